Context: an optimization exercise on an open-source flow, tuned for small area. The choices shown serve that exercise and are no tape-out recipe. The RTL was checked by simulation tests, not by an equivalence proof against the original design. Order is by start time. A run may have started before the one above it ended, and the first run may already hold edits. Some runs may be left out. An edit can pass the tests and still lose a function that they never use. The clock cells of runs 7 to 17 come from the design's own scripts or RTL, not from TritonCTS. No driver is modelled on the clock port, so clock power and skew are understated where the tree is cut down; a real chip needs a root buffer or a tree.

[config.mk]
export PLATFORM = sky130hd
export DESIGN_NAME = reuleaux
export DESIGN_NICKNAME = reuleaux
export VERILOG_FILES = /design/flow/design.v
export SDC_FILE = /design/flow/constraint.sdc
export NUM_CORES = 4
export LEC_CHECK = 0
export CAP_MARGIN = 20
export CORE_MARGIN = 2
export CORE_UTILIZATION = 40
export SLEW_MARGIN = 20
[design.v]
module reuleaux(input logic clk, input logic rst_n, input logic [2:0] colour,
                input logic [7:0] centre_x, input logic [6:0] centre_y, input logic [7:0] diameter,
                input logic start, output logic done,
                output logic [7:0] vga_x, output logic [6:0] vga_y,
                output logic [2:0] vga_colour, output logic vga_plot);
     localparam logic [15:0] sqrt3_fixed = 16'd444;  
     logic [7:0] c_x1, c_x2, c_x3;
     logic [6:0] c_y1, c_y2, c_y3;
     logic [15:0] diameter_val_fixed;  
     logic [23:0] temp_x1, temp_x2, temp_x3;   
     logic [23:0] temp_y1, temp_y2, temp_y3;
     logic [7:0] offset_y;
     logic [7:0] offset_x ;
     logic signed [15:0] crit;
     logic [7:0] x_count;
     logic [6:0] y_count;
     logic [7:0] centre_x_rst;
     logic [6:0] centre_y_rst;
     logic [7:0] diameter_val;
     enum{s0,s1,s2,s3,s4,s5,s6,s7,s8,s9,s10,s11,s12,s13,s14,s15,s16,s17,s18,s19,s20,s21,s22,s23,s24,s25,s26,s27,s28,s29,s30, start_state} ps;
     always_comb begin 
          diameter_val_fixed = diameter_val << 8;
          temp_x1 = (centre_x_rst << 8) + (diameter_val_fixed >> 1);   
          temp_y1 = (centre_y_rst << 8) + ((diameter_val_fixed * sqrt3_fixed) / 6);   
          temp_x2 = (centre_x_rst << 8) - (diameter_val_fixed >> 1);   
          temp_y2 = (centre_y_rst << 8) + ((diameter_val_fixed * sqrt3_fixed) / 6);   
          temp_x3 = (centre_x_rst << 8);   
          temp_y3 = 120 - ((centre_y_rst << 8) - ((diameter_val * sqrt3_fixed) / 3));   
          c_x1 = (temp_x1 + (1 << 7)) >> 8;   
          c_y1 = (temp_y1 + (1 << 7)) >> 8;   
          c_x2 = (temp_x2 + (1 << 7)) >> 8;   
          c_y2 = (temp_y2 + (1 << 7)) >> 8;   
          c_x3 = (temp_x3 + (1 << 7)) >> 8;   
			 c_y3 = 6'd23;
     end
     always_ff @(posedge clk) begin 
          if(!rst_n) begin 
          	done <= 1'b0;
               vga_plot <= 1'b0;
               x_count <= 8'b0;
               y_count <= 7'b0;
               centre_x_rst <= 8'd80;
               centre_y_rst <= 7'd60;
               diameter_val <= 8'd80;
               ps <= s0;
          end
          else begin 
               case(ps) 
                    s0 : begin 
                         if(x_count < 8'd160) begin  
                    		if(y_count < 7'd120) begin  
                              	vga_colour <= 3'b000;
                              	vga_x <= x_count;
                              	vga_y <= y_count;
                              	y_count <= y_count + 1'b1;
                              	vga_plot <= 1'b1;
                              	ps <= s0;
                            	end
                            	else begin 
                              	x_count <= x_count + 1'b1;
                              	y_count <= 7'b0;
                              	ps <= s0;
                            	end
                        end
                         else begin 
                              vga_plot <= 1'b0;
                         	x_count <= 8'b0;
                         	y_count <= 7'b0;
                              offset_y <= 8'b0;
                              offset_x <= diameter_val;
                              crit <= 1 - diameter_val;
                              ps <= s1;
                         end
                    end
				s1 : begin 
					if(offset_y <= offset_x) begin
                              vga_colour <= colour;
                              done <= 1'b0;
                              if((c_x1 + offset_x) < 8'd160 && (c_y1 + offset_y) < 7'd120 && ((c_x1 + offset_x) <= c_x3 && (c_x1 + offset_x) >= c_x2 && (c_y1 + offset_y) <= c_y2 && (c_y1 + offset_y) >= c_y3)) begin 
                                   vga_plot <= 1'b1;
                                   vga_x <= c_x1 + offset_x;  
                                   vga_y <= c_y1 + offset_y;
                              end
                              else begin 
                                   vga_plot <= 1'b0;
                                   vga_x <= c_x1 + offset_x;  
                                   vga_y <= c_y1 + offset_y;
                              end
                              ps <= s2;
                         end
                         else begin 
                              vga_plot <= 1'b0;
                              offset_y <= 8'b0;
                              offset_x <= diameter_val;
                              crit <= 1 - diameter_val;
                              ps <= s9;
                         end
				end
				s2 : begin 
                         vga_colour <= colour;
                         done <= 1'b0;
                         if((c_x1 + offset_y) < 8'd160 && (c_y1 + offset_x) < 7'd120 && ((c_x1 + offset_y) <= c_x3 && (c_x1 + offset_y) >= c_x2 && (c_y1 + offset_x) <= c_y2 && (c_y1 + offset_x) >= c_y3)) begin 
                              vga_plot <= 1'b1;
                              vga_x <= c_x1 + offset_y;  
                              vga_y <= c_y1 + offset_x;
                         end
                         else begin 
                              vga_plot <= 1'b0;
                              vga_x <= c_x1 + offset_y;  
                              vga_y <= c_y1 + offset_x;
                         end
                         ps <= s3;
				end
				s3 : begin 
                         vga_colour <= colour;
                         done <= 1'b0;
                         if((c_x1 - offset_y) < 8'd160 && (c_y1 + offset_x) < 7'd120 && ((c_x1 - offset_y) <= c_x3 && (c_x1 - offset_y) >= c_x2 && (c_y1 + offset_x) <= c_y2 && (c_y1 + offset_x) >= c_y3)) begin 
                              vga_plot <= 1'b1;
                              vga_x <= c_x1 - offset_y;  
                              vga_y <= c_y1 + offset_x;
                         end
                         else begin 
                              vga_plot <= 1'b0;
                              vga_x <= c_x1 - offset_y;  
                              vga_y <= c_y1 + offset_x;
                         end
                         ps <= s4;
				end
				s4 : begin 
                         vga_colour <= colour;
                         done <= 1'b0;
                         if((c_x1 - offset_x) < 8'd160 && (c_y1 + offset_y) < 7'd120 && ((c_x1 - offset_x) <= c_x3 && (c_x1 - offset_x) >= c_x2 && (c_y1 + offset_y) <= c_y2 && (c_y1 + offset_y) >= c_y3)) begin 
                              vga_plot <= 1'b1;
                              vga_x <= c_x1 - offset_x;  
                              vga_y <= c_y1 + offset_y;
                         end
                         else begin 
                              vga_plot <= 1'b0;
                              vga_x <= c_x1 - offset_x;  
                              vga_y <= c_y1 + offset_y;
                         end
                         ps <= s5;
				end
				s5 : begin 
                         vga_colour <= colour;
                         done <= 1'b0;
                         if((c_x1 - offset_x) < 8'd160 && (c_y1 - offset_y) < 7'd120 && ((c_x1 - offset_x) <= c_x3 && (c_x1 - offset_x) >= c_x2 && (c_y1 - offset_y) <= c_y2 && (c_y1 - offset_y) >= c_y3)) begin 
                              vga_plot <= 1'b1;
                              vga_x <= c_x1 - offset_x;  
                              vga_y <= c_y1 - offset_y;
                         end
                         else begin 
                              vga_plot <= 1'b0;
                              vga_x <= c_x1 - offset_x;  
                              vga_y <= c_y1 - offset_y;
                         end
                         ps <= s6;
				end
				s6 : begin 
                         vga_colour <= colour;
                         done <= 1'b0;
                         vga_x <= c_x1 - offset_y;  
                         vga_y <= c_y1 - offset_x;
                         if((c_x1 - offset_y) < 8'd160 && (c_y1 - offset_x) < 7'd120 && ((c_x1 - offset_y) <= c_x3 && (c_x1 - offset_y) >= c_x2 && (c_y1 - offset_x) <= c_y2 && (c_y1 - offset_x) >= c_y3)) begin 
                              vga_plot <= 1'b1;
                              vga_x <= c_x1 - offset_y;  
                              vga_y <= c_y1 - offset_x;
                         end
                         else begin 
                              vga_plot <= 1'b0;
                              vga_x <= c_x1 - offset_y;  
                              vga_y <= c_y1 - offset_x;
                         end
                         ps <= s7;
				end
				s7 : begin 
                         vga_colour <= colour;
                         done <= 1'b0;
                         if((c_x1 + offset_y) < 8'd160 && (c_y1 - offset_x) < 7'd120 && ((c_x1 + offset_y) <= c_x3 && (c_x1 + offset_y) >= c_x2 && (c_y1 - offset_x) <= c_y2 && (c_y1 - offset_x) >= c_y3)) begin 
                              vga_plot <= 1'b1;
                              vga_x <= c_x1 + offset_y;  
                              vga_y <= c_y1 - offset_x;
                         end
                         else begin 
                              vga_plot <= 1'b0;
                              vga_x <= c_x1 + offset_y;  
                              vga_y <= c_y1 - offset_x;
                         end
                         ps <= s8;
				end
				s8 : begin 
                         vga_colour <= colour;
                         done <= 1'b0;
                         if((c_x1 + offset_x) < 8'd160 && (c_y1 - offset_y) < 7'd120 && ((c_x1 + offset_x) <= c_x3 && (c_x1 + offset_x) >= c_x2 && (c_y1 - offset_y) <= c_y2 && (c_y1 - offset_y) >= c_y3)) begin 
                              vga_plot <= 1'b1;
                              vga_x <= c_x1 + offset_x;  
                              vga_y <= c_y1 - offset_y;
                         end
                         else begin 
                              vga_plot <= 1'b0;
                              vga_x <= c_x1 + offset_x;  
                              vga_y <= c_y1 - offset_y;
                         end
                         offset_y <= (offset_y) + 1;
                         ps <= s25;
				end
                    s25 : begin 
                         if(crit <= 0) begin 
                              crit <= (crit) + 2 * offset_y + 1;
                              ps <= s1;
                         end
                         else begin 
                              offset_x <= offset_x - 1;
                              ps <= s26;
                         end
                    end
                    s26 : begin 
                         crit <= (crit) + 2 * ((offset_y) - (offset_x)) + 1;
                         ps <= s1;
                    end
				s9 : begin 
					if(offset_y <= offset_x) begin
                              vga_colour <= colour;
                              done <= 1'b0;
                              if((c_x2 + offset_x) < 8'd160 && (c_y2 + offset_y) < 7'd120 && ((c_x2 + offset_x) <= c_x1 && (c_x2 + offset_x) >= c_x3 && (c_y2 + offset_y) <= c_y1 && (c_y2 + offset_y) >= c_y3)) begin 
                                   vga_plot <= 1'b1;
                                   vga_x <= c_x2 + offset_x;  
                                   vga_y <= c_y2 + offset_y;
                              end
                              else begin 
                                   vga_plot <= 1'b0;
                                   vga_x <= c_x2 + offset_x;  
                                   vga_y <= c_y2 + offset_y;
                              end
                              ps <= s10;
                         end
                         else begin 
                              vga_plot <= 1'b0;
                              offset_y <= 8'b0;
                              offset_x <= diameter_val;
                              crit <= 1 - diameter_val;
                              ps <= s17;
                         end
				end
				s10 : begin 
                         vga_colour <= colour;
                         done <= 1'b0;
                         if((c_x2 + offset_y) < 8'd160 && (c_y2 + offset_x) < 7'd120 && ((c_x2 + offset_y) <= c_x1 && (c_x2 + offset_y) >= c_x3 && (c_y2 + offset_x) <= c_y1 && (c_y2 + offset_x) >= c_y3)) begin 
                              vga_plot <= 1'b1;
                              vga_x <= c_x2 + offset_y;  
                              vga_y <= c_y2 + offset_x;
                         end
                         else begin 
                              vga_plot <= 1'b0;
                              vga_x <= c_x2 + offset_y;  
                              vga_y <= c_y2 + offset_x;
                         end
                         ps <= s11;
				end
				s11 : begin 
                         vga_colour <= colour;
                         done <= 1'b0;
                         if((c_x2 - offset_y) < 8'd160 && (c_y2 + offset_x) < 7'd120 && ((c_x2 - offset_y) <= c_x1 && (c_x2 - offset_y) >= c_x3 && (c_y2 + offset_x) <= c_y1 && (c_y2 + offset_x) >= c_y3)) begin 
                              vga_plot <= 1'b1;
                              vga_x <= c_x2 - offset_y;  
                              vga_y <= c_y2 + offset_x;
                         end
                         else begin 
                              vga_plot <= 1'b0;
                              vga_x <= c_x2 - offset_y;  
                              vga_y <= c_y2 + offset_x;
                         end
                         ps <= s12;
				end
				s12 : begin 
                         vga_colour <= colour;
                         done <= 1'b0;
                         if((c_x2 - offset_x) < 8'd160 && (c_y2 + offset_y) < 7'd120 && ((c_x2 - offset_x) <= c_x1 && (c_x2 - offset_x) >= c_x3 && (c_y2 + offset_y) <= c_y1 && (c_y2 + offset_y) >= c_y3)) begin 
                              vga_plot <= 1'b1;
                              vga_x <= c_x2 - offset_x;  
                              vga_y <= c_y2 + offset_y;
                         end
                         else begin 
                              vga_plot <= 1'b0;
                              vga_x <= c_x2 - offset_x;  
                              vga_y <= c_y2 + offset_y;
                         end
                         ps <= s13;
				end
				s13 : begin 
                         vga_colour <= colour;
                         done <= 1'b0;
                         if((c_x2 - offset_x) < 8'd160 && (c_y2 - offset_y) < 7'd120 && ((c_x2 - offset_x) <= c_x1 && (c_x2 - offset_x) >= c_x3 && (c_y2 - offset_y) <= c_y1 && (c_y2 - offset_y) >= c_y3)) begin 
                              vga_plot <= 1'b1;
                              vga_x <= c_x2 - offset_x;  
                              vga_y <= c_y2 - offset_y;
                         end
                         else begin 
                              vga_plot <= 1'b0;
                              vga_x <= c_x2 - offset_x;  
                              vga_y <= c_y2 - offset_y;
                         end
                         ps <= s14;
				end
				s14 : begin 
                         vga_colour <= colour;
                         done <= 1'b0;
                         if((c_x2 - offset_y) < 8'd160 && (c_y2 - offset_x) < 7'd120 && ((c_x2 - offset_y) <= c_x1 && (c_x2 - offset_y) >= c_x3 && (c_y2 - offset_x) <= c_y1 && (c_y2 - offset_x) >= c_y3)) begin 
                              vga_plot <= 1'b1;
                              vga_x <= c_x2 - offset_y;  
                              vga_y <= c_y2 - offset_x;
                         end
                         else begin 
                              vga_plot <= 1'b0;
                              vga_x <= c_x2 - offset_y;  
                              vga_y <= c_y2 - offset_x;
                         end
                         ps <= s15;
				end
				s15 : begin 
                         vga_colour <= colour;
                         done <= 1'b0;
                         if((c_x2 + offset_y) < 8'd160 && (c_y2 - offset_x) < 7'd120 && ((c_x2 + offset_y) <= c_x1 && (c_x2 + offset_y) >= c_x3 && (c_y2 - offset_x) <= c_y1 && (c_y2 - offset_x) >= c_y3)) begin 
                              vga_plot <= 1'b1;
                              vga_x <= c_x2 + offset_y;  
                              vga_y <= c_y2 - offset_x;
                         end
                         else begin 
                              vga_plot <= 1'b0;
                              vga_x <= c_x2 + offset_y;  
                              vga_y <= c_y2 - offset_x;
                         end
                         ps <= s16;
				end
				s16 : begin 
                         vga_colour <= colour;
                         done <= 1'b0;
                         if((c_x2 + offset_x) < 8'd160 && (c_y2 - offset_y) < 7'd120 && ((c_x2 + offset_x) <= c_x1 && (c_x2 + offset_x) >= c_x3 && (c_y2 - offset_y) <= c_y1 && (c_y2 - offset_y) >= c_y3)) begin 
                              vga_plot <= 1'b1;
                              vga_x <= c_x2 + offset_x;  
                              vga_y <= c_y2 - offset_y;
                         end
                         else begin 
                              vga_plot <= 1'b0;
                              vga_x <= c_x2 + offset_x;  
                              vga_y <= c_y2 - offset_y;
                         end
                         offset_y <= (offset_y) + 1;
                         ps <= s27;
				end
                    s27 : begin 
                         if(crit <= 0) begin 
                              crit <= (crit) + 2 * offset_y + 1;
                              ps <= s9;
                         end
                         else begin 
                              offset_x <= offset_x - 1;
                              ps <= s28;
                         end
                    end
                    s28 : begin 
                         crit <= (crit) + 2 * ((offset_y) - (offset_x)) + 1;
                         ps <= s9;
                    end
				s17 : begin 
					if(offset_y <= offset_x) begin
                              vga_colour <= colour;
                              done <= 1'b0;
                              if((c_x3 + offset_x) < 8'd160 && (c_y3 + offset_y) < 7'd120 && ((c_x3 + offset_x) <= c_x1 && (c_x3 + offset_x) >= c_x2 && (c_y3 + offset_y) >= c_y1)) begin 
                                   vga_plot <= 1'b1;
                                   vga_x <= c_x3 + offset_x;  
                                   vga_y <= c_y3 + offset_y;
                              end
                              else begin 
                                   vga_plot <= 1'b0;
                                   vga_x <= c_x3 + offset_x;  
                                   vga_y <= c_y3 + offset_y;
                              end
                              ps <= s18;
                         end
                         else begin 
                              done <= 1'b1;
                              vga_plot <= 1'b0;
                              offset_y <= 8'b0;
                              ps <= start_state;
                         end
				end
				s18 : begin 
                         vga_colour <= colour;
                         done <= 1'b0;
                         if((c_x3 + offset_y) < 8'd160 && (c_y3 + offset_x) < 7'd120 && ((c_x3 + offset_y) <= c_x1 && (c_x3 + offset_y) >= c_x2 && (c_y3 + offset_x) >= c_y1)) begin 
                              vga_plot <= 1'b1;
                              vga_x <= c_x3 + offset_y;  
                              vga_y <= c_y3 + offset_x;
                         end
                         else begin 
                              vga_plot <= 1'b0;
                              vga_x <= c_x3 + offset_y;  
                              vga_y <= c_y3 + offset_x;
                         end
                         ps <= s19;
				end
				s19 : begin 
                         vga_colour <= colour;
                         done <= 1'b0;
                         if((c_x3 - offset_y) < 8'd160 && (c_y3 + offset_x) < 7'd120 && ((c_x3 - offset_y) <= c_x1 && (c_x3 - offset_y) >= c_x2 && (c_y3 + offset_x) >= c_y1)) begin 
                              vga_plot <= 1'b1;
                              vga_x <= c_x3 - offset_y;  
                              vga_y <= c_y3 + offset_x;
                         end
                         else begin 
                              vga_plot <= 1'b0;
                              vga_x <= c_x3 - offset_y;  
                              vga_y <= c_y3 + offset_x;
                         end
                         ps <= s20;
				end
				s20 : begin 
                         vga_colour <= colour;
                         done <= 1'b0;
                         if((c_x3 - offset_x) < 8'd160 && (c_y3 + offset_y) < 7'd120 && ((c_x3 - offset_x) <= c_x1 && (c_x3 - offset_x) >= c_x2 && (c_y3 + offset_y) >= c_y1)) begin 
                              vga_plot <= 1'b1;
                              vga_x <= c_x3 - offset_x;  
                              vga_y <= c_y3 + offset_y;
                         end
                         else begin 
                              vga_plot <= 1'b0;
                              vga_x <= c_x3 - offset_x;  
                              vga_y <= c_y3 + offset_y;
                         end
                         ps <= s21;
				end
				s21 : begin 
                         vga_colour <= colour;
                         done <= 1'b0;
                         if((c_x3 - offset_x) < 8'd160 && (c_y3 - offset_y) < 7'd120 && ((c_x3 - offset_x) <= c_x1 && (c_x3 - offset_x) >= c_x2 && (c_y3 - offset_y) >= c_y1)) begin 
                              vga_plot <= 1'b1;
                              vga_x <= c_x3 - offset_x;  
                              vga_y <= c_y3 - offset_y;
                         end
                         else begin 
                              vga_plot <= 1'b0;
                              vga_x <= c_x3 - offset_x;  
                              vga_y <= c_y3 - offset_y;
                         end
                         ps <= s22;
				end
				s22 : begin 
                         vga_colour <= colour;
                         done <= 1'b0;
                         if((c_x3 - offset_y) < 8'd160 && (c_y3 - offset_x) < 7'd120 && ((c_x3 - offset_y) <= c_x1 && (c_x3 - offset_y) >= c_x2 && (c_y3 - offset_x) >= c_y1)) begin 
                              vga_plot <= 1'b1;
                              vga_x <= c_x3 - offset_y;  
                              vga_y <= c_y3 - offset_x;
                         end
                         else begin 
                              vga_plot <= 1'b0;
                              vga_x <= c_x3 - offset_y;  
                              vga_y <= c_y3 - offset_x;
                         end
                         ps <= s23;
				end
				s23 : begin 
                         vga_colour <= colour;
                         done <= 1'b0;
                         if((c_x3 + offset_y) < 8'd160 && (c_y3 - offset_x) < 7'd120 && ((c_x3 + offset_y) <= c_x1 && (c_x3 + offset_y) >= c_x2 && (c_y3 - offset_x) >= c_y1)) begin 
                              vga_plot <= 1'b1;
                              vga_x <= c_x3 + offset_y;  
                              vga_y <= c_y3 - offset_x;
                         end
                         else begin 
                              vga_plot <= 1'b0;
                              vga_x <= c_x3 + offset_y;  
                              vga_y <= c_y3 - offset_x;
                         end
                         ps <= s24;
				end
				s24 : begin 
                         vga_colour <= colour;
                         done <= 1'b0;
                         if((c_x3 + offset_x) < 8'd160 && (c_y3 - offset_y) < 7'd120 && ((c_x3 + offset_x) <= c_x1 && (c_x3 + offset_x) >= c_x2 && (c_y3 - offset_y) >= c_y1)) begin 
                              vga_plot <= 1'b1;
                              vga_x <= c_x3 + offset_x;  
                              vga_y <= c_y3 - offset_y;
                         end
                         else begin 
                              vga_plot <= 1'b0;
                              vga_x <= c_x3 + offset_x;  
                              vga_y <= c_y3 - offset_y;
                         end
                         offset_y <= (offset_y) + 1;
                         ps <= s29;
				end
                    s29 : begin 
                         if(crit <= 0) begin 
                              crit <= (crit) + 2 * offset_y + 1;
                              ps <= s17;
                         end
                         else begin 
                              offset_x <= offset_x - 1;
                              ps <= s30;
                         end
                    end
                    s30 : begin 
                         crit <= (crit) + 2 * ((offset_y) - (offset_x)) + 1;
                         ps <= s17;
                    end
                    start_state : begin 
                         if(start) begin 
                              done <= 1'b0;
                              centre_x_rst <= centre_x;
                              centre_y_rst <= centre_y;
                              diameter_val <= diameter;
                              offset_x <= diameter;
                              crit <= 1 - diameter;
                              ps <= s1;
                         end
                         else begin 
                              ps <= start_state;
                         end
                    end
               endcase
          end
     end
endmodule
[constraint.sdc]
create_clock -name core_clock -period 18.0 [get_ports {clk}]
set_input_delay 3.6000 -clock core_clock [delete_from_list [all_inputs] [get_ports {clk}]]
set_output_delay 3.6000 -clock core_clock [all_outputs]
set_load 0.01 [all_outputs]
[run.sh]
#!/bin/bash
# synth_recipe.tcl (not shown) runs the flow's synth.tcl, then flattens the netlist and writes it again
# the make line also repeats each setting of config.mk as NAME=value (left out here)
make -C /OpenROAD-flow-scripts/flow DESIGN_CONFIG=/design/flow/config.mk WORK_HOME=/design/flow/orfs CLKGATE_MAP_FILE= SYNTH_SCRIPT=/design/flow/synth_recipe.tcl finish
==> results of run 1 <==
## stage by stage
step           hold slack, ps  TNS, ps  cells  cell area (µm²)  utilization, %
2_1_floorplan             447        0   3031            23500               -
3_3_place_gp              475        0   3814            25000            43.2
3_5_place_dp              480     -190   3814            25000            43.2
4_1_cts                   495        0   3834            25400            43.9
5_1_grt                   518     -209   3875            26200            45.2
6_report                  492        0   3877            26200            45.2
## cell type report
| type | count | area, µm² | area share (%) |
|---|---|---|---|
| multi-input combinational | 2652 | 20400 | 78.1 |
| sequential | 95 | 2410 | 9.21 |
| timing repair buffer | 159 | 1320 | 5.04 |
| tap | 765 | 957 | 3.66 |
| inverter | 188 | 717 | 2.74 |
| clock buffer | 9 | 225 | 0.861 |
| clock inverter | 7 | 88.8 | 0.340 |
| antenna | 2 | 5.00 | 0.0191 |
## per-layer routing
metal / vias to the layer above / GRT usage (%) / wire length [µm]
met3: 216 / 3.83 / 6580
met5: - / 0 / 26
met1: 11300 / 39.3 / 40000
li1: 11200 / - / -
met4: 4 / 13.9 / 4690
met2: 999 / 49.5 / 42400
## timing repair
action / CTS / global route
buffers inserted: 4 / 40
hold buffers: 0 / 0
pin swaps: 2 / 24
gates resized for setup: 8 / 82
cloned: 0 / 1
setup endpoints to repair: 1 / 4
## cells in the final DEF, fill, tap and decap left out, types with 16 or more instances in the layout
master | netlist | routed
nand2b_1 | 79 | 79
o22ai_1 | 20 | 20
a221oi_1 | 27 | 25
nor2_1 | 300 | 298
inv_1 | 188 | 184
nor2b_1 | 66 | 66
nand4_1 | 48 | 48
dfxtp_1 | 45 | 41
a21boi_0 | 20 | 19
ha_1 | 461 | 458
and3_1 | 27 | 26
nand3_1 | 82 | 82
a31oi_1 | 22 | 18
a21o_1 | 75 | 75
o21bai_1 | 40 | 40
o211ai_1 | 36 | 36
a21oi_1 | 255 | 251
edfxtp_1 | 50 | 50
nor4_1 | 18 | 18
o21ai_0 | 165 | 162
clkdlybuf4s50_1 | 0 | 48
fa_1 | 42 | 41
and2_1 | 21 | 20
or2_2 | 17 | 17
buf_4 | 1 | 110
nand2_1 | 206 | 206
a211oi_1 | 21 | 16
xnor2_1 | 138 | 131
xor2_1 | 102 | 99
o21a_1 | 21 | 21
mux2i_1 | 21 | 19
nor3_1 | 58 | 52
## cells by family after synthesis
family	after synthesis
AND/OR/NAND/NOR	991
flip-flops	95
buffers and inverters	285
multiplexers	29
XOR/XNOR	241
AO/OA/AOI/OAI	884
adder cells (fa/ha/maj)	506
## registers in the layout, indices dropped and copies added (netlist names)
signal and flops:
vga_y 7, crit 16, offset_y 8, diameter_val 8, done 1, y_count 7, vga_x 8, centre_y_rst 7
centre_x_rst 8, ps 5, x_count 8, vga_colour 3, offset_x 8, vga_plot 1
## final timing paths
| path | endpoint | start | slack, ps | cells after the start |
|---|---|---|---|---|
| worst max-delay path | vga_plot | diameter_val[3] | 610 | 77 |
| worst min-delay path | centre_y_rst[5] | centre_y_rst[5] | 490 | 2 |
| worst max register to register | vga_plot | diameter_val[3] | 610 | 77 |
| worst min register to register | centre_y_rst[5] | centre_y_rst[5] | 490 | 2 |
## worst max-delay path, delay by kind of cell (launching register included)
kind                       cells  cell delay, ps
xor gates and xnor gates       3             660
AOI/OAI and AO/OA             28            6120
and+or+nand+nor               21            3960
buffers and inverters         11            1330
muxes                          4            1210
DFF                            1             380
adders and majority gates     10            3570
==> results.yml, run 1 <==
run_status:
  status: "complete, no violations"
synthesis:
  synth.most_common_cell: "ha_1"
  synthAdderAreaFrac_pct: 28.3
  synth_compound_area_share_pct: 25.3
  yosys.area_share.simple_pct: 21.0
  yosys_most_used_dff: "edfxtp_1"
  synth_largest_area_cell: "ha_1"
  synth-seq-area-share_pct: 10.2
  synth_cell_types: 119
  synth_commonest_cells: "ha_1 (461), nor2_1 (300), a21oi_1 (255), nand2_1 (206), inv_1 (188)"
  syn_area_per_cell_um2: 7.75
  synth-async-reset-ratio_pct: 0
  syn_nets: 3563
  synth_top_area_share_pct: 24.6
  synth_edf_count: 50
  yosys-top-cells-area: "ha_1 (25%), edfxtp_1 (6.4%), a21oi_1 (5.4%), xnor2_1 (5.1%), nor2_1 (4.8%)"
  synth_top_family_by_area: "adder cells"
  ys_warn_count: 1
  synthMuxAreaShare_pct: 1.35
  synthCells: 3031
  ys_ff_latch: 95
  netlist_area_um2: 23500
  synthXorXnorAreaFrac_pct: 9.06
timing:
  min_period_over_period_pct: 96.6
  worst_pin_slew_ps: 1120
  period_minus_slack_ps: 17390
  max_freq_ghz: 0.0575
  hold_viol: 0
  fin_worst_skew_ps: 18.5
  fin_ws_ps: 607
  slew_viol_final: 0
  slew-limit-headroom_pct: 25.5
  setup-violations-final: 0
die:
  start_util_pct: 40.6
  io_pins: 49
  die_area_um2: 60700
  core-area_um2: 57900
  die_y_um: 246
  die_w_um: 246
  rows: 88
final_layout:
  layout-area-overhead-vs-synth_pct: 11.3
  fill_cells: 5834
  finalNetCount: 3637
  drive_gt1_share_pct: 9.20
setup_path:
  path_max_fanout: 11
  cp.arrival_ps: 17690
  start_kind: "register"
  crit_required_ps: 18300
  cp_slowest_cell: "fa_1"
  max_stage_delay_ps: 560
  end_kind: "register"
  cp_common_cell: "nor2_1"
  critPathKind: "register to register"
clocking:
  clkLatencyLatePin_ps: 400
  ctsLongestPathBuffers: 2
  clk_pin_slew_ps: 90
  root_buffer: "clkbuf_16"
  numCtsBuffers: 9
  cts_tree: "built"
  clock-sinks: 95
  htreeDepth: 3
route:
  first_pass_iters: 6
  num_vias: 23700
  drc_errors: 0
  wl_per_cell_um: 24.2
  viasPerCell: 6.11
  drt_iter0_markers: 2283
  drtAntennaViolNets: 0
  wl_um: 93600
placement:
  portBuffers: 48
  dpl_worst_slack_ps: -190
  dp_hpwl_um: 75700
  gp_congestion: 1.06
grt:
  overflow: 0
  grt_max_degree: 43
  antenna_found_initial: 5
  grt_usage_pct: 30.2
  grt_pass1_vias: 22800
  grt_pass1_wl_um: 140000
min_path:
  min_path_type: "register to register"
flow_run:
  drv_cap: 0
Power of run 1 is not shown: the default activity estimate is doubtful for this run.
==> run 2, diff against run 1 <==
==> design.v (replaced) <==
module reuleaux(input logic clk, input logic rst_n, input logic [2:0] colour,
                input logic [7:0] centre_x, input logic [6:0] centre_y, input logic [7:0] diameter,
                input logic start, output logic done,
                output logic [7:0] vga_x, output logic [6:0] vga_y,
                output logic [2:0] vga_colour, output logic vga_plot);
     function automatic logic [8:0] add8(input logic [7:0] x, input logic [7:0] y, input logic ci);
          logic c;
          c = ci;
          for (int i = 0; i < 8; i++) begin
               add8[i] = x[i] ^ y[i] ^ c;
               c = (x[i] & y[i]) | (c & (x[i] ^ y[i]));
          end
          add8[8] = c;
     endfunction
     function automatic logic [9:0] add10(input logic [9:0] x, input logic [9:0] y);
          logic c;
          c = 1'b0;
          for (int i = 0; i < 10; i++) begin
               add10[i] = x[i] ^ y[i] ^ c;
               c = (x[i] & y[i]) | (c & (x[i] ^ y[i]));
          end
     endfunction
     function automatic logic ge8(input logic [7:0] x, input logic [7:0] y);
          logic c;
          c = 1'b1;
          for (int i = 0; i < 8; i++)
               c = (x[i] & ~y[i]) | (c & (x[i] | ~y[i]));
          ge8 = c;
     endfunction
     logic       busy;       
     logic       dflt;       
     logic [1:0] circ;       
     logic [2:0] oct;        
     logic [7:0] ox, oy;
     logic [9:0] k;          
     logic [7:0] d, cx;
     logic [6:0] cy;
     assign d  = dflt ? 8'd80 : diameter;
     assign cx = dflt ? 8'd80 : centre_x;
     assign cy = dflt ? 7'd60 : centre_y;
     logic [7:0] cx1, cx2;
     logic [6:0] cy1;
     assign cx1 = add8(cx, {1'b0, d[7:1]}, d[0]);
     assign cx2 = add8(cx, {1'b1, ~d[7:1]}, 1'b1);
     logic [8:0] cy_t, cy_u;    
     assign cy_t = add8({2'b0, cy[6:1]}, {2'b0, d[5:0]}, 1'b0);
     assign cy_u = add8({2'b0, cy_t[5:0]}, {2'b0, d[3] ^ d[0], d[2:0], 2'b0}, 1'b0);
     assign cy1  = {cy_u[5:0], cy[0]};
     logic clr;
     assign clr = (circ == 2'd3);
     logic [7:0] ccx;
     logic [6:0] ccy;
     always_comb begin
          case (circ)
               2'd0: begin ccx = cx1; ccy = cy1; end
               2'd1: begin ccx = cx2; ccy = cy1; end
               2'd2: begin ccx = cx;  ccy = 7'd23; end
               default: begin ccx = 8'd0; ccy = 7'd0; end
          endcase
     end
     logic [7:0] a, b, px, py;
     assign a  = oct[0] ? oy : ox;
     assign b  = oct[0] ? ox : oy;
     assign px = add8(ccx, a ^ {8{oct[1]}}, oct[1]);
     assign py = add8({1'b0, ccy}, b ^ {8{oct[2]}}, oct[2]);
     logic [7:0] lo, hi;
     assign lo = (circ == 2'd1) ? cx : cx2;
     assign hi = (circ == 2'd0) ? cx : cx1;
     logic inx, iny, onscr, loop_ok;
     assign inx   = ge8(px, lo) && ge8(hi, px);
     assign iny   = circ[1] ? ge8(py, {1'b0, cy1}) : (ge8({1'b0, cy1}, py) && (py >= 8'd23));
     assign onscr = (px < 8'd160) && (py < 8'd120);
     assign loop_ok = ge8(ox, oy);
     assign vga_x      = px;
     assign vga_y      = py[6:0];
     assign vga_colour = clr ? 3'b000 : colour;
     assign vga_plot   = busy && onscr && (clr || (inx && iny && loop_ok));
     assign done       = !busy;
     logic [7:0] oy_inc, ox_dec;
     assign oy_inc = add8(oy, 8'd0, 1'b1);
     assign ox_dec = add8(ox, 8'hff, 1'b0);
     logic [9:0] k_sum;
     assign k_sum = add10(k, (oct == 3'd0) ? {2'b11, ~oy, 1'b1} : {2'b00, ox_dec, 1'b0});
     always_ff @(posedge clk) begin
          if (!rst_n) begin
               busy <= 1'b1;
               dflt <= 1'b1;
               circ <= 2'd3;
               oct  <= 3'd0;
               ox[7] <= 1'b1;
               ox[5] <= 1'b1;
          end else if (!busy) begin
               if (start) begin
                    busy <= 1'b1;
                    circ <= 2'd0;
                    oct  <= 3'd0;
                    ox   <= d;
                    oy   <= 8'd0;
                    k    <= {2'b00, d};
               end
          end else if (clr) begin
               oy <= oy_inc;
               if (oy == 8'hff) begin
                    ox <= ox_dec;
                    if (ox == 8'd0) begin
                         circ <= 2'd0;
                         oct  <= 3'd0;
                         ox   <= d;
                         oy   <= 8'd0;
                         k    <= {2'b00, d};
                    end
               end
          end else if (!loop_ok) begin
               if (circ == 2'd2) begin
                    busy <= 1'b0;
                    dflt <= 1'b0;
               end
               circ <= circ + 2'd1;
               oct  <= 3'd0;
               ox   <= d;
               oy   <= 8'd0;
               k    <= {2'b00, d};
          end else begin
               oct <= oct + 3'd1;
               if (oct == 3'd0) k <= k_sum;
               if (oct == 3'd7) begin
                    oy <= oy_inc;
                    if (k[9]) begin
                         ox <= ox_dec;
                         k  <= k_sum;
                    end
               end
          end
     end
endmodule
==> run 2 against run 1 <==
  * Worst hold slack better by 110 ps
  * Fmax up 24%
  * Still clean
  * Sequential share of layout area up 7.6 points
==> results.yml, run 2 <==
grt:
  grt_max_degree: 25
  overflow: 0
  grt_pass1_wl_um: 19600
  antenna_found_initial: 0
  grt_usage_pct: 19.5
  grt_pass1_vias: 3906
setup_path:
  path_buf_inv: 6
  cp.arrival_ps: 10410
  cp_slowest_cell: "clkdlybuf4s50_1"
  path_delay_family: "adder cells"
  critPathKind: "input port to output port"
  end_kind: "output port"
  cp_common_cell: "fa_1"
  crit_required_ps: 14400
  start_kind: "input port"
  path_max_fanout: 5
  max_stage_delay_ps: 580
timing:
  setup_tns_ps: 0
  period_minus_slack_ps: 14010
  min_period_over_period_pct: 77.9
  slew_viol_final: 0
  fin_worst_skew_ps: 3.17
  max_freq_ghz: 0.0714
  slew-limit-headroom_pct: 37.2
  hold_viol: 0
  rsz0062_at_grt: "no"
  setup-violations-final: 0
  worst_pin_slew_ps: 941
synthesis:
  yosys_most_used_dff: "edfxtp_1"
  synth-seq-area-share_pct: 19.6
  syn_nets: 620
  yosys-top-cells-area: "fa_1 (17%), edfxtp_1 (16%), ha_1 (6.5%), inv_1 (5.7%), mux2i_1 (5.4%)"
  netlist_area_um2: 4600
  synth_edf_count: 24
  synth-async-reset-ratio_pct: 0
  ys_ff_latch: 33
  syn_area_per_cell_um2: 8.70
  synth_top_area_share_pct: 16.5
  synthCells: 529
  synth_largest_area_cell: "fa_1"
  synth_cell_types: 65
  ys_warn_count: 1
  synth.most_common_cell: "inv_1"
  synth_commonest_cells: "inv_1 (70), nand2_1 (51), fa_1 (38), nor2_1 (35), o21ai_0 (34)"
final_layout:
  reg_top3: "k: 10 flops, ox: 8 flops, oy: 8 flops"
  finalNetCount: 661
  layout_commonest_cell: "inv_1"
  layout-area-overhead-vs-synth_pct: 16.7
  mostFrequentLayoutCells: "inv_1 (70), nand2_1 (51), clkdlybuf4s50_1 (48)"
  fill_cells: 1141
  regMostFlops: "k"
  largest_reg_flops: 10
  diodes: 0
  drive_gt1_share_pct: 6.83
  multi_input_area_um2: 3350
  regArea_um2: 901
clocking:
  post_cts_buffers: 0
  ctsLongestPathBuffers: 2
  cts_tree: "built"
  root_buffer: "clkbuf_16"
  hold_buffers: 0
  clock-sinks: 33
  htreeDepth: 2
  clkLatencyLatePin_ps: 280
  cts_resized: 0
  numCtsBuffers: 5
  clk_pin_slew_ps: 50
route:
  viasPerCell: 5.49
  drtAntennaViolNets: 0
  num_vias: 3923
  wl_per_cell_um: 16.9
  drt_iter0_markers: 265
  drc_errors: 0
  first_pass_iters: 5
  wl_um: 12000
placement:
  dp_hpwl_um: 9510
  portBuffers: 48
  gp_congestion: 0.875
die:
  die_y_um: 111
  die_area_um2: 12400
  start_util_pct: 40.6
  io_pins: 49
  core-area_um2: 11300
  die_w_um: 111
  rows: 39
run_status:
  status: "complete, no violations"
min_path:
  min_path_type: "register to register"
flow_run:
  drv_cap: 0
==> run 2: worst paths after layout <==
kind | start | endpoint | slack [ps] | cells past startpoint
hold reg to reg | busy | circ[1] | 600 | 2
setup / recovery | diameter[1] | vga_plot | 3990 | 26
hold / removal | busy | circ[1] | 600 | 2
setup reg to reg | oct[0] | k[9] | 12580 | 15
==> run 2: cells by family after synthesis <==
group	Yosys count	synth area share (%)
simple gates	148	15.4
compound gates	122	18.3
buf+inv	91	7.78
fa+ha+maj	68	24.4
mux	35	8.13
flops	33	19.6
xor+xnor	32	6.42
==> run 2: cell type report <==
| class | instances | area share [%] |
|---|---|---|
| Inverter | 70 | 4.89 |
| Timing Repair Buffer | 55 | 9.93 |
| Multi-Input combinational cell | 405 | 62.3 |
| Clock buffer | 8 | 2.73 |
| Sequential cell | 33 | 16.8 |
| Tap cell | 143 | 3.33 |
==> run 2: per-layer routing <==
| layer | vias to the layer above | GRT usage, % | part of all wire [%] | wire length [µm] |
|---|---|---|---|---|
| li1 | 1911 | - | - | - |
| met1 | 1899 | 26.5 | 46 | 5590 |
| met2 | 98 | 33.1 | 48 | 5730 |
| met3 | 15 | 2.13 | 3.9 | 471 |
| met4 | 0 | 5.60 | 2.0 | 244 |
| met5 | - | 0 | 0 | 0 |
==> run 2: worst register-to-register path, delay by kind of cell, from the launching register on <==
| kind | cells | cell delay (ps) |
|---|---|---|
| buffers and inverters | 3 | 370 |
| AO/OA/AOI/OAI | 2 | 570 |
| flip-flops | 1 | 940 |
| adder cells (fa/ha/maj) | 9 | 3170 |
| AND/OR/NAND/NOR | 1 | 120 |
==> run 2: through the flow <==
stage | hold WS (ps) | setup slack [ps] | area, µm² | util, % | std cells
after floorplan | 543 | 5220 | 4600 | - | 529
after global placement | 576 | 4120 | 5220 | 46.1 | 706
after detailed placement | 596 | 4000 | 5220 | 46.1 | 706
after CTS | 601 | 3990 | 5370 | 47.4 | 714
after global routing | 637 | 3520 | 5370 | 47.4 | 714
final | 604 | 3990 | 5370 | 47.4 | 714
Power of run 2 is not shown: the default activity estimate is doubtful for this run.
==> run 3, diff against run 2 <==
==> design.v (replaced) <==
module reuleaux(input logic clk, input logic rst_n, input logic [2:0] colour,
                input logic [7:0] centre_x, input logic [6:0] centre_y, input logic [7:0] diameter,
                input logic start, output logic done,
                output logic [7:0] vga_x, output logic [6:0] vga_y,
                output logic [2:0] vga_colour, output logic vga_plot);
     logic       busy;       
     logic       dflt;       
     logic [1:0] circ;       
     logic       ini;        
     logic [2:0] oct;        
     logic [2:0] bc;         
     logic [7:0] ox, oy, m;  
     logic       ms;         
     logic [6:0] srx, sry;   
     logic       e;          
     logic [3:0] dl;         
     logic       c1, c2, ca, cb, cx_c, cy_c, cm, ci, bi;   
     logic       gl, gh, gy, lp;                           
     logic clr, b0, b7;
     assign clr = (circ == 2'd3);
     assign b0  = (bc == 3'd0);
     assign b7  = (bc == 3'd7);
     logic [7:0] dv, xv;
     logic [6:0] yv;
     assign dv = dflt ? 8'd80 : diameter;
     assign xv = dflt ? 8'd80 : centre_x;
     assign yv = dflt ? 7'd60 : centre_y;
     logic dn, xb, yb, d0, hb;
     assign dn = dv[bc + 3'd1];           
     assign xb = xv[bc];
     assign yb = b7 ? 1'b0 : yv[bc];
     assign d0 = dv[0];
     assign hb = b7 ? 1'b0 : dn;          
     logic x1b, x2b, k1, k2, ta, tb, ty, yc, y1b;
     assign k1  = b0 ? d0 : c1;
     assign x1b = xb ^ hb ^ k1;
     assign k2  = b0 ? 1'b1 : c2;
     assign x2b = xb ^ ~hb ^ k2;
     assign ta  = b0 ? 1'b0 : dl[1];                      
     assign ty  = yb ^ ta ^ (ca & !b0);
     assign tb  = (bc >= 3'd3) ? dl[3] : 1'b0;            
     assign yc  = cb & !b0;
     assign y1b = b7 ? 1'b0 : (ty ^ tb ^ yc ^ ((bc == 3'd6) & d0));    
     logic cxb, cyb, lob, hib;
     always_comb begin
          case (circ)
               2'd0: begin cxb = x1b; cyb = y1b; end
               2'd1: begin cxb = x2b; cyb = y1b; end
               default: begin cxb = xb; cyb = (bc == 3'd0) | (bc == 3'd1) | (bc == 3'd2) | (bc == 3'd4); end   
          endcase
     end
     assign lob = (circ == 2'd1) ? xb : x2b;
     assign hib = (circ == 2'd0) ? xb : x1b;
     logic ab, bb, sx, sy, kx, ky, pxb, pyb, ax, by;
     assign sx  = oct[1];
     assign sy  = oct[2];
     assign ab  = oct[0] ? oy[0] : ox[0];
     assign bb  = oct[0] ? ox[0] : oy[0];
     assign ax  = ab ^ sx;
     assign by  = bb ^ sy;
     assign kx  = b0 ? sx : cx_c;
     assign ky  = b0 ? sy : cy_c;
     assign pxb = cxb ^ ax ^ kx;
     assign pyb = cyb ^ by ^ ky;
     logic gl_n, gh_n, gy_n, lp_n, yp, yq;
     assign gl_n = (pxb ^ lob) ? pxb : (b0 | gl);           
     assign gh_n = (pxb ^ hib) ? hib : (b0 | gh);           
     assign yp   = circ[1] ? pyb : y1b;
     assign yq   = circ[1] ? y1b : pyb;
     assign gy_n = (yp ^ yq) ? yp : (b0 | gy);              
     assign lp_n = (ox[0] ^ oy[0]) ? ox[0] : (b0 | lp);     
     logic x_on, y_on, y_23, draw_ok;
     assign x_on = !pxb | (!srx[6] & !srx[5]);                     
     assign y_on = !pyb & !(sry[6] & sry[5] & sry[4] & sry[3]);    
     assign y_23 = pyb | sry[6] | sry[5] | (sry[4] & (sry[3] | (sry[2] & sry[1] & sry[0])));
     assign draw_ok = b7 && !ini && x_on && y_on && gl_n && gh_n && gy_n && lp_n && (circ[1] || y_23);
     logic c_on, lz;
     assign c_on = (!e | (!srx[6] & !srx[5])) & !(sry[6] & sry[5] & sry[4] & sry[3]);
     assign lz   = !e && (srx == 7'd0) && (sry == 7'd0);
     assign vga_x      = {clr ? e : pxb, srx};
     assign vga_y      = sry;
     assign vga_colour = clr ? 3'b000 : colour;
     assign vga_plot   = busy && (clr ? c_on : draw_ok);
     assign done       = !busy;
     logic o7, o0, kc, kb, oy_n, ox_n, mop, mk, m_n, mc;
     assign o7   = !ini && (oct == 3'd7);
     assign o0   = !ini && (oct == 3'd0);
     assign kc   = b0 ? o7 : ci;
     assign kb   = b0 ? (o7 & ms) : bi;
     assign oy_n = oy[0] ^ kc;
     assign ox_n = ox[0] ^ kb;
     assign mop  = o0 ? !oy[0] : (o7 & ms & ox_n);
     assign mk   = b0 ? (o0 & (d0 ^ oy[0])) : cm;
     assign m_n  = m[0] ^ mop ^ mk;
     assign mc   = (m[0] & mop) | (mk & (m[0] ^ mop));
     always_ff @(posedge clk) begin
          bc   <= bc + 3'd1;
          dl   <= {dl[2:0], dn};
          c1   <= (xb & hb) | (k1 & (xb ^ hb));
          c2   <= (xb & ~hb) | (k2 & (xb ^ ~hb));
          ca   <= (yb & ta) | ((ca & !b0) & (yb ^ ta));
          cb   <= (ty & tb) | (yc & (ty ^ tb));
          cx_c <= (cxb & ax) | (kx & (cxb ^ ax));
          cy_c <= (cyb & by) | (ky & (cyb ^ by));
          gl   <= gl_n;
          gh   <= gh_n;
          gy   <= gy_n;
          lp   <= lp_n;
          ci   <= oy[0] & kc;
          bi   <= !ox[0] & kb;
          cm   <= mc;
          oy   <= {ini ? 1'b0 : oy_n, oy[7:1]};
          ox   <= {ini ? (b0 ? d0 : dl[0]) : ox_n, ox[7:1]};
          m    <= {ini ? hb : m_n, m[7:1]};
          if (ini) ms <= 1'b0;
          else if (b7) ms <= ms ^ o0 ^ mc;
          srx  <= {clr ? sry[0] : pxb, srx[6:1]};
          sry  <= {clr ? !(e ^ srx[0]) : pyb, sry[6:1]};
          e    <= srx[0];
          if (!rst_n) begin
               busy   <= 1'b1;
               dflt   <= 1'b1;
               circ   <= 2'd3;
               oct[0] <= 1'b0;
               e      <= 1'b0;
          end else if (!busy) begin
               if (start) begin
                    busy <= 1'b1;
                    dflt <= 1'b0;
                    circ <= 2'd0;
                    ini  <= 1'b1;
                    oct  <= 3'd0;
                    bc   <= 3'd0;
               end
          end else if (clr) begin
               if (lz) begin
                    oct[0] <= 1'b1;
                    if (oct[0]) begin
                         circ <= 2'd0;
                         ini  <= 1'b1;
                         oct  <= 3'd0;
                         bc   <= 3'd0;
                    end
               end
          end else if (b7) begin
               if (ini) begin
                    ini <= 1'b0;
               end else if (oct == 3'd0 && !lp_n) begin
                    if (circ == 2'd2) busy <= 1'b0;
                    circ <= circ + 2'd1;
                    ini  <= 1'b1;
               end else begin
                    oct <= oct + 3'd1;
               end
          end
     end
endmodule
==> run 3 against run 2 <==
  * Area after synthesis is 36% lower
  * Critical path depth is 7 lower
  * Design area is 31% lower
  * Fmax is 19% higher
  * Clock-buffer cell count is 1 higher
  * Worst setup slack better by 2300 ps
  * Core utilization is 4.0 points higher
  * First-iteration DRC count is 82% lower
  * Wire length is 52% lower
  * Synthesized cell count is 47% lower
  * Via count is 46% lower
  * Flip-flop and latch count is 35 higher
  * Largest cell class unchanged
  * Highest routed layer unchanged
==> results.yml, run 3 <==
setup_path:
  startpoint: "centre_y[0]"
  cp_common_cell: "fa_1"
  critPathKind: "input port to output port"
  start_kind: "input port"
  timing.rr.end: "gy"
  reg2reg_depth: 15
  path_buf_inv: 3
  cp.arrival_ps: 8160
  cp_slowest_cell: "fa_1"
  max_stage_delay_ps: 590
  path_max_fanout: 3
  end_kind: "output port"
  reg2reg_slack_ps: 13490
  cp_cell_sequence: "clkdlybuf4s50_1, mux2_2, a21oi_1, a31oi_1, o21ai_0, nor2_1, fa_1, inv_1, fa_1, nor2b_1, mux2i_1, o21ai_0, fa_1, or4_1, a21oi_1, nor4_1, nand2_1, o41ai_2, clkdlybuf4s50_1"
  path_delay_family: "adder cells"
  r2r_start: "bc[0]"
  crit_required_ps: 14400
synthesis:
  synth-seq-area-share_pct: 47.4
  syn_nets: 332
  syn_area_per_cell_um2: 10.4
  synthCells: 281
  synth_largest_area_cell: "dfxtp_1"
  yosys_most_used_dff: "dfxtp_1"
  synth_commonest_cells: "dfxtp_1 (65), inv_1 (24), nand2_1 (24), nor2_1 (16), ha_1 (15)"
  ys_warn_count: 1
  synth_top_area_share_pct: 44.3
  yosys-top-cells-area: "dfxtp_1 (44%), ha_1 (6.4%), fa_1 (4.8%), edfxtp_1 (3.1%), inv_1 (3.1%)"
  synth_cell_types: 53
  synth-async-reset-ratio_pct: 0
  synth_edf_count: 3
  netlist_area_um2: 2930
  synth.most_common_cell: "dfxtp_1"
  ys_ff_latch: 68
route:
  drtAntennaViolNets: 0
  wl_um: 5790
  drt_iter0_markers: 47
  num_vias: 2132
  first_pass_iters: 4
  drc_errors: 0
  viasPerCell: 4.88
  wl_per_cell_um: 13.2
grt:
  antenna_found_initial: 0
  grt_usage_pct: 16.0
  grtUsageMet1_pct: 20.1
  use_met2_pct: 25.7
  grt_pass1_wl_um: 9520
  overflow: 0
  grt_busiest_layer: "met2"
  grtUsageMet3_pct: 5.30
  grt_max_degree: 16
  grt_pass1_vias: 2025
flow_run:
  drv_cap: 0
timing:
  slew_viol_final: 0
  max_freq_ghz: 0.0850
  min_period_over_period_pct: 65.3
  slew-limit-headroom_pct: 61.9
  period_minus_slack_ps: 11760
  hold_viol: 0
  worst_pin_slew_ps: 570
  setup_tns_ps: 0
  setup-violations-final: 0
  fin_worst_skew_ps: 8.32
  rsz0062_at_grt: "no"
final_layout:
  reg_top3: "m: 8 flops, ox: 8 flops, oy: 8 flops"
  diodes: 0
  mostFrequentLayoutCells: "dfxtp_1 (65), clkdlybuf4s50_1 (48), inv_1 (24), nand2_1 (24), nor2_1 (16)"
  layout-area-overhead-vs-synth_pct: 25.8
  layout_commonest_cell: "dfxtp_1"
  drive_gt1_share_pct: 9.47
  finalNetCount: 384
clocking:
  numCtsBuffers: 9
  clk_pin_slew_ps: 80
  cts_tree: "built"
  post_cts_buffers: 0
  root_buffer: "clkbuf_8"
  hold_buffers: 0
  clkLatencyLatePin_ps: 340
  ctsLongestPathBuffers: 2
  htreeDepth: 3
  clock-sinks: 68
  cts_resized: 0
min_path:
  min_delay_worst_endpoint: "ox[0]"
  hold_path.startpoint: "ox[1]"
  holdPathStages: 0
  min_path_type: "register to register"
placement:
  gp_congestion: 0.822
  portBuffers: 48
  dp_hpwl_um: 4330
die:
  io_pins: 49
  rows: 31
  die_w_um: 89.6
  core-area_um2: 7180
  die_y_um: 89.6
  die_area_um2: 8040
  start_util_pct: 40.9
run_status:
  status: "complete, no violations"
## run 3: cell types whose count changed after synthesis, sizes merged, moves of 12 or more
cell    change
nand2      -27
clkbuf     -12
dfxtp      +56
xnor2      -17
nor2       -19
inv        -46
o21ai      -23
mux2i      -19
edfxtp     -21
fa         -31
## run 3: layout make-up
class                           instances  area, µm²
Clock buffer                            9        124
Tap cell                               99        124
Multi-Input combinational cell        182       1400
Inverter                               24       90.1
Sequential cell                        68       1390
Clock inverter                          7       80.1
Timing Repair Buffer                   48        480
Fill cell                             654       3480
## run 3: cell families after synthesis
kind of cell	synth area share [%]
and+or+nand+nor	15.8
adders and majority gates	12.2
DFF	47.4
muxes	4.95
xor gates and xnor gates	1.79
AOI/OAI and AO/OA	13.0
buffers and inverters	4.78
## run 3: worst max-delay path by stage
| stage | slack, ps | cells past startpoint | to |
|---|---|---|---|
| after floorplan | 7360 | 17 | vga_plot |
| after global placement | 6210 | 19 | vga_plot |
| after detailed placement | 6190 | 19 | vga_plot |
| after CTS | 6190 | 19 | vga_plot |
| after global routing | 5820 | 19 | vga_plot |
| final | 6240 | 19 | vga_plot |
## run 3: per-layer routing
layer / share of wire (%) / routed length, µm / vias to the layer above
li1: - / - / 1086
met3: 5.2 / 301 / 6
met2: 46 / 2640 / 42
met4: 1.1 / 65 / 0
met1: 48 / 2780 / 998
met5: 0 / 0 / -
## run 3: worst reg2reg max path, delay by kind of cell, from the launching register on
family | cells | cell delay, ps
flops | 1 | 620
mux | 2 | 410
fa+ha+maj | 5 | 2020
buf+inv | 4 | 390
simple gates | 3 | 810
compound gates | 1 | 150
## run 3: metrics by stage
| stage | setup WS (ps) | instance area [µm²] | cells | utilization, % | hold slack, ps |
|---|---|---|---|---|---|
| floorplan | 7360 | 2930 | 281 | - | 310 |
| global placement | 6210 | 3490 | 421 | 48.6 | 311 |
| detailed placement | 6190 | 3490 | 421 | 48.6 | 314 |
| CTS | 6190 | 3690 | 437 | 51.5 | 325 |
| global route | 5820 | 3690 | 437 | 51.5 | 329 |
| finish | 6240 | 3690 | 437 | 51.5 | 321 |
Power of run 3 is not shown: the default activity estimate is doubtful for this run.
==> run 4, diff against run 3 <==
--- a/config.mk
+++ b/config.mk
@@ -6,6 +6,7 @@
 export NUM_CORES = 4
 export LEC_CHECK = 0
-export CAP_MARGIN = 20
+export CAP_MARGIN = 0
 export CORE_MARGIN = 2
 export CORE_UTILIZATION = 40
-export SLEW_MARGIN = 20
+export CTS_BUF_LIST = sky130_fd_sc_hd__clkbuf_4
+export SLEW_MARGIN = 0
==> run 4 against run 3 <==
  * Flip-flop and latch count is the same
  * Critical path depth unchanged
  * Critical path type unchanged
  * Still clean on timing, DRC and antenna
  * Register-to-register slack got worse by 30 ps
  * Critical endpoint unchanged
  * Global-route usage fell by 0.099 points
==> results.yml, run 4 <==
route:
  drt_iter0_markers: 45
  first_pass_iters: 4
  drc_errors: 0
  viasPerCell: 4.89
  wl_um: 5750
  drtAntennaViolNets: 0
  wl_per_cell_um: 13.2
  num_vias: 2139
timing:
  slew_viol_final: 0
  setup_tns_ps: 0
  hold_viol: 0
  rsz0062_at_grt: "no"
  setup-violations-final: 0
  fin_worst_skew_ps: 15.5
  min_period_over_period_pct: 65.3
  worst_pin_slew_ps: 577
  slew-limit-headroom_pct: 61.5
  period_minus_slack_ps: 11760
  max_freq_ghz: 0.0850
grt:
  use_met2_pct: 25.5
  overflow: 0
  grt_pass1_wl_um: 9470
  grt_usage_pct: 15.9
  grt_max_degree: 16
  grtUsageMet3_pct: 5.30
  grt_busiest_layer: "met2"
  antenna_found_initial: 0
  grtUsageMet1_pct: 19.7
  grt_pass1_vias: 2029
synthesis:
  synth_largest_area_cell: "dfxtp_1"
  synth_commonest_cells: "dfxtp_1 (65), inv_1 (24), nand2_1 (24), nor2_1 (16), ha_1 (15)"
  yosys-top-cells-area: "dfxtp_1 (44%), ha_1 (6.4%), fa_1 (4.8%), edfxtp_1 (3.1%), inv_1 (3.1%)"
  synth.most_common_cell: "dfxtp_1"
  synth_edf_count: 3
  synthXorXnorAreaFrac_pct: 1.79
  ys_warn_count: 1
  yosys.area_share.simple_pct: 15.8
  synth_top_family_by_area: "simple AND/OR/NAND/NOR gates"
  syn_area_per_cell_um2: 10.4
  ys_ff_latch: 68
  synthCells: 281
  synth-seq-area-share_pct: 47.4
  synth_cell_types: 53
  synth_top_area_share_pct: 44.3
  synth_compound_area_share_pct: 13.0
  synth-async-reset-ratio_pct: 0
  synthMuxAreaShare_pct: 4.95
  syn_nets: 332
  netlist_area_um2: 2930
  yosys_most_used_dff: "dfxtp_1"
  synthAdderAreaFrac_pct: 12.2
clocking:
  clock-sinks: 68
  cts_resized: 0
  cts_tree: "built"
  clk_pin_slew_ps: 120
  htreeDepth: 3
  root_buffer: "clkbuf_4"
  hold_buffers: 0
  numCtsBuffers: 9
  ctsLongestPathBuffers: 2
  clkLatencyLatePin_ps: 430
  post_cts_buffers: 0
final_layout:
  diodes: 0
  reg_top3: "m: 8 flops, ox: 8 flops, oy: 8 flops"
  layout-area-overhead-vs-synth_pct: 23.9
  finalNetCount: 384
  drive_gt1_share_pct: 9.47
  mostFrequentLayoutCells: "dfxtp_1 (65), clkdlybuf4s50_1 (48), inv_1 (24), nand2_1 (24), nor2_1 (16)"
  layout_commonest_cell: "dfxtp_1"
  fin_area_um2: 3640
setup_path:
  end_kind: "output port"
  max_stage_delay_ps: 590
  cp.arrival_ps: 8160
  start_kind: "input port"
  path_max_fanout: 3
  critPathKind: "input port to output port"
  cp_slowest_cell: "fa_1"
  cp_cell_sequence: "clkdlybuf4s50_1, mux2_2, a21oi_1, a31oi_1, o21ai_0, nor2_1, fa_1, inv_1, fa_1, nor2b_1, mux2i_1, o21ai_0, fa_1, or4_1, a21oi_1, nor4_1, nand2_1, o41ai_2, clkdlybuf4s50_1"
  cp_common_cell: "fa_1"
  crit_required_ps: 14400
die:
  die_w_um: 89.6
  core-area_um2: 7180
  start_util_pct: 40.9
  die_y_um: 89.6
  rows: 31
  io_pins: 49
  die_area_um2: 8040
placement:
  detailed_place.area_um2: 3490
  portBuffers: 48
  gp_congestion: 0.822
  dp_hpwl_um: 4330
flow_run:
  drv_cap: 0
run_status:
  status: "complete, no violations"
min_path:
  min_path_type: "register to register"
==> run 4: routing by layer <==
metal  wire (µm)  part of all wire [%]
met5           0                     0
met4          68                   1.2
met3         325                   5.7
met2        2580                    45
met1        2770                    48
==> run 4: final cells by class <==
class	instances	area (µm²)
Clock buffer	9	67.6
Clock inverter	7	80.1
Fill cell	665	3540
Inverter	24	90.1
Multi-Input combinational cell	182	1400
Sequential cell	68	1390
Tap cell	99	124
Timing Repair Buffer	48	480
==> run 4: cell families (layout without fill, tap and decap cells) <==
logic type | Yosys count | count (layout)
AOI/OAI and AO/OA | 51 | 51
xor gates and xnor gates | 6 | 6
adders and majority gates | 25 | 25
buffers and inverters | 31 | 88
DFF | 68 | 68
muxes | 12 | 12
and+or+nand+nor | 88 | 88
==> run 4: stage by stage <==
stage / std cells / hold WS, ps / worst slack (ps) / utilization (%)
floorplan: 281 / 310 / 7360 / -
global placement: 421 / 311 / 6210 / 48.6
detailed placement: 421 / 314 / 6190 / 48.6
CTS: 437 / 325 / 6190 / 50.7
global route: 437 / 326 / 5820 / 50.7
finish: 437 / 324 / 6240 / 50.7
==> run 4: worst paths after layout <==
kind / startpoint / end / slack [ps] / depth (start not counted)
max: centre_y[0] / vga_plot / 6240 / 19
min: ox[1] / ox[0] / 320 / 0
max reg2reg: bc[0] / gy / 13460 / 15
min reg2reg: ox[1] / ox[0] / 320 / 0
==> run 4: critical path: cells and delay by family <==
family,cells,cell delay [ps]
buffers and inverters,3,1040
adders and majority gates,3,1610
and+or+nand+nor,5,700
AOI/OAI and AO/OA,6,760
muxes,2,450
Power of run 4 is not shown: the default activity estimate is doubtful for this run.
==> run 5, diff against run 4 <==
--- a/config.mk
+++ b/config.mk
@@ -6,7 +6,8 @@
 export NUM_CORES = 4
 export LEC_CHECK = 0
-export CAP_MARGIN = 0
+export CAP_MARGIN = 20
 export CORE_MARGIN = 2
 export CORE_UTILIZATION = 40
-export CTS_BUF_LIST = sky130_fd_sc_hd__clkbuf_4
-export SLEW_MARGIN = 0
+export CTS_CLUSTER_DIAMETER = 200
+export CTS_CLUSTER_SIZE = 30
+export SLEW_MARGIN = 20
==> run 5 against run 4 <==
  * Still clean on timing, DRC and antenna
  * Worst setup slack is essentially flat
  * Critical path depth is the same
  * Sequential share of layout area shrank 0.58 points
  * Area after synthesis is the same
  * Clock-buffer cell count is the same
  * First-iteration DRC count grew 4.4%
  * Critical path type unchanged
==> results.yml, run 5 <==
timing:
  worst_pin_slew_ps: 570
  hold_viol: 0
  rsz0062_at_grt: "no"
  setup-violations-final: 0
  min_period_over_period_pct: 65.3
  slew-limit-headroom_pct: 61.9
  fin_worst_skew_ps: 8.32
  setup_tns_ps: 0
  slew_viol_final: 0
  period_minus_slack_ps: 11760
  max_freq_ghz: 0.0850
route:
  maxUsedRoutingLayer: "met4"
  wl_met3_um: 301
  drtAntennaViolNets: 0
  first_pass_iters: 4
  wl_um: 5790
  num_vias: 2132
  viasPerCell: 4.88
  m1WireLength_um: 2780
  wl_met2_um: 2640
  wl_per_cell_um: 13.2
  drc_errors: 0
  drt_iter0_markers: 47
clocking:
  numCtsBuffers: 9
  cts_tree: "built"
  hold_buffers: 0
  htreeDepth: 3
  clkLatencyLatePin_ps: 340
  root_buffer: "clkbuf_8"
  clock-sinks: 68
  ctsLongestPathBuffers: 2
  clk_pin_slew_ps: 80
  post_cts_buffers: 0
  cts_resized: 0
synthesis:
  synth_cell_types: 53
  ys_warn_count: 1
  netlist_area_um2: 2930
  ys_ff_latch: 68
  synth_top_area_share_pct: 44.3
  yosys_most_used_dff: "dfxtp_1"
  synth_edf_count: 3
  synth-async-reset-ratio_pct: 0
  synthCells: 281
  syn_area_per_cell_um2: 10.4
  synth_commonest_cells: "dfxtp_1 (65), inv_1 (24), nand2_1 (24), nor2_1 (16), ha_1 (15)"
  syn_nets: 332
  synth.most_common_cell: "dfxtp_1"
  yosys-top-cells-area: "dfxtp_1 (44%), ha_1 (6.4%), fa_1 (4.8%), edfxtp_1 (3.1%), inv_1 (3.1%)"
  synth_largest_area_cell: "dfxtp_1"
  synth-seq-area-share_pct: 47.4
final_layout:
  layout-area-overhead-vs-synth_pct: 25.8
  reg_top3: "m: 8 flops, ox: 8 flops, oy: 8 flops"
  drive_gt1_share_pct: 9.47
  finalNetCount: 384
  mostFrequentLayoutCells: "dfxtp_1 (65), clkdlybuf4s50_1 (48), inv_1 (24), nand2_1 (24), nor2_1 (16)"
  diodes: 0
  fill_cells: 654
  layout_commonest_cell: "dfxtp_1"
setup_path:
  cp_common_cell: "fa_1"
  cp_slowest_cell: "fa_1"
  cp.arrival_ps: 8160
  end_kind: "output port"
  path_buf_inv: 3
  start_kind: "input port"
  path_delay_family: "adder cells"
  crit_required_ps: 14400
  cp_cell_sequence: "clkdlybuf4s50_1, mux2_2, a21oi_1, a31oi_1, o21ai_0, nor2_1, fa_1, inv_1, fa_1, nor2b_1, mux2i_1, o21ai_0, fa_1, or4_1, a21oi_1, nor4_1, nand2_1, o41ai_2, clkdlybuf4s50_1"
  max_stage_delay_ps: 590
  path_max_fanout: 3
  critPathKind: "input port to output port"
die:
  core-area_um2: 7180
  io_pins: 49
  start_util_pct: 40.9
  rows: 31
  die_area_um2: 8040
  die_w_um: 89.6
  die_y_um: 89.6
grt:
  grt_pass1_vias: 2025
  grt_usage_pct: 16.0
  grt_max_degree: 16
  overflow: 0
  grt_pass1_wl_um: 9520
  antenna_found_initial: 0
placement:
  portBuffers: 48
  dp_hpwl_um: 4330
  gp_congestion: 0.822
flow_run:
  drv_cap: 0
run_status:
  status: "complete, no violations"
min_path:
  min_path_type: "register to register"
run 5: cell counts after synthesis:
No cell type changed its count.
run 5: area by class of cell:
class | instances | area, µm² | share of cell area [%]
multi-input cells | 182 | 1400 | 38.0
flip-flops and latches | 68 | 1390 | 37.7
repair buffers | 48 | 480 | 13.0
clock buffers | 9 | 124 | 3.35
well taps | 99 | 124 | 3.35
inverters | 24 | 90.1 | 2.44
clock inverters | 7 | 80.1 | 2.17
run 5: path summary, 6_finish.rpt:
| path | startpoint | to | slack [ps] | cells past startpoint |
|---|---|---|---|---|
| setup reg to reg | bc[0] | gy | 13490 | 15 |
| hold / removal | ox[1] | ox[0] | 320 | 0 |
| hold reg to reg | ox[1] | ox[0] | 320 | 0 |
| setup / recovery | centre_y[0] | vga_plot | 6240 | 19 |
run 5: worst register-to-register path, cell delays in order, from the launching register on:
cell      delay [ps]
dfxtp_1          620
inv_1            170
ha_1             260
nand2b_1         420
and2_1           240
fa_1             430
inv_1             90
fa_1             400
nor2b_1          150
mux2i_1          200
o21ai_0          150
fa_1             590
inv_1             70
maj3_1           340
mux2i_1          210
inv_1             60
run 5: stage by stage:
step | utilization (%) | setup WS [ps] | cell area, µm² | hold slack (ps) | std cells
2_1_floorplan | - | 7360 | 2930 | 310 | 281
3_3_place_gp | 48.6 | 6210 | 3490 | 311 | 421
3_5_place_dp | 48.6 | 6190 | 3490 | 314 | 421
4_1_cts | 51.5 | 6190 | 3690 | 325 | 437
5_1_grt | 51.5 | 5820 | 3690 | 329 | 437
6_report | 51.5 | 6240 | 3690 | 321 | 437
run 5: routing by layer:
| layer | up-vias | track usage, % |
|---|---|---|
| li1 | 1086 | - |
| met1 | 998 | 20.1 |
| met2 | 42 | 25.7 |
| met3 | 6 | 5.30 |
| met4 | 0 | 5.83 |
| met5 | - | 0 |
run 5: kinds of logic after synthesis:
| family | count (synthesis) | share of synthesized area, % |
|---|---|---|
| AOI/OAI and AO/OA | 51 | 13.0 |
| DFF | 68 | 47.4 |
| and+or+nand+nor | 88 | 15.8 |
| buffers and inverters | 31 | 4.78 |
| adders and majority gates | 25 | 12.2 |
| muxes | 12 | 4.95 |
| xor gates and xnor gates | 6 | 1.79 |
Power of run 5 is not shown: the default activity estimate is doubtful for this run.
==> run 6, diff against run 5 <==
==> flow/run.sh (new file) <==
#!/bin/bash
# Standard layout, with the port buffers made of the smallest buffer cell.
set -euo pipefail
bash standard.sh 'BUFFER_PORTS_ARGS=-buffer_cell sky130_fd_sc_hd__buf_1' finish > standard_flow.log 2>&1
==> standard.sh (new file) <==
#!/bin/bash
# synth_recipe.tcl (not shown) runs the flow's synth.tcl, then flattens the netlist and writes it again
# the make line also repeats each setting of config.mk as NAME=value (left out here)
make -C /OpenROAD-flow-scripts/flow DESIGN_CONFIG=/design/flow/config.mk WORK_HOME=/design/flow/orfs CLKGATE_MAP_FILE= SYNTH_SCRIPT=/design/flow/synth_recipe.tcl "${@:-finish}"
--- a/config.mk
+++ b/config.mk
@@ -9,5 +9,3 @@
 export CORE_MARGIN = 2
 export CORE_UTILIZATION = 40
-export CTS_CLUSTER_DIAMETER = 200
-export CTS_CLUSTER_SIZE = 30
 export SLEW_MARGIN = 20
removed: run.sh
==> run 6 against run 5 <==
  * Sequential share of layout area rose by 3.5 points
  * Worst hold slack improved by 4.7 ps
  * Via count rose by 0.42%
  * Design area fell by 8.5%
  * Area after synthesis did not move
  * Wire length fell by 2.5%
  * Critical path depth did not move
  * Core utilization fell by 4.4 points
  * Cell count fell by 0.23%
  * Die area did not move
  * First-iteration DRC count rose by 8.5%
  * Critical endpoint unchanged
==> results.yml, run 6 <==
clocking:
  cts_tree: "built"
  clkLatencyLatePin_ps: 330
  clock-sinks: 68
  clk_pin_slew_ps: 70
  cts_resized: 0
  htreeDepth: 3
  root_buffer: "clkbuf_8"
  post_cts_buffers: 0
  numCtsBuffers: 9
  hold_buffers: 0
  ctsLongestPathBuffers: 2
synthesis:
  synth_largest_area_cell: "dfxtp_1"
  syn_nets: 332
  synth_cell_types: 53
  synth-seq-area-share_pct: 47.4
  syn_area_per_cell_um2: 10.4
  synth_commonest_cells: "dfxtp_1 (65), inv_1 (24), nand2_1 (24), nor2_1 (16), ha_1 (15)"
  yosys_most_used_dff: "dfxtp_1"
  netlist_area_um2: 2930
  synth.most_common_cell: "dfxtp_1"
  synth-async-reset-ratio_pct: 0
  synth_top_area_share_pct: 44.3
  ys_ff_latch: 68
  synthCells: 281
  ys_warn_count: 1
  synth_edf_count: 3
  yosys-top-cells-area: "dfxtp_1 (44%), ha_1 (6.4%), fa_1 (4.8%), edfxtp_1 (3.1%), inv_1 (3.1%)"
timing:
  slew_viol_final: 0
  setup_tns_ps: 0
  hold_viol: 0
  slew-limit-headroom_pct: 64.8
  max_freq_ghz: 0.0902
  setup-violations-final: 0
  worst_pin_slew_ps: 528
  rsz0062_at_grt: "no"
  fin_worst_skew_ps: 6.48
  period_minus_slack_ps: 11080
  min_period_over_period_pct: 61.6
min_path:
  hold_path.startpoint: "dl[2]"
  min_path_type: "register to register"
route:
  num_vias: 2141
  drc_errors: 0
  first_pass_iters: 4
  wl_um: 5640
  drt_iter0_markers: 51
  drtAntennaViolNets: 0
  viasPerCell: 4.91
  wl_per_cell_um: 12.9
die:
  start_util_pct: 40.9
  die_area_um2: 8040
  core-area_um2: 7180
  die_y_um: 89.6
  io_pins: 49
  rows: 31
  die_w_um: 89.6
grt:
  antenna_found_initial: 0
  grt_pass1_vias: 2020
  grt_max_degree: 16
  grt_usage_pct: 15.3
  overflow: 0
  grt_pass1_wl_um: 9130
final_layout:
  drive_gt1_share_pct: 8.90
  diodes: 0
  reg_top3: "m: 8 flops, ox: 8 flops, oy: 8 flops"
  finalNetCount: 384
  layout_commonest_cell: "dfxtp_1"
  mostFrequentLayoutCells: "dfxtp_1 (65), buf_1 (48), inv_1 (24), nand2_1 (24), nor2_1 (16)"
  layout-area-overhead-vs-synth_pct: 15.1
  fill_cells: 684
setup_path:
  end_kind: "output port"
  startpoint: "centre_y[1]"
  critPathKind: "input port to output port"
  crit_required_ps: 14400
  path_max_fanout: 3
  r2r_start: "bc[0]"
  start_kind: "input port"
  cp.arrival_ps: 7480
run_status:
  status: "complete, no violations"
flow_run:
  drv_cap: 0
placement:
  dp_hpwl_um: 4370
  portBuffers: 48
  gp_congestion: 0.775
## run 6: changes by cell type in the layout (fill, tap and decap cells not counted), sizes merged
cell           before  now
buf                 0   48
clkdlybuf4s50      48    0
inv                28   25
clkbuf              9   11
clkinv              0    1
clkinvlp            2    1
## run 6: kinds of logic (layout without fill, tap and decap cells)
kind of cell    Yosys count  after routing  share of synthesized area [%]
fa+ha+maj                25             25                           12.2
compound gates           51             51                           13.0
flops                    68             68                           47.4
mux                      12             12                           4.95
xor+xnor                  6              6                           1.79
simple gates             88             88                           15.8
buf+inv                  31             87                           4.78
## run 6: critical path, stage by stage
cell and delay (ps):
buf_1 70, mux2_2 250, a21oi_1 140, a31oi_1 50, o21ai_0 170, nor2_1 80, fa_1 540, inv_1 60
fa_1 490, nor2b_1 160, mux2i_1 230, o21ai_0 180, fa_1 600, or4_1 110, a21oi_1 30, nor4_1 260
nand2_1 90, o41ai_2 200, buf_1 180
## run 6: routing by layer
layer,up-vias,part of all wire (%),track usage [%]
met5,-,0,0
met4,0,1.7,6.51
met3,9,5.4,5.03
met2,53,48,25.4
met1,999,45,18.2
li1,1080,-,-
## run 6: area by class of cell
cell class	count	area [µm²]	share of cell area, %
Sequential cell	68	1390	41.2
Clock inverter	4	48.8	1.44
Inverter	24	90.1	2.67
Clock buffer	11	141	4.19
Multi-Input combinational cell	182	1400	41.5
Timing Repair Buffer	48	180	5.33
Tap cell	99	124	3.67
## run 6: path summary, 6_finish.rpt
check / end / slack, ps / cells past startpoint
max reg2reg: gy / 13440 / 15
min: dl[3] / 330 / 0
min reg2reg: dl[3] / 330 / 0
max: vga_plot / 6920 / 19
## run 6: through the flow
stage | hold slack (ps) | instances | cell area [µm²] | setup slack (ps) | utilization (%)
after global placement | 311 | 421 | 3190 | 6970 | 44.4
after CTS | 327 | 436 | 3380 | 6910 | 47.1
after floorplan | 310 | 281 | 2930 | 7360 | -
final | 325 | 436 | 3380 | 6920 | 47.1
after global routing | 332 | 436 | 3380 | 6480 | 47.1
after detailed placement | 315 | 421 | 3190 | 6920 | 44.4
Power of run 6 is not shown: the default activity estimate is doubtful for this run.
==> run 7, diff against run 6 <==
--- a/design.v
+++ b/design.v
@@ -4,5 +4,4 @@
                 output logic [7:0] vga_x, output logic [6:0] vga_y,
                 output logic [2:0] vga_colour, output logic vga_plot);
-     logic       busy;       
      logic       dflt;       
      logic [1:0] circ;       
@@ -13,10 +12,10 @@
      logic       ms;         
      logic [6:0] srx, sry;   
-     logic       e;          
      logic [3:0] dl;         
      logic       c1, c2, ca, cb, cx_c, cy_c, cm, ci, bi;   
      logic       gl, gh, gy, lp;                           
-     logic clr, b0, b7;
-     assign clr = (circ == 2'd3);
+     logic clr, idle, b0, b7;
+     assign clr  = (circ == 2'd3) & !oct[2];
+     assign idle = (circ == 2'd3) & oct[2];
      assign b0  = (bc == 3'd0);
      assign b7  = (bc == 3'd7);
@@ -74,13 +73,13 @@
      assign y_on = !pyb & !(sry[6] & sry[5] & sry[4] & sry[3]);    
      assign y_23 = pyb | sry[6] | sry[5] | (sry[4] & (sry[3] | (sry[2] & sry[1] & sry[0])));
-     assign draw_ok = b7 && !ini && x_on && y_on && gl_n && gh_n && gy_n && lp_n && (circ[1] || y_23);
+     assign draw_ok = (circ != 2'd3) && b7 && !ini && x_on && y_on && gl_n && gh_n && gy_n && lp_n && (circ[1] || y_23);
      logic c_on, lz;
-     assign c_on = (!e | (!srx[6] & !srx[5])) & !(sry[6] & sry[5] & sry[4] & sry[3]);
-     assign lz   = !e && (srx == 7'd0) && (sry == 7'd0);
-     assign vga_x      = {clr ? e : pxb, srx};
+     assign c_on = (!bc[0] | (!srx[6] & !srx[5])) & !(sry[6] & sry[5] & sry[4] & sry[3]);
+     assign lz   = !bc[0] && (srx == 7'd0) && (sry == 7'd0);
+     assign vga_x      = {clr ? bc[0] : pxb, srx};
      assign vga_y      = sry;
      assign vga_colour = clr ? 3'b000 : colour;
-     assign vga_plot   = busy && (clr ? c_on : draw_ok);
-     assign done       = !busy;
+     assign vga_plot   = clr ? c_on : draw_ok;
+     assign done       = idle;
      logic o7, o0, kc, kb, oy_n, ox_n, mop, mk, m_n, mc;
      assign o7   = !ini && (oct == 3'd7);
@@ -116,15 +115,13 @@
           else if (b7) ms <= ms ^ o0 ^ mc;
           srx  <= {clr ? sry[0] : pxb, srx[6:1]};
-          sry  <= {clr ? !(e ^ srx[0]) : pyb, sry[6:1]};
-          e    <= srx[0];
+          sry  <= {clr ? !(srx[0] ^ srx[1] ^ srx[2] ^ sry[5]) : pyb, sry[6:1]};
           if (!rst_n) begin
-               busy   <= 1'b1;
                dflt   <= 1'b1;
                circ   <= 2'd3;
+               oct[2] <= 1'b0;
                oct[0] <= 1'b0;
-               e      <= 1'b0;
-          end else if (!busy) begin
+               srx[0] <= 1'b0;
+          end else if (idle) begin
                if (start) begin
-                    busy <= 1'b1;
                     dflt <= 1'b0;
                     circ <= 2'd0;
@@ -147,7 +144,7 @@
                     ini <= 1'b0;
                end else if (oct == 3'd0 && !lp_n) begin
-                    if (circ == 2'd2) busy <= 1'b0;
                     circ <= circ + 2'd1;
-                    ini  <= 1'b1;
+                    if (circ == 2'd2) oct <= 3'b100;
+                    else ini <= 1'b1;
                end else begin
                     oct <= oct + 3'd1;
==> flow/run.sh (replaced) <==
#!/bin/bash
# Standard layout, except: the port buffers are the smallest buffer cell, and
# the clock tree is built by flow/cts.tcl in place of TritonCTS.
set -euo pipefail
B='BUFFER_PORTS_ARGS=-buffer_cell sky130_fd_sc_hd__buf_1'
bash standard.sh "$B" place > standard_place.log 2>&1
RDIR="$PWD/orfs/results/$FLOW_PLATFORM/reuleaux/base" LEAVES=4 LEAFBUF=sky130_fd_sc_hd__clkbuf_8 ROOTBUF=none \
  openroad -exit flow/cts.tcl > cts.log 2>&1
bash standard.sh "$B" finish > standard_finish.log 2>&1
==> flow/cts.tcl (new file) <==
# Clock tree: the registers are split by place into groups (halves, then
# quarters); each group gets a leaf buffer at its centre, and the leaves hang
# off one root buffer at their centre (or, with no root, off the clock port).
set pdir $::env(FLOW_HOME)/platforms/sky130hd
set rdir $::env(RDIR)
read_liberty $pdir/lib/sky130_fd_sc_hd__tt_025C_1v80.lib
read_db $rdir/3_place.odb
read_sdc $rdir/3_place.sdc
source $pdir/setRC.tcl
set block [ord::get_db_block]
set db [ord::get_db]
set clk [$block findNet clk]

proc centre {its} {
  set sx 0; set sy 0
  foreach it $its {
    set bb [[$it getInst] getBBox]
    set sx [expr {$sx + ([$bb xMin] + [$bb xMax]) / 2}]
    set sy [expr {$sy + ([$bb yMin] + [$bb yMax]) / 2}]
  }
  set n [llength $its]
  return [list [expr {$sx / $n}] [expr {$sy / $n}]]
}
# split a list of iterms in two by the median of x (axis 0) or y (axis 1)
proc split2 {its axis} {
  set keyed {}
  foreach it $its {
    set bb [[$it getInst] getBBox]
    if {$axis == 0} { set k [expr {[$bb xMin] + [$bb xMax]}] } else { set k [expr {[$bb yMin] + [$bb yMax]}] }
    lappend keyed [list $k $it]
  }
  set keyed [lsort -integer -index 0 $keyed]
  set h [expr {[llength $keyed] / 2}]
  set a {}; set b {}
  foreach p [lrange $keyed 0 [expr {$h - 1}]] { lappend a [lindex $p 1] }
  foreach p [lrange $keyed $h end] { lappend b [lindex $p 1] }
  return [list $a $b]
}
proc add_buf {name master its loc} {
  set block [ord::get_db_block]
  set buf [odb::dbInst_create $block [[ord::get_db] findMaster $master] $name]
  set net [odb::dbNet_create $block net_$name]
  $net setSigType CLOCK
  foreach it $its { $it disconnect; $it connect $net }
  [$buf findITerm X] connect $net
  $buf setLocation [lindex $loc 0] [lindex $loc 1]
  $buf setPlacementStatus PLACED
  return $buf
}

set sinks [$clk getITerms]
set groups [list $sinks]
set nl $::env(LEAVES)
if {$nl >= 2} { set groups [split2 $sinks 0] }
if {$nl >= 4} {
  set g {}
  foreach grp $groups { foreach s [split2 $grp 1] { lappend g $s } }
  set groups $g
}
set leaves {}
set i 0
foreach grp $groups {
  set b [add_buf clkbuf_leaf_$i $::env(LEAFBUF) $grp [centre $grp]]
  lappend leaves [$b findITerm A]
  puts "leaf $i: [llength $grp] registers"
  incr i
}
if {$::env(ROOTBUF) ne "none"} {
  set r [add_buf clkbuf_root $::env(ROOTBUF) $leaves [centre $leaves]]
  [$r findITerm A] connect $clk
} else {
  foreach a $leaves { $a connect $clk }
}
detailed_placement
check_placement -verbose
set_propagated_clock [all_clocks]
estimate_parasitics -placement
report_clock_skew
write_db $rdir/4_1_cts.odb
write_sdc $rdir/4_cts.sdc
==> run 7 against run 6 <==
  * Still clean
  * Global-route usage is 0.18 points higher
  * Worst hold slack got worse by 7.1 ps
  * Largest cell class unchanged
  * Critical endpoint unchanged
  * Fmax fell by 0.83%
  * Sequential share of layout area up 0.53 points
  * Wire length up 5.4%
  * Flip-flop and latch count down 2
  * Critical path type unchanged
  * Clock skew rose by 6.7 ps
  * Cell count down 1.4%
  * Highest routed layer unchanged
  * Via count about the same
  * Critical path depth unchanged
  * Synthesized cell count up 2.8%
  * Design area decreased by 4.8%
==> results.yml, run 7 <==
final_layout:
  mostFrequentLayoutCells: "dfxtp_1 (64), buf_1 (48), inv_1 (21), nor2_1 (21), nand2_1 (19)"
  layout-area-overhead-vs-synth_pct: 10.6
  finalNetCount: 385
  diodes: 0
  layout_commonest_cell: "dfxtp_1"
  reg_top3: "m: 8 flops, ox: 8 flops, oy: 8 flops"
  fill_cells: 743
  drive_gt1_share_pct: 5.44
synthesis:
  yosys-top-cells-area: "dfxtp_1 (44%), ha_1 (6.9%), fa_1 (4.8%), inv_1 (2.7%), nor2_1 (2.7%)"
  syn_nets: 341
  ys_warn_count: 1
  synth_largest_area_cell: "dfxtp_1"
  synth-seq-area-share_pct: 46.1
  synth_commonest_cells: "dfxtp_1 (64), inv_1 (21), nor2_1 (21), nand2_1 (19), ha_1 (16)"
  netlist_area_um2: 2910
  ys_ff_latch: 66
  synth.most_common_cell: "dfxtp_1"
  synth_cell_types: 55
  synthCells: 289
  yosys_most_used_dff: "dfxtp_1"
  synth-async-reset-ratio_pct: 0
  syn_area_per_cell_um2: 10.1
  synth_top_area_share_pct: 44.1
  synth_edf_count: 2
die:
  io_pins: 49
  start_util_pct: 40.7
  die_area_um2: 7970
  core-area_um2: 7140
  die_w_um: 89.3
  rows: 31
  die_y_um: 89.3
timing:
  hold_viol: 0
  slew_viol_final: 0
  slew-limit-headroom_pct: 59.5
  fin_worst_skew_ps: 13.2
  rsz0062_at_grt: "no"
  period_minus_slack_ps: 11180
  setup-violations-final: 0
  max_freq_ghz: 0.0895
  min_period_over_period_pct: 62.1
  worst_pin_slew_ps: 607
  setup_tns_ps: 0
clocking:
  clk_pin_slew_ps: 110
  clkLatencyLatePin_ps: 160
route:
  drtAntennaViolNets: 0
  first_pass_iters: 4
  viasPerCell: 4.98
  num_vias: 2142
  wl_per_cell_um: 13.8
  drt_iter0_markers: 65
  wl_um: 5940
  drc_errors: 0
setup_path:
  reg2reg_depth: 14
  cp_common_cell: "fa_1"
  critPathKind: "input port to output port"
  reg2reg_slack_ps: 13320
  cp.arrival_ps: 7580
  cp_slowest_cell: "fa_1"
  path_max_fanout: 7
  crit_required_ps: 14400
  max_stage_delay_ps: 670
  r2r_start: "bc[0]"
  start_kind: "input port"
  cp_cell_sequence: "buf_1, mux2_2, a21oi_1, a31oi_1, o21ai_0, nor2_1, fa_1, inv_1, fa_1, nor2b_1, mux2i_1, o21ai_0, fa_1, nor4_1, nand3_1, o311a_1, o211ai_1, o31ai_1, buf_1"
  timing.rr.end: "gy"
  end_kind: "output port"
  startpoint: "centre_y[0]"
run_status:
  status: "complete, no violations"
placement:
  gp_congestion: 0.802
  dp_hpwl_um: 4490
  portBuffers: 48
grt:
  grt_pass1_vias: 2064
  antenna_found_initial: 0
  grt_max_degree: 18
  grt_pass1_wl_um: 9840
  grt_usage_pct: 15.5
  overflow: 0
min_path:
  hold_path.startpoint: "ox[4]"
  min_delay_worst_endpoint: "ox[3]"
  holdPathStages: 0
  min_path_type: "register to register"
flow_run:
  drv_cap: 0
## run 7: layer usage
metal | wire length, µm | GRT usage (%) | up-vias
met5 | 0 | 0 | -
met4 | 85 | 2.04 | 0
met3 | 242 | 0.923 | 6
met2 | 2720 | 27.3 | 48
met1 | 2890 | 21.6 | 1009
li1 | - | - | 1079
## run 7: cells by family after synthesis
group,share of synthesized area (%)
simple gates,16.8
flops,46.1
compound gates,14.3
buf+inv,4.48
fa+ha+maj,11.7
mux,4.52
xor+xnor,2.11
## run 7: worst max path at each step
stage                     to  slack, ps
finish              vga_plot       6820
global route        vga_plot       6570
detailed placement  vga_plot       6810
global placement    vga_plot       6960
floorplan           vga_plot       7240
## run 7: final cells by class
class | instances | area, µm² | area share [%]
inverters | 21 | 78.8 | 2.45
well taps | 99 | 124 | 3.85
repair buffers | 48 | 180 | 5.60
flip-flops and latches | 66 | 1340 | 41.7
multi-input cells | 192 | 1440 | 44.7
plain buffers | 4 | 55.1 | 1.71
## run 7: critical path, delay by kind of cell
| kind | cells | cell delay [ps] |
|---|---|---|
| buffers and inverters | 3 | 310 |
| adders and majority gates | 3 | 1720 |
| AOI/OAI and AO/OA | 7 | 1010 |
| and+or+nand+nor | 4 | 390 |
| muxes | 2 | 550 |
## run 7: stage by stage
stage	instances	utilization, %	worst slack (ps)	hold slack [ps]	cell area [µm²]
after floorplan	289	-	7240	310	2910
after global placement	426	44.3	6960	310	3160
after detailed placement	426	44.3	6810	312	3160
after global routing	430	45.1	6570	333	3220
final	430	45.1	6820	318	3220
Power of run 7 is not shown: the default activity estimate is doubtful for this run.
==> run 8, diff against run 7 <==
--- a/flow/run.sh
+++ b/flow/run.sh
@@ -5,5 +5,5 @@
 B='BUFFER_PORTS_ARGS=-buffer_cell sky130_fd_sc_hd__buf_1'
 bash standard.sh "$B" place > standard_place.log 2>&1
-RDIR="$PWD/orfs/results/$FLOW_PLATFORM/reuleaux/base" LEAVES=4 LEAFBUF=sky130_fd_sc_hd__clkbuf_8 ROOTBUF=none \
+RDIR="$PWD/orfs/results/$FLOW_PLATFORM/reuleaux/base" LEAVES=4 LEAFBUF=sky130_fd_sc_hd__clkbuf_8 ROOTBUF=sky130_fd_sc_hd__clkbuf_4 \
   openroad -exit flow/cts.tcl > cts.log 2>&1
 bash standard.sh "$B" finish > standard_finish.log 2>&1
==> run 8 against run 7 <==
  * Area after synthesis is the same
  * Fmax is essentially flat
  * Design area grew 0.23%
  * Critical path depth is the same
  * Flip-flop and latch count is the same
  * Synthesized cell count is the same
  * Via count grew 1.1%
==> results.yml, run 8 <==
run_status:
  status: "complete, no violations"
setup_path:
  critPathKind: "input port to output port"
  cp_common_cell: "fa_1"
  timing.rr.end: "gy"
  end_kind: "output port"
  cp_slowest_cell: "fa_1"
  reg2reg_depth: 14
  cp_cell_sequence: "buf_1, mux2_2, a21oi_1, a31oi_1, o21ai_0, nor2_1, fa_1, inv_1, fa_1, nor2b_1, mux2i_1, o21ai_0, fa_1, nor4_1, nand3_1, o311a_1, o211ai_1, o31ai_1, buf_1"
  cp.arrival_ps: 7580
  r2r_start: "bc[0]"
  max_stage_delay_ps: 670
  path_max_fanout: 7
  reg2reg_slack_ps: 13320
  start_kind: "input port"
  crit_required_ps: 14400
final_layout:
  finalNonFillerCells: 431
  layout_commonest_cell: "dfxtp_1"
  multi_input_area_um2: 1440
  regArea_um2: 1340
  diodes: 0
  post-route-util_pct: 45.2
  finalNetCount: 386
  mostFrequentLayoutCells: "dfxtp_1 (64), buf_1 (48), inv_1 (21), nor2_1 (21), nand2_1 (19)"
  drive_gt1_share_pct: 5.72
  layout-area-overhead-vs-synth_pct: 10.8
  fill_cells: 742
  reg_top3: "m: 8 flops, ox: 8 flops, oy: 8 flops"
route:
  num_vias: 2166
  wl_um: 6000
  drtAntennaViolNets: 0
  viasPerCell: 5.03
  first_pass_iters: 4
  drc_errors: 0
  drt_iter0_markers: 77
  wl_per_cell_um: 13.9
grt:
  grt_pass1_wl_um: 9900
  grt_usage_pct: 15.6
  grt_max_degree: 18
  grt_pass1_vias: 2077
  antenna_found_initial: 0
  overflow: 0
die:
  die_y_um: 89.3
  io_pins: 49
  core-area_um2: 7140
  die_area_um2: 7970
  die_w_um: 89.3
  rows: 31
  start_util_pct: 40.7
clocking:
  clk_pin_slew_ps: 110
  clkLatencyLatePin_ps: 390
min_path:
  holdPathStages: 0
  hold_path.startpoint: "ox[4]"
  min_delay_worst_endpoint: "ox[3]"
  min_path_type: "register to register"
timing:
  rsz0062_at_grt: "no"
  hold_viol: 0
  setup-violations-final: 0
  min_period_over_period_pct: 62.1
  slew-limit-headroom_pct: 59.3
  period_minus_slack_ps: 11180
  setup_tns_ps: 0
  worst_pin_slew_ps: 610
  slew_viol_final: 0
  max_freq_ghz: 0.0895
  fin_worst_skew_ps: 14.9
synthesis:
  syn_area_per_cell_um2: 10.1
  synth_cell_types: 55
  yosys-top-cells-area: "dfxtp_1 (44%), ha_1 (6.9%), fa_1 (4.8%), inv_1 (2.7%), nor2_1 (2.7%)"
  syn_nets: 341
  synth_edf_count: 2
  synthCells: 289
  netlist_area_um2: 2910
  synth_largest_area_cell: "dfxtp_1"
  ys_ff_latch: 66
  yosys_most_used_dff: "dfxtp_1"
  synth_top_area_share_pct: 44.1
  synth-async-reset-ratio_pct: 0
  synth-seq-area-share_pct: 46.1
  synth.most_common_cell: "dfxtp_1"
  ys_warn_count: 1
  synth_commonest_cells: "dfxtp_1 (64), inv_1 (21), nor2_1 (21), nand2_1 (19), ha_1 (16)"
placement:
  gp_congestion: 0.802
  portBuffers: 48
  dp_hpwl_um: 4490
  dpl.cell_count: 426
flow_run:
  drv_cap: 0
==> run 8: cell count changes in the layout (fill, tap and decap cells not counted), sizes merged <==
cell,delta
clkbuf,+1
==> run 8: area by class of cell <==
cell class / count / share of cell area, %
inverter: 21 / 2.45
sequential: 66 / 41.6
timing repair buffer: 48 / 5.59
buffer: 5 / 1.94
tap: 99 / 3.84
multi-input combinational: 192 / 44.6
==> run 8: critical path, delay by kind of cell <==
family                     cells  cell delay (ps)
adders and majority gates      3             1720
AOI/OAI and AO/OA              7             1010
muxes                          2              550
and+or+nand+nor                4              390
buffers and inverters          3              310
==> run 8: kinds of logic after synthesis <==
logic type                 share of synthesized area [%]
adders and majority gates                           11.7
DFF                                                 46.1
AOI/OAI and AO/OA                                   14.3
xor gates and xnor gates                            2.11
buffers and inverters                               4.48
muxes                                               4.52
and+or+nand+nor                                     16.8
==> run 8: worst max-delay path by stage <==
stage | from | endpoint | slack (ps) | depth (start not counted)
3_3_place_gp | centre_y[1] | vga_plot | 6960 | 19
2_1_floorplan | centre_y[1] | vga_plot | 7240 | 17
5_1_grt | centre_y[0] | vga_plot | 6570 | 19
6_report | centre_y[0] | vga_plot | 6820 | 19
3_5_place_dp | centre_y[0] | vga_plot | 6810 | 19
==> run 8: metrics by stage <==
step / hold slack [ps] / setup slack [ps] / area, µm²
floorplan: 310 / 7240 / 2910
global placement: 310 / 6960 / 3160
detailed placement: 312 / 6810 / 3160
global route: 333 / 6570 / 3220
finish: 316 / 6820 / 3220
==> run 8: routing by layer <==
metal | GRT usage [%] | vias up | part of all wire (%)
met4 | 2.44 | 0 | 1.7
met2 | 27.3 | 55 | 45
met1 | 21.6 | 1023 | 48
met5 | 0 | - | 0
li1 | - | 1080 | -
met3 | 1.29 | 8 | 4.9
Power of run 8 is not shown: the default activity estimate is doubtful for this run.
==> run 9, diff against run 8 <==
==> flow/run.sh (replaced) <==
#!/bin/bash
# The standard layout (standard.sh), with three changes:
#  - synthesis maps the logic with an area-oriented ABC script (flow/abc_area.script)
#    and leaves adders to ABC instead of mapping them to full-adder cells first;
#    registers are mapped exactly as in the standard synthesis;
#  - the port buffers are the smallest buffer cell;
#  - the clock tree is built by flow/cts.tcl in place of TritonCTS: one root
#    buffer and four leaf buffers, one per quarter of the registers.
# Each step's output goes to its own log file here.
set -euo pipefail
rm -rf synth_scripts
cp -r "$FLOW_HOME/scripts" synth_scripts
cp flow/abc_area.script synth_scripts/abc_speed.script
bash standard.sh "SCRIPTS_DIR=$PWD/synth_scripts" 'ADDER_MAP_FILE=' synth > standard_synth.log 2>&1
B='BUFFER_PORTS_ARGS=-buffer_cell sky130_fd_sc_hd__buf_1'
bash standard.sh "$B" place > standard_place.log 2>&1
RDIR="$PWD/orfs/results/$FLOW_PLATFORM/reuleaux/base" LEAVES=4 LEAFBUF=sky130_fd_sc_hd__clkbuf_8 \
  ROOTBUF=sky130_fd_sc_hd__clkbuf_4 openroad -exit flow/cts.tcl > cts.log 2>&1
bash standard.sh "$B" finish > standard_finish.log 2>&1
==> flow/abc_area.script (new file) <==
strash
&get -n
&deepsyn -T 20
&put
dch -f
amap
topo
dnsize -c
==> run 9 against run 8 <==
  * Register-to-register slack improved by 520 ps
  * Clock skew decreased by 3.4 ps
  * Critical endpoint unchanged
  * Worst hold slack improved by 18 ps
  * Wire length decreased by 8.3%
  * Cell count decreased by 0.93%
  * Area after synthesis decreased by 13%
  * Global-route usage about the same
  * Fmax increased by 7.4%
  * Sequential share of layout area increased by 5.3 points
==> results.yml, run 9 <==
synthesis:
  synth_top_area_share_pct: 50.7
  synth_largest_area_cell: "dfxtp_1"
  syn_nets: 328
  syn_area_per_cell_um2: 8.44
  synth-async-reset-ratio_pct: 0
  yosys-top-cells-area: "dfxtp_1 (51%), nor2_1 (7.9%), clkinv_1 (5.9%), a21oi_1 (4.4%), o21ai_0 (4.4%)"
  yosys_most_used_dff: "dfxtp_1"
  netlist_area_um2: 2520
  synth.most_common_cell: "dfxtp_1"
  synth-seq-area-share_pct: 53.1
  synthCells: 299
  ys_ff_latch: 66
  synth_commonest_cells: "dfxtp_1 (64), nor2_1 (53), clkinv_1 (40), a21oi_1 (22), o21ai_0 (22)"
  ys_warn_count: 1
  synth_cell_types: 34
  synth_edf_count: 2
min_path:
  min_delay_worst_endpoint: "oy[1]"
  holdPathStages: 0
  hold_path.startpoint: "oy[2]"
  min_path_type: "register to register"
setup_path:
  timing.rr.end: "gh"
  cp.arrival_ps: 6800
  start_kind: "input port"
  crit_required_ps: 14400
  startpoint: "diameter[1]"
  end_kind: "output port"
  reg2reg_slack_ps: 13840
  path_max_fanout: 5
  reg2reg_depth: 24
  critPathKind: "input port to output port"
  r2r_start: "bc[1]"
final_layout:
  layout-area-overhead-vs-synth_pct: 13.3
  regArea_um2: 1340
  layout_commonest_cell: "dfxtp_1"
  reg_top3: "m: 8 flops, ox: 8 flops, oy: 8 flops"
  fill_cells: 634
  mostFrequentLayoutCells: "dfxtp_1 (64), nor2_1 (53), buf_1 (48)"
  finalNetCount: 383
  multi_input_area_um2: 1030
  drive_gt1_share_pct: 1.42
  diodes: 0
grt:
  grt_max_degree: 18
  grt_pass1_wl_um: 9350
  overflow: 0
  antenna_found_initial: 0
  grt_pass1_vias: 2019
  grt_usage_pct: 15.6
timing:
  max_freq_ghz: 0.0961
  hold_viol: 0
  setup_tns_ps: 0
  worst_pin_slew_ps: 432
  setup-violations-final: 0
  slew-limit-headroom_pct: 71.0
  period_minus_slack_ps: 10400
  slew_viol_final: 0
  rsz0062_at_grt: "no"
  fin_worst_skew_ps: 11.5
  min_period_over_period_pct: 57.8
die:
  rows: 28
  die_y_um: 83.5
  core-area_um2: 6030
  die_area_um2: 6960
  start_util_pct: 41.9
  die_w_um: 83.5
  io_pins: 49
flow_run:
  drv_cap: 0
placement:
  portBuffers: 48
  gp_congestion: 0.893
  dp_hpwl_um: 4190
route:
  drc_errors: 0
  wl_um: 5500
  wl_per_cell_um: 12.9
  drt_iter0_markers: 96
  drtAntennaViolNets: 0
  first_pass_iters: 5
  viasPerCell: 5.16
  num_vias: 2203
clocking:
  clkLatencyLatePin_ps: 380
  clk_pin_slew_ps: 90
run_status:
  status: "complete, no violations"
[run 9: cell count changes after synthesis, sizes merged, moves of 9 or more]
cell	change
and2	-9
o22ai	+11
a21oi	+10
ha	-16
nor2	+32
inv	-21
clkinv	+40
[run 9: area by class of cell]
cell class,count,area share (%)
sequential,66,46.9
timing repair buffer,48,6.30
inverter,40,5.25
buffer,5,2.19
multi-input combinational,193,36.1
tap,75,3.28
[run 9: worst max-delay path, stage by stage]
cell	delay (ps)
buf_1	70
a221o_1	330
nand3_1	80
o211ai_1	120
o32ai_1	210
nor2_1	140
clkinv_1	100
nor3_1	60
nor2b_1	190
clkinv_1	110
a21oi_1	140
or2_0	150
nor2_1	50
a211oi_1	260
nor2_1	110
a21oi_1	310
nor2_1	90
nor2_1	100
a21oi_1	60
o22a_1	210
a41oi_1	150
buf_1	170
[run 9: kinds of logic after synthesis]
logic type / synth area share [%]
AND/OR/NAND/NOR: 17.1
buffers and inverters: 5.95
AO/OA/AOI/OAI: 23.4
XOR/XNOR: 0.347
flip-flops: 53.1
[run 9: how the worst max path moves through the flow]
| stage | to | slack, ps | cells after the start |
|---|---|---|---|
| after floorplan | vga_plot | 8230 | 20 |
| after global placement | vga_plot | 7610 | 22 |
| after detailed placement | vga_plot | 7660 | 22 |
| after global routing | vga_plot | 7200 | 22 |
| final | vga_plot | 7600 | 22 |
[run 9: routing by layer]
metal	wire length (µm)	global-route usage, %	vias up	part of all wire, %
li1	-	-	1161	-
met5	0	0	-	0
met2	2450	26.5	53	45
met1	2690	22.0	981	49
met3	275	1.88	8	5.0
met4	80	2.05	0	1.5
[run 9: metrics by stage]
stage / utilization [%] / hold slack [ps] / worst slack, ps / std cells / instance area [µm²]
global route: 47.5 / 345 / 7200 / 427 / 2860
detailed placement: 46.4 / 312 / 7660 / 422 / 2800
finish: 47.5 / 334 / 7600 / 427 / 2860
floorplan: - / 310 / 8230 / 299 / 2520
global placement: 46.4 / 310 / 7610 / 422 / 2800
Power of run 9 is not shown: the default activity estimate is doubtful for this run.
==> run 10, diff against run 9 <==
--- a/design.v
+++ b/design.v
@@ -12,22 +12,25 @@
      logic       ms;         
      logic [6:0] srx, sry;   
-     logic [3:0] dl;         
-     logic       c1, c2, ca, cb, cx_c, cy_c, cm, ci, bi;   
-     logic       gl, gh, gy, lp;                           
-     logic clr, idle, b0, b7;
+     logic [1:0] dl;         
+     logic       c1, c2, ca, cb, cx_c, cy_c, cm;       
+     logic       gl, gh, gy;                           
+     logic       lb;         
+     logic clr, idle, b0, b7, o0, o1, o7;
      assign clr  = (circ == 2'd3) & !oct[2];
      assign idle = (circ == 2'd3) & oct[2];
      assign b0  = (bc == 3'd0);
      assign b7  = (bc == 3'd7);
-     logic [7:0] dv, xv;
-     logic [6:0] yv;
-     assign dv = dflt ? 8'd80 : diameter;
-     assign xv = dflt ? 8'd80 : centre_x;
-     assign yv = dflt ? 7'd60 : centre_y;
-     logic dn, xb, yb, d0, hb;
-     assign dn = dv[bc + 3'd1];           
-     assign xb = xv[bc];
-     assign yb = b7 ? 1'b0 : yv[bc];
-     assign d0 = dv[0];
+     assign o0  = !ini && (oct == 3'd0);    
+     assign o1  = !ini && (oct == 3'd1);
+     assign o7  = !ini && (oct == 3'd7);
+     logic [2:0] bn;
+     logic k80, k80n, dn, xb, yb, d0, hb;
+     assign bn   = bc + 3'd1;
+     assign k80  = (bc == 3'd4) | (bc == 3'd6);             
+     assign k80n = (bn == 3'd4) | (bn == 3'd6);
+     assign dn = dflt ? k80n : diameter[bn];              
+     assign xb = dflt ? k80 : centre_x[bc];
+     assign yb = b7 ? 1'b0 : (dflt ? ((bc >= 3'd2) & (bc <= 3'd5)) : centre_y[bc]);    
+     assign d0 = !dflt & diameter[0];
      assign hb = b7 ? 1'b0 : dn;          
      logic x1b, x2b, k1, k2, ta, tb, ty, yc, y1b;
@@ -38,5 +41,5 @@
      assign ta  = b0 ? 1'b0 : dl[1];                      
      assign ty  = yb ^ ta ^ (ca & !b0);
-     assign tb  = (bc >= 3'd3) ? dl[3] : 1'b0;            
+     assign tb  = (bc >= 3'd3) & !dflt & diameter[{1'b0, bn[1:0]}];    
      assign yc  = cb & !b0;
      assign y1b = b7 ? 1'b0 : (ty ^ tb ^ yc ^ ((bc == 3'd6) & d0));    
@@ -68,10 +71,10 @@
      assign yq   = circ[1] ? y1b : pyb;
      assign gy_n = (yp ^ yq) ? yp : (b0 | gy);              
-     assign lp_n = (ox[0] ^ oy[0]) ? ox[0] : (b0 | lp);     
+     assign lp_n = (ox[0] ^ oy[0]) ? ox[0] : (b0 | lb);     
      logic x_on, y_on, y_23, draw_ok;
      assign x_on = !pxb | (!srx[6] & !srx[5]);                     
      assign y_on = !pyb & !(sry[6] & sry[5] & sry[4] & sry[3]);    
      assign y_23 = pyb | sry[6] | sry[5] | (sry[4] & (sry[3] | (sry[2] & sry[1] & sry[0])));
-     assign draw_ok = (circ != 2'd3) && b7 && !ini && x_on && y_on && gl_n && gh_n && gy_n && lp_n && (circ[1] || y_23);
+     assign draw_ok = (circ != 2'd3) && b7 && !ini && x_on && y_on && gl_n && gh_n && gy_n && (lp_n || !o0) && (circ[1] || y_23);
      logic c_on, lz;
      assign c_on = (!bc[0] | (!srx[6] & !srx[5])) & !(sry[6] & sry[5] & sry[4] & sry[3]);
@@ -82,18 +85,16 @@
      assign vga_plot   = clr ? c_on : draw_ok;
      assign done       = idle;
-     logic o7, o0, kc, kb, oy_n, ox_n, mop, mk, m_n, mc;
-     assign o7   = !ini && (oct == 3'd7);
-     assign o0   = !ini && (oct == 3'd0);
-     assign kc   = b0 ? o7 : ci;
-     assign kb   = b0 ? (o7 & ms) : bi;
+     logic kc, kb, oy_n, ox_n, mop, mk, m_n, mc;
+     assign kc   = o7 & (b0 | cm);
+     assign kb   = o7 & (b0 ? ms : lb);
      assign oy_n = oy[0] ^ kc;
      assign ox_n = ox[0] ^ kb;
-     assign mop  = o0 ? !oy[0] : (o7 & ms & ox_n);
-     assign mk   = b0 ? (o0 & (d0 ^ oy[0])) : cm;
+     assign mop  = o1 ? !oy[0] : (o0 & ms & ox[0]);
+     assign mk   = b0 ? (o1 & (d0 ^ oy[0])) : (cm & !o7);
      assign m_n  = m[0] ^ mop ^ mk;
      assign mc   = (m[0] & mop) | (mk & (m[0] ^ mop));
      always_ff @(posedge clk) begin
           bc   <= bc + 3'd1;
-          dl   <= {dl[2:0], dn};
+          dl   <= {dl[0], dn};
           c1   <= (xb & hb) | (k1 & (xb ^ hb));
           c2   <= (xb & ~hb) | (k2 & (xb ^ ~hb));
@@ -105,13 +106,11 @@
           gh   <= gh_n;
           gy   <= gy_n;
-          lp   <= lp_n;
-          ci   <= oy[0] & kc;
-          bi   <= !ox[0] & kb;
-          cm   <= mc;
+          lb   <= o7 ? (!ox[0] & kb) : lp_n;
+          cm   <= o7 ? (oy[0] & kc) : mc;
           oy   <= {ini ? 1'b0 : oy_n, oy[7:1]};
           ox   <= {ini ? (b0 ? d0 : dl[0]) : ox_n, ox[7:1]};
           m    <= {ini ? hb : m_n, m[7:1]};
           if (ini) ms <= 1'b0;
-          else if (b7) ms <= ms ^ o0 ^ mc;
+          else if (b7) ms <= ms ^ o1 ^ mc;
           srx  <= {clr ? sry[0] : pxb, srx[6:1]};
           sry  <= {clr ? !(srx[0] ^ srx[1] ^ srx[2] ^ sry[5]) : pyb, sry[6:1]};
==> flow/abc_area.script (replaced) <==
strash
dch -f
amap
strash
dch -f
amap
strash
dch -f
amap
topo
dnsize -c
==> run 10 against run 9 <==
  * Clock skew shrank 6.7 ps
  * Wire length increased by 1.1%
  * First-iteration DRC count is 1.0% higher
  * Critical path type unchanged
  * Sequential share of layout area decreased by 1.6 points
  * Via count grew 1.8%
  * Synthesized cell count grew 0.33%
  * Critical path depth down 1
  * Fmax shrank 5.6%
==> results.yml, run 10 <==
run_status:
  status: "complete, no violations"
synthesis:
  synthXorXnorAreaFrac_pct: 0
  syn_nets: 329
  synthCells: 300
  yosys.area_share.simple_pct: 20.0
  synth.most_common_cell: "dfxtp_1"
  synth_commonest_cells: "dfxtp_1 (60), nor2_1 (54), clkinv_1 (36), nand2_1 (27), o21ai_0 (24)"
  synth_compound_area_share_pct: 23.0
  synth_edf_count: 2
  synth_top_area_share_pct: 49.0
  synth_top_family_by_area: "compound AO/OA/AOI/OAI gates"
  ys_warn_count: 1
  yosys-top-cells-area: "dfxtp_1 (49%), nor2_1 (8.3%), clkinv_1 (5.5%), o21ai_0 (4.9%), nand2_1 (4.1%)"
  yosys_most_used_dff: "dfxtp_1"
  ys_ff_latch: 62
  netlist_area_um2: 2450
  synth-seq-area-share_pct: 51.5
  synthAdderAreaFrac_pct: 0
  syn_area_per_cell_um2: 8.17
  synth_cell_types: 35
  synth_largest_area_cell: "dfxtp_1"
  synthMuxAreaShare_pct: 0
  synth-async-reset-ratio_pct: 0
grt:
  overflow: 0
  grt_max_degree: 17
  grt_pass1_vias: 2043
  grt_pass1_wl_um: 9350
  antenna_found_initial: 0
  grt_usage_pct: 17.2
timing:
  max_freq_ghz: 0.0908
  setup-violations-final: 0
  min_period_over_period_pct: 61.2
  fin_ws_ps: 6980
  fin_worst_skew_ps: 4.73
  slew_viol_final: 0
  period_minus_slack_ps: 11020
  setup_tns_ps: 0
  holdWs_ps: 333
  rsz0062_at_grt: "no"
  worst_pin_slew_ps: 926
  hold_viol: 0
  slew-limit-headroom_pct: 38.0
placement:
  portBuffers: 48
  dp_hpwl_um: 4310
  gp_congestion: 0.825
  dpl_worst_slack_ps: 7010
  detailed_place.area_um2: 2720
die:
  core-area_um2: 5920
  die_y_um: 82.3
  io_pins: 49
  die_w_um: 82.3
  rows: 28
  die_area_um2: 6770
  start_util_pct: 41.4
clocking:
  clk_pin_slew_ps: 90
  clkLatencyLatePin_ps: 370
setup_path:
  crit_required_ps: 14400
  max_stage_delay_ps: 500
  path_buf_inv: 3
  path_delay_family: "compound AO/OA/AOI/OAI gates"
  critPathKind: "input port to output port"
  cp_cell_sequence: "buf_1, o22ai_1, or3_1, a31o_1, a21oi_1, nand2_1, o21a_1, o21ai_0, nor2_1, a21oi_1, nor2_1, a211oi_1, o32a_1, o21ai_0, o21ai_0, or2_0, o22ai_1, a31oi_1, clkinv_1, o21ai_0, buf_1"
  cp_common_cell: "o21ai_0"
  start_kind: "input port"
  path_depth: 21
  cp.arrival_ps: 7420
  end_kind: "output port"
  reg2reg_depth: 20
  path_max_fanout: 4
  cp_slowest_cell: "o21ai_0"
final_layout:
  fin_area_um2: 2790
  finalNetCount: 384
  mostFrequentLayoutCells: "dfxtp_1 (60), nor2_1 (54), buf_1 (48)"
  drive_gt1_share_pct: 1.42
  layout_commonest_cell: "dfxtp_1"
  layout-area-overhead-vs-synth_pct: 13.7
  reg_top3: "m: 8 flops, ox: 8 flops, oy: 8 flops"
  diodes: 0
flow_run:
  drv_cap: 0
route:
  wl_per_cell_um: 13.0
  drtAntennaViolNets: 0
  first_pass_iters: 5
  drc_errors: 0
  viasPerCell: 5.24
  wl_um: 5570
  drt_iter0_markers: 97
  num_vias: 2242
min_path:
  min_path_type: "register to register"
  holdPathStages: 0
[run 10: worst paths after layout]
kind / from / to / slack [ps]
max reg2reg: bc[0] / gy / 12740
max: centre_y[0] / vga_plot / 6980
min reg2reg: oy[3] / oy[2] / 330
min: oy[3] / oy[2] / 330
[run 10: per-stage QoR]
stage                     cells  util (%)
final                       428      47.1
after global routing        428      47.1
after detailed placement    423      46.0
after global placement      423      46.0
after floorplan             300         -
[run 10: cell type report]
class,count,area (µm²)
Buffer,5,62.6
Fill cell,617,3130
Inverter,36,135
Multi-Input combinational cell,202,1050
Sequential cell,62,1260
Tap cell,75,93.8
Timing Repair Buffer,48,180
[run 10: cell families (layout without fill, tap and decap cells)]
family | after synthesis | count (layout)
buffers and inverters | 36 | 89
flip-flops | 62 | 62
AO/OA/AOI/OAI | 89 | 89
AND/OR/NAND/NOR | 113 | 113
[run 10: routing by layer]
metal	vias up	part of all wire, %	global-route usage (%)
met5	-	0	0
met4	0	2.0	3.00
met3	10	6.8	1.30
met2	68	43	28.7
met1	993	48	24.6
li1	1171	-	-
[run 10: worst reg2reg max path, cell delays in order, from the launching register on]
cell and delay, ps:
dfxtp_1 420, nor2_1 370, clkinv_1 250, nor2_1 750, clkinv_1 490, nand2_1 240
nor2_1 70, a21oi_1 150, nand2_1 90, o21a_1 110, o21ai_0 260, nor2_1 70
a21oi_1 160, nor2_1 60, a211oi_1 350, o32a_1 210, o21ai_0 130, o21ai_0 500
or2_0 210, o22ai_1 80, a31oi_1 210
Power of run 10 is not shown: the default activity estimate is doubtful for this run.
==> run 11, diff against run 10 <==
--- a/design.v
+++ b/design.v
@@ -79,5 +79,5 @@
      logic c_on, lz;
      assign c_on = (!bc[0] | (!srx[6] & !srx[5])) & !(sry[6] & sry[5] & sry[4] & sry[3]);
-     assign lz   = !bc[0] && (srx == 7'd0) && (sry == 7'd0);
+     assign lz   = bc[0] && (srx == 7'd1) && (sry == 7'd0);
      assign vga_x      = {clr ? bc[0] : pxb, srx};
      assign vga_y      = sry;
@@ -119,6 +119,7 @@
                circ   <= 2'd3;
                oct[2] <= 1'b0;
-               oct[0] <= 1'b0;
-               srx[0] <= 1'b0;
+               bc     <= 3'd0;
+               srx    <= 7'd0;
+               sry    <= 7'd0;
           end else if (idle) begin
                if (start) begin
@@ -131,11 +132,8 @@
           end else if (clr) begin
                if (lz) begin
-                    oct[0] <= 1'b1;
-                    if (oct[0]) begin
-                         circ <= 2'd0;
-                         ini  <= 1'b1;
-                         oct  <= 3'd0;
-                         bc   <= 3'd0;
-                    end
+                    circ <= 2'd0;
+                    ini  <= 1'b1;
+                    oct  <= 3'd0;
+                    bc   <= 3'd0;
                end
           end else if (b7) begin
==> run 11 against run 10 <==
  * Cell count is 2.1% higher
  * Highest routed layer unchanged
  * Fmax is 2.3% lower
  * Worst setup slack worse by 260 ps
  * Synthesized cell count is 2.7% higher
  * Sequential share of layout area is 0.66 points lower
  * First-iteration DRC count is 13% lower
  * Worst hold slack hardly changed
  * Critical endpoint unchanged
==> results.yml, run 11 <==
synthesis:
  netlist_area_um2: 2510
  synth_edf_count: 3
  synth_top_area_share_pct: 47.1
  ys_ff_latch: 62
  ys_warn_count: 1
  synth_commonest_cells: "dfxtp_1 (59), nor2_1 (59), clkinv_1 (40), o21ai_0 (25), nand2_1 (22)"
  yosys-top-cells-area: "dfxtp_1 (47%), nor2_1 (8.8%), clkinv_1 (6.0%), o21ai_0 (5.0%), o22ai_1 (4.2%)"
  synthCells: 308
  syn_area_per_cell_um2: 8.14
  synth-seq-area-share_pct: 50.7
  synth_largest_area_cell: "dfxtp_1"
  syn_nets: 337
  synth-async-reset-ratio_pct: 0
  synth_cell_types: 34
  yosys_most_used_dff: "dfxtp_1"
placement:
  dp_hpwl_um: 4330
  portBuffers: 48
  gp_congestion: 0.813
die:
  die_y_um: 83.2
  io_pins: 49
  die_area_um2: 6910
  die_w_um: 83.2
  start_util_pct: 41.8
  core-area_um2: 5990
  rows: 28
route:
  wl_um: 5740
  drt_iter0_markers: 84
  num_vias: 2270
  wl_per_cell_um: 13.1
  drtAntennaViolNets: 0
  viasPerCell: 5.19
  drc_errors: 0
  first_pass_iters: 4
timing:
  period_minus_slack_ps: 11270
  min_period_over_period_pct: 62.6
  setup-violations-final: 0
  worst_pin_slew_ps: 758
  rsz0062_at_grt: "no"
  fin_worst_skew_ps: 12.7
  hold_viol: 0
  slew_viol_final: 0
  max_freq_ghz: 0.0887
  slew-limit-headroom_pct: 48.9
  setup_tns_ps: 0
grt:
  grt_max_degree: 20
  overflow: 0
  grt_usage_pct: 16.4
  grt_pass1_wl_um: 9920
  grt_pass1_vias: 2147
  antenna_found_initial: 0
run_status:
  status: "complete, no violations"
clocking:
  clk_pin_slew_ps: 80
  clkLatencyLatePin_ps: 380
setup_path:
  critPathCapture: "vga_plot"
  startpoint: "centre_x[1]"
  cp_cell_sequence: "buf_1, and3_1, a2111o_1, o21ai_0, nor2_1, a21oi_1, clkinv_1, o21ai_0, nor2_1, nor3_1, a21oi_1, o21ai_0, clkinv_1, a222oi_1, nor2_1, nor4_1, nand3_1, o31ai_1, buf_1"
  reg2reg_slack_ps: 13050
  r2r_start: "bc[0]"
  cp_slowest_cell: "o21ai_0"
  timing.rr.end: "gl"
  start_kind: "input port"
  critPathKind: "input port to output port"
  cp.arrival_ps: 7670
  reg2reg_depth: 20
  end_kind: "output port"
  crit_required_ps: 14400
  path_max_fanout: 7
  max_stage_delay_ps: 600
final_layout:
  mostFrequentLayoutCells: "nor2_1 (59), dfxtp_1 (59), buf_1 (48)"
  diodes: 0
  finalNetCount: 393
  drive_gt1_share_pct: 1.66
  reg_top3: "m: 8 flops, ox: 8 flops, oy: 8 flops"
  layout-area-overhead-vs-synth_pct: 13.7
min_path:
  min_path_type: "register to register"
  holdPathStages: 0
flow_run:
  drv_cap: 0
[run 11: cell families after synthesis]
| group | Yosys count | synth area share [%] |
|---|---|---|
| simple gates | 115 | 20.1 |
| compound gates | 91 | 23.2 |
| flops | 62 | 50.7 |
| buf+inv | 40 | 5.99 |
[run 11: how the worst min path moves through the flow]
| stage | from | endpoint | slack [ps] |
|---|---|---|---|
| floorplan | m[1] | m[0] | 310 |
| global placement | m[5] | m[4] | 310 |
| detailed placement | oy[3] | oy[2] | 310 |
| global route | m[2] | m[1] | 340 |
| finish | oy[6] | oy[5] | 330 |
[run 11: metrics by stage]
stage	cells	cell area (µm²)	utilization, %	hold WS (ps)	setup WS, ps
2_1_floorplan	308	2510	-	310	7650
3_3_place_gp	432	2790	46.5	311	6740
3_5_place_dp	432	2790	46.5	313	6740
5_1_grt	437	2850	47.6	339	6100
6_report	437	2850	47.6	333	6730
[run 11: layout make-up]
type                            instances  area (µm²)
Buffer                                  5        62.6
Fill cell                             629        3140
Inverter                               40         150
Multi-Input combinational cell        206        1080
Sequential cell                        62        1270
Tap cell                               75        93.8
Timing Repair Buffer                   49         188
[run 11: critical path: cells and delay by family]
| family | cells | cell delay, ps |
|---|---|---|
| buf+inv | 4 | 650 |
| compound gates | 8 | 2360 |
| simple gates | 7 | 1060 |
[run 11: per-layer routing]
| metal | global-route usage, % | vias to the layer above | wire length [µm] |
|---|---|---|---|
| li1 | - | 1202 | - |
| met3 | 2.29 | 7 | 236 |
| met4 | 2.83 | 0 | 93 |
| met1 | 22.1 | 1026 | 2790 |
| met5 | 0 | - | 0 |
| met2 | 28.2 | 35 | 2610 |
Power of run 11 is not shown: the default activity estimate is doubtful for this run.
==> run 12, diff against run 11 <==
--- a/design.v
+++ b/design.v
@@ -83,5 +83,5 @@
      assign vga_y      = sry;
      assign vga_colour = clr ? 3'b000 : colour;
-     assign vga_plot   = clr ? c_on : draw_ok;
+     assign vga_plot   = rst_n && (clr ? c_on : draw_ok);    
      assign done       = idle;
      logic kc, kb, oy_n, ox_n, mop, mk, m_n, mc;
==> run 12 against run 11 <==
  * Still clean on timing, DRC and antenna
  * Worst setup slack lost 310 ps
  * Via count grew 2.2%
  * Sequential share of layout area shrank 0.18 points
  * Area after synthesis grew 0.45%
  * Critical endpoint unchanged
==> results.yml, run 12 <==
synthesis:
  synth.most_common_cell: "nor2_1"
  syn_area_per_cell_um2: 7.99
  netlist_area_um2: 2520
  synth_largest_area_cell: "dfxtp_1"
  synth_cell_types: 32
  synthCells: 315
  synth_commonest_cells: "nor2_1 (62), dfxtp_1 (59), clkinv_1 (43), o21ai_0 (25), nand2_1 (24)"
  synth-seq-area-share_pct: 50.5
  yosys_most_used_dff: "dfxtp_1"
  syn_nets: 344
  synth-async-reset-ratio_pct: 0
  synth_edf_count: 3
  yosys-top-cells-area: "dfxtp_1 (47%), nor2_1 (9.2%), clkinv_1 (6.4%), o21ai_0 (5.0%), a21oi_1 (3.8%)"
  ys_warn_count: 1
  ys_ff_latch: 62
  synth_top_area_share_pct: 46.9
final_layout:
  layout_commonest_cell: "nor2_1"
  drive_gt1_share_pct: 1.63
  finalNetCount: 400
  finalNonFillerCells: 444
  mostFrequentLayoutCells: "nor2_1 (62), dfxtp_1 (59), buf_1 (48)"
  layout-area-overhead-vs-synth_pct: 13.7
  diodes: 0
  reg_top3: "m: 8 flops, ox: 8 flops, oy: 8 flops"
clocking:
  clkLatencyLatePin_ps: 370
  clk_pin_slew_ps: 100
route:
  wl_um: 5660
  viasPerCell: 5.22
  num_vias: 2319
  wl_per_cell_um: 12.8
  first_pass_iters: 5
  drt_iter0_markers: 157
  drtAntennaViolNets: 0
  drc_errors: 0
timing:
  hold_viol: 0
  worst_pin_slew_ps: 608
  min_period_over_period_pct: 64.3
  fin_worst_skew_ps: 9.73
  slew_viol_final: 0
  period_minus_slack_ps: 11580
  setup_tns_ps: 0
  rsz0062_at_grt: "no"
  setup-violations-final: 0
  slew-limit-headroom_pct: 59.3
  max_freq_ghz: 0.0863
  fin_ws_ps: 6420
setup_path:
  critPathKind: "input port to output port"
  r2r_start: "bc[0]"
  cp_common_cell: "o21ai_0"
  cp_cell_sequence: "buf_1, and3_1, a2111oi_0, nor3_1, a21oi_1, nor2_1, a21oi_1, clkinv_1, o21ai_0, o22a_1, o21ai_0, nand2_1, o21ai_0, o21ai_0, clkinv_1, a222oi_1, nor2_1, nor4_1, a21oi_1, a2111oi_0, buf_1"
  end_kind: "output port"
  max_stage_delay_ps: 420
  start_kind: "input port"
  path_max_fanout: 7
  cp.arrival_ps: 7980
  startpoint: "centre_x[5]"
  cp_slowest_cell: "a2111oi_0"
  crit_required_ps: 14400
min_path:
  hold_path.startpoint: "ox[3]"
  min_path_type: "register to register"
die:
  die_y_um: 83.3
  die_w_um: 83.3
  io_pins: 49
  core-area_um2: 5990
  start_util_pct: 42.0
  rows: 28
  die_area_um2: 6940
placement:
  dpl.cell_count: 439
  dp_hpwl_um: 4270
  portBuffers: 48
  dpl_worst_slack_ps: 6470
  gp_congestion: 0.883
grt:
  grt_pass1_vias: 2117
  grt_pass1_wl_um: 9630
  antenna_found_initial: 0
  overflow: 0
  grt_usage_pct: 16.1
  grt_max_degree: 19
flow_run:
  drv_cap: 0
run_status:
  status: "complete, no violations"
-- run 12: cell types whose count changed in the layout (fill, tap and decap cells not counted), moves of 3 or more --
cell,previous run,this run
nor2_1,59,62
and3_1,6,3
nor4_1,3,6
clkinv_1,40,43
-- run 12: metal layers --
metal	vias up	routed length (µm)	global-route usage [%]
met5	-	0	0
met4	0	86	2.09
met3	8	333	1.79
met2	56	2390	25.8
met1	1038	2850	23.9
li1	1217	-	-
-- run 12: area by class of cell --
class	count	area [µm²]
Fill cell	610	3130
Buffer	5	62.6
Tap cell	75	93.8
Inverter	43	161
Timing Repair Buffer	49	188
Sequential cell	62	1270
Multi-Input combinational cell	210	1080
-- run 12: final timing paths --
kind	end	slack, ps	depth (start not counted)
max	vga_plot	6420	21
min	ox[2]	330	0
max reg2reg	gh	13410	23
min reg2reg	ox[2]	330	0
-- run 12: worst max-delay path, delay by kind of cell --
family          cells  cell delay [ps]
compound gates     11             2820
simple gates        6              880
buf+inv             4              660
-- run 12: stage by stage --
step                utilization (%)  instance area [µm²]  hold slack, ps
floorplan                         -                 2520             310
global placement               46.7                 2800             310
detailed placement             46.7                 2800             312
global route                   47.8                 2860             342
finish                         47.8                 2860             328
-- run 12: logic make-up (layout without fill, tap and decap cells) --
family | Yosys count | in the layout | share of synthesized area (%)
AND/OR/NAND/NOR | 121 | 121 | 20.8
AO/OA/AOI/OAI | 89 | 89 | 22.3
flip-flops | 62 | 62 | 50.5
buffers and inverters | 43 | 97 | 6.41
Power of run 12 is not shown: the default activity estimate is doubtful for this run.
==> run 13, diff against run 12 <==
--- a/design.v
+++ b/design.v
@@ -6,5 +6,4 @@
      logic       dflt;       
      logic [1:0] circ;       
-     logic       ini;        
      logic [2:0] oct;        
      logic [2:0] bc;         
@@ -16,12 +15,13 @@
      logic       gl, gh, gy;                           
      logic       lb;         
-     logic clr, idle, b0, b7, o0, o1, o7;
-     assign clr  = (circ == 2'd3) & !oct[2];
+     logic clr, idle, ini, b0, b7, o0, o1, o7;
+     assign clr  = (circ == 2'd3) & !oct[2] & !oct[1];
      assign idle = (circ == 2'd3) & oct[2];
+     assign ini  = (circ == 2'd3) & oct[1];
      assign b0  = (bc == 3'd0);
      assign b7  = (bc == 3'd7);
-     assign o0  = !ini && (oct == 3'd0);    
-     assign o1  = !ini && (oct == 3'd1);
-     assign o7  = !ini && (oct == 3'd7);
+     assign o0  = (circ == 2'd0) && (oct == 3'd0);    
+     assign o1  = (circ == 2'd0) && (oct == 3'd1);
+     assign o7  = (circ == 2'd2) && (oct == 3'd7);
      logic [2:0] bn;
      logic k80, k80n, dn, xb, yb, d0, hb;
@@ -76,12 +76,12 @@
      assign y_on = !pyb & !(sry[6] & sry[5] & sry[4] & sry[3]);    
      assign y_23 = pyb | sry[6] | sry[5] | (sry[4] & (sry[3] | (sry[2] & sry[1] & sry[0])));
-     assign draw_ok = (circ != 2'd3) && b7 && !ini && x_on && y_on && gl_n && gh_n && gy_n && (lp_n || !o0) && (circ[1] || y_23);
+     assign draw_ok = (circ != 2'd3) && b7 && x_on && y_on && gl_n && gh_n && gy_n && (lp_n || !o0) && (circ[1] || y_23);
      logic c_on, lz;
      assign c_on = (!bc[0] | (!srx[6] & !srx[5])) & !(sry[6] & sry[5] & sry[4] & sry[3]);
-     assign lz   = bc[0] && (srx == 7'd1) && (sry == 7'd0);
+     assign lz   = !bc[0] && (srx == 7'd0) && (sry == 7'd0);
      assign vga_x      = {clr ? bc[0] : pxb, srx};
      assign vga_y      = sry;
      assign vga_colour = clr ? 3'b000 : colour;
-     assign vga_plot   = rst_n && (clr ? c_on : draw_ok);    
+     assign vga_plot   = clr ? c_on : draw_ok;
      assign done       = idle;
      logic kc, kb, oy_n, ox_n, mop, mk, m_n, mc;
@@ -118,32 +118,30 @@
                dflt   <= 1'b1;
                circ   <= 2'd3;
-               oct[2] <= 1'b0;
-               bc     <= 3'd0;
-               srx    <= 7'd0;
-               sry    <= 7'd0;
+               oct    <= 3'd0;
+               srx[0] <= 1'b0;
           end else if (idle) begin
                if (start) begin
                     dflt <= 1'b0;
-                    circ <= 2'd0;
-                    ini  <= 1'b1;
-                    oct  <= 3'd0;
+                    oct  <= 3'b010;
                     bc   <= 3'd0;
                end
           end else if (clr) begin
                if (lz) begin
-                    circ <= 2'd0;
-                    ini  <= 1'b1;
-                    oct  <= 3'd0;
-                    bc   <= 3'd0;
+                    oct[0] <= 1'b1;
+                    if (oct[0]) begin
+                         oct  <= 3'b010;
+                         bc   <= 3'd0;
+                    end
                end
           end else if (b7) begin
                if (ini) begin
-                    ini <= 1'b0;
-               end else if (oct == 3'd0 && !lp_n) begin
-                    circ <= circ + 2'd1;
-                    if (circ == 2'd2) oct <= 3'b100;
-                    else ini <= 1'b1;
+                    circ <= 2'd0;
+                    oct  <= 3'd0;
+               end else if (o0 && !lp_n) begin
+                    circ <= 2'd3;
+                    oct  <= 3'b100;
                end else begin
                     oct <= oct + 3'd1;
+                    if (oct == 3'd7) circ <= (circ == 2'd2) ? 2'd0 : circ + 2'd1;
                end
           end
==> run 13 against run 12 <==
  * Worst hold slack better by 3.7 ps
  * Die area fell by 4.2%
  * Clock skew down 3.5 ps
  * Largest cell class unchanged
==> results.yml, run 13 <==
run_status:
  status: "complete, no violations"
synthesis:
  synthCells: 300
  synth_cell_types: 26
  synth-async-reset-ratio_pct: 0
  synth.most_common_cell: "dfxtp_1"
  ys_ff_latch: 61
  syn_area_per_cell_um2: 8.02
  syn_nets: 329
  netlist_area_um2: 2410
  yosys-top-cells-area: "dfxtp_1 (51%), nor2_1 (8.1%), clkinv_1 (6.1%), o21ai_0 (5.4%), nand2_1 (4.5%)"
  synth-seq-area-share_pct: 50.8
  yosys_most_used_dff: "dfxtp_1"
  synth_commonest_cells: "dfxtp_1 (61), nor2_1 (52), clkinv_1 (39), nand2_1 (29), o21ai_0 (26)"
  synth_top_area_share_pct: 50.8
  synth_largest_area_cell: "dfxtp_1"
  synth_edf_count: 0
  ys_warn_count: 1
die:
  die_y_um: 81.6
  io_pins: 49
  rows: 28
  die_area_um2: 6650
  core-area_um2: 5850
  die_w_um: 81.6
  start_util_pct: 41.1
final_layout:
  finalNetCount: 385
  regArea_um2: 1220
  post-route-util_pct: 47.0
  mostFrequentLayoutCells: "dfxtp_1 (61), nor2_1 (52), buf_1 (48)"
  multi_input_area_um2: 1040
  layout-area-overhead-vs-synth_pct: 14.3
  layout_commonest_cell: "dfxtp_1"
  diodes: 0
  fill_cells: 591
  drive_gt1_share_pct: 1.69
  reg_top3: "m: 8 flops, ox: 8 flops, oy: 8 flops"
route:
  num_vias: 2206
  wl_per_cell_um: 12.8
  wl_um: 5490
  drtAntennaViolNets: 0
  drt_iter0_markers: 75
  first_pass_iters: 4
  viasPerCell: 5.14
  drc_errors: 0
placement:
  gp_congestion: 0.904
  dp_hpwl_um: 4300
  portBuffers: 48
  dpl_worst_slack_ps: 6750
setup_path:
  crit_required_ps: 14400
  critPathKind: "input port to output port"
  path_max_fanout: 3
  end_kind: "output port"
  cp.arrival_ps: 7640
  start_kind: "input port"
timing:
  max_freq_ghz: 0.0890
  hold_viol: 0
  slew-limit-headroom_pct: 46.2
  fin_worst_skew_ps: 6.28
  min_period_over_period_pct: 62.4
  fin_ws_ps: 6760
  rsz0062_at_grt: "no"
  slew_viol_final: 0
  setup_tns_ps: 0
  holdWs_ps: 332
  worst_pin_slew_ps: 800
  setup-violations-final: 0
  period_minus_slack_ps: 11240
flow_run:
  drv_cap: 0
clocking:
  clkLatencyLatePin_ps: 360
  clk_pin_slew_ps: 90
grt:
  antenna_found_initial: 0
  grt_pass1_wl_um: 8980
  grt_max_degree: 17
  grt_pass1_vias: 1980
  overflow: 0
  grt_usage_pct: 16.6
min_path:
  min_path_type: "register to register"
[run 13: changes by cell type after synthesis, moves of 4 or more]
cell      before  now
nand2_1       24   29
o22ai_1       15   11
a31oi_1        0    7
nor2_1        62   52
a22oi_1        6    2
clkinv_1      43   39
[run 13: through the flow]
step | instances | area, µm²
finish | 429 | 2750
global route | 429 | 2750
global placement | 424 | 2690
floorplan | 300 | 2410
detailed placement | 424 | 2690
[run 13: cells by family (layout without fill, tap and decap cells)]
logic type	Yosys count	in the layout	synth area share (%)
AOI/OAI and AO/OA	90	90	23.7
DFF	61	61	50.8
buffers and inverters	39	93	6.08
and+or+nand+nor	110	110	19.4
[run 13: worst max-delay path, stage by stage]
cell and delay [ps]:
buf_1 70, a21oi_1 130, nor3_1 70, o22a_1 150, o21ai_0 280, nor2_1 70, a21oi_1 170, nand2_1 90
o21a_1 110, o21ai_0 250, nor2_1 70, a21oi_1 160, nor2_1 60, a211oi_1 440, o32a_1 240, nand2_1 60
o21ai_0 130, nor2_1 90, a21oi_1 230, clkinv_1 190, nor2_1 150, nor3_1 60, a221oi_1 340, o2111ai_1 150
o21ai_0 100, buf_1 180
[run 13: metal layers]
metal / vias up / wire length [µm] / GRT usage, %
li1: 1179 / - / -
met1: 967 / 2640 / 22.5
met2: 50 / 2520 / 29.0
met3: 10 / 252 / 1.87
met4: 0 / 84 / 2.71
met5: - / 0 / 0
[run 13: path summary, 6_finish.rpt]
| kind | start | to | slack, ps | cells after the start |
|---|---|---|---|---|
| min reg2reg | oy[1] | oy[0] | 330 | 0 |
| max reg2reg | bc[0] | gy | 12980 | 25 |
| max | centre_y[5] | vga_plot | 6760 | 26 |
| min | oy[1] | oy[0] | 330 | 0 |
[run 13: cell type report]
| class | instances | area share (%) |
|---|---|---|
| Buffer | 5 | 2.27 |
| Inverter | 39 | 5.32 |
| Sequential cell | 61 | 44.4 |
| Timing Repair Buffer | 49 | 6.82 |
| Multi-Input combinational cell | 200 | 37.8 |
| Tap cell | 75 | 3.41 |
Power of run 13 is not shown: the default activity estimate is doubtful for this run.
==> run 14, diff against run 13 <==
--- a/design.v
+++ b/design.v
@@ -15,8 +15,9 @@
      logic       gl, gh, gy;                           
      logic       lb;         
-     logic clr, idle, ini, b0, b7, o0, o1, o7;
+     logic clr, idle, ini, pre, b0, b7, o0, o1, o7;
      assign clr  = (circ == 2'd3) & !oct[2] & !oct[1];
      assign idle = (circ == 2'd3) & oct[2];
-     assign ini  = (circ == 2'd3) & oct[1];
+     assign ini  = (circ == 2'd3) & oct[1] & !oct[0];
+     assign pre  = (circ == 2'd3) & oct[1] & oct[0];
      assign b0  = (bc == 3'd0);
      assign b7  = (bc == 3'd7);
@@ -25,5 +26,5 @@
      assign o7  = (circ == 2'd2) && (oct == 3'd7);
      logic [2:0] bn;
-     logic k80, k80n, dn, xb, yb, d0, hb;
+     logic k80, k80n, dn, xb, yb, hb;
      assign bn   = bc + 3'd1;
      assign k80  = (bc == 3'd4) | (bc == 3'd6);             
@@ -32,8 +33,7 @@
      assign xb = dflt ? k80 : centre_x[bc];
      assign yb = b7 ? 1'b0 : (dflt ? ((bc >= 3'd2) & (bc <= 3'd5)) : centre_y[bc]);    
-     assign d0 = !dflt & diameter[0];
      assign hb = b7 ? 1'b0 : dn;          
      logic x1b, x2b, k1, k2, ta, tb, ty, yc, y1b;
-     assign k1  = b0 ? d0 : c1;
+     assign k1  = b0 ? dl[0] : c1;                       
      assign x1b = xb ^ hb ^ k1;
      assign k2  = b0 ? 1'b1 : c2;
@@ -41,7 +41,9 @@
      assign ta  = b0 ? 1'b0 : dl[1];                      
      assign ty  = yb ^ ta ^ (ca & !b0);
-     assign tb  = (bc >= 3'd3) & !dflt & diameter[{1'b0, bn[1:0]}];    
+     logic [3:0] d9;
+     assign d9  = {diameter[3] ^ diameter[0], diameter[2:0]};        
+     assign tb  = (bc >= 3'd3) & !dflt & d9[bn[1:0]];    
      assign yc  = cb & !b0;
-     assign y1b = b7 ? 1'b0 : (ty ^ tb ^ yc ^ ((bc == 3'd6) & d0));    
+     assign y1b = b7 ? 1'b0 : (ty ^ tb ^ yc);
      logic cxb, cyb, lob, hib;
      always_comb begin
@@ -91,5 +93,5 @@
      assign ox_n = ox[0] ^ kb;
      assign mop  = o1 ? !oy[0] : (o0 & ms & ox[0]);
-     assign mk   = b0 ? (o1 & (d0 ^ oy[0])) : (cm & !o7);
+     assign mk   = b0 ? (o1 & (dl[0] ^ oy[0])) : (cm & !o7);
      assign m_n  = m[0] ^ mop ^ mk;
      assign mc   = (m[0] & mop) | (mk & (m[0] ^ mop));
@@ -109,5 +111,5 @@
           cm   <= o7 ? (oy[0] & kc) : mc;
           oy   <= {ini ? 1'b0 : oy_n, oy[7:1]};
-          ox   <= {ini ? (b0 ? d0 : dl[0]) : ox_n, ox[7:1]};
+          ox   <= {ini ? dl[0] : ox_n, ox[7:1]};
           m    <= {ini ? hb : m_n, m[7:1]};
           if (ini) ms <= 1'b0;
@@ -123,17 +125,15 @@
                if (start) begin
                     dflt <= 1'b0;
-                    oct  <= 3'b010;
-                    bc   <= 3'd0;
+                    oct  <= 3'b011;
                end
           end else if (clr) begin
                if (lz) begin
                     oct[0] <= 1'b1;
-                    if (oct[0]) begin
-                         oct  <= 3'b010;
-                         bc   <= 3'd0;
-                    end
+                    if (oct[0]) oct <= 3'b011;
                end
           end else if (b7) begin
-               if (ini) begin
+               if (pre) begin
+                    oct  <= 3'b010;
+               end else if (ini) begin
                     circ <= 2'd0;
                     oct  <= 3'd0;
==> run 14 against run 13 <==
  * Core utilization down 0.32 points
  * Worst setup slack better by 350 ps
  * Register-to-register slack better by 400 ps
  * Worst hold slack about the same
  * Flip-flop and latch count unchanged
  * Sequential share of layout area up 0.31 points
  * First-iteration DRC count up 13%
  * Cell count down 2.1%
  * Clock skew up 8.0 ps
  * Die area down 1.0%
  * Critical endpoint unchanged
==> results.yml, run 14 <==
die:
  die_y_um: 81.1
  die_area_um2: 6580
  rows: 28
  io_pins: 49
  core-area_um2: 5850
  die_w_um: 81.1
  start_util_pct: 40.7
synthesis:
  synth_cell_types: 35
  synth_commonest_cells: "dfxtp_1 (61), nor2_1 (53), clkinv_1 (33), nand2_1 (23), o21ai_0 (22)"
  yosys_most_used_dff: "dfxtp_1"
  synth.most_common_cell: "dfxtp_1"
  ys_ff_latch: 61
  syn_nets: 319
  netlist_area_um2: 2380
  ys_warn_count: 1
  yosys-top-cells-area: "dfxtp_1 (51%), nor2_1 (8.4%), clkinv_1 (5.2%), o21ai_0 (4.6%), a21oi_1 (4.0%)"
  synth-seq-area-share_pct: 51.3
  synth_largest_area_cell: "dfxtp_1"
  synthCells: 290
  synth-async-reset-ratio_pct: 0
  syn_area_per_cell_um2: 8.21
  synth_top_area_share_pct: 51.3
  synth_edf_count: 0
placement:
  dp_hpwl_um: 4090
  portBuffers: 48
  gp_congestion: 0.812
timing:
  hold_viol: 0
  rsz0062_at_grt: "no"
  max_freq_ghz: 0.0919
  min_period_over_period_pct: 60.5
  fin_worst_skew_ps: 14.3
  period_minus_slack_ps: 10890
  slew_viol_final: 0
  setup_tns_ps: 0
  setup-violations-final: 0
  slew-limit-headroom_pct: 39.5
  worst_pin_slew_ps: 900
run_status:
  status: "complete, no violations"
final_layout:
  diodes: 0
  layout_commonest_cell: "dfxtp_1"
  reg_top3: "m: 8 flops, ox: 8 flops, oy: 8 flops"
  drive_gt1_share_pct: 2.03
  layout-area-overhead-vs-synth_pct: 14.8
  finalNetCount: 376
  mostFrequentLayoutCells: "dfxtp_1 (61), nor2_1 (53), buf_1 (48)"
setup_path:
  path_delay_family: "compound AO/OA/AOI/OAI gates"
  cp_slowest_cell: "o21ai_0"
  start_kind: "input port"
  path_max_fanout: 5
  cp.arrival_ps: 7290
  critPathKind: "input port to output port"
  cp_cell_sequence: "buf_1, o22ai_1, a2111oi_0, nor3_1, a211oi_1, nand2_1, clkinv_1, nor2_1, a21oi_1, clkinv_1, o21ai_0, nor2_1, nor3_1, a21oi_1, o21ai_0, o21ai_0, a21oi_1, o2111ai_1, o32ai_1, buf_1"
  end_kind: "output port"
  path_buf_inv: 4
  max_stage_delay_ps: 410
  crit_required_ps: 14400
flow_run:
  drv_cap: 0
grt:
  grt_pass1_wl_um: 8660
  grt_usage_pct: 16.1
  grt_pass1_vias: 1952
  grt_max_degree: 17
  overflow: 0
  antenna_found_initial: 0
min_path:
  min_path_type: "register to register"
route:
  drt_iter0_markers: 85
  maxUsedRoutingLayer: "met4"
  wl_um: 5270
  viasPerCell: 5.22
  first_pass_iters: 4
  drc_errors: 0
  drtAntennaViolNets: 0
  num_vias: 2192
  wl_met2_um: 2350
  wl_met3_um: 284
  m1WireLength_um: 2560
  wl_per_cell_um: 12.6
clocking:
  clkLatencyLatePin_ps: 360
  clk_pin_slew_ps: 80
==> run 14: cell count changes after synthesis, moves of 4 or more <==
cell and delta:
a31oi_1 -6, clkinv_1 -6, nand2_1 -6, o21ai_0 -4
==> run 14: worst paths after layout <==
path	startpoint	endpoint	slack (ps)	depth (start not counted)
worst max register to register	bc[0]	gh	13380	21
worst min-delay path	m[5]	m[4]	330	0
worst max-delay path	diameter[0]	vga_plot	7110	20
worst min register to register	m[5]	m[4]	330	0
==> run 14: cell type report <==
cell class / count / area, µm²
sequential: 61 / 1220
tap: 75 / 93.8
fill: 616 / 3120
timing repair buffer: 50 / 195
buffer: 5 / 62.6
multi-input combinational: 196 / 1030
inverter: 33 / 124
==> run 14: layer usage <==
layer	global-route usage (%)	vias to the layer above
met5	0	-
met4	2.20	0
met3	1.22	8
met2	27.5	57
met1	22.8	980
li1	-	1147
==> run 14: per-stage QoR <==
stage	instance area [µm²]	hold slack (ps)	worst slack, ps	cells	utilization, %
after floorplan	2380	310	7740	290	-
after global placement	2670	310	7150	415	45.6
after detailed placement	2670	312	7120	415	45.6
after global routing	2730	339	6540	420	46.7
final	2730	332	7110	420	46.7
==> run 14: logic make-up after synthesis <==
group | count (synthesis) | share of synthesized area [%]
flip-flops | 61 | 51.3
AND/OR/NAND/NOR | 113 | 21.3
AO/OA/AOI/OAI | 83 | 22.1
buffers and inverters | 33 | 5.21
Power of run 14 is not shown: the default activity estimate is doubtful for this run.
==> run 15, diff against run 14 <==
--- a/config.mk
+++ b/config.mk
@@ -6,6 +6,6 @@
 export NUM_CORES = 4
 export LEC_CHECK = 0
-export CAP_MARGIN = 20
+export CAP_MARGIN = 0
 export CORE_MARGIN = 2
 export CORE_UTILIZATION = 40
-export SLEW_MARGIN = 20
+export SLEW_MARGIN = 0
==> run 15 against run 14 <==
  * Fmax unchanged
  * Sequential share of layout area unchanged
  * Core utilization unchanged
  * First-iteration DRC count unchanged
  * Worst setup slack unchanged
  * Synthesized cell count unchanged
  * Die area unchanged
  * Via count unchanged
  * Highest routed layer unchanged
==> results.yml, run 15 <==
run_status:
  status: "complete, no violations"
die:
  io_pins: 49
  die_y_um: 81.1
  rows: 28
  start_util_pct: 40.7
  die_area_um2: 6580
  core-area_um2: 5850
  die_w_um: 81.1
final_layout:
  layout_commonest_cell: "dfxtp_1"
  drive_gt1_share_pct: 2.03
  diodes: 0
  layout-area-overhead-vs-synth_pct: 14.8
  post-route-util_pct: 46.7
  mostFrequentLayoutCells: "dfxtp_1 (61), nor2_1 (53), buf_1 (48)"
  reg_top3: "m: 8 flops, ox: 8 flops, oy: 8 flops"
  finalNetCount: 376
route:
  wl_per_cell_um: 12.6
  wl_um: 5270
  drc_errors: 0
  drt_iter0_markers: 85
  first_pass_iters: 4
  viasPerCell: 5.22
  num_vias: 2192
  drtAntennaViolNets: 0
synthesis:
  synth_edf_count: 0
  ys_ff_latch: 61
  yosys_most_used_dff: "dfxtp_1"
  synth_commonest_cells: "dfxtp_1 (61), nor2_1 (53), clkinv_1 (33), nand2_1 (23), o21ai_0 (22)"
  synthCells: 290
  synth_cell_types: 35
  yosys-top-cells-area: "dfxtp_1 (51%), nor2_1 (8.4%), clkinv_1 (5.2%), o21ai_0 (4.6%), a21oi_1 (4.0%)"
  synth-seq-area-share_pct: 51.3
  synth_top_area_share_pct: 51.3
  synth_largest_area_cell: "dfxtp_1"
  syn_nets: 319
  synth.most_common_cell: "dfxtp_1"
  syn_area_per_cell_um2: 8.21
  ys_warn_count: 1
  synth-async-reset-ratio_pct: 0
  netlist_area_um2: 2380
setup_path:
  path_buf_inv: 4
  end_kind: "output port"
  crit_required_ps: 14400
  startpoint: "diameter[0]"
  max_stage_delay_ps: 410
  path_max_fanout: 5
  cp.arrival_ps: 7290
  cp_cell_sequence: "buf_1, o22ai_1, a2111oi_0, nor3_1, a211oi_1, nand2_1, clkinv_1, nor2_1, a21oi_1, clkinv_1, o21ai_0, nor2_1, nor3_1, a21oi_1, o21ai_0, o21ai_0, a21oi_1, o2111ai_1, o32ai_1, buf_1"
  r2r_start: "bc[0]"
  critPathKind: "input port to output port"
  path_delay_family: "compound AO/OA/AOI/OAI gates"
  cp_slowest_cell: "o21ai_0"
  start_kind: "input port"
timing:
  rsz0062_at_grt: "no"
  hold_viol: 0
  min_period_over_period_pct: 60.5
  slew_viol_final: 0
  period_minus_slack_ps: 10890
  setup_tns_ps: 0
  setup-violations-final: 0
  slew-limit-headroom_pct: 39.5
  worst_pin_slew_ps: 900
  fin_worst_skew_ps: 14.3
  max_freq_ghz: 0.0919
min_path:
  min_path_type: "register to register"
  hold_path.startpoint: "m[5]"
grt:
  grt_pass1_vias: 1952
  overflow: 0
  grt_pass1_wl_um: 8660
  antenna_found_initial: 0
  grt_max_degree: 17
  grt_usage_pct: 16.1
clocking:
  clkLatencyLatePin_ps: 360
  clk_pin_slew_ps: 80
placement:
  gp_congestion: 0.812
  portBuffers: 48
  dp_hpwl_um: 4090
flow_run:
  drv_cap: 0
[run 15: area by class of cell]
type,count,area [µm²]
plain buffers,5,62.6
fillers,616,3120
inverters,33,124
multi-input cells,196,1030
flip-flops and latches,61,1220
well taps,75,93.8
repair buffers,50,195
[run 15: worst paths after layout]
kind / endpoint / slack [ps] / depth (start not counted)
worst max-delay path: vga_plot / 7110 / 20
worst min-delay path: m[4] / 330 / 0
worst max register to register: gh / 13380 / 21
worst min register to register: m[4] / 330 / 0
[run 15: through the flow]
| step | setup slack (ps) | hold WS, ps | area, µm² | instances |
|---|---|---|---|---|
| global route | 6540 | 339 | 2730 | 420 |
| finish | 7110 | 332 | 2730 | 420 |
| global placement | 7150 | 310 | 2670 | 415 |
| floorplan | 7740 | 310 | 2380 | 290 |
| detailed placement | 7120 | 312 | 2670 | 415 |
[run 15: cells by family after synthesis]
kind of cell           count (synthesis)  synth area share (%)
AOI/OAI and AO/OA                     83                  22.1
buffers and inverters                 33                  5.21
and+or+nand+nor                      113                  21.3
DFF                                   61                  51.3
[run 15: metal layers]
| metal | track usage, % | wire length (µm) |
|---|---|---|
| met3 | 1.22 | 284 |
| met4 | 2.20 | 77 |
| met5 | 0 | 0 |
| met2 | 27.5 | 2350 |
| met1 | 22.8 | 2560 |
Power of run 15 is not shown: the default activity estimate is doubtful for this run.
==> run 16, diff against run 15 <==
--- a/config.mk
+++ b/config.mk
@@ -6,6 +6,7 @@
 export NUM_CORES = 4
 export LEC_CHECK = 0
-export CAP_MARGIN = 0
+export CAP_MARGIN = 20
 export CORE_MARGIN = 2
 export CORE_UTILIZATION = 40
-export SLEW_MARGIN = 0
+export GPL_TIMING_DRIVEN = 0
+export SLEW_MARGIN = 20
==> run 16 against run 15 <==
  * Register-to-register slack got worse by 350 ps
  * Critical path depth did not move
  * Wire length fell by 0.21%
  * Worst hold slack barely moved
  * Clock skew fell by 0.82 ps
  * Area after synthesis did not move
  * Cell count fell by 0.48%
  * Fmax fell by 1.8%
  * First-iteration DRC count rose by 52%
  * Critical endpoint unchanged
  * Highest routed layer unchanged
==> results.yml, run 16 <==
route:
  num_vias: 2138
  viasPerCell: 5.11
  drc_errors: 0
  wl_um: 5260
  wl_per_cell_um: 12.6
  drt_iter0_markers: 129
  first_pass_iters: 4
  drtAntennaViolNets: 0
final_layout:
  layout_commonest_cell: "dfxtp_1"
  mostFrequentLayoutCells: "dfxtp_1 (61), nor2_1 (53), buf_1 (48)"
  finalNetCount: 374
  reg_top3: "m: 8 flops, ox: 8 flops, oy: 8 flops"
  regArea_um2: 1220
  drive_gt1_share_pct: 1.75
  finalNonFillerCells: 418
  multi_input_area_um2: 1040
  fill_cells: 603
  diodes: 0
  layout-area-overhead-vs-synth_pct: 14.5
timing:
  period_minus_slack_ps: 11080
  slew-limit-headroom_pct: 37.3
  rsz0062_at_grt: "no"
  setup_tns_ps: 0
  hold_viol: 0
  max_freq_ghz: 0.0902
  min_period_over_period_pct: 61.6
  fin_worst_skew_ps: 13.5
  setup-violations-final: 0
  holdWs_ps: 332
  slew_viol_final: 0
  worst_pin_slew_ps: 936
synthesis:
  ys_ff_latch: 61
  synth_largest_area_cell: "dfxtp_1"
  synth_commonest_cells: "dfxtp_1 (61), nor2_1 (53), clkinv_1 (33), nand2_1 (23), o21ai_0 (22)"
  synthCells: 290
  synth_edf_count: 0
  netlist_area_um2: 2380
  syn_area_per_cell_um2: 8.21
  synth_top_area_share_pct: 51.3
  synth-seq-area-share_pct: 51.3
  synth.most_common_cell: "dfxtp_1"
  synth-async-reset-ratio_pct: 0
  yosys_most_used_dff: "dfxtp_1"
  ys_warn_count: 1
  syn_nets: 319
  yosys-top-cells-area: "dfxtp_1 (51%), nor2_1 (8.4%), clkinv_1 (5.2%), o21ai_0 (4.6%), a21oi_1 (4.0%)"
  synth_cell_types: 35
grt:
  grt_max_degree: 17
  grt_usage_pct: 16.8
  grt_pass1_wl_um: 9050
  antenna_found_initial: 0
  grt_pass1_vias: 1942
  overflow: 0
setup_path:
  start_kind: "input port"
  timing.rr.end: "gy"
  critPathKind: "input port to output port"
  reg2reg_depth: 23
  path_max_fanout: 5
  startpoint: "diameter[0]"
  end_kind: "output port"
  r2r_start: "bc[1]"
  reg2reg_slack_ps: 13030
  crit_required_ps: 14400
  cp.arrival_ps: 7480
die:
  die_w_um: 81.1
  io_pins: 49
  die_area_um2: 6580
  core-area_um2: 5850
  start_util_pct: 40.7
  die_y_um: 81.1
  rows: 28
clocking:
  clk_pin_slew_ps: 90
  clkLatencyLatePin_ps: 380
min_path:
  hold_path.startpoint: "oy[2]"
  holdPathStages: 0
  min_delay_worst_endpoint: "oy[1]"
  min_path_type: "register to register"
placement:
  dpl.cell_count: 413
  gp_congestion: 0.805
  dp_hpwl_um: 3960
  portBuffers: 48
flow_run:
  drv_cap: 0
run_status:
  status: "complete, no violations"
## run 16: cell counts after synthesis
No cell type changed its count.
## run 16: logic make-up after synthesis
family,share of synthesized area [%]
compound gates,22.1
buf+inv,5.21
flops,51.3
simple gates,21.3
## run 16: worst max-delay path, cell delays in order
cell	delay [ps]
buf_1	130
o22ai_1	120
a2111oi_0	380
nor3_1	90
a211oi_1	360
nand2_1	170
clkinv_1	100
nor2_1	40
a21oi_1	270
clkinv_1	150
o21ai_0	260
nor2_1	70
nor3_1	310
a21oi_1	140
o21ai_0	480
o21ai_0	220
a21oi_1	160
o2111ai_1	110
o32ai_1	140
buf_1	180
## run 16: how the worst max path moves through the flow
| stage | to | cells past startpoint |
|---|---|---|
| after floorplan | vga_plot | 22 |
| after global placement | vga_plot | 20 |
| after detailed placement | vga_plot | 20 |
| after global routing | vga_plot | 20 |
| final | vga_plot | 20 |
## run 16: area by class of cell
type,instances,area share [%]
flip-flops and latches,61,44.8
repair buffers,48,6.61
plain buffers,5,2.30
well taps,75,3.45
multi-input cells,196,38.3
inverters,33,4.55
## run 16: per-stage QoR
stage / util, % / worst slack [ps] / area [µm²]
final: 46.6 / 6920 / 2720
after global placement: 45.4 / 6910 / 2650
after detailed placement: 45.5 / 6880 / 2660
after floorplan: - / 7740 / 2380
after global routing: 46.6 / 6240 / 2720
## run 16: per-layer routing
layer	GRT usage [%]	up-vias	part of all wire (%)
met5	0	-	0
met2	26.9	47	42
li1	-	1144	-
met3	1.22	9	4.6
met4	3.05	0	2.0
met1	24.9	938	51
Power of run 16 is not shown: the default activity estimate is doubtful for this run.
==> run 17, diff against run 16 <==
--- a/config.mk
+++ b/config.mk
@@ -6,7 +6,7 @@
 export NUM_CORES = 4
 export LEC_CHECK = 0
-export CAP_MARGIN = 20
+export CAP_MARGIN = 0
 export CORE_MARGIN = 2
 export CORE_UTILIZATION = 40
 export GPL_TIMING_DRIVEN = 0
-export SLEW_MARGIN = 20
+export SLEW_MARGIN = 0
==> run 17 against run 16 <==
  * Fmax fell by 1.3%
  * Die area stayed put
  * Sequential share of layout area up 0.12 points
  * Still clean on timing, DRC and antenna
  * Critical path type unchanged
  * Highest routed layer unchanged
  * Wire length barely moved
  * Worst setup slack worse by 140 ps
  * Flip-flop and latch count unchanged
  * Core utilization down 0.13 points
==> results.yml, run 17 <==
run_status:
  status: "complete, no violations"
synthesis:
  synth-seq-area-share_pct: 51.3
  synth_commonest_cells: "dfxtp_1 (61), nor2_1 (53), clkinv_1 (33), nand2_1 (23), o21ai_0 (22)"
  synth.most_common_cell: "dfxtp_1"
  synthCells: 290
  synth-async-reset-ratio_pct: 0
  yosys-top-cells-area: "dfxtp_1 (51%), nor2_1 (8.4%), clkinv_1 (5.2%), o21ai_0 (4.6%), a21oi_1 (4.0%)"
  netlist_area_um2: 2380
  synth_top_area_share_pct: 51.3
  synth_cell_types: 35
  ys_ff_latch: 61
  syn_area_per_cell_um2: 8.21
  synth_edf_count: 0
  yosys_most_used_dff: "dfxtp_1"
  ys_warn_count: 1
  synth_largest_area_cell: "dfxtp_1"
  syn_nets: 319
timing:
  fin_worst_skew_ps: 16.6
  slew-limit-headroom_pct: 18.8
  setup_tns_ps: 0
  rsz0062_at_grt: "no"
  period_minus_slack_ps: 11220
  hold_viol: 0
  slew_viol_final: 0
  max_freq_ghz: 0.0891
  worst_pin_slew_ps: 1200
  setup-violations-final: 0
  min_period_over_period_pct: 62.4
die:
  die_y_um: 81.1
  core-area_um2: 5850
  die_area_um2: 6580
  rows: 28
  die_w_um: 81.1
  io_pins: 49
  start_util_pct: 40.7
final_layout:
  reg_top3: "m: 8 flops, ox: 8 flops, oy: 8 flops"
  layout-area-overhead-vs-synth_pct: 14.1
  finalNetCount: 374
  layout_commonest_cell: "dfxtp_1"
  drive_gt1_share_pct: 1.46
  fill_cells: 607
  diodes: 0
  mostFrequentLayoutCells: "dfxtp_1 (61), nor2_1 (53), buf_1 (48)"
min_path:
  min_delay_worst_endpoint: "m[4]"
  holdPathStages: 0
  min_path_type: "register to register"
  hold_path.startpoint: "m[5]"
route:
  first_pass_iters: 4
  num_vias: 2134
  drt_iter0_markers: 128
  viasPerCell: 5.11
  wl_um: 5260
  wl_per_cell_um: 12.6
  drc_errors: 0
  drtAntennaViolNets: 0
setup_path:
  path_max_fanout: 5
  max_stage_delay_ps: 470
  reg2reg_depth: 23
  crit_required_ps: 14400
  reg2reg_slack_ps: 13060
  end_kind: "output port"
  critPathKind: "input port to output port"
  start_kind: "input port"
  timing.rr.end: "gy"
  path_delay_family: "compound AO/OA/AOI/OAI gates"
  cp_cell_sequence: "buf_1, o22ai_1, a2111oi_0, nor3_1, a211oi_1, nand2_1, clkinv_1, nor2_1, a21oi_1, clkinv_1, o21ai_0, nor2_1, nor3_1, a21oi_1, o21ai_0, o21ai_0, a21oi_1, o2111ai_1, o32ai_1, buf_1"
  cp_slowest_cell: "o21ai_0"
  r2r_start: "bc[1]"
  path_buf_inv: 4
  cp.arrival_ps: 7620
placement:
  portBuffers: 48
  gp_congestion: 0.805
  dp_hpwl_um: 4010
grt:
  overflow: 0
  grt_max_degree: 17
  grt_pass1_vias: 1888
  grt_pass1_wl_um: 8790
  antenna_found_initial: 0
  grt_usage_pct: 16.3
clocking:
  clkLatencyLatePin_ps: 370
  clk_pin_slew_ps: 90
flow_run:
  drv_cap: 0
-- run 17: cell types whose count changed in the layout (fill, tap and decap cells not counted) --
cell,change
o41ai_2,-1
o41ai_1,+1
-- run 17: worst max path at each step --
| stage | end | start | depth (start not counted) |
|---|---|---|---|
| floorplan | vga_plot | centre_y[1] | 22 |
| global placement | vga_plot | diameter[0] | 20 |
| detailed placement | vga_plot | diameter[0] | 20 |
| global route | vga_plot | diameter[0] | 20 |
| finish | vga_plot | diameter[0] | 20 |
-- run 17: stage by stage --
step | utilization, % | worst slack (ps) | instance area (µm²) | instances | hold WS, ps
2_1_floorplan | - | 7740 | 2380 | 290 | 310
3_3_place_gp | 45.4 | 6910 | 2650 | 413 | 310
3_5_place_dp | 45.4 | 6810 | 2650 | 413 | 312
5_1_grt | 46.4 | 6200 | 2720 | 418 | 337
6_report | 46.4 | 6780 | 2720 | 418 | 330
-- run 17: area by class of cell --
class / instances / area [µm²] / area share [%]
Multi-Input combinational cell: 196 / 1030 / 38.1
Timing Repair Buffer: 48 / 180 / 6.63
Sequential cell: 61 / 1220 / 45.0
Buffer: 5 / 62.6 / 2.30
Tap cell: 75 / 93.8 / 3.45
Inverter: 33 / 124 / 4.56
-- run 17: cells by family after synthesis --
kind of cell	Yosys count	share of synthesized area, %
and+or+nand+nor	113	21.3
DFF	61	51.3
buffers and inverters	33	5.21
AOI/OAI and AO/OA	83	22.1
-- run 17: routing by layer --
| layer | track usage (%) | vias to the layer above | share of wire [%] |
|---|---|---|---|
| met5 | 0 | - | 0 |
| met4 | 2.20 | 0 | 1.2 |
| met3 | 1.11 | 7 | 3.7 |
| met2 | 26.3 | 39 | 42 |
| met1 | 24.6 | 941 | 53 |
| li1 | - | 1147 | - |
Power of run 17 is not shown: the default activity estimate is doubtful for this run.

## what the ideal ports hide
In the flow no input, the clock included, has a driving cell. The finished layouts below were timed again as built, in two steps. Step 1 sets driving cells, clkbuf_16 on the clock port and buf_2 on the other inputs (assumed; they add their load-dependent delay and slew). Step 2 also shifts input and output timing later by t, the mid clock arrival at the registers, as if the neighbouring blocks saw the same clock. a / b / c = ideal ports / drivers / drivers and shift; a / b = the first two.
| run | t (ns) | setup slack, ns | worst slew at a driven data input, ns |
|---|---|---|---|
| run 1 | 0.447 | 0.607 / 0.607 / 0.607 | 0.08 |
| run 2 | 0.308 | 3.985 / 3.963 / 3.963 | 0.04 |
| run 3 | 0.369 | 6.237 / 6.211 / 6.211 | 0.05 |
| run 4 | 0.449 | 6.238 / 6.211 / 6.211 | 0.05 |
| run 5 | 0.369 | 6.237 / 6.211 / 6.211 | 0.05 |
| run 6 | 0.358 | 6.918 / 6.899 / 6.899 | 0.03 |
| run 7 | 0.216 | 6.825 / 6.805 / 6.805 | 0.03 |
| run 8 | 0.407 | 6.825 / 6.804 / 6.804 | 0.03 |
| run 9 | 0.397 | 7.597 / 7.574 / 7.574 | 0.03 |
| run 10 | 0.390 | 6.982 / 6.958 / 6.958 | 0.03 |
| run 11 | 0.397 | 6.726 / 6.706 / 6.706 | 0.04 |
| run 12 | 0.395 | 6.417 / 6.393 / 6.393 | 0.04 |
| run 13 | 0.384 | 6.761 / 6.739 / 6.739 | 0.03 |
| run 14 | 0.382 | 7.113 / 7.087 / 7.087 | 0.03 |
| run 15 | 0.382 | 7.113 / 7.087 / 7.087 | 0.03 |
| run 16 | 0.398 | 6.917 / 6.891 / 6.891 | 0.03 |
| run 17 | 0.386 | 6.777 / 6.751 / 6.751 | 0.03 |
After both steps every run listed still meets setup and hold. The setup slack of run 4, which loses most, moves by -0.027 ns with the drivers and by -0.027 ns with both steps.
